This is an optimization exercise on Yosys and OpenROAD, whose aim is small area, not a production implementation.
Where RTL was checked, it was by simulation tests only, not by an equivalence proof against the original.
The runs stand in the order in which they began. Some may have run side by side, so a run need not build on the results above it, and the first need not be the original design.
Not every run is shown, and edits may drop behaviour that the tests do not exercise.
Only the layout flow was run in runs 2 to 6, 15, 24 and 29; the RTL was not checked for function there.
The clock port is modelled as an ideal driver; clocking choices that lean on that would not hold on a real chip.
Power and IR drop assume default switching activity.

## design/flow/config.mk

```make
export PLATFORM = sky130hd
export DESIGN_NAME = relogio
export DESIGN_NICKNAME = relogio
export VERILOG_FILES = /design/flow/design.v
export SDC_FILE = /design/flow/constraint.sdc
export NUM_CORES = 4
export LEC_CHECK = 0
export CAP_MARGIN = 20
export CORE_MARGIN = 2
export CORE_UTILIZATION = 40
export SLEW_MARGIN = 20
```

## design/flow/run.sh

```bash
#!/bin/bash
# synth_recipe.tcl (not shown) runs the flow's synth.tcl, then flattens the netlist and writes it again
# the make line also repeats each setting of config.mk as NAME=value (left out here)
make -C /OpenROAD-flow-scripts/flow DESIGN_CONFIG=/design/flow/config.mk WORK_HOME=/design/flow/orfs CLKGATE_MAP_FILE= SYNTH_SCRIPT=/design/flow/synth_recipe.tcl finish
```

## design/flow/constraint.sdc

```tcl
create_clock -name core_clock -period 10.0 [get_ports {clock}]
set_input_delay 2.0000 -clock core_clock [delete_from_list [all_inputs] [get_ports {clock}]]
set_output_delay 2.0000 -clock core_clock [all_outputs]
set_load 0.01 [all_outputs]
```

## design/flow/design.v

```verilog
module edge_detector
#(parameter DEBOUNCE = 130)
(
  input clock, reset, din,
  output reg rising
);
  reg [16:0] contador;
  reg [1:0] EA;
  always @(posedge clock or posedge reset)
  begin
    if (reset == 1'b1) begin
	  EA <= 2'd0;
      rising <= 1'b0;
	  contador <= 17'd0;
    end
    else begin
      case (EA)
        2'd0 : begin
          if (din == 1'b1) begin
            contador <= 17'd0;
			EA <= 2'd1;
			rising <= 1'b1;
          end
        end
        2'd1 : begin
	      EA <= 2'd2;
	      rising <= 1'b0;
        end	
        default : begin
          if (din == 1'b0 && contador > DEBOUNCE) begin  
            EA <= 2'd0;
		  end
		  else begin
		    contador <= contador + 1;
          end
        end
      endcase
    end
  end
endmodule
module timer
  #(parameter HALF_MS_CONT = 5000)
(
  input [2:0] cont,
  input [6:0] min,
  input [6:0] sec,
  input [6:0] hora,
  input reset,
  input clock,
  output [7:0] an,   
  output [7:0] dec_cat,  
  output reg [6:0] hora_left, min_left, sec_left
);
    reg clk_1;
    reg [31:0] cont_50K;
    always @(posedge clock or posedge reset)
    begin
      if (reset == 1'b1) begin  
        clk_1   <= 1'b0;
        cont_50K <= 32'd0;  
      end
      else begin
        if (cont_50K == HALF_MS_CONT-1) begin
          clk_1  <= ~clk_1;  
          cont_50K <= 32'd0;  
       end
      else begin
        cont_50K <= cont_50K + 1'b1;  
      end
    end
end
wire tick_1 = (cont_50K == HALF_MS_CONT-1) && (clk_1 == 1'b0);
always @(posedge clock or posedge reset)
begin
  if(reset)begin
    hora_left <= 7'd0;
    min_left <= 7'd0;
    sec_left <= 7'd0;
  end
  else if (tick_1) begin
    if(cont != 2'd0)begin
      hora_left <= hora;
      min_left <= min;
      sec_left <= sec;
    end
    else begin
      if(hora_left == 7'd23 && min_left == 7'd59 && sec_left == 7'd59)
      begin
          hora_left <= 7'd0;
          min_left <= 7'd0;
          sec_left <= 7'd0;
      end
      else if (min_left == 7'd59 && sec_left == 7'd59)
      begin
          hora_left <= hora_left + 1'b1;
          min_left <= 7'd0;
          sec_left <= 7'd0;
      end
      else if (sec_left == 7'd59)
      begin
          min_left <= min_left + 1'b1;
          sec_left <= 7'd0;
      end
      else begin
          sec_left <= sec_left + 1'b1;
      end
    end
  end
end
endmodule                                                  
module dspl_drv_NexysA7 
#(parameter HALF_MS_COUNT = 5)
(
  input clock, reset,
  input [5:0] d1, d2, d3, d4, d5, d6, d7, d8,
  output reg [7:0] an, dec_cat
);
  reg ck_1KHz;
  reg [2:0] dig_selection;
  reg [4:0] selected_dig;
  reg [31:0] count_50K;
  always @(posedge clock or posedge reset)
  begin
    if (reset == 1'b1) begin
      ck_1KHz   <= 1'b0;
      count_50K <= 32'd0;
    end
    else begin
      if (count_50K == HALF_MS_COUNT-1) begin
        ck_1KHz   <= ~ck_1KHz;
        count_50K <= 32'd0;
      end
      else begin
        count_50K <= count_50K + 1;
      end
    end
  end
  wire tick_1KHz = (count_50K == HALF_MS_COUNT-1) && (ck_1KHz == 1'b0);
  always @(posedge clock or posedge reset)
  begin
    if (reset == 1'b1) begin
      dig_selection <= 3'd0;
      selected_dig  <= 5'd0;
      an            <= 8'b11111111;  
    end
    else if (tick_1KHz) begin
      if (dig_selection == 3'b111) begin
        dig_selection <= 3'd0;
      end
      else begin
        dig_selection <= dig_selection + 1;
      end
      case (dig_selection)
        3'd0 : begin
          selected_dig <= d1[4:0];
          an <= {7'b1111111, ~d1[5]};
        end
        3'd1 : begin
          selected_dig <= d2[4:0];
          an <= {6'b111111, ~d2[5], 1'b1};
        end
        3'd2 : begin
          selected_dig <= d3[4:0];
          an <= {5'b11111, ~d3[5], 2'b11};
        end
        3'd3 : begin
          selected_dig <= d4[4:0];
          an <= {4'b1111, ~d4[5], 3'b111};
        end
        3'd4 : begin
          selected_dig <= d5[4:0];
          an <= {3'b111, ~d5[5], 4'b1111};
        end
        3'd5 : begin
          selected_dig <= d6[4:0];
          an <= {2'b11, ~d6[5], 5'b11111};
        end
        3'd6 : begin
          selected_dig <= d7[4:0];
          an <= {1'b1, ~d7[5], 6'b111111};
        end
        default : begin
          selected_dig <= d8[4:0];
          an <= {~d8[5], 7'b1111111};
        end
      endcase
    end
  end
  always @*
  begin
    case (selected_dig[4:1])
      4'h0 : dec_cat[7:1] = 7'b0000001;
      4'h1 : dec_cat[7:1] = 7'b1001111;
      4'h2 : dec_cat[7:1] = 7'b0010010;
      4'h3 : dec_cat[7:1] = 7'b0000110;
      4'h4 : dec_cat[7:1] = 7'b1001100;
      4'h5 : dec_cat[7:1] = 7'b0100100;
      4'h6 : dec_cat[7:1] = 7'b0100000;
      4'h7 : dec_cat[7:1] = 7'b0001111;
      4'h8 : dec_cat[7:1] = 7'b0000000;
      4'h9 : dec_cat[7:1] = 7'b0000100;
      4'hA : dec_cat[7:1] = 7'b0001000;
      4'hB : dec_cat[7:1] = 7'b1100000;
      4'hC : dec_cat[7:1] = 7'b0110001;
      4'hD : dec_cat[7:1] = 7'b1000010;
      4'hE : dec_cat[7:1] = 7'b0110000;
      default : dec_cat[7:1] = 7'b0111000;
    endcase
    dec_cat[0] = ~selected_dig[0];
  end
endmodule
module relogio
#(parameter HALF_MS_COUNT = 5000)
(
        input clock,
        input reset,
        input soma,
        input subtracao,
        input cont,
        input start,
        output [7:0]an,
        output [7:0]dec_cat
    );
    reg [1:0]EA;  
    reg [2:0]cont_a;  
    reg [6:0] r_hora,r_min,r_sec;  
    wire soma_ed, subtracao_ed,cont_ed,luz_h,luz_m,luz_s;
    wire [7:0] an_s, dec_cat_timer;
    reg clock500ms;
    reg [31:0] count;
    wire [3:0] uni_hora, dez_hora, uni_min, dez_min, uni_seg, dez_seg;
    wire [6:0] hora, min, sec;
     always @(posedge clock or posedge reset)
  begin
    if (reset == 1'b1) 
    begin
      clock500ms <= 1'b0;
      count <= 32'd0;
    end
    else 
    begin
            if (count == (HALF_MS_COUNT/2)-1 || cont_ed == 1'b1) 
      begin
        clock500ms <= ~clock500ms;
        count <= 32'd0;
      end
      else 
      begin
        count <= count + 32'd1;
      end
    end
  end
    assign luz_h = (clock500ms == 1'b0 && EA == 2'd1) ? 1'b0 :
                    1'b1;
    assign luz_m = (clock500ms == 1'b0 && EA == 2'd2) ? 1'b0 :
                    1'b1;
    assign luz_s = (clock500ms == 1'b0 && EA == 2'd3) ? 1'b0 :
                    1'b1;
    timer timepp (.clock(clock), .reset(reset), .hora(r_hora), .min(r_min), .sec(r_sec), .an(an_s), .dec_cat(dec_cat_timer), .cont(cont_a), .hora_left(hora), .min_left(min), .sec_left(sec)); 
    edge_detector menosf (.clock(clock), .reset(reset), .din(subtracao), .rising(subtracao_ed));
    edge_detector maisf (.clock(clock), .reset(reset), .din(soma), .rising(soma_ed));
    edge_detector contf (.clock(clock), .reset(reset), .din(cont), .rising(cont_ed));
    always@(posedge reset or posedge clock)begin   
    if(reset == 1 )begin
        EA <= 2'd0;
    end 
    else begin
    case(EA)
      2'd0: 
        begin
          if(cont_a == 1)begin 
            EA <= 2'd1;
          end
        end
      2'd1: 
        begin
          if(cont_a == 2)begin 
            EA <= 2'd2; 
          end
        end
      2'd2: 
        begin
          if(cont_a == 3)begin 
            EA <= 2'd3; 
          end
        end
      2'd3:  
      begin
          if(cont_a == 4)begin 
            EA <= 2'd0;
          end 
       end
       default: begin
            EA <= 2'd0; 
       end 
    endcase
    end
    end
always @(posedge clock or posedge reset)
begin
    if(reset == 1'b1)
    begin
        r_hora <= 7'd0;
        r_min <= 7'd0;
        r_sec <= 7'd0;
    end
    else
    begin
         if(EA == 2'd0)
         begin
             r_hora <= hora;
             r_min <= min;
             r_sec <= sec;
         end
        else
        if(EA == 2'd1)
        begin
           if(soma_ed == 1'b1)
           begin
                if(r_hora < 7'd23)
                begin
                     r_hora <= r_hora + 7'd1;
                end
                else
                begin
                     r_hora <= 7'd23;
                end
              end
              else if(subtracao_ed == 1'b1)
              begin
                if(r_hora > 7'd0)
                begin
                     r_hora <= r_hora - 7'd1;
                end
                else
                begin
                     r_hora <= 7'd0;
                end
              end
        end
        else if(EA == 2'd2)
        begin
            if(soma_ed == 1'b1)
           begin
                if(r_min < 7'd59)
                begin
                     r_min <= r_min + 7'd1;
                end
                else
                begin
                     r_min <= 7'd59;
                end
              end
              else if(subtracao_ed == 1'b1)
              begin
                if(r_min > 7'd0)
                begin
                     r_min <= r_min - 7'd1;
                end
                else
                begin
                     r_min <= 7'd0;
                end
              end
        end
        else if(EA == 2'd3)
        begin
            if(soma_ed == 1'b1)
           begin
                if(r_sec < 7'd59)
                begin
                     r_sec <= r_sec + 7'd1;
                end
                else
                begin
                     r_sec <= 7'd59;
                end
              end
              else if(subtracao_ed == 1'b1)
              begin
                if(r_sec > 7'd0)
                begin
                     r_sec <= r_sec - 7'd1;
                end
                else
                begin
                     r_sec <= 7'd0;
                end
              end
        end
    end
end
always @(posedge clock or posedge reset)
begin
    if(reset == 1'b1)
    begin
        cont_a <= 3'd0;
    end
    else
    begin
        if(cont_ed == 1'b1)
        begin
            cont_a <= cont_a + 1;
    end
        if(EA == 2'd0 && cont_a == 3'd4)
        begin
            cont_a <= 3'd0;
        end
    end
end
assign dez_hora = (r_hora/10);
assign uni_hora = (r_hora%10);
assign uni_min = (r_min%10);
assign dez_min = (r_min/10);
assign uni_seg = (r_sec%10);
assign dez_seg = (r_sec/10);
dspl_drv_NexysA7 driver (.reset(reset), .clock(clock), .d1({luz_s,uni_seg[3:0],1'b0}), .d2({luz_s,dez_seg[3:0],1'b0}), .d3({luz_m,uni_min[3:0],1'b0}), .d4({luz_m,dez_min[3:0],1'b0}), .d5({luz_h,uni_hora[3:0],1'b0}), .d6({luz_h,dez_hora[3:0],1'b0}), .d8({1'b1,2'b0, EA[1:0],1'b0}), .d7(6'd0), .an(an), .dec_cat(dec_cat));
endmodule
```

==> results_dict.tcl, run 1 <==
set metrics [dict create \
    globalRouteTotalUtil_pct 16.9 \
    first_iter_violations 664 \
    seq_area_um2 5510 \
    hold_class "flip-flop to flip-flop" \
    seq_area_frac_synth_pct 42.4 \
    synthTopCellsByArea "dfrtp_1, xnor2_1, nor2_1" \
    synth_area_per_cell_um2 8.99 \
    clkPwrFrac_pct 28.6 \
    postLayoutSetupSlackWorst_ps 5450 \
    layout_common_cells "dfrtp_1, nor2_1, nand2_1, nand3_1, o21ai_0" \
    areaGrowthSynthToFinish_pct 11.2 \
    p_leak_nw 6.34 \
    fmax_mhz 220 \
    p_per_area_nw_per_um2 230 \
    nFillCells 3139 \
    relSlewSlack_pct 31.7 \
    overflow 0 \
    io_pins 22 \
    drc 0 \
    synth_adder_area_share_pct 4.14 \
    vias 10190 \
    vias_per_cell 5.38 \
    ys_ff_latch 220 \
    cp_max_fo 6 \
    drive_gt1_share_pct 6.88 \
    grt_pass1_wl_mm 48.7 \
    post_cts_resized 0 \
    critPathArrivalTime_ps 2550 \
    skew_ps 17.6 \
    rrSetupSlack_ps 5520 \
    grt_pass1_vias 9917 \
    rsz0062_at_grt "no" \
    post-place-ws_ps 5250 \
    antenna_found_initial 0 \
    finalPower_mw 3.32 \
    rows 66 \
    ctsRootBufferMaster "clkbuf_16" \
    multi_input_area_um2 7060 \
    yosys.area_share.simple_pct 23.5 \
    internal_power_mw 2.07 \
    ctsLongestPathBuffers 3 \
    portBuffers 18 \
    fin_crit_sh_pct 45.5 \
    fp.dieH_um 184 \
    synth_top_area_cell "dfrtp_1" \
    setup_viol_count_final 0 \
    hold_viol 0 \
    switching_share_pct 37.8 \
    synth_top_area_share_pct 41.0 \
    p_sw_mw 1.26 \
    synth_edf_count 0 \
    critical_path.startpoint_type "flip-flop" \
    synth_area_um2 13000 \
    synth_top_family_by_area "simple AND/OR/NAND/NOR gates" \
    report.final.slew_viol_count 0 \
    synth-main-ff-cell "dfrtp_1" \
    initial_core_util_pct 40.3 \
    synth.distinct_cells 78 \
    tns_ps 0 \
    endpoint_kind "output pin" \
    wl_per_cell_um 14.7 \
    yosys_warnings 4 \
    finalWirelength_mm 27.8 \
    ir_drop_mv 0.166 \
    place_congestion 0.831 \
    async_flop_share_pct 100 \
    tightest_slew_ps 1010 \
    coreArea_um2 32300 \
    synth_compound_gate_area_share_pct 12.8 \
    whs_ps 456 \
    clk_latency_ps 550 \
    cts_tree "yes" \
    antenna_cells 0 \
    hold_buffers 0 \
    final_cells 1895 \
    finalCriticalPeriod_ps 4550 \
    post-cts-setup-buffers 0 \
    syn-instance-count 1446 \
    status "complete, no violations" \
    grt_max_degree 95 \
    dp_cells 1848 \
    drv_cap 0 \
    critPathRequiredTime_ps 8000 \
    dieArea_um2 34000 \
    mostFrequentLayoutCell "dfrtp_1" \
    synth.area.mux_share_pct 3.56 \
    cts.sinks 220 \
    place_hpwl_mm 18.8 \
    pwr-share-seq_pct 36.3 \
    synthXorXnorAreaFrac_pct 9.97 \
    p_comb_share_pct 35.1 \
    clk_pin_slew_worst_paths_ps 60 \
    die_w_um 184 \
    fin_nets 1485 \
    ant_nets 0 \
    htreeDepth 1 \
    crit_type "flip-flop to output pin" \
    first_pass_iters 5 \
    numCtsBuffers 27 \
]
worst max-delay path, cell delays in order (launching register included):
cell and delay [ps]:
dfrtp_1 450, inv_1 150, ha_1 240, nor2b_1 80, or3b_2 450, o21ai_0 90, clkdlybuf4s50_1 560
Yosys cell counts, types with 6 or more instances:
library cell,n
nor3b_1,6
nor2b_1,18
mux2_2,10
nand3_1,90
inv_1,48
a22oi_1,8
a211oi_1,10
and3_1,44
and4_1,9
nor2_1,176
dfstp_2,7
ha_1,43
nor4_1,26
o21ai_1,13
or3_1,8
xor2_1,72
mux2i_1,30
and2_1,11
o211ai_1,8
nand2b_1,13
buf_2,12
a31oi_1,10
nand4_1,21
o21ai_0,87
o311ai_0,7
xnor2_1,76
or4_1,6
a21oi_1,62
clkbuf_1,46
nand2_1,110
o31ai_1,9
nor3_1,40
a21o_1,6
dfrtp_1,213
final cells by class:
| type | count | share of cell area (%) |
|---|---|---|
| multi-input combinational | 1110 | 48.8 |
| timing repair buffer | 27 | 1.85 |
| inverter | 50 | 1.35 |
| clock buffer | 39 | 5.47 |
| sequential | 220 | 38.1 |
| clock inverter | 7 | 0.562 |
| tap | 442 | 3.82 |
worst paths after layout:
path	start	to	cells past startpoint
max reg2reg	driver.dig_selection[2]$_DFFE_PP0P_	driver.selected_dig[2]$_DFFE_PP0P_	13
max in group asynchronous	reset	timepp.cont_50K[27]$_DFF_PP0_	3
min in group asynchronous	reset	count[7]$_DFF_PP0_	2
min	timepp.clk_1$_DFFE_PP0N_	timepp.clk_1$_DFFE_PP0N_	1
max	driver.selected_dig[2]$_DFFE_PP0P_	dec_cat[7]	6
min reg2reg	timepp.clk_1$_DFFE_PP0N_	timepp.clk_1$_DFFE_PP0N_	1
power groups by stage:
stage / logic [mW] / registers (mW) / clock network, mW
2_1_floorplan: 0.978 / 1.08 / 0
3_3_place_gp: 1.13 / 1.21 / 0
3_5_place_dp: 1.15 / 1.21 / 0
4_1_cts: 1.16 / 1.20 / 0.987
5_1_grt: 1.33 / 1.23 / 1.02
6_report: 1.17 / 1.21 / 0.951
logic make-up after synthesis:
| family | after synthesis |
|---|---|
| compound gates | 264 |
| other cells | 1 |
| fa+ha+maj | 43 |
| simple gates | 610 |
| buf+inv | 117 |
| xor+xnor | 148 |
| flops | 220 |
| mux | 43 |
stage by stage:
stage	instance area, µm²	utilization, %
global placement	13500	41.9
detailed placement	13500	41.9
finish	14500	44.8
global route	14500	44.8
floorplan	13000	-
CTS	14400	44.6
sequential cells by signal, summed over array words and instances, names as in the netlist, 2 cells and up:
signal                flops
r_hora                    7
contf.contador           17
driver.count_50K         32
maisf.contador           17
contf.EA                  2
timepp.min_left           7
EA                        2
maisf.EA                  2
r_sec                     7
r_min                     7
cont_a                    3
timepp.hora_left          7
menosf.EA                 2
menosf.contador          17
count                    32
driver.an                 7
driver.dig_selection      3
timepp.cont_50K          32
driver.selected_dig       4
timepp.sec_left           7
per-layer routing:
layer | track usage [%] | share of wire (%)
met1 | 23.9 | 49
met2 | 27.6 | 46
met3 | 2.07 | 3.1
met4 | 4.42 | 1.9
met5 | 0 | 0
==> run 2, diff against run 1 <==
==> design/flow/design.v (replaced) <==
module edge_detector
#(parameter DEBOUNCE = 130)
(
  input clock, reset, din,
  output reg rising
);
  reg        waiting;
  reg [16:0] contador;
  wire done = ~din & (contador > DEBOUNCE);
  always @(posedge clock or posedge reset)
  begin
    if (reset == 1'b1) begin
      rising  <= 1'b0;
      waiting <= 1'b0;
    end
    else begin
      rising  <= ~rising & ~waiting & din;
      waiting <= rising | (waiting & ~done);
    end
  end
  always @(posedge clock)
  begin
    if (rising)
      contador <= 17'd0;
    else
      contador <= contador + 17'd1;
  end
endmodule
module relogio
(
        input clock,
        input reset,
        input soma,
        input subtracao,
        input cont,
        input start,
        output [7:0] an,
        output [7:0] dec_cat
);
  wire soma_ed, subtracao_ed, cont_ed;
  edge_detector menosf (.clock(clock), .reset(reset), .din(subtracao), .rising(subtracao_ed));
  edge_detector maisf  (.clock(clock), .reset(reset), .din(soma),      .rising(soma_ed));
  edge_detector contf  (.clock(clock), .reset(reset), .din(cont),      .rising(cont_ed));
  reg [3:0] ph;
  reg [2:0] dig;
  reg [6:0] q;
  wire ph_end = ph[3] & ph[0];                     
  wire q_end  = &q[6:2];                           
  wire step   = ph_end;
  wire tick   = (ph == 4'd4) & (dig == 3'd4) & (q == 7'd62);
  always @(posedge clock or posedge reset)
  begin
    if (reset) begin
      ph  <= 4'd5;
      dig <= 3'd0;
      q   <= 7'd0;
    end
    else begin
      ph <= ph_end ? 4'd0 : ph + 4'd1;
      if (step) begin
        dig <= dig + 3'd1;
        if (dig == 3'd7)
          q <= q_end ? 7'd0 : q + 7'd1;
      end
    end
  end
  reg [1:0] EA;
  reg r1, ca;
  always @(posedge clock or posedge reset)
  begin
    if (reset) begin
      EA <= 2'd0;
      r1 <= 1'b0;
      ca <= 1'b0;
    end
    else begin
      r1 <= cont_ed;
      ca <= cont_ed | r1 | (EA != 2'd0);
      if (r1)
        EA <= EA + 2'd1;
    end
  end
  reg [11:0] bcnt;
  reg blink;
  wire bend = bcnt[11] & bcnt[8] & bcnt[7] & bcnt[6] & bcnt[1] & bcnt[0];  
  always @(posedge clock or posedge reset)
  begin
    if (reset) begin
      bcnt  <= 12'd0;
      blink <= 1'b0;
    end
    else if (bend | cont_ed) begin
      bcnt  <= 12'd0;
      blink <= ~blink;
    end
    else
      bcnt <= bcnt + 12'd1;
  end
  reg [1:0] ah1; reg [3:0] ah0;
  reg [2:0] am1; reg [3:0] am0;
  reg [2:0] as1; reg [3:0] as0;
  reg [1:0] bh1; reg [3:0] bh0;
  reg [2:0] bm1; reg [3:0] bm0;
  reg [2:0] bs1; reg [3:0] bs0;
  wire s0_9  = as0[3] & as0[0];
  wire s1_5  = as1[2] & as1[0];
  wire m0_9  = am0[3] & am0[0];
  wire m1_5  = am1[2] & am1[0];
  wire h_23  = ah1[1] & (ah0 == 4'd3);
  wire h0_9  = ah0[3] & ah0[0];
  wire s_59  = s1_5 & s0_9;
  wire m_59  = m1_5 & m0_9;
  wire [3:0] is0 = s0_9 ? 4'd0 : as0 + 4'd1;
  wire [2:0] is1 = s0_9 ? (s1_5 ? 3'd0 : as1 + 3'd1) : as1;
  wire [3:0] im0 = s_59 ? (m0_9 ? 4'd0 : am0 + 4'd1) : am0;
  wire [2:0] im1 = (s_59 & m0_9) ? (m1_5 ? 3'd0 : am1 + 3'd1) : am1;
  wire hinc = s_59 & m_59;
  wire [3:0] ih0 = hinc ? ((h0_9 | h_23) ? 4'd0 : ah0 + 4'd1) : ah0;
  wire [1:0] ih1 = hinc ? (h_23 ? 2'd0 : (h0_9 ? ah1 + 2'd1 : ah1)) : ah1;
  always @(posedge clock or posedge reset)
  begin
    if (reset) begin
      {bh1, bh0, bm1, bm0, bs1, bs0} <= 20'd0;
    end
    else if (tick) begin
      if (ca)
        {bh1, bh0, bm1, bm0, bs1, bs0} <= {ah1, ah0, am1, am0, as1, as0};
      else
        {bh1, bh0, bm1, bm0, bs1, bs0} <= {ih1, ih0, im1, im0, is1, is0};
    end
  end
  wire up = soma_ed;
  wire dn = subtracao_ed & ~soma_ed;
  reg [1:0] nh1; reg [3:0] nh0;
  reg [2:0] nm1; reg [3:0] nm0;
  reg [2:0] ns1; reg [3:0] ns0;
  always @*
  begin
    {nh1, nh0, nm1, nm0, ns1, ns0} = {ah1, ah0, am1, am0, as1, as0};
    case (EA)
      2'd1: begin
        if (up & ~h_23) begin
          nh0 = h0_9 ? 4'd0 : ah0 + 4'd1;
          nh1 = h0_9 ? ah1 + 2'd1 : ah1;
        end
        else if (dn & ((ah1 != 2'd0) | (ah0 != 4'd0))) begin
          nh0 = (ah0 == 4'd0) ? 4'd9 : ah0 - 4'd1;
          nh1 = (ah0 == 4'd0) ? ah1 - 2'd1 : ah1;
        end
      end
      2'd2: begin
        if (up & ~m_59) begin
          nm0 = m0_9 ? 4'd0 : am0 + 4'd1;
          nm1 = m0_9 ? am1 + 3'd1 : am1;
        end
        else if (dn & ((am1 != 3'd0) | (am0 != 4'd0))) begin
          nm0 = (am0 == 4'd0) ? 4'd9 : am0 - 4'd1;
          nm1 = (am0 == 4'd0) ? am1 - 3'd1 : am1;
        end
      end
      2'd3: begin
        if (up & ~s_59) begin
          ns0 = s0_9 ? 4'd0 : as0 + 4'd1;
          ns1 = s0_9 ? as1 + 3'd1 : as1;
        end
        else if (dn & ((as1 != 3'd0) | (as0 != 4'd0))) begin
          ns0 = (as0 == 4'd0) ? 4'd9 : as0 - 4'd1;
          ns1 = (as0 == 4'd0) ? as1 - 3'd1 : as1;
        end
      end
      default: begin
        {nh1, nh0, nm1, nm0, ns1, ns0} = {bh1, bh0, bm1, bm0, bs1, bs0};
      end
    endcase
  end
  always @(posedge clock)
  begin
    {ah1, ah0, am1, am0, as1, as0} <= {nh1, nh0, nm1, nm0, ns1, ns0};
  end
  reg [3:0] sel;
  reg lit;
  wire luz_h = blink | (EA != 2'd1);
  wire luz_m = blink | (EA != 2'd2);
  wire luz_s = blink | (EA != 2'd3);
  reg [3:0] dval;
  reg dlit;
  always @*
  begin
    case (dig)
      3'd0: begin dval = as0;          dlit = luz_s; end
      3'd1: begin dval = {1'b0, as1};  dlit = luz_s; end
      3'd2: begin dval = am0;          dlit = luz_m; end
      3'd3: begin dval = {1'b0, am1};  dlit = luz_m; end
      3'd4: begin dval = ah0;          dlit = luz_h; end
      3'd5: begin dval = {2'b0, ah1};  dlit = luz_h; end
      3'd6: begin dval = 4'd0;         dlit = 1'b0;  end
      default: begin dval = {2'b0, EA}; dlit = 1'b1; end
    endcase
  end
  always @(posedge clock or posedge reset)
  begin
    if (reset) begin
      sel <= 4'd0;
      lit <= 1'b0;
    end
    else if (step) begin
      sel <= dval;
      lit <= dlit;
    end
  end
  wire [2:0] shown = dig - 3'd1;
  genvar gi;
  generate
    for (gi = 0; gi < 8; gi = gi + 1) begin : g_an
      assign an[gi] = ~(lit & (shown == gi));
    end
  endgenerate
  wire d3 = sel[3], d2 = sel[2], d1 = sel[1], d0 = sel[0];
  wire [6:0] seg;
  assign seg[6] = ~(d3 | d1 | (d2 & d0) | (~d2 & ~d0));
  assign seg[5] = ~(~d2 | ~(d1 ^ d0));
  assign seg[4] = ~(d2 | ~d1 | d0);
  assign seg[3] = ~(d3 | (~d2 & ~d0) | (d1 & ~d0) | (~d2 & d1) | (d2 & ~d1 & d0));
  assign seg[2] = ~((~d2 & ~d0) | (d1 & ~d0));
  assign seg[1] = ~(d3 | (~d1 & ~d0) | (d2 & ~d1) | (d2 & ~d0));
  assign seg[0] = ~(d3 | (d1 & ~d2) | (d2 & ~d1) | (d1 & ~d0));
  assign dec_cat = {seg, 1'b1};
endmodule
==> run 2 against run 1 <==
Compared with the run above: clock-buffer cell count fell by 19; worst setup slack improved by 340 ps; die area fell by 42%; clock power fell by 28%; sequential share of layout area fell by 0.64 points; global-route usage fell by 0.81 points; utilization rose by 0.95 points; flip-flop and latch count fell by 87; register-to-register slack improved by 1600 ps; cell count fell by 44%; total power fell by 31%; sequential power fell by 24%; highest routed layer unchanged.
==> results_dict.tcl, run 2 <==
set metrics [dict create \
    status "complete, no violations" \
    finalWirelength_mm 15.2 \
    final_cells 1064 \
    endpoint_kind "output pin" \
    finalCriticalPeriod_ps 4210 \
    p_per_area_nw_per_um2 271 \
    grt_pass1_wl_mm 26.1 \
    critPathRequiredTime_ps 8000 \
    hold_viol 0 \
    grt_pass1_vias 5355 \
    clkPwrFrac_pct 29.9 \
    min_path_cells 1 \
    switching_share_pct 36.2 \
    io_pins 22 \
    ir_drop_mv 0.144 \
    portBuffers 19 \
    antenna_cells 0 \
    tns_ps 0 \
    synthTopCellsByArea "dfrtp_1, dfxtp_1, edfxtp_1" \
    vias_per_cell 5.35 \
    drive_gt1_share_pct 7.59 \
    seq_area_frac_synth_pct 42.4 \
    p_comb_share_pct 30.2 \
    finalPower_mw 2.30 \
    first_pass_iters 7 \
    worst_r2r_path_depth 6 \
    ctsLongestPathBuffers 2 \
    skew_ps 9.91 \
    clk_latency_ps 420 \
    hold_buffers 0 \
    report.final.slew_viol_count 0 \
    cts.sinks 133 \
    postLayoutSetupSlackWorst_ps 5790 \
    rr_startpoint "am0[0]$_DFFE_PP_" \
    fmax_mhz 237 \
    coreArea_um2 18500 \
    globalRouteTotalUtil_pct 16.1 \
    fp.dieH_um 141 \
    grt_max_degree 63 \
    first_iter_violations 327 \
    synth_top_area_share_pct 20.0 \
    place_hpwl_mm 10.1 \
    areaGrowthSynthToFinish_pct 13.1 \
    ys_ff_latch 133 \
    yosys_warnings 2 \
    ant_nets 0 \
    synth.top_cells.by_count "nor2_1, nand2_1, dfrtp_1" \
    post_cts_resized 0 \
    dp_cells 1032 \
    synth_edf_count 20 \
    critPathArrivalTime_ps 2210 \
    synth_area_um2 7490 \
    vias 5692 \
    place_congestion 0.791 \
    drc 0 \
    async_flop_share_pct 46.6 \
    post-cts-setup-buffers 0 \
    p_leak_nw 3.55 \
    synth-main-ff-cell "dfrtp_1" \
    relSlewSlack_pct 43.0 \
    initial_core_util_pct 40.4 \
    r2r-end "am1[0]$_DFFE_PP_" \
    rsz0062_at_grt "no" \
    ctsRootBufferMaster "clkbuf_16" \
    holdPathEnd "contf.rising$_DFF_PP0_" \
    nFillCells 1765 \
    cp_max_fo 7 \
    tightest_slew_ps 849 \
    mostFrequentLayoutCell "nor2_1" \
    internal_power_mw 1.46 \
    setup_viol_count_final 0 \
    critical_path.startpoint_type "flip-flop" \
    min_from "contf.waiting$_DFF_PP0_" \
    syn-instance-count 820 \
    dieArea_um2 19800 \
    antenna_found_initial 0 \
    cts_tree "yes" \
    synth_top_area_cell "dfrtp_1" \
    numCtsBuffers 17 \
    synth_area_per_cell_um2 9.13 \
    fin_crit_sh_pct 42.1 \
    yosysMostFrequentCell "nor2_1" \
    p_sw_uw 833 \
    drv_cap 0 \
    overflow 0 \
    post-place-ws_ps 6220 \
    synth.distinct_cells 73 \
    clk_pin_slew_worst_paths_ps 60 \
    die_w_um 141 \
    rows 50 \
    crit_type "flip-flop to output pin" \
    hold_class "flip-flop to flip-flop" \
    fin_nets 861 \
    layout_common_cells "nor2_1, nand2_1, dfrtp_1, dfxtp_1, o21ai_0" \
    pwr-share-seq_pct 39.9 \
    top_regs "contf.contador (17), maisf.contador (17), menosf.contador (17)" \
    htreeDepth 4 \
    rrSetupSlack_ps 7090 \
    wl_per_cell_um 14.3 \
]
-- run 2: critical path, cell delays in order, from the launching register on --
cell             delay, ps
dfrtp_1                460
inv_1                  120
ha_1                   230
xor2_1                 160
and2_1                 210
nand2_1                 70
clkdlybuf4s50_1        540
-- run 2: logic make-up (layout without fill, tap and decap cells) --
group,after synthesis,in the layout,share of synthesized area [%]
DFF,133,133,42.4
muxes,18,18,2.61
AOI/OAI and AO/OA,160,160,14.1
other,1,1,0.0501
xor gates and xnor gates,59,59,6.90
buffers and inverters,82,92,4.34
adders and majority gates,38,38,6.35
and+or+nand+nor,329,329,23.3
-- run 2: area by class of cell --
cell class / count / area, µm² / area share, %
clock buffers: 20 / 500 / 5.91
repair buffers: 22 / 213 / 2.51
well taps: 234 / 293 / 3.46
multi-input cells: 605 / 3990 / 47.1
clock inverters: 12 / 159 / 1.88
flip-flops and latches: 133 / 3180 / 37.5
inverters: 38 / 143 / 1.68
-- run 2: stage by stage --
stage               utilization, %  hold slack (ps)  cell area [µm²]
detailed placement            42.2              431             7810
global placement              42.2              424             7810
floorplan                        -              405             7490
finish                        45.8              438             8470
global route                  45.8              456             8470
CTS                           45.8              438             8470
-- run 2: power by group through the flow --
stage | logic [mW] | registers (mW) | clock network (mW)
floorplan | 0.613 | 0.799 | 0
global placement | 0.689 | 0.922 | 0
detailed placement | 0.698 | 0.927 | 0
CTS | 0.700 | 0.917 | 0.705
global route | 0.789 | 0.946 | 0.729
finish | 0.694 | 0.916 | 0.687
-- run 2: how the worst max path moves through the flow --
stage                             from                end  slack (ps)
global placement    dig[1]$_DFFE_PP0P_              an[7]        6260
finish              dig[1]$_DFFE_PP0P_              an[7]        5790
global route        dig[1]$_DFFE_PP0P_              an[0]        5650
detailed placement  dig[1]$_DFFE_PP0P_              an[7]        6220
floorplan                        reset  EA[0]$_DFFE_PP0P_        6460
CTS                 dig[1]$_DFFE_PP0P_              an[7]        5770
-- run 2: layer usage --
layer	part of all wire [%]	vias to the layer above	GRT usage, %
li1	-	2902	-
met1	50	2685	21.9
met2	45	87	24.9
met3	3.7	18	3.67
met4	1.2	0	6.68
met5	0	-	0
==> run 3, diff against run 2 <==
--- a/design/flow/config.mk
+++ b/design/flow/config.mk
@@ -7,5 +7,5 @@
 export LEC_CHECK = 0
 export CAP_MARGIN = 20
 export CORE_MARGIN = 2
-export CORE_UTILIZATION = 40
+export CORE_UTILIZATION = 70
 export SLEW_MARGIN = 20
==> run 3 against run 2 <==
Compared with the run above: maximum frequency is 3.7% lower; critical path depth stayed put; still clean on timing, DRC and antenna; hold slack better by 17 ps; utilization is 34 points higher; register-to-register slack better by 40 ps; total power is 3.5% lower; largest cell class unchanged; die area is 42% lower; synthesized cell count stayed put; global-route usage is 12 points higher; non-clock buffer count stayed put.
==> results_dict.tcl, run 3 <==
set metrics [dict create \
    status "complete, no violations" \
    met1_length_mm 6.80 \
    synth.top_cells.by_count "nor2_1, nand2_1, dfrtp_1" \
    crit_type "flip-flop to output pin" \
    post_cts_resized 0 \
    rows 37 \
    skew_ps 4.62 \
    topRoutingLayerUsed "met4" \
    grt_max_degree 63 \
    antenna_cells 0 \
    initial_core_util_pct 72.2 \
    clk_pin_slew_worst_paths_ps 60 \
    worst_path_max_delay_cell "clkdlybuf4s50_1" \
    relSlewSlack_pct 41.5 \
    vias 5987 \
    pwr-share-seq_pct 41.3 \
    cts_tree "yes" \
    hold_class "flip-flop to flip-flop" \
    synth_top_area_share_pct 20.0 \
    switching_share_pct 37.5 \
    tns_ps 0 \
    vias_per_cell 6.20 \
    fin_nets 861 \
    portBuffers 19 \
    path_cells "inv_1, ha_1, xnor2_1, and2_1, nand2_1, clkdlybuf4s50_1" \
    top_regs "contf.contador (17), maisf.contador (17), menosf.contador (17)" \
    hold_buffers 0 \
    ys_ff_latch 133 \
    ctsLongestPathBuffers 2 \
    first_pass_iters 6 \
    globalRouteTotalUtil_pct 28.4 \
    synth.distinct_cells 73 \
    internal_power_mw 1.38 \
    hold_viol 0 \
    wl_per_cell_um 16.0 \
    finalWirelength_mm 15.5 \
    min_from "menosf.waiting$_DFF_PP0_" \
    finalCoreUtilization_pct 79.6 \
    synth_edf_count 20 \
    placed_cell_area_um2 7690 \
    rsz0062_at_grt "no" \
    finalPower_mw 2.22 \
    endpoint_kind "output pin" \
    fmax_mhz 229 \
    p_sw_uw 831 \
    critical_path.startpoint_type "flip-flop" \
    drc 0 \
    async_flop_share_pct 46.6 \
    mostFrequentLayoutCell "nor2_1" \
    r2r-end "am1[1]$_DFFE_PP_" \
    yosysMostFrequentCell "nor2_1" \
    synth_area_um2 7490 \
    design_area_um2 8260 \
    die_w_um 107 \
    setup_viol_count_final 0 \
    p_leak_nw 3.51 \
    grt_pass1_vias 5726 \
    coreArea_um2 10400 \
    areaGrowthSynthToFinish_pct 10.2 \
    post-cts-setup-buffers 0 \
    synth_area_per_cell_um2 9.13 \
    critPathRequiredTime_ps 8000 \
    routed-wl-met2_mm 7.65 \
    syn-instance-count 820 \
    drive_gt1_share_pct 7.35 \
    io_pins 22 \
    place_congestion 0.910 \
    slowest_delay_ps 510 \
    critPathArrivalTime_ps 2370 \
    synthTopCellsByArea "dfrtp_1, dfxtp_1, edfxtp_1" \
    ir_drop_mv 0.179 \
    fin_crit_sh_pct 43.7 \
    finalCriticalPeriod_ps 4370 \
    cp_max_fo 7 \
    met3WireLength_um 776 \
    clkPwrFrac_pct 26.7 \
    holdPathEnd "menosf.rising$_DFF_PP0_" \
    p_per_area_nw_per_um2 268 \
    rrSetupSlack_ps 7130 \
    drv_cap 0 \
    clk_latency_ps 540 \
    ant_nets 0 \
    cts.sinks 133 \
    place_hpwl_mm 10.2 \
    yosys_warnings 2 \
    min_path_cells 1 \
    rr_startpoint "am0[0]$_DFFE_PP_" \
    synth-main-ff-cell "dfrtp_1" \
    htreeDepth 4 \
    tightest_slew_ps 871 \
    overflow 0 \
    synth_top_area_cell "dfrtp_1" \
    dieArea_um2 11500 \
    numCtsBuffers 17 \
    fp.dieH_um 107 \
    first_iter_violations 504 \
    crit_start "dig[1]$_DFFE_PP0P_" \
    grt_pass1_wl_mm 26.3 \
    layout_common_cells "nor2_1, nand2_1, dfrtp_1, dfxtp_1, o21ai_0" \
    ctsRootBufferMaster "clkbuf_8" \
    seq_area_frac_synth_pct 42.4 \
    antenna_found_initial 0 \
    worst_r2r_path_depth 6 \
    report.final.slew_viol_count 0 \
    p_comb_share_pct 32.0 \
]
run 3: cell count changes in the layout (fill, tap and decap cells not counted), sizes merged:
cell and change:
bufinv -2, clkbuf +2, clkinv +1, inv -1
run 3: power by group through the flow:
stage / sequential, mW / combinational [mW] / clock, mW
detailed placement: 0.920 / 0.701 / 0
CTS: 0.911 / 0.708 / 0.600
finish: 0.916 / 0.709 / 0.591
floorplan: 0.799 / 0.613 / 0
global route: 0.940 / 0.803 / 0.621
global placement: 0.908 / 0.669 / 0
run 3: cells by family (layout without fill, tap and decap cells):
logic type	count (synthesis)	in the layout	share of synthesized area (%)
muxes	18	18	2.61
AOI/OAI and AO/OA	160	160	14.1
adders and majority gates	38	38	6.35
and+or+nand+nor	329	329	23.3
DFF	133	133	42.4
other	1	1	0.0501
buffers and inverters	82	92	4.34
xor gates and xnor gates	59	59	6.90
run 3: worst max path at each step:
stage	to	slack, ps	cells past startpoint
after floorplan	EA[0]$_DFFE_PP0P_	6460	1
after global placement	an[7]	6290	6
after detailed placement	an[5]	6230	6
after CTS	an[3]	5610	6
after global routing	an[3]	5500	6
final	an[3]	5630	6
run 3: routing by layer:
layer	track usage, %	vias up
met3	6.66	24
met1	35.4	2896
met2	47.6	170
met4	11.4	0
li1	-	2897
met5	0	-
run 3: layout make-up:
type	instances	area [µm²]
Clock buffer	22	474
Clock inverter	10	92.6
Fill cell	706	2110
Inverter	38	143
Multi-Input combinational cell	605	3990
Sequential cell	133	3180
Tap cell	136	170
Timing Repair Buffer	22	213
run 3: per-stage QoR:
step                      worst slack (ps)  hold WS (ps)  cells
after floorplan                       6460           405    820
after global placement                6290           420    934
after detailed placement              6230           428    934
after CTS                             5610           455    966
after global routing                  5500           458    966
final                                 5630           455    966
run 3: worst max-delay path: cells and delay by family, from the launching register on:
kind	cells	cell delay, ps
XOR/XNOR	1	190
adder cells (fa/ha/maj)	1	230
buffers and inverters	2	620
AND/OR/NAND/NOR	2	330
flip-flops	1	460
==> run 4, diff against run 3 <==
--- a/design/flow/config.mk
+++ b/design/flow/config.mk
@@ -5,6 +5,7 @@
 export SDC_FILE = /design/flow/constraint.sdc
 export NUM_CORES = 4
 export LEC_CHECK = 0
+export ABC_AREA = 1
 export CAP_MARGIN = 20
 export CORE_MARGIN = 2
 export CORE_UTILIZATION = 70
==> run 4 against run 3 <==
Compared with the run above: maximum frequency shrank 1.7%; largest power group unchanged; worst setup slack worse by 74 ps; via count increased by 14%; critical endpoint is now an[6]; critical path type unchanged; global-route usage grew 2.0 points; die area rose by 3.6%; sequential power shrank 4.4%; cell count increased by 28%; register-to-register slack better by 730 ps; critical path depth is 1 higher; largest cell class unchanged; highest routed layer unchanged; hold slack got worse by 28 ps; combinational power increased by 3.0%.
==> results_dict.tcl, run 4 <==
set metrics [dict create \
    overflow 0 \
    p_leak_nw 4.05 \
    finalCriticalPeriod_ps 4440 \
    fmax_mhz 225 \
    seq_area_frac_synth_pct 40.9 \
    place_hpwl_mm 11.6 \
    p_per_area_nw_per_um2 260 \
    finalWirelength_mm 17.0 \
    grt_pass1_wl_mm 28.8 \
    report.final.slew_viol_count 0 \
    synth_top_area_cell "dfrtp_1" \
    post-cts-setup-buffers 0 \
    synth_area_um2 7770 \
    vias_per_cell 5.50 \
    grt_max_degree 63 \
    areaGrowthSynthToFinish_pct 10.8 \
    min_from "contf.waiting$_DFF_PP0_" \
    vias 6812 \
    place_congestion 0.913 \
    critPathRequiredTime_ps 8000 \
    holdPathEnd "contf.rising$_DFF_PP0_" \
    top_regs "contf.contador (17), maisf.contador (17), menosf.contador (17)" \
    endpoint_kind "output pin" \
    crit_top_cell "inv_1" \
    worst_r2r_path_depth 5 \
    fin_nets 1129 \
    synth.distinct_cells 45 \
    slowest_delay_ps 540 \
    mostFrequentLayoutCell "nand2_1" \
    htreeDepth 4 \
    worst_path_max_delay_cell "clkdlybuf4s50_1" \
    ant_nets 0 \
    synth_area_per_cell_um2 7.27 \
    hold_buffers 0 \
    ir_drop_mv 0.199 \
    ctsRootBufferMaster "clkbuf_8" \
    status "complete, no violations" \
    ys_ff_latch 133 \
    tightest_slew_ps 886 \
    r2r-end "am0[3]$_DFFE_PP_" \
    syn-instance-count 1069 \
    synth_edf_count 20 \
    synthTopCellsByArea "dfrtp_1, nand2_1, dfxtp_1" \
    wl_per_cell_um 13.8 \
    hold_viol 0 \
    drive_gt1_share_pct 7.65 \
    cts.sinks 133 \
    first_pass_iters 7 \
    numCtsBuffers 17 \
    clk_pin_slew_worst_paths_ps 60 \
    ctsLongestPathBuffers 2 \
    die_w_um 109 \
    antenna_cells 0 \
    tns_ps 0 \
    first_iter_violations 663 \
    portBuffers 19 \
    synth-main-ff-cell "dfrtp_1" \
    rrSetupSlack_ps 7860 \
    skew_ps 6.43 \
    fp.dieH_um 109 \
    post_cts_resized 0 \
    critPathArrivalTime_ps 2440 \
    io_pins 22 \
    cts_tree "yes" \
    final_cells 1238 \
    yosysMostFrequentCell "nand2_1" \
    rr_startpoint "maisf.rising$_DFF_PP0_" \
    antenna_found_initial 0 \
    async_flop_share_pct 46.6 \
    dieArea_um2 12000 \
    grt_pass1_vias 6476 \
    hold_class "flip-flop to flip-flop" \
    setup_viol_count_final 0 \
    yosys_warnings 2 \
    layout_common_cells "nand2_1, nor2_1, inv_1, nand3_1, dfrtp_1" \
    crit_type "flip-flop to output pin" \
    rsz0062_at_grt "no" \
    rows 38 \
    path_cells "inv_1, ha_1, or2_2, nand2_1, inv_1, nand3_1, clkdlybuf4s50_1" \
    initial_core_util_pct 71.7 \
    critical_path.startpoint_type "flip-flop" \
    clk_latency_ps 540 \
    whs_ps 427 \
    synth_top_area_share_pct 19.3 \
    globalRouteTotalUtil_pct 30.4 \
    cp_max_fo 5 \
    fin_crit_sh_pct 44.4 \
    dp_cells 1206 \
    synth.top_cells.by_count "nand2_1, nor2_1, inv_1" \
    relSlewSlack_pct 40.9 \
    drv_cap 0 \
    coreArea_um2 10800 \
    min_path_cells 1 \
    drc 0 \
]
run 4: layout make-up:
type / count / area, µm²
clock buffers: 18 / 418
clock inverters: 14 / 175
fillers: 808 / 2230
inverters: 139 / 524
multi-input cells: 774 / 3940
flip-flops and latches: 133 / 3180
well taps: 140 / 175
repair buffers: 20 / 198
run 4: cells by family after synthesis:
family / count (synthesis) / synth area share (%)
xor gates and xnor gates: 24 / 2.71
and+or+nand+nor: 578 / 32.3
DFF: 133 / 40.9
adders and majority gates: 38 / 6.12
other: 1 / 0.0483
AOI/OAI and AO/OA: 133 / 9.54
buffers and inverters: 162 / 8.36
run 4: worst max-delay path by stage:
stage                       startpoint                 to
finish              dig[1]$_DFFE_PP0P_              an[6]
floorplan                        reset  EA[0]$_DFFE_PP0P_
global route        dig[1]$_DFFE_PP0P_              an[6]
global placement    dig[1]$_DFFE_PP0P_              an[4]
detailed placement  dig[1]$_DFFE_PP0P_              an[6]
CTS                 dig[1]$_DFFE_PP0P_              an[6]
run 4: critical path, delay by kind of cell, from the launching register on:
family	cells	cell delay, ps
buf+inv	3	760
flops	1	410
fa+ha+maj	1	210
simple gates	3	520
run 4: routing by layer:
metal | GRT usage [%] | part of all wire (%)
met2 | 51.5 | 49
met3 | 5.45 | 4.7
met5 | 0 | 0
met1 | 38.2 | 44
met4 | 12.9 | 2.5
run 4: where the power goes:
group / switching (mW) / leakage, nW / internal (mW)
clock network: 0.249 / 0.286 / 0.384
logic: 0.452 / 2.34 / 0.278
registers: 0.176 / 1.42 / 0.700
run 4: through the flow:
stage	power [mW]	utilization, %	setup WS (ps)	area [µm²]
after floorplan	1.39	-	6460	7770
after global placement	1.56	73.9	6220	8020
after detailed placement	1.59	73.9	6150	8020
after CTS	2.23	79.4	5560	8610
after global routing	2.39	79.4	5390	8610
final	2.24	79.4	5560	8610
==> run 5, diff against run 4 <==
--- a/design/flow/config.mk
+++ b/design/flow/config.mk
@@ -5,8 +5,8 @@
 export SDC_FILE = /design/flow/constraint.sdc
 export NUM_CORES = 4
 export LEC_CHECK = 0
-export ABC_AREA = 1
 export CAP_MARGIN = 20
 export CORE_MARGIN = 2
 export CORE_UTILIZATION = 70
+export CTS_BUF_LIST = sky130_fd_sc_hd__clkbuf_4
 export SLEW_MARGIN = 20
==> run 5 against run 4 <==
Compared with the run above: utilization decreased by 2.6 points; worst setup slack improved by 100 ps; sequential power increased by 4.2%; synthesized cell count decreased by 23%; critical path type unchanged; clock skew increased by 8.8 ps; cell count decreased by 22%; routed wire length decreased by 12%; combinational power decreased by 3.0%; highest routed layer unchanged.
==> results_dict.tcl, run 5 <==
set metrics [dict create \
    critPathBufInv 2 \
    areaGrowthSynthToFinish_pct 6.31 \
    relSlewSlack_pct 41.5 \
    initial_core_util_pct 72.2 \
    endpoint_kind "output pin" \
    tns_ps 0 \
    vias_per_cell 6.21 \
    hold_class "flip-flop to flip-flop" \
    synth.top_cells.by_count "nor2_1, nand2_1, dfrtp_1" \
    tightest_slew_ps 872 \
    die_w_um 107 \
    hold_viol 0 \
    globalRouteTotalUtil_pct 27.4 \
    post-cts-setup-buffers 0 \
    synth.distinct_cells 73 \
    fp.dieH_um 107 \
    ant_nets 0 \
    clk_latency_ps 560 \
    hold_buffers 0 \
    synth_area_um2 7490 \
    skew_ps 15.2 \
    yosys_warnings 2 \
    numCtsBuffers 17 \
    cp_max_fo 7 \
    synthTopCellsByArea "dfrtp_1, dfxtp_1, edfxtp_1" \
    first_pass_iters 5 \
    place_hpwl_mm 10.2 \
    layout_common_cells "nor2_1, nand2_1, dfrtp_1, dfxtp_1, o21ai_0" \
    drive_gt1_share_pct 7.35 \
    place_congestion 0.910 \
    ctsLongestPathBuffers 2 \
    dieArea_um2 11500 \
    synth_edf_count 20 \
    setup_viol_count_final 0 \
    io_pins 22 \
    p_per_area_nw_per_um2 248 \
    vias 5998 \
    synth_top_area_cell "dfrtp_1" \
    antenna_cells 0 \
    fmax_mhz 230 \
    post_cts_resized 0 \
    report.final.slew_viol_count 0 \
    grt_max_degree 63 \
    fin_crit_sh_pct 43.4 \
    async_flop_share_pct 46.6 \
    ir_drop_mv 0.195 \
    synth-main-ff-cell "dfrtp_1" \
    synth_top_area_share_pct 20.0 \
    crit_type "flip-flop to output pin" \
    overflow 0 \
    synth_area_per_cell_um2 9.13 \
    portBuffers 19 \
    drv_cap 0 \
    first_iter_violations 517 \
    htreeDepth 4 \
    slowest_delay_ps 540 \
    critical_path.startpoint_type "flip-flop" \
    fin_nets 861 \
    grt_pass1_vias 5660 \
    drc 0 \
    status "complete, no violations" \
    mostFrequentLayoutCell "nor2_1" \
    worst_path_max_delay_cell "clkdlybuf4s50_1" \
    p_leak_nw 3.38 \
    yosysMostFrequentCell "nor2_1" \
    seq_area_um2 3180 \
    cts.sinks 133 \
    cts_tree "yes" \
    whs_ps 440 \
    rsz0062_at_grt "no" \
    critPathRequiredTime_ps 8000 \
    wl_per_cell_um 15.5 \
    clk_pin_slew_worst_paths_ps 110 \
    ys_ff_latch 133 \
    ctsRootBufferMaster "clkbuf_4" \
    critPathArrivalTime_ps 2340 \
    rows 37 \
    finalWirelength_mm 15.0 \
    top_regs "contf.contador (17), maisf.contador (17), menosf.contador (17)" \
    grt_pass1_wl_mm 25.4 \
    finalPower_mw 1.97 \
    critPathTopFamily "buffers and inverters" \
    antenna_found_initial 0 \
    seq_area_frac_synth_pct 42.4 \
    finalCoreUtilization_pct 76.8 \
    finalCriticalPeriod_ps 4340 \
    path_cells "inv_1, ha_1, xor2_1, and2_1, nand2_1, clkdlybuf4s50_1" \
    syn-instance-count 820 \
    multi_input_area_um2 3990 \
    nFillCells 769 \
    coreArea_um2 10400 \
]
## run 5: worst reg2reg max path, delay by kind of cell (launching register included)
family	cells	cell delay (ps)
simple gates	2	490
fa+ha+maj	1	280
buf+inv	1	140
flops	1	700
compound gates	2	1000
## run 5: logic make-up after synthesis
logic type                 share of synthesized area [%]
and+or+nand+nor                                     23.3
AOI/OAI and AO/OA                                   14.1
DFF                                                 42.4
buffers and inverters                               4.34
xor gates and xnor gates                            6.90
adders and majority gates                           6.35
muxes                                               2.61
other                                             0.0501
## run 5: layer usage
| metal | part of all wire, % | track usage [%] |
|---|---|---|
| met4 | 1.7 | 11.1 |
| met3 | 5.6 | 6.78 |
| met1 | 44 | 33.9 |
| met2 | 49 | 45.9 |
| met5 | 0 | 0 |
## run 5: final cells by class
cell class / count / area share, %
well taps: 136 / 2.14
multi-input cells: 605 / 50.1
repair buffers: 22 / 2.67
inverters: 38 / 1.79
clock buffers: 19 / 1.79
clock inverters: 13 / 1.63
flip-flops and latches: 133 / 39.9
## run 5: through the flow
stage	area [µm²]	setup WS, ps	std cells
finish	7960	5660	966
CTS	7960	5580	966
floorplan	7490	6460	820
global route	7960	5460	966
detailed placement	7690	6230	934
global placement	7690	6290	934
## run 5: path summary, 6_finish.rpt
path                                                from                       to  slack, ps  cells past startpoint
worst max-delay path                  dig[1]$_DFFE_PP0P_                    an[5]       5660                      6
worst min-delay path            menosf.waiting$_DFF_PP0_  menosf.rising$_DFF_PP0_        440                      1
worst max register to register          am0[0]$_DFFE_PP_         am1[1]$_DFFE_PP_       7110                      6
worst min register to register  menosf.waiting$_DFF_PP0_  menosf.rising$_DFF_PP0_        440                      1
max in group asynchronous                          reset       bh0[1]$_DFFE_PP0P_       7470                      3
min in group asynchronous                          reset  contf.waiting$_DFF_PP0_       1990                      3
## run 5: where the power goes
group	switching [mW]	leakage [nW]	internal (mW)	total, mW
clock network	0.199	0.157	0.153	0.353
registers	0.219	1.42	0.694	0.913
logic	0.379	1.80	0.329	0.708
total	0.797	3.38	1.18	1.97
==> run 6, diff against run 5 <==
--- a/design/flow/config.mk
+++ b/design/flow/config.mk
@@ -8,5 +8,5 @@
 export CAP_MARGIN = 20
 export CORE_MARGIN = 2
 export CORE_UTILIZATION = 70
-export CTS_BUF_LIST = sky130_fd_sc_hd__clkbuf_4
+export CTS_BUF_LIST = sky130_fd_sc_hd__clkbuf_8
 export SLEW_MARGIN = 20
==> run 6 against run 5 <==
Compared with the run above: non-clock buffer count unchanged; routed wire length up 1.2%; flip-flop and latch count unchanged; utilization up 1.1 points; final area up 1.5%; highest routed layer unchanged; largest cell class unchanged; clock power up 25%; largest power group unchanged; hold slack worse by 5.2 ps; first-iteration DRC count down 6.2%.
==> results_dict.tcl, run 6 <==
set metrics [dict create \
    status "complete, no violations" \
    syn-instance-count 820 \
    portBuffers 19 \
    mostFrequentLayoutCell "nor2_1" \
    synthTopCellsByArea "dfrtp_1, dfxtp_1, edfxtp_1" \
    post_cts_resized 0 \
    multi_input_area_um2 3990 \
    placed_cell_area_um2 7690 \
    seq_area_um2 3180 \
    rsz0062_at_grt "no" \
    areaGrowthSynthToFinish_pct 7.90 \
    synth.distinct_cells 73 \
    grt_max_degree 63 \
    top_regs "contf.contador (17), maisf.contador (17), menosf.contador (17)" \
    antenna_cells 0 \
    clkPwrFrac_pct 21.4 \
    p_comb_share_pct 34.4 \
    wl_per_cell_um 15.7 \
    crit_type "flip-flop to output pin" \
    drc 0 \
    overflow 0 \
    die_w_um 107 \
    place_hpwl_mm 10.2 \
    yosysMostFrequentCell "nor2_1" \
    coreArea_um2 10400 \
    fmax_mhz 236 \
    htreeDepth 4 \
    cp_max_fo 7 \
    layout_common_cells "nor2_1, nand2_1, dfrtp_1, dfxtp_1, o21ai_0" \
    tightest_slew_ps 860 \
    skew_ps 9.19 \
    synth-main-ff-cell "dfrtp_1" \
    place_congestion 0.910 \
    hold_class "flip-flop to flip-flop" \
    report.final.slew_viol_count 0 \
    ctsRootBufferMaster "clkbuf_8" \
    internal_power_mw 1.26 \
    synth_area_per_cell_um2 9.13 \
    drive_gt1_share_pct 7.35 \
    synth_top_area_cell "dfrtp_1" \
    hold_viol 0 \
    finalCriticalPeriod_ps 4240 \
    vias_per_cell 6.18 \
    endpoint_kind "output pin" \
    ir_drop_mv 0.189 \
    whs_ps 435 \
    antenna_found_initial 0 \
    clk_latency_ps 450 \
    first_iter_violations 485 \
    fin_crit_sh_pct 42.4 \
    p_sw_uw 809 \
    p_per_area_nw_per_um2 256 \
    critical_path.startpoint_type "flip-flop" \
    grt_pass1_vias 5653 \
    setup_viol_count_final 0 \
    ys_ff_latch 133 \
    clk_pin_slew_worst_paths_ps 70 \
    pwr-share-seq_pct 44.3 \
    async_flop_share_pct 46.6 \
    globalRouteTotalUtil_pct 27.5 \
    hold_buffers 0 \
    nFillCells 750 \
    post-cts-setup-buffers 0 \
    numCtsBuffers 17 \
    critPathArrivalTime_ps 2240 \
    fin_nets 861 \
    path_cells "inv_1, ha_1, xor2_1, and2_1, nand2_1, clkdlybuf4s50_1" \
    first_pass_iters 9 \
    initial_core_util_pct 72.2 \
    rows 37 \
    dieArea_um2 11500 \
    slowest_delay_ps 540 \
    synth_area_um2 7490 \
    tns_ps 0 \
    design_area_um2 8080 \
    io_pins 22 \
    ant_nets 0 \
    fp.dieH_um 107 \
    cts.sinks 133 \
    relSlewSlack_pct 42.3 \
    ctsLongestPathBuffers 2 \
    cts_tree "yes" \
    vias 5971 \
    critPathRequiredTime_ps 8000 \
    yosys_warnings 2 \
    drv_cap 0 \
    worst_path_max_delay_cell "clkdlybuf4s50_1" \
    synth_edf_count 20 \
    grt_pass1_wl_mm 25.6 \
    synth.top_cells.by_count "nor2_1, nand2_1, dfrtp_1" \
    synth_top_area_share_pct 20.0 \
    seq_area_frac_synth_pct 42.4 \
    switching_share_pct 39.1 \
    p_leak_nw 3.44 \
    finalWirelength_mm 15.2 \
]
run 6: cell count changes in the layout (fill, tap and decap cells not counted), sizes merged:
cell	delta
clkinv	-2
inv	+2
run 6: path summary, 6_finish.rpt:
| check | cells after the start | from | slack (ps) | to |
|---|---|---|---|---|
| max in group asynchronous | 3 | reset | 7350 | bm1[1]$_DFFE_PP0P_ |
| min in group asynchronous | 3 | reset | 2100 | contf.waiting$_DFF_PP0_ |
| worst min-delay path | 1 | contf.waiting$_DFF_PP0_ | 440 | contf.rising$_DFF_PP0_ |
| worst max-delay path | 6 | dig[1]$_DFFE_PP0P_ | 5760 | an[5] |
| worst min register to register | 1 | contf.waiting$_DFF_PP0_ | 440 | contf.rising$_DFF_PP0_ |
| worst max register to register | 6 | am0[0]$_DFFE_PP_ | 7130 | am1[1]$_DFFE_PP_ |
run 6: metrics by stage:
step | cells | total power [mW] | setup WS (ps) | utilization [%]
after floorplan | 820 | 1.41 | 6460 | -
after global placement | 934 | 1.58 | 6290 | 74.2
after detailed placement | 934 | 1.62 | 6230 | 74.2
after CTS | 966 | 2.07 | 5730 | 77.9
after global routing | 966 | 2.21 | 5610 | 77.9
final | 966 | 2.07 | 5760 | 77.9
run 6: layer usage:
metal	GRT usage (%)	part of all wire, %	vias to the layer above	wire [µm]
met5	0	0	-	0
met4	10.2	1.6	0	243
met3	6.90	4.6	25	697
met2	46.1	49	137	7420
met1	34.4	45	2910	6830
li1	-	-	2899	-
run 6: area by class of cell:
cell class | count | area share (%)
multi-input cells | 605 | 49.4
inverters | 38 | 1.76
clock inverters | 13 | 1.61
clock buffers | 19 | 3.24
repair buffers | 22 | 2.63
flip-flops and latches | 133 | 39.3
well taps | 136 | 2.11
run 6: power by group through the flow:
| stage | clock [mW] | sequential [mW] | combinational, mW |
|---|---|---|---|
| floorplan | 0 | 0.799 | 0.613 |
| global placement | 0 | 0.908 | 0.669 |
| detailed placement | 0 | 0.920 | 0.701 |
| CTS | 0.449 | 0.910 | 0.708 |
| global route | 0.470 | 0.939 | 0.804 |
| finish | 0.442 | 0.915 | 0.711 |
run 6: logic make-up after synthesis:
logic type / share of synthesized area, %
simple gates: 23.3
compound gates: 14.1
flops: 42.4
buf+inv: 4.34
xor+xnor: 6.90
fa+ha+maj: 6.35
mux: 2.61
other cells: 0.0501
run 6: worst max-delay path: cells and delay by family (launching register included):
family	cells	cell delay [ps]
and+or+nand+nor	2	290
buffers and inverters	2	660
DFF	1	470
adders and majority gates	1	230
xor gates and xnor gates	1	160
==> run 7, diff against run 6 <==
--- a/design/flow/design.v
+++ b/design/flow/design.v
@@ -96,87 +96,51 @@
     else
       bcnt <= bcnt + 12'd1;
   end
-  reg [1:0] ah1; reg [3:0] ah0;
-  reg [2:0] am1; reg [3:0] am0;
-  reg [2:0] as1; reg [3:0] as0;
-  reg [1:0] bh1; reg [3:0] bh0;
-  reg [2:0] bm1; reg [3:0] bm0;
-  reg [2:0] bs1; reg [3:0] bs0;
-  wire s0_9  = as0[3] & as0[0];
-  wire s1_5  = as1[2] & as1[0];
-  wire m0_9  = am0[3] & am0[0];
-  wire m1_5  = am1[2] & am1[0];
-  wire h_23  = ah1[1] & (ah0 == 4'd3);
-  wire h0_9  = ah0[3] & ah0[0];
-  wire s_59  = s1_5 & s0_9;
-  wire m_59  = m1_5 & m0_9;
-  wire [3:0] is0 = s0_9 ? 4'd0 : as0 + 4'd1;
-  wire [2:0] is1 = s0_9 ? (s1_5 ? 3'd0 : as1 + 3'd1) : as1;
-  wire [3:0] im0 = s_59 ? (m0_9 ? 4'd0 : am0 + 4'd1) : am0;
-  wire [2:0] im1 = (s_59 & m0_9) ? (m1_5 ? 3'd0 : am1 + 3'd1) : am1;
-  wire hinc = s_59 & m_59;
-  wire [3:0] ih0 = hinc ? ((h0_9 | h_23) ? 4'd0 : ah0 + 4'd1) : ah0;
-  wire [1:0] ih1 = hinc ? (h_23 ? 2'd0 : (h0_9 ? ah1 + 2'd1 : ah1)) : ah1;
+  reg [4:0] ah, bh;
+  reg [5:0] am, as, bm, bs;
+  wire s_59 = (as == 6'd59);
+  wire m_59 = (am == 6'd59);
+  wire h_23 = (ah == 5'd23);
+  wire sel_h = (EA == 2'd1) | ((EA == 2'd0) & s_59 & m_59);
+  wire sel_m = (EA == 2'd2) | ((EA == 2'd0) & s_59 & ~m_59);
+  wire [5:0] f = sel_h ? {1'b0, ah} : sel_m ? am : as;
+  wire f_max = sel_h ? h_23 : sel_m ? m_59 : s_59;
+  wire [5:0] f_inc = f + 6'd1;
+  wire [5:0] f_dec = f - 6'd1;
+  wire [5:0] is = sel_h | sel_m ? 6'd0 : f_inc;
+  wire [5:0] im = sel_h ? 6'd0 : sel_m ? f_inc : am;
+  wire [4:0] ih = sel_h ? (h_23 ? 5'd0 : f_inc[4:0]) : ah;
   always @(posedge clock or posedge reset)
   begin
     if (reset) begin
-      {bh1, bh0, bm1, bm0, bs1, bs0} <= 20'd0;
+      {bh, bm, bs} <= 17'd0;
     end
     else if (tick) begin
       if (ca)
-        {bh1, bh0, bm1, bm0, bs1, bs0} <= {ah1, ah0, am1, am0, as1, as0};
+        {bh, bm, bs} <= {ah, am, as};
       else
-        {bh1, bh0, bm1, bm0, bs1, bs0} <= {ih1, ih0, im1, im0, is1, is0};
+        {bh, bm, bs} <= {ih, im, is};
     end
   end
   wire up = soma_ed;
   wire dn = subtracao_ed & ~soma_ed;
-  reg [1:0] nh1; reg [3:0] nh0;
-  reg [2:0] nm1; reg [3:0] nm0;
-  reg [2:0] ns1; reg [3:0] ns0;
+  wire [5:0] fn = (up & ~f_max) ? f_inc : (dn & (f != 6'd0)) ? f_dec : f;
+  wire [4:0] nh = (EA == 2'd0) ? bh : (EA == 2'd1) ? fn[4:0] : ah;
+  wire [5:0] nm = (EA == 2'd0) ? bm : (EA == 2'd2) ? fn : am;
+  wire [5:0] ns = (EA == 2'd0) ? bs : (EA == 2'd3) ? fn : as;
+  always @(posedge clock)
+    {ah, am, as} <= {nh, nm, ns};
+  reg [5:0] fsel;
   always @*
-  begin
-    {nh1, nh0, nm1, nm0, ns1, ns0} = {ah1, ah0, am1, am0, as1, as0};
-    case (EA)
-      2'd1: begin
-        if (up & ~h_23) begin
-          nh0 = h0_9 ? 4'd0 : ah0 + 4'd1;
-          nh1 = h0_9 ? ah1 + 2'd1 : ah1;
-        end
-        else if (dn & ((ah1 != 2'd0) | (ah0 != 4'd0))) begin
-          nh0 = (ah0 == 4'd0) ? 4'd9 : ah0 - 4'd1;
-          nh1 = (ah0 == 4'd0) ? ah1 - 2'd1 : ah1;
-        end
-      end
-      2'd2: begin
-        if (up & ~m_59) begin
-          nm0 = m0_9 ? 4'd0 : am0 + 4'd1;
-          nm1 = m0_9 ? am1 + 3'd1 : am1;
-        end
-        else if (dn & ((am1 != 3'd0) | (am0 != 4'd0))) begin
-          nm0 = (am0 == 4'd0) ? 4'd9 : am0 - 4'd1;
-          nm1 = (am0 == 4'd0) ? am1 - 3'd1 : am1;
-        end
-      end
-      2'd3: begin
-        if (up & ~s_59) begin
-          ns0 = s0_9 ? 4'd0 : as0 + 4'd1;
-          ns1 = s0_9 ? as1 + 3'd1 : as1;
-        end
-        else if (dn & ((as1 != 3'd0) | (as0 != 4'd0))) begin
-          ns0 = (as0 == 4'd0) ? 4'd9 : as0 - 4'd1;
-          ns1 = (as0 == 4'd0) ? as1 - 3'd1 : as1;
-        end
-      end
-      default: begin
-        {nh1, nh0, nm1, nm0, ns1, ns0} = {bh1, bh0, bm1, bm0, bs1, bs0};
-      end
+    case (dig[2:1])
+      2'd0: fsel = as;
+      2'd1: fsel = am;
+      default: fsel = {1'b0, ah};
     endcase
-  end
-  always @(posedge clock)
-  begin
-    {ah1, ah0, am1, am0, as1, as0} <= {nh1, nh0, nm1, nm0, ns1, ns0};
-  end
+  wire [2:0] ftens = (fsel >= 6'd50) ? 3'd5 : (fsel >= 6'd40) ? 3'd4 : (fsel >= 6'd30) ? 3'd3 :
+                     (fsel >= 6'd20) ? 3'd2 : (fsel >= 6'd10) ? 3'd1 : 3'd0;
+  wire [5:0] funits6 = fsel - ftens * 4'd10;
+  wire [3:0] funits = funits6[3:0];
   reg [3:0] sel;
   reg lit;
   wire luz_h = blink | (EA != 2'd1);
@@ -187,14 +151,17 @@
   always @*
   begin
     case (dig)
-      3'd0: begin dval = as0;          dlit = luz_s; end
-      3'd1: begin dval = {1'b0, as1};  dlit = luz_s; end
-      3'd2: begin dval = am0;          dlit = luz_m; end
-      3'd3: begin dval = {1'b0, am1};  dlit = luz_m; end
-      3'd4: begin dval = ah0;          dlit = luz_h; end
-      3'd5: begin dval = {2'b0, ah1};  dlit = luz_h; end
-      3'd6: begin dval = 4'd0;         dlit = 1'b0;  end
-      default: begin dval = {2'b0, EA}; dlit = 1'b1; end
+      3'd0, 3'd2, 3'd4: dval = funits;
+      3'd1, 3'd3, 3'd5: dval = {1'b0, ftens};
+      3'd6: dval = 4'd0;
+      default: dval = {2'b0, EA};
+    endcase
+    case (dig)
+      3'd0, 3'd1: dlit = luz_s;
+      3'd2, 3'd3: dlit = luz_m;
+      3'd4, 3'd5: dlit = luz_h;
+      3'd6: dlit = 1'b0;
+      default: dlit = 1'b1;
     endcase
   end
   always @(posedge clock or posedge reset)
==> run 7 against run 6 <==
Compared with the run above: still clean; hold slack worse by 3.0 ps; final area shrank 5.5%; register-to-register slack worse by 1300 ps; largest power group is now combinational cells; highest routed layer unchanged.
==> results_dict.tcl, run 7 <==
set metrics [dict create \
    status "complete, no violations" \
    first_pass_iters 7 \
    synth_area_per_cell_um2 9.14 \
    p_per_area_nw_per_um2 288 \
    overflow 0 \
    tns_ps 0 \
    rows 36 \
    synth.distinct_cells 71 \
    p_leak_nw 3.28 \
    numCtsBuffers 17 \
    tightest_slew_ps 1080 \
    globalRouteTotalUtil_pct 27.8 \
    rsz0062_at_grt "no" \
    coreArea_um2 9730 \
    portBuffers 19 \
    async_flop_share_pct 46.5 \
    setup_viol_count_final 0 \
    critPathTopFamily "buffers and inverters" \
    htreeDepth 4 \
    antenna_cells 0 \
    synth_top_area_share_pct 20.4 \
    drv_cap 0 \
    vias 5692 \
    post-cts-setup-buffers 0 \
    critPathRequiredTime_ps 8000 \
    cp_max_fo 12 \
    fin_crit_sh_pct 45.4 \
    fp.dieH_um 104 \
    skew_ps 15.7 \
    clk_pin_slew_worst_paths_ps 70 \
    path_cells "inv_1, ha_1, xnor2_1, nand3_1, clkdlybuf4s50_1" \
    critPathBufInv 2 \
    hold_viol 0 \
    drive_gt1_share_pct 5.96 \
    finalCriticalPeriod_ps 4540 \
    ir_drop_mv 0.167 \
    clk_latency_ps 450 \
    grt_pass1_vias 5309 \
    yosys_warnings 2 \
    synth_area_um2 7000 \
    antenna_found_initial 0 \
    first_iter_violations 366 \
    synth_top_area_cell "dfrtp_1" \
    place_congestion 0.936 \
    critical_path.startpoint_type "flip-flop" \
    synth.top_cells.by_count "nor2_1, dfrtp_1, nand2_1" \
    cts_tree "yes" \
    dp_cells 889 \
    initial_core_util_pct 72.0 \
    post_cts_resized 0 \
    synth-main-ff-cell "dfrtp_1" \
    drc 0 \
    final_cells 921 \
    ys_ff_latch 127 \
    io_pins 22 \
    place_hpwl_mm 10.1 \
    critPathArrivalTime_ps 2540 \
    seq_area_frac_synth_pct 43.0 \
    wl_per_cell_um 16.1 \
    hold_class "flip-flop to flip-flop" \
    die_w_um 104 \
    grt_max_degree 60 \
    yosysMostFrequentCell "nor2_1" \
    slowest_delay_ps 680 \
    worst_path_max_delay_cell "dfrtp_1" \
    grt_pass1_wl_mm 24.5 \
    placed_cell_area_um2 7250 \
    ctsLongestPathBuffers 2 \
    synth_edf_count 17 \
    areaGrowthSynthToFinish_pct 9.06 \
    mostFrequentLayoutCell "nor2_1" \
    report.final.slew_viol_count 0 \
    synthTopCellsByArea "dfrtp_1, dfxtp_1, edfxtp_1" \
    cts.sinks 127 \
    hold_buffers 0 \
    relSlewSlack_pct 27.6 \
    design_area_um2 7640 \
    nFillCells 663 \
    fmax_mhz 220 \
    crit_type "flip-flop to output pin" \
    syn-instance-count 766 \
    dieArea_um2 10800 \
    finalWirelength_mm 14.8 \
    layout_common_cells "nor2_1, dfrtp_1, nand2_1, dfxtp_1, xor2_1" \
    vias_per_cell 6.18 \
    fin_nets 812 \
    endpoint_kind "output pin" \
    ant_nets 0 \
    ctsRootBufferMaster "clkbuf_8" \
    top_regs "contf.contador (17), maisf.contador (17), menosf.contador (17)" \
]
[run 7: layout make-up]
class                   instances  area, µm²  share of cell area [%]
clock buffers                  20        275                    3.60
clock inverters                12        106                    1.39
inverters                      34        128                    1.67
multi-input cells             573       3740                    48.9
flip-flops and latches        127       3010                    39.4
well taps                     133        166                    2.18
repair buffers                 22        213                    2.79
[run 7: cells by family after synthesis]
group	count (synthesis)	synth area share, %
buf+inv	66	3.72
xor+xnor	67	8.38
simple gates	317	22.6
compound gates	141	14.2
other cells	1	0.0536
fa+ha+maj	31	5.65
mux	16	2.43
flops	127	43.0
[run 7: worst paths after layout]
kind                       depth (start not counted)                        to                    start  slack (ps)
max in group asynchronous                          3         bs[3]$_DFFE_PP0P_                    reset        7430
min                                                1    contf.rising$_DFF_PP0_  contf.waiting$_DFF_PP0_         430
max                                                5                     an[3]       dig[1]$_DFFE_PP0P_        5460
max reg2reg                                       14           am[1]$_DFFE_PP_        EA[0]$_DFFE_PP0P_        5810
min in group asynchronous                          3  menosf.waiting$_DFF_PP0_                    reset        2080
min reg2reg                                        1    contf.rising$_DFF_PP0_  contf.waiting$_DFF_PP0_         430
[run 7: per-layer routing]
metal	up-vias	wire length [µm]	part of all wire [%]	GRT usage, %
li1	2735	-	-	-
met5	-	0	0	0
met4	0	476	3.2	13.2
met2	164	7070	48	45.1
met1	2750	6430	43	36.4
met3	43	811	5.5	4.95
[run 7: per-stage QoR]
| stage | total power, mW | util, % | setup WS (ps) | hold slack, ps |
|---|---|---|---|---|
| floorplan | 1.50 | - | 6530 | 408 |
| global placement | 1.70 | 74.6 | 6040 | 415 |
| detailed placement | 1.75 | 74.6 | 5930 | 423 |
| CTS | 2.19 | 78.5 | 5460 | 433 |
| global route | 2.33 | 78.5 | 5320 | 453 |
| finish | 2.20 | 78.5 | 5460 | 432 |
[run 7: where the power goes]
part	total (mW)	internal, mW	leakage, nW	switching (mW)
Combinational	0.926	0.377	1.70	0.550
Sequential	0.842	0.675	1.35	0.167
Clock	0.428	0.235	0.220	0.193
Total	2.20	1.29	3.28	0.910
==> run 8, diff against run 7 <==
==> design/flow/flow/run.sh (new file) <==
#!/bin/bash
# Own layout flow: the standard flow (standard.sh) with
#  - the standard synthesis script plus an area-oriented ABC script and
#    no full/half-adder extraction (flow/abc_proc.tcl, flow/area.abc);
#  - ports buffered with the smallest buffer.
# Each tool's full output stays in orfs/logs/ (one log per step); make's own
# output goes to flow_make.log.
set -euo pipefail
W=$(pwd)
export OWN_ABC_SCRIPT=$W/flow/area.abc
{ head -n 1 "$W/synth_recipe.tcl"; cat "$W/flow/abc_proc.tcl"; tail -n +2 "$W/synth_recipe.tcl"; } > "$W/own_synth.tcl"
bash "$W/standard.sh" SYNTH_SCRIPT="$W/own_synth.tcl" ADDER_MAP_FILE= \
  BUFFER_PORTS_ARGS="-buffer_cell sky130_fd_sc_hd__buf_1" finish > "$W/flow_make.log" 2>&1
==> design/flow/flow/abc_proc.tcl (new file) <==
# Map the logic for area: run ABC with flow/area.abc in place of the
# script the standard synthesis passes (registers are mapped before ABC
# runs, so they stay as the standard synthesis makes them).
proc abc {args} {
  set i [lsearch $args -script]
  if {$i >= 0} { lset args [expr {$i + 1}] $::env(OWN_ABC_SCRIPT) }
  yosys abc {*}$args
}
==> design/flow/flow/area.abc (new file) <==
strash
ifraig
dc2
strash
dch -f
amap
==> design/flow/standard.sh (new file) <==
#!/bin/bash
# synth_recipe.tcl (not shown) runs the flow's synth.tcl, then flattens the netlist and writes it again
# the make line also repeats each setting of config.mk as NAME=value (left out here)
make -C /OpenROAD-flow-scripts/flow DESIGN_CONFIG=/design/flow/config.mk WORK_HOME=/design/flow/orfs CLKGATE_MAP_FILE= SYNTH_SCRIPT=/design/flow/synth_recipe.tcl "${@:-finish}"
removed: design/flow/run.sh
==> run 8 against run 7 <==
Compared with the run above: sequential share of layout area grew 8.1 points; maximum frequency shrank 8.8%; clock-buffer cell count shrank 2; critical path depth grew 10; cell count shrank 9.9%; register-to-register slack lost 780 ps; global-route usage grew 3.0 points; utilization grew 2.6 points; hold slack lost 8.1 ps; critical path type is now flip-flop to flip-flop; largest cell class is now sequential cells; highest routed layer unchanged.
==> results_dict.tcl, run 8 <==
set metrics [dict create \
    status "complete, no violations" \
    grt_max_degree 60 \
    antenna_found_initial 0 \
    cts_tree "yes" \
    synth.top_cells.by_count "nor2_1, clkinv_1, o21ai_0" \
    first_pass_iters 5 \
    ys_ff_latch 127 \
    whs_ps 424 \
    finalWirelength_mm 12.6 \
    place_hpwl_mm 8.53 \
    crit_start "EA[0]$_DFFE_PP0P_" \
    grt_pass1_wl_mm 21.4 \
    antenna_cells 0 \
    numCtsBuffers 17 \
    async_flop_share_pct 46.5 \
    synth_area_per_cell_um2 8.46 \
    io_pins 22 \
    ir_drop_mv 0.230 \
    fp.dieH_um 94.2 \
    hold_buffers 0 \
    mostFrequentLayoutCell "nor2_1" \
    dieArea_um2 8880 \
    setup_viol_count_final 0 \
    tightest_slew_ps 1030 \
    vias_per_cell 6.15 \
    synth_top_area_share_pct 25.0 \
    synth.distinct_cells 38 \
    cts.sinks 127 \
    finalCriticalPeriod_ps 4970 \
    critPathBufInv 3 \
    wl_per_cell_um 15.2 \
    critical_path.startpoint_type "flip-flop" \
    rows 32 \
    rr_startpoint "EA[0]$_DFFE_PP0P_" \
    synth-main-ff-cell "dfrtp_1" \
    drive_gt1_share_pct 5.49 \
    path_cells "clkinv_1, a31oi_1, clkinv_1, or2_0, a32oi_1, nor2b_1, nand4_1, o211ai_1, clkinv_1, nand2_1, o31ai_1, o21ai_0, a21oi_1, o21ai_0, o21ai_0" \
    ctsRootBufferMaster "clkbuf_8" \
    coreArea_um2 7810 \
    top_regs "contf.contador (17), maisf.contador (17), menosf.contador (17)" \
    endpoint_kind "flip-flop" \
    vias 5107 \
    post-cts-setup-buffers 0 \
    hold_class "flip-flop to flip-flop" \
    first_iter_violations 571 \
    synth_top_area_cell "dfrtp_1" \
    initial_core_util_pct 73.0 \
    layout_common_cells "nor2_1, clkinv_1, o21ai_0, dfrtp_1, dfxtp_1" \
    p_leak_nw 2.46 \
    seq_area_frac_synth_pct 52.8 \
    drc 0 \
    relSlewSlack_pct 30.7 \
    min_from "menosf.contador[0]$_SDFF_PP0_" \
    p_per_area_nw_per_um2 288 \
    yosysMostFrequentCell "nor2_1" \
    post_cts_resized 0 \
    htreeDepth 4 \
    critPathTopFamily "compound AO/OA/AOI/OAI gates" \
    syn-instance-count 673 \
    skew_ps 12.1 \
    areaGrowthSynthToFinish_pct 11.2 \
    tns_ps 0 \
    drv_cap 0 \
    portBuffers 19 \
    die_w_um 94.2 \
    report.final.slew_viol_count 0 \
    place_congestion 0.913 \
    ctsLongestPathBuffers 2 \
    critPathArrivalTime_ps 5130 \
    globalRouteTotalUtil_pct 30.9 \
    overflow 0 \
    slowest_delay_ps 630 \
    synth_edf_count 17 \
    fmax_mhz 201 \
    critPathRequiredTime_ps 10160 \
    clk_latency_ps 430 \
    synthTopCellsByArea "dfrtp_1, dfxtp_1, edfxtp_1" \
    synth_area_um2 5700 \
    yosys_warnings 2 \
    clk_pin_slew_worst_paths_ps 80 \
    worst_path_max_delay_cell "a31oi_1" \
    rsz0062_at_grt "no" \
    cp_max_fo 12 \
    hold_viol 0 \
    fin_crit_sh_pct 49.7 \
    fin_nets 721 \
    crit_type "flip-flop to flip-flop" \
    ant_nets 0 \
    grt_pass1_vias 4775 \
]
==> run 8: changes by cell type in the layout (fill, tap and decap cells not counted), moves of 28 or more <==
cell      change
xor2_1       -47
clkinv_1     +72
ha_1         -30
inv_1        -37
o21ai_0      +37
nor3_1       +28
==> run 8: stage by stage <==
stage          cells  area [µm²]  total power [mW]  setup WS [ps]  util, %
6_report         830        6330              1.83           5030     81.1
5_1_grt          830        6330              1.94           4730     81.1
4_1_cts          830        6330              1.81           5250     81.1
3_5_place_dp     798        5930              1.36           5270     76.0
3_3_place_gp     798        5930              1.32           5380     76.0
2_1_floorplan    673        5700              1.18           5950        -
==> run 8: cells by family (layout without fill, tap and decap cells) <==
logic type	count (synthesis)	after routing	share of synthesized area, %
other	1	1	0.0658
AO/OA/AOI/OAI	166	166	17.7
buffers and inverters	75	130	5.01
flip-flops	127	127	52.8
AND/OR/NAND/NOR	304	304	24.3
==> run 8: worst paths after layout <==
| path | endpoint | slack [ps] | depth (start not counted) |
|---|---|---|---|
| max | ah[4]$_DFFE_PP_ | 5030 | 15 |
| min | menosf.contador[0]$_SDFF_PP0_ | 420 | 1 |
| max reg2reg | ah[4]$_DFFE_PP_ | 5030 | 15 |
| min reg2reg | menosf.contador[0]$_SDFF_PP0_ | 420 | 1 |
| max in group asynchronous | EA[1]$_DFFE_PP0P_ | 7770 | 3 |
| min in group asynchronous | bcnt[9]$_DFF_PP0_ | 1760 | 3 |
==> run 8: routing by layer <==
layer | GRT usage, % | wire length (µm) | vias up | part of all wire, %
met5 | 0 | 0 | - | 0
met4 | 14.3 | 324 | 0 | 2.6
met3 | 6.90 | 895 | 42 | 7.1
met2 | 49.4 | 6060 | 217 | 48
met1 | 40.1 | 5350 | 2375 | 42
li1 | - | - | 2473 | -
==> run 8: worst reg2reg max path, stage by stage (launching register included) <==
cell,delay (ps)
dfrtp_1,470
clkinv_1,400
a31oi_1,630
clkinv_1,500
or2_0,330
a32oi_1,450
nor2b_1,350
nand4_1,170
o211ai_1,370
clkinv_1,150
nand2_1,130
o31ai_1,110
o21ai_0,210
a21oi_1,130
o21ai_0,160
o21ai_0,150
==> run 8: report_power, final <==
| group | internal, mW | leakage (nW) | total, mW | switching [mW] |
|---|---|---|---|---|
| registers | 0.669 | 1.35 | 0.784 | 0.115 |
| logic | 0.199 | 0.910 | 0.596 | 0.397 |
| clock network | 0.233 | 0.203 | 0.448 | 0.215 |
| total | 1.10 | 2.46 | 1.83 | 0.727 |
==> run 8: area by class of cell <==
cell class / count / area (µm²)
flip-flops and latches: 127 / 3010
multi-input cells: 471 / 2410
well taps: 102 / 128
clock buffers: 18 / 248
clock inverters: 14 / 155
fillers: 507 / 1470
repair buffers: 24 / 109
inverters: 74 / 278
==> run 9, diff against run 8 <==
--- a/design/flow/flow/run.sh
+++ b/design/flow/flow/run.sh
@@ -10,4 +10,5 @@
 export OWN_ABC_SCRIPT=$W/flow/area.abc
 { head -n 1 "$W/synth_recipe.tcl"; cat "$W/flow/abc_proc.tcl"; tail -n +2 "$W/synth_recipe.tcl"; } > "$W/own_synth.tcl"
 bash "$W/standard.sh" SYNTH_SCRIPT="$W/own_synth.tcl" ADDER_MAP_FILE= \
-  BUFFER_PORTS_ARGS="-buffer_cell sky130_fd_sc_hd__buf_1" finish > "$W/flow_make.log" 2>&1
+  BUFFER_PORTS_ARGS="-buffer_cell sky130_fd_sc_hd__buf_1" \
+  CTS_ARGS="-sink_clustering_enable -repair_clock_nets -dont_use_dummy_load -buf_list sky130_fd_sc_hd__clkbuf_4" finish > "$W/flow_make.log" 2>&1
==> run 9 against run 8 <==
Compared with the run above: hold slack improved by 6.6 ps; non-clock buffer count stayed put; total power fell by 12%; sequential power about the same; largest cell class unchanged; largest power group unchanged; highest routed layer unchanged.
==> results_dict.tcl, run 9 <==
set metrics [dict create \
    seq_area_frac_synth_pct 52.8 \
    ant_nets 0 \
    layout_common_cells "nor2_1, clkinv_1, o21ai_0, dfrtp_1, dfxtp_1" \
    yosysMostFrequentCell "nor2_1" \
    io_pins 22 \
    fp.dieH_um 94.2 \
    post-cts-setup-buffers 0 \
    async_flop_share_pct 46.5 \
    tns_ps 0 \
    synth.top_cells.by_count "nor2_1, clkinv_1, o21ai_0" \
    ctsRootBufferMaster "clkbuf_4" \
    synth.distinct_cells 38 \
    report.final.slew_viol_count 0 \
    ir_drop_mv 0.199 \
    fmax_mhz 201 \
    synth-main-ff-cell "dfrtp_1" \
    coreArea_um2 7810 \
    mostFrequentLayoutCell "nor2_1" \
    synthXorXnorAreaFrac_pct 0 \
    grt_max_degree 60 \
    hold_class "flip-flop to flip-flop" \
    clk_pin_slew_worst_paths_ps 100 \
    ctsLongestPathBuffers 2 \
    endpoint_kind "flip-flop" \
    grt_pass1_wl_mm 21.1 \
    yosys_warnings 2 \
    whs_ps 431 \
    rows 32 \
    skew_ps 53.7 \
    cts_tree "yes" \
    hold_buffers 0 \
    dieArea_um2 8880 \
    hold_viol 0 \
    critPathRequiredTime_ps 10230 \
    cts.sinks 127 \
    status "complete, no violations" \
    htreeDepth 4 \
    overflow 0 \
    drv_cap 0 \
    die_w_um 94.2 \
    synth_top_area_cell "dfrtp_1" \
    critPathArrivalTime_ps 5200 \
    synth_area_um2 5700 \
    setup_viol_count_final 0 \
    p_leak_nw 2.33 \
    clk_latency_ps 540 \
    synth_adder_area_share_pct 0 \
    ys_ff_latch 127 \
    vias_per_cell 6.18 \
    drive_gt1_share_pct 3.65 \
    drc 0 \
    antenna_found_initial 0 \
    grt_pass1_vias 4649 \
    finalCriticalPeriod_ps 4970 \
    critical_path.startpoint_type "flip-flop" \
    syn-instance-count 673 \
    globalRouteTotalUtil_pct 30.4 \
    numCtsBuffers 17 \
    place_congestion 0.913 \
    synth_top_family_by_area "simple AND/OR/NAND/NOR gates" \
    first_iter_violations 483 \
    synth_top_area_share_pct 25.0 \
    first_pass_iters 6 \
    rsz0062_at_grt "no" \
    synth_edf_count 17 \
    top_regs "contf.contador (17), maisf.contador (17), menosf.contador (17)" \
    yosys.area_share.simple_pct 24.3 \
    synth_area_per_cell_um2 8.46 \
    crit_type "flip-flop to flip-flop" \
    fin_crit_sh_pct 49.7 \
    post_cts_resized 0 \
    wl_per_cell_um 15.1 \
    place_hpwl_mm 8.53 \
    synthTopCellsByArea "dfrtp_1, dfxtp_1, edfxtp_1" \
    finalCoreUtilization_pct 77.6 \
    synth_compound_gate_area_share_pct 17.7 \
    vias 5034 \
    fin_nets 721 \
    p_per_area_nw_per_um2 265 \
    synth.area.mux_share_pct 0 \
    finalWirelength_mm 12.3 \
    portBuffers 19 \
    nFillCells 575 \
    relSlewSlack_pct 30.8 \
    initial_core_util_pct 73.0 \
    antenna_cells 0 \
    areaGrowthSynthToFinish_pct 6.35 \
    cp_max_fo 12 \
    tightest_slew_ps 1030 \
]
==> run 9: cell types whose count changed in the layout (fill, tap and decap cells not counted) <==
cell / change
inv_6: -6
inv_1: -1
clkinvlp_4: -2
clkbuf_4: +17
clkbuf_8: -18
clkinv_4: -2
bufinv_16: -2
inv_4: -1
==> run 9: final timing paths <==
path	from	to	slack [ps]	depth (start not counted)
setup reg to reg	EA[0]$_DFFE_PP0P_	ah[4]$_DFFE_PP_	5030	15
max in group asynchronous	reset	ca$_DFF_PP0_	7820	3
hold reg to reg	menosf.contador[0]$_SDFF_PP0_	menosf.contador[0]$_SDFF_PP0_	430	1
setup / recovery	EA[0]$_DFFE_PP0P_	ah[4]$_DFFE_PP_	5030	15
min in group asynchronous	reset	bcnt[2]$_DFF_PP0_	1640	3
hold / removal	menosf.contador[0]$_SDFF_PP0_	menosf.contador[0]$_SDFF_PP0_	430	1
==> run 9: per-layer routing <==
metal  GRT usage [%]  wire length [µm]
met1            40.7              5410
met2            47.9              5760
met3            6.90               861
met4            12.9               295
met5               0                 0
==> run 9: area by class of cell <==
cell class,count,area (µm²),area share (%)
clock buffer,17,128,2.11
inverter,74,278,4.58
multi-input combinational,471,2410,39.7
sequential,127,3010,49.7
tap,102,128,2.11
timing repair buffer,24,109,1.80
==> run 9: stage by stage <==
| stage | instance area, µm² | total power, mW | cells | worst slack, ps |
|---|---|---|---|---|
| after CTS | 6060 | 1.59 | 815 | 5250 |
| after floorplan | 5700 | 1.18 | 673 | 5950 |
| after detailed placement | 5930 | 1.36 | 798 | 5270 |
| after global placement | 5930 | 1.32 | 798 | 5380 |
| after global routing | 6060 | 1.72 | 815 | 4740 |
| final | 6060 | 1.60 | 815 | 5030 |
==> run 9: cells by family (layout without fill, tap and decap cells) <==
logic type      Yosys count  in the layout
flops                   127            127
simple gates            304            304
compound gates          166            166
buf+inv                  75            115
other cells               1              1
==> run 9: power breakdown <==
part / internal (mW) / switching [mW]
Clock: 0.0775 / 0.150
Combinational: 0.199 / 0.395
Sequential: 0.668 / 0.114
Total: 0.945 / 0.660
==> run 9: worst max-delay path, stage by stage (launching register included) <==
cell	delay, ps
dfrtp_1	470
clkinv_1	400
a31oi_1	630
clkinv_1	480
or2_0	320
a32oi_1	460
nor2b_1	350
nand4_1	180
o211ai_1	370
clkinv_1	150
nand2_1	130
o31ai_1	100
o21ai_0	200
a21oi_1	120
o21ai_0	170
o21ai_0	160
==> run 10, diff against run 9 <==
--- a/design/flow/flow/run.sh
+++ b/design/flow/flow/run.sh
@@ -11,4 +11,4 @@
 { head -n 1 "$W/synth_recipe.tcl"; cat "$W/flow/abc_proc.tcl"; tail -n +2 "$W/synth_recipe.tcl"; } > "$W/own_synth.tcl"
 bash "$W/standard.sh" SYNTH_SCRIPT="$W/own_synth.tcl" ADDER_MAP_FILE= \
   BUFFER_PORTS_ARGS="-buffer_cell sky130_fd_sc_hd__buf_1" \
-  CTS_ARGS="-sink_clustering_enable -repair_clock_nets -dont_use_dummy_load -buf_list sky130_fd_sc_hd__clkbuf_4" finish > "$W/flow_make.log" 2>&1
+  CTS_ARGS="-sink_clustering_enable -repair_clock_nets -dont_use_dummy_load -buf_list sky130_fd_sc_hd__clkbuf_8" finish > "$W/flow_make.log" 2>&1
==> run 10 against run 9 <==
Compared with the run above: final area is 1.8% higher; flip-flop and latch count unchanged; global-route usage up 0.081 points; utilization grew 1.4 points; first-iteration DRC count increased by 17%; total power increased by 5.3%; synthesized cell count did not move; critical path type unchanged; largest cell class unchanged; largest power group unchanged.
==> results_dict.tcl, run 10 <==
set metrics [dict create \
    status "complete, no violations" \
    coreArea_um2 7810 \
    routed-wl-met2_mm 6.01 \
    hold_buffers 0 \
    critical_path.startpoint_type "flip-flop" \
    top_regs "contf.contador (17), maisf.contador (17), menosf.contador (17)" \
    ant_nets 0 \
    ir_drop_mv 0.208 \
    report.final.slew_viol_count 0 \
    globalRouteTotalUtil_pct 30.5 \
    async_flop_share_pct 46.5 \
    synth_adder_area_share_pct 0 \
    dieArea_um2 8880 \
    clk_pin_slew_worst_paths_ps 70 \
    drive_gt1_share_pct 3.65 \
    initial_core_util_pct 73.0 \
    topRoutingLayerUsed "met4" \
    hold_viol 0 \
    synth_top_area_share_pct 25.0 \
    seq_area_frac_synth_pct 52.8 \
    first_pass_iters 8 \
    grt_pass1_wl_mm 21.2 \
    clkPwrFrac_pct 18.4 \
    numCtsBuffers 17 \
    finalCriticalPeriod_ps 5000 \
    yosysMostFrequentCell "nor2_1" \
    cp_max_fo 12 \
    p_comb_share_pct 35.2 \
    syn-instance-count 673 \
    wl_per_cell_um 15.4 \
    p_per_area_nw_per_um2 274 \
    fin_nets 721 \
    grt_pass1_vias 4710 \
    synth_area_um2 5700 \
    yosys_warnings 2 \
    first_iter_violations 563 \
    synth.area.mux_share_pct 0 \
    switching_share_pct 39.8 \
    io_pins 22 \
    portBuffers 19 \
    layout_common_cells "nor2_1, clkinv_1, o21ai_0, dfrtp_1, dfxtp_1" \
    fin_crit_sh_pct 50.0 \
    met1_length_mm 5.37 \
    rsz0062_at_grt "no" \
    fp.dieH_um 94.2 \
    place_hpwl_mm 8.53 \
    synth_compound_gate_area_share_pct 17.7 \
    p_leak_nw 2.38 \
    synth.distinct_cells 38 \
    endpoint_kind "flip-flop" \
    internal_power_mw 1.02 \
    antenna_found_initial 0 \
    grt_max_degree 60 \
    htreeDepth 4 \
    clk_latency_ps 440 \
    drv_cap 0 \
    ctsRootBufferMaster "clkbuf_8" \
    post_cts_resized 0 \
    ctsLongestPathBuffers 2 \
    overflow 0 \
    crit_type "flip-flop to flip-flop" \
    met3WireLength_um 888 \
    critPathArrivalTime_ps 5130 \
    areaGrowthSynthToFinish_pct 8.21 \
    cts_tree "yes" \
    synth.top_cells.by_count "nor2_1, clkinv_1, o21ai_0" \
    ys_ff_latch 127 \
    drc 0 \
    yosys.area_share.simple_pct 24.3 \
    tns_ps 0 \
    finalWirelength_mm 12.6 \
    post-cts-setup-buffers 0 \
    skew_ps 34.5 \
    synth_area_per_cell_um2 8.46 \
    vias 5073 \
    die_w_um 94.2 \
    hold_class "flip-flop to flip-flop" \
    rows 32 \
    setup_viol_count_final 0 \
    synthTopCellsByArea "dfrtp_1, dfxtp_1, edfxtp_1" \
    critPathRequiredTime_ps 10130 \
    tightest_slew_ps 1040 \
    place_congestion 0.913 \
    synth-main-ff-cell "dfrtp_1" \
    antenna_cells 0 \
    synth_edf_count 17 \
    synthXorXnorAreaFrac_pct 0 \
    synth_top_area_cell "dfrtp_1" \
    pwr-share-seq_pct 46.4 \
    mostFrequentLayoutCell "nor2_1" \
    p_sw_uw 672 \
    fmax_mhz 200 \
    cts.sinks 127 \
    relSlewSlack_pct 29.6 \
    vias_per_cell 6.22 \
    synth_top_family_by_area "simple AND/OR/NAND/NOR gates" \
    finalCoreUtilization_pct 79.0 \
]
## run 10: cell types whose count changed in the layout (fill, tap and decap cells not counted)
cell      previous run  this run
clkbuf_4            17         0
clkbuf_8             0        17
## run 10: logic make-up after synthesis
family,Yosys count
flip-flops,127
other,1
buffers and inverters,75
AO/OA/AOI/OAI,166
AND/OR/NAND/NOR,304
## run 10: final timing paths
path                                                    start                       endpoint  slack, ps  depth (start not counted)
worst max register to register              EA[0]$_DFFE_PP0P_                ah[4]$_DFFE_PP_       5000                         15
worst min register to register  menosf.contador[0]$_SDFF_PP0_  menosf.contador[0]$_SDFF_PP0_        430                          1
worst max-delay path                        EA[0]$_DFFE_PP0P_                ah[4]$_DFFE_PP_       5000                         15
min in group asynchronous                               reset              bcnt[2]$_DFF_PP0_       1750                          3
worst min-delay path            menosf.contador[0]$_SDFF_PP0_  menosf.contador[0]$_SDFF_PP0_        430                          1
max in group asynchronous                               reset              bh[0]$_DFFE_PP0P_       7740                          3
## run 10: through the flow
step | cells | setup slack (ps) | hold WS (ps) | cell area, µm² | total power [mW]
after floorplan | 673 | 5950 | 394 | 5700 | 1.18
after global placement | 798 | 5380 | 405 | 5930 | 1.32
after detailed placement | 798 | 5270 | 412 | 5930 | 1.36
after CTS | 815 | 5220 | 428 | 6160 | 1.67
after global routing | 815 | 4710 | 446 | 6160 | 1.80
final | 815 | 5000 | 426 | 6160 | 1.69
## run 10: metal layers
metal  global-route usage, %  vias to the layer above
met3                    6.34                       39
met5                       0                        -
met2                    48.6                      237
li1                        -                     2454
met4                    13.3                        0
met1                    40.5                     2343
## run 10: final cells by class
type / count / area (µm²)
Clock buffer: 17 / 234
Inverter: 74 / 278
Sequential cell: 127 / 3010
Timing Repair Buffer: 24 / 109
Multi-Input combinational cell: 471 / 2410
Tap cell: 102 / 128
Fill cell: 546 / 1640
## run 10: critical path: stages, from the launching register on
cell      delay [ps]
dfrtp_1          460
clkinv_1         420
a31oi_1          620
clkinv_1         480
or2_0            320
a32oi_1          460
nor2b_1          360
nand4_1          180
o211ai_1         370
clkinv_1         140
nand2_1          130
o31ai_1          100
o21ai_0          210
a21oi_1          120
o21ai_0          170
o21ai_0          160
## run 10: power by group through the flow
stage	Sequential, mW	Combinational, mW	Clock (mW)
after detailed placement	0.788	0.571	0
after floorplan	0.750	0.432	0
after CTS	0.780	0.580	0.313
after global routing	0.797	0.668	0.337
final	0.785	0.594	0.311
after global placement	0.782	0.542	0
==> run 11, diff against run 10 <==
--- a/design/flow/flow/run.sh
+++ b/design/flow/flow/run.sh
@@ -11,4 +11,4 @@
 { head -n 1 "$W/synth_recipe.tcl"; cat "$W/flow/abc_proc.tcl"; tail -n +2 "$W/synth_recipe.tcl"; } > "$W/own_synth.tcl"
 bash "$W/standard.sh" SYNTH_SCRIPT="$W/own_synth.tcl" ADDER_MAP_FILE= \
   BUFFER_PORTS_ARGS="-buffer_cell sky130_fd_sc_hd__buf_1" \
-  CTS_ARGS="-sink_clustering_enable -repair_clock_nets -dont_use_dummy_load -buf_list sky130_fd_sc_hd__clkbuf_8" finish > "$W/flow_make.log" 2>&1
+  CTS_ARGS="-sink_clustering_enable -repair_clock_nets -dont_use_dummy_load -buf_list sky130_fd_sc_hd__clkbuf_8 -sink_clustering_size 30 -sink_clustering_max_diameter 200" finish > "$W/flow_make.log" 2>&1
==> run 11 against run 10 <==
Compared with the run above: still clean; routed wire length unchanged; via count unchanged; total power unchanged; sequential share of layout area unchanged; global-route usage unchanged; maximum frequency unchanged; critical path type unchanged; largest cell class unchanged; highest routed layer unchanged.
==> results_dict.tcl, run 11 <==
set metrics [dict create \
    status "complete, no violations" \
    critPathArrivalTime_ps 5130 \
    setup_viol_count_final 0 \
    ys_ff_latch 127 \
    p_leak_nw 2.38 \
    synth_top_area_cell "dfrtp_1" \
    mostFrequentLayoutCell "nor2_1" \
    critical_path.startpoint_type "flip-flop" \
    drv_cap 0 \
    htreeDepth 4 \
    critPathTopFamily "compound AO/OA/AOI/OAI gates" \
    fin_nets 721 \
    drive_gt1_share_pct 3.65 \
    areaGrowthSynthToFinish_pct 8.21 \
    endpoint_kind "flip-flop" \
    antenna_found_initial 0 \
    first_pass_iters 8 \
    finalWirelength_mm 12.6 \
    dp_cells 798 \
    synthTopCellsByArea "dfrtp_1, dfxtp_1, edfxtp_1" \
    syn-instance-count 673 \
    synth.top_cells.by_count "nor2_1, clkinv_1, o21ai_0" \
    cts_tree "yes" \
    grt_pass1_vias 4710 \
    synth-main-ff-cell "dfrtp_1" \
    relSlewSlack_pct 29.6 \
    hold_viol 0 \
    vias 5073 \
    ir_drop_mv 0.208 \
    p_per_area_nw_per_um2 274 \
    clk_latency_ps 440 \
    cts.sinks 127 \
    overflow 0 \
    fp.dieH_um 94.2 \
    synth_area_per_cell_um2 8.46 \
    place_hpwl_mm 8.53 \
    seq_area_frac_synth_pct 52.8 \
    ant_nets 0 \
    vias_per_cell 6.22 \
    finalCriticalPeriod_ps 5000 \
    coreArea_um2 7810 \
    synth_edf_count 17 \
    die_w_um 94.2 \
    initial_core_util_pct 73.0 \
    ctsRootBufferMaster "clkbuf_8" \
    dieArea_um2 8880 \
    yosys_warnings 2 \
    tightest_slew_ps 1040 \
    post_cts_resized 0 \
    finalCoreUtilization_pct 79.0 \
    slowest_delay_ps 620 \
    crit_type "flip-flop to flip-flop" \
    first_iter_violations 563 \
    synth_top_area_share_pct 25.0 \
    path_cells "clkinv_1, a31oi_1, clkinv_1, or2_0, a32oi_1, nor2b_1, nand4_1, o211ai_1, clkinv_1, nand2_1, o31ai_1, o21ai_0, a21oi_1, o21ai_0, o21ai_0" \
    drc 0 \
    fmax_mhz 200 \
    rsz0062_at_grt "no" \
    skew_ps 34.5 \
    clk_pin_slew_worst_paths_ps 70 \
    portBuffers 19 \
    wl_per_cell_um 15.4 \
    tns_ps 0 \
    report.final.slew_viol_count 0 \
    grt_max_degree 60 \
    antenna_cells 0 \
    globalRouteTotalUtil_pct 30.5 \
    place_congestion 0.913 \
    async_flop_share_pct 46.5 \
    layout_common_cells "nor2_1, clkinv_1, o21ai_0, dfrtp_1, dfxtp_1" \
    rows 32 \
    critPathBufInv 3 \
    synth.distinct_cells 38 \
    yosysMostFrequentCell "nor2_1" \
    critPathRequiredTime_ps 10130 \
    grt_pass1_wl_mm 21.2 \
    numCtsBuffers 17 \
    final_cells 815 \
    top_regs "contf.contador (17), maisf.contador (17), menosf.contador (17)" \
    cp_max_fo 12 \
    nFillCells 546 \
    io_pins 22 \
    hold_buffers 0 \
    hold_class "flip-flop to flip-flop" \
    fin_crit_sh_pct 50.0 \
    synth_area_um2 5700 \
    ctsLongestPathBuffers 2 \
    post-cts-setup-buffers 0 \
    worst_path_max_delay_cell "a31oi_1" \
]
==> run 11: cell counts in the layout (fill, tap and decap cells not counted) <==
No cell type changed its count.
==> run 11: area by class of cell <==
| cell class | instances | area [µm²] | area share, % |
|---|---|---|---|
| Clock buffer | 17 | 234 | 3.80 |
| Inverter | 74 | 278 | 4.51 |
| Multi-Input combinational cell | 471 | 2410 | 39.0 |
| Sequential cell | 127 | 3010 | 48.8 |
| Tap cell | 102 | 128 | 2.07 |
| Timing Repair Buffer | 24 | 109 | 1.77 |
==> run 11: final timing paths <==
path                                                from                            end  slack (ps)  cells after the start
max in group asynchronous                          reset              bh[0]$_DFFE_PP0P_        7740                      3
setup / recovery                       EA[0]$_DFFE_PP0P_                ah[4]$_DFFE_PP_        5000                     15
min in group asynchronous                          reset              bcnt[2]$_DFF_PP0_        1750                      3
hold / removal             menosf.contador[0]$_SDFF_PP0_  menosf.contador[0]$_SDFF_PP0_         430                      1
setup reg to reg                       EA[0]$_DFFE_PP0P_                ah[4]$_DFFE_PP_        5000                     15
hold reg to reg            menosf.contador[0]$_SDFF_PP0_  menosf.contador[0]$_SDFF_PP0_         430                      1
==> run 11: power breakdown <==
group / total [mW] / internal, mW / switching, mW / leakage, nW
sequential: 0.785 / 0.670 / 0.115 / 1.35
combinational: 0.594 / 0.199 / 0.395 / 0.910
clock: 0.311 / 0.149 / 0.162 / 0.122
==> run 11: layer usage <==
metal | global-route usage, % | vias up | share of wire (%)
li1 | - | 2454 | -
met1 | 40.5 | 2343 | 43
met2 | 48.6 | 237 | 48
met3 | 6.34 | 39 | 7.1
met4 | 13.3 | 0 | 2.4
met5 | 0 | - | 0
==> run 11: stage by stage <==
stage / instance area, µm² / hold WS [ps] / worst slack [ps] / total power [mW]
floorplan: 5700 / 394 / 5950 / 1.18
global placement: 5930 / 405 / 5380 / 1.32
detailed placement: 5930 / 412 / 5270 / 1.36
CTS: 6160 / 428 / 5220 / 1.67
global route: 6160 / 446 / 4710 / 1.80
finish: 6160 / 426 / 5000 / 1.69
==> run 11: logic make-up (layout without fill, tap and decap cells) <==
group                  Yosys count  after routing  share of synthesized area (%)
AOI/OAI and AO/OA              166            166                           17.7
buffers and inverters           75            115                           5.01
and+or+nand+nor                304            304                           24.3
DFF                            127            127                           52.8
other                            1              1                         0.0658
==> run 12, diff against run 11 <==
--- a/design/flow/flow/run.sh
+++ b/design/flow/flow/run.sh
@@ -11,4 +11,4 @@
 { head -n 1 "$W/synth_recipe.tcl"; cat "$W/flow/abc_proc.tcl"; tail -n +2 "$W/synth_recipe.tcl"; } > "$W/own_synth.tcl"
 bash "$W/standard.sh" SYNTH_SCRIPT="$W/own_synth.tcl" ADDER_MAP_FILE= \
   BUFFER_PORTS_ARGS="-buffer_cell sky130_fd_sc_hd__buf_1" \
-  CTS_ARGS="-sink_clustering_enable -repair_clock_nets -dont_use_dummy_load -buf_list sky130_fd_sc_hd__clkbuf_8 -sink_clustering_size 30 -sink_clustering_max_diameter 200" finish > "$W/flow_make.log" 2>&1
+  CTS_ARGS="-sink_clustering_enable -repair_clock_nets -dont_use_dummy_load -buf_list sky130_fd_sc_hd__clkbuf_16 -sink_clustering_size 40 -sink_clustering_max_diameter 200" finish > "$W/flow_make.log" 2>&1
==> run 12 against run 11 <==
Compared with the run above: final area grew 3.1%; area after synthesis stayed put; sequential power up 0.5%; clock skew fell by 14 ps; critical path type unchanged; largest cell class unchanged; largest power group unchanged.
==> results_dict.tcl, run 12 <==
set metrics [dict create \
    numCtsBuffers 17 \
    die_w_um 94.2 \
    wl_per_cell_um 16.0 \
    synth_top_area_share_pct 25.0 \
    synth.top_cells.by_count "nor2_1, clkinv_1, o21ai_0" \
    place_congestion 0.913 \
    synthTopCellsByArea "dfrtp_1, dfxtp_1, edfxtp_1" \
    synth.distinct_cells 38 \
    worst_path_max_delay_cell "a31oi_1" \
    hold_viol 0 \
    finalWirelength_mm 13.0 \
    seq_area_um2 3010 \
    p_leak_nw 2.46 \
    tightest_slew_ps 1070 \
    htreeDepth 4 \
    path_cells "clkinv_1, a31oi_1, clkinv_1, or2_0, a32oi_1, nor2b_1, nand4_1, o211ai_1, clkinv_1, nand2_1, o31ai_1, o21ai_0, a21oi_1, o21ai_0, o21ai_0" \
    grt.busiest_layer "met2" \
    p_per_area_nw_per_um2 294 \
    io_pins 22 \
    nFillCells 521 \
    hold_class "flip-flop to flip-flop" \
    top_regs "contf.contador (17), maisf.contador (17), menosf.contador (17)" \
    cts.sinks 127 \
    critPathRequiredTime_ps 10130 \
    ctsRootBufferMaster "clkbuf_16" \
    endpoint_kind "flip-flop" \
    drive_gt1_share_pct 3.65 \
    clk_pin_slew_worst_paths_ps 50 \
    tns_ps 0 \
    syn-instance-count 673 \
    vias_per_cell 6.26 \
    critical_path.startpoint_type "flip-flop" \
    overflow 0 \
    seq_area_frac_synth_pct 52.8 \
    grtUsageMet1_pct 40.9 \
    ir_drop_mv 0.236 \
    grt_use_met3_pct 8.03 \
    ctsLongestPathBuffers 2 \
    antenna_cells 0 \
    post-cts-setup-buffers 0 \
    initial_core_util_pct 73.0 \
    drc 0 \
    rows 32 \
    fp.dieH_um 94.2 \
    rsz0062_at_grt "no" \
    ant_nets 0 \
    crit_type "flip-flop to flip-flop" \
    setup_viol_count_final 0 \
    report.final.slew_viol_count 0 \
    drv_cap 0 \
    mostFrequentLayoutCell "nor2_1" \
    cp_max_fo 12 \
    grt_pass1_wl_mm 22.1 \
    yosys_warnings 2 \
    place_hpwl_mm 8.53 \
    synth-main-ff-cell "dfrtp_1" \
    coreArea_um2 7810 \
    async_flop_share_pct 46.5 \
    relSlewSlack_pct 28.0 \
    synth_edf_count 17 \
    layout_common_cells "nor2_1, clkinv_1, o21ai_0, dfrtp_1, dfxtp_1" \
    fin_crit_sh_pct 50.9 \
    slowest_delay_ps 650 \
    portBuffers 19 \
    finalPower_mw 1.87 \
    post_cts_resized 0 \
    grt_pass1_vias 4813 \
    vias 5104 \
    finalCriticalPeriod_ps 5090 \
    skew_ps 20.4 \
    areaGrowthSynthToFinish_pct 11.6 \
    multi_input_area_um2 2410 \
    status "complete, no violations" \
    synth_top_area_cell "dfrtp_1" \
    clk_latency_ps 410 \
    met2_usage_pct 52.3 \
    hold_buffers 0 \
    critPathArrivalTime_ps 5220 \
    yosysMostFrequentCell "nor2_1" \
    fin_nets 721 \
    first_iter_violations 509 \
    synth_area_um2 5700 \
    cts_tree "yes" \
    grt_max_degree 60 \
    ys_ff_latch 127 \
    first_pass_iters 6 \
    antenna_found_initial 0 \
    globalRouteTotalUtil_pct 32.0 \
    synth_area_per_cell_um2 8.46 \
    fmax_mhz 197 \
    dieArea_um2 8880 \
]
-- run 12: cell counts after synthesis --
No cell type changed its count.
-- run 12: logic make-up (layout without fill, tap and decap cells) --
| kind of cell | count (synthesis) | in the layout | synth area share [%] |
|---|---|---|---|
| compound gates | 166 | 166 | 17.7 |
| buf+inv | 75 | 115 | 5.01 |
| flops | 127 | 127 | 52.8 |
| other cells | 1 | 1 | 0.0658 |
| simple gates | 304 | 304 | 24.3 |
-- run 12: cell type report --
type | count | share of cell area, %
clock buffer | 17 | 6.69
inverter | 74 | 4.37
multi-input combinational | 471 | 37.9
sequential | 127 | 47.4
tap | 102 | 2.01
timing repair buffer | 24 | 1.71
-- run 12: metrics by stage --
step	setup slack (ps)	util (%)	instance area, µm²	cells	hold WS [ps]
after floorplan	5950	-	5700	673	394
after global placement	5380	76.0	5930	798	405
after detailed placement	5270	76.0	5930	798	412
after CTS	5190	81.4	6360	815	427
after global routing	4680	81.4	6360	815	440
final	4910	81.4	6360	815	422
-- run 12: final timing paths --
path,startpoint,end,slack [ps],depth (start not counted)
max in group asynchronous,reset,maisf.rising$_DFF_PP0_,7720,3
max reg2reg,EA[0]$_DFFE_PP0P_,as[4]$_DFFE_PP_,4910,15
min reg2reg,menosf.contador[0]$_SDFF_PP0_,menosf.contador[0]$_SDFF_PP0_,420,1
max,EA[0]$_DFFE_PP0P_,as[4]$_DFFE_PP_,4910,15
min in group asynchronous,reset,bcnt[2]$_DFF_PP0_,1780,3
min,menosf.contador[0]$_SDFF_PP0_,menosf.contador[0]$_SDFF_PP0_,420,1
-- run 12: power by group --
group	leakage, nW	switching, mW	total, mW	internal (mW)
Clock	0.209	0.184	0.477	0.292
Sequential	1.35	0.118	0.789	0.671
Combinational	0.910	0.402	0.601	0.199
-- run 12: critical path: cells and delay by family, from the launching register on --
family / cells / cell delay [ps]
buffers and inverters: 3 / 1070
flip-flops: 1 / 470
AND/OR/NAND/NOR: 4 / 1010
AO/OA/AOI/OAI: 8 / 2250
-- run 12: metal layers --
metal | up-vias | wire (µm)
li1 | 2454 | -
met1 | 2395 | 5560
met2 | 220 | 6380
met3 | 35 | 845
met4 | 0 | 265
met5 | - | 0
==> run 13, diff against run 12 <==
--- a/design/flow/flow/run.sh
+++ b/design/flow/flow/run.sh
@@ -11,4 +11,4 @@
 { head -n 1 "$W/synth_recipe.tcl"; cat "$W/flow/abc_proc.tcl"; tail -n +2 "$W/synth_recipe.tcl"; } > "$W/own_synth.tcl"
 bash "$W/standard.sh" SYNTH_SCRIPT="$W/own_synth.tcl" ADDER_MAP_FILE= \
   BUFFER_PORTS_ARGS="-buffer_cell sky130_fd_sc_hd__buf_1" \
-  CTS_ARGS="-sink_clustering_enable -repair_clock_nets -dont_use_dummy_load -buf_list sky130_fd_sc_hd__clkbuf_16 -sink_clustering_size 40 -sink_clustering_max_diameter 200" finish > "$W/flow_make.log" 2>&1
+  CTS_ARGS="-sink_clustering_enable -repair_clock_nets -dont_use_dummy_load -buf_list {sky130_fd_sc_hd__clkbuf_4 sky130_fd_sc_hd__clkbuf_8}" finish > "$W/flow_make.log" 2>&1
==> run 13 against run 12 <==
Compared with the run above: still clean; flip-flop and latch count is the same; critical path depth is the same; synthesized cell count is the same; largest power group unchanged; highest routed layer unchanged.
==> results_dict.tcl, run 13 <==
set metrics [dict create \
    p_leak_nw 2.38 \
    ant_nets 0 \
    holdPathEnd "menosf.contador[0]$_SDFF_PP0_" \
    layout_common_cells "nor2_1, clkinv_1, o21ai_0, dfrtp_1, dfxtp_1" \
    place_congestion 0.913 \
    finalCriticalPeriod_ps 5000 \
    ctsRootBufferMaster "clkbuf_8" \
    antenna_cells 0 \
    ctsLongestPathBuffers 2 \
    ys_ff_latch 127 \
    fin_crit_sh_pct 50.0 \
    finalPower_mw 1.69 \
    io_pins 22 \
    async_flop_share_pct 46.5 \
    min_from "menosf.contador[0]$_SDFF_PP0_" \
    clk_pin_slew_worst_paths_ps 70 \
    place_hpwl_mm 8.53 \
    rrSetupSlack_ps 5000 \
    synth_edf_count 17 \
    vias 5073 \
    top_regs "contf.contador (17), maisf.contador (17), menosf.contador (17)" \
    worst_path_max_delay_cell "a31oi_1" \
    synth.top_cells.by_count "nor2_1, clkinv_1, o21ai_0" \
    fp.dieH_um 94.2 \
    critical_path.startpoint_type "flip-flop" \
    worst_r2r_path_depth 15 \
    slowest_delay_ps 620 \
    tightest_slew_ps 1040 \
    relSlewSlack_pct 29.6 \
    areaGrowthSynthToFinish_pct 8.21 \
    critPathTopFamily "compound AO/OA/AOI/OAI gates" \
    finalCoreUtilization_pct 79.0 \
    synth_top_area_share_pct 25.0 \
    seq_area_frac_synth_pct 52.8 \
    r2r-end "ah[4]$_DFFE_PP_" \
    synth_area_um2 5700 \
    coreArea_um2 7810 \
    dp_cells 798 \
    cp_max_fo 12 \
    synthTopCellsByArea "dfrtp_1, dfxtp_1, edfxtp_1" \
    critPathArrivalTime_ps 5130 \
    first_iter_violations 563 \
    initial_core_util_pct 73.0 \
    rows 32 \
    path_cells "clkinv_1, a31oi_1, clkinv_1, or2_0, a32oi_1, nor2b_1, nand4_1, o211ai_1, clkinv_1, nand2_1, o31ai_1, o21ai_0, a21oi_1, o21ai_0, o21ai_0" \
    globalRouteTotalUtil_pct 30.5 \
    wl_per_cell_um 15.4 \
    rsz0062_at_grt "no" \
    cts_tree "yes" \
    critPathBufInv 3 \
    design_area_um2 6160 \
    mostFrequentLayoutCell "nor2_1" \
    grt_pass1_vias 4710 \
    yosys_warnings 2 \
    overflow 0 \
    report.final.slew_viol_count 0 \
    finalWirelength_mm 12.6 \
    vias_per_cell 6.22 \
    numCtsBuffers 17 \
    hold_viol 0 \
    die_w_um 94.2 \
    post-cts-setup-buffers 0 \
    fmax_mhz 200 \
    yosysMostFrequentCell "nor2_1" \
    synth.distinct_cells 38 \
    clk_latency_ps 440 \
    cts.sinks 127 \
    synth_area_per_cell_um2 8.46 \
    setup_viol_count_final 0 \
    hold_class "flip-flop to flip-flop" \
    skew_ps 34.5 \
    status "complete, no violations" \
    nFillCells 546 \
    placed_cell_area_um2 5930 \
    crit_type "flip-flop to flip-flop" \
    critPathRequiredTime_ps 10130 \
    endpoint_kind "flip-flop" \
    ir_drop_mv 0.208 \
    rr_startpoint "EA[0]$_DFFE_PP0P_" \
    grt_pass1_wl_mm 21.2 \
    synth-main-ff-cell "dfrtp_1" \
    drc 0 \
    drv_cap 0 \
    htreeDepth 4 \
    min_path_cells 1 \
    drive_gt1_share_pct 3.65 \
    hold_buffers 0 \
    dieArea_um2 8880 \
    portBuffers 19 \
    fin_nets 721 \
    tns_ps 0 \
    antenna_found_initial 0 \
    final_cells 815 \
    post_cts_resized 0 \
    grt_max_degree 60 \
    first_pass_iters 8 \
    synth_top_area_cell "dfrtp_1" \
    p_per_area_nw_per_um2 274 \
    syn-instance-count 673 \
]
## run 13: worst max path at each step
| stage | start | endpoint | slack, ps | cells after the start |
|---|---|---|---|---|
| floorplan | as[3]$_DFFE_PP_ | ah[4]$_DFFE_PP_ | 5950 | 16 |
| global placement | EA[0]$_DFFE_PP0P_ | ah[4]$_DFFE_PP_ | 5380 | 15 |
| CTS | EA[0]$_DFFE_PP0P_ | ah[4]$_DFFE_PP_ | 5220 | 15 |
| finish | EA[0]$_DFFE_PP0P_ | ah[4]$_DFFE_PP_ | 5000 | 15 |
| detailed placement | EA[0]$_DFFE_PP0P_ | ah[4]$_DFFE_PP_ | 5270 | 15 |
| global route | EA[0]$_DFFE_PP0P_ | ah[4]$_DFFE_PP_ | 4710 | 15 |
## run 13: worst reg2reg max path: cells and delay by family, from the launching register on
kind | cells | cell delay (ps)
AND/OR/NAND/NOR | 4 | 1000
buffers and inverters | 3 | 1040
AO/OA/AOI/OAI | 8 | 2210
flip-flops | 1 | 460
## run 13: logic make-up (layout without fill, tap and decap cells)
family	count (synthesis)	after routing	share of synthesized area, %
flops	127	127	52.8
simple gates	304	304	24.3
compound gates	166	166	17.7
other cells	1	1	0.0658
buf+inv	75	115	5.01
## run 13: area by class of cell
class	instances	area, µm²	area share, %
timing repair buffer	24	109	1.77
tap	102	128	2.07
clock buffer	17	234	3.80
inverter	74	278	4.51
multi-input combinational	471	2410	39.0
sequential	127	3010	48.8
## run 13: report_power, final
part | internal (mW) | switching (mW)
registers | 0.670 | 0.115
clock network | 0.149 | 0.162
logic | 0.199 | 0.395
total | 1.02 | 0.672
## run 13: per-stage QoR
stage	hold slack, ps	setup WS (ps)
2_1_floorplan	394	5950
3_3_place_gp	405	5380
3_5_place_dp	412	5270
4_1_cts	428	5220
5_1_grt	446	4710
6_report	426	5000
## run 13: routing by layer
metal	GRT usage (%)	share of wire [%]	vias up
met5	0	0	-
met4	13.3	2.4	0
met3	6.34	7.1	39
li1	-	-	2454
met2	48.6	48	237
met1	40.5	43	2343
==> run 14, diff against run 13 <==
--- a/design/flow/flow/run.sh
+++ b/design/flow/flow/run.sh
@@ -11,4 +11,4 @@
 { head -n 1 "$W/synth_recipe.tcl"; cat "$W/flow/abc_proc.tcl"; tail -n +2 "$W/synth_recipe.tcl"; } > "$W/own_synth.tcl"
 bash "$W/standard.sh" SYNTH_SCRIPT="$W/own_synth.tcl" ADDER_MAP_FILE= \
   BUFFER_PORTS_ARGS="-buffer_cell sky130_fd_sc_hd__buf_1" \
-  CTS_ARGS="-sink_clustering_enable -repair_clock_nets -dont_use_dummy_load -buf_list {sky130_fd_sc_hd__clkbuf_4 sky130_fd_sc_hd__clkbuf_8}" finish > "$W/flow_make.log" 2>&1
+  CTS_ARGS="-sink_clustering_enable -repair_clock_nets -dont_use_dummy_load -buf_list sky130_fd_sc_hd__clkbuf_4" finish > "$W/flow_make.log" 2>&1
--- a/design/flow/config.mk
+++ b/design/flow/config.mk
@@ -7,6 +7,6 @@
 export LEC_CHECK = 0
 export CAP_MARGIN = 20
 export CORE_MARGIN = 2
-export CORE_UTILIZATION = 70
+export CORE_UTILIZATION = 85
 export CTS_BUF_LIST = sky130_fd_sc_hd__clkbuf_8
 export SLEW_MARGIN = 20
==> run 14 against run 13 <==
Compared with the run above: area after synthesis unchanged; synthesized cell count unchanged; the flow now stops in global placement without I/O (3_1_place_gp_skip_io).
==> results_dict.tcl, run 14 <==
set metrics [dict create \
    status "aborted with a tool error" \
    lastStage "global placement without I/O (3_1_place_gp_skip_io)" \
    first-error "[ERROR GPL-0301] Utilization 101.117 % exceeds 100%." \
    synthTopCellsByArea "dfrtp_1, dfxtp_1, edfxtp_1" \
    synth_area_per_cell_um2 8.46 \
    synth_area_um2 5700 \
    rows 29 \
    synth.distinct_cells 38 \
    yosys_warnings 2 \
    yosysMostFrequentCell "nor2_1" \
    synth.top_cells.by_count "nor2_1, clkinv_1, o21ai_0" \
    synth_edf_count 17 \
    syn-instance-count 673 \
    async_flop_share_pct 46.5 \
    die_w_um 85.9 \
    synth-main-ff-cell "dfrtp_1" \
    synth_top_area_cell "dfrtp_1" \
    initial_core_util_pct 88.7 \
    ys_ff_latch 127 \
    fp.dieH_um 85.9 \
    synth_top_area_share_pct 25.0 \
    seq_area_frac_synth_pct 52.8 \
]
## run 14: cell counts after synthesis
Identical to the previous run, type by type.
## run 14: kinds of logic after synthesis
group / count (synthesis) / synth area share, %
buffers and inverters: 75 / 5.01
other: 1 / 0.0658
DFF: 127 / 52.8
and+or+nand+nor: 304 / 24.3
AOI/OAI and AO/OA: 166 / 17.7
==> run 15, diff against run 14 <==
--- a/design/flow/design.v
+++ b/design/flow/design.v
@@ -7,7 +7,7 @@
   reg        waiting;
   reg [16:0] contador;
   wire done = ~din & (contador > DEBOUNCE);
-  always @(posedge clock or posedge reset)
+  always @(posedge clock)
   begin
     if (reset == 1'b1) begin
       rising  <= 1'b0;
@@ -48,7 +48,7 @@
   wire q_end  = &q[6:2];                           
   wire step   = ph_end;
   wire tick   = (ph == 4'd4) & (dig == 3'd4) & (q == 7'd62);
-  always @(posedge clock or posedge reset)
+  always @(posedge clock)
   begin
     if (reset) begin
       ph  <= 4'd5;
@@ -66,7 +66,7 @@
   end
   reg [1:0] EA;
   reg r1, ca;
-  always @(posedge clock or posedge reset)
+  always @(posedge clock)
   begin
     if (reset) begin
       EA <= 2'd0;
@@ -82,19 +82,21 @@
   end
   reg [11:0] bcnt;
   reg blink;
-  wire bend = bcnt[11] & bcnt[8] & bcnt[7] & bcnt[6] & bcnt[1] & bcnt[0];  
-  always @(posedge clock or posedge reset)
+  wire bend = (bcnt == 12'd518);
+  wire bfb  = ~(bcnt[11] ^ bcnt[5] ^ bcnt[3] ^ bcnt[0]);
+  always @(posedge clock)
   begin
-    if (reset) begin
-      bcnt  <= 12'd0;
+    if (reset | bend | cont_ed)
+      bcnt <= 12'd0;
+    else
+      bcnt <= {bcnt[10:0], bfb};
+  end
+  always @(posedge clock)
+  begin
+    if (reset)
       blink <= 1'b0;
-    end
-    else if (bend | cont_ed) begin
-      bcnt  <= 12'd0;
+    else if (bend | cont_ed)
       blink <= ~blink;
-    end
-    else
-      bcnt <= bcnt + 12'd1;
   end
   reg [4:0] ah, bh;
   reg [5:0] am, as, bm, bs;
@@ -110,7 +112,7 @@
   wire [5:0] is = sel_h | sel_m ? 6'd0 : f_inc;
   wire [5:0] im = sel_h ? 6'd0 : sel_m ? f_inc : am;
   wire [4:0] ih = sel_h ? (h_23 ? 5'd0 : f_inc[4:0]) : ah;
-  always @(posedge clock or posedge reset)
+  always @(posedge clock)
   begin
     if (reset) begin
       {bh, bm, bs} <= 17'd0;
--- a/design/flow/flow/run.sh
+++ b/design/flow/flow/run.sh
@@ -11,4 +11,4 @@
 { head -n 1 "$W/synth_recipe.tcl"; cat "$W/flow/abc_proc.tcl"; tail -n +2 "$W/synth_recipe.tcl"; } > "$W/own_synth.tcl"
 bash "$W/standard.sh" SYNTH_SCRIPT="$W/own_synth.tcl" ADDER_MAP_FILE= \
   BUFFER_PORTS_ARGS="-buffer_cell sky130_fd_sc_hd__buf_1" \
-  CTS_ARGS="-sink_clustering_enable -repair_clock_nets -dont_use_dummy_load -buf_list sky130_fd_sc_hd__clkbuf_4" finish > "$W/flow_make.log" 2>&1
+  CTS_ARGS="-sink_clustering_enable -repair_clock_nets -dont_use_dummy_load -root_buf sky130_fd_sc_hd__clkbuf_16 -buf_list sky130_fd_sc_hd__clkbuf_4" finish > "$W/flow_make.log" 2>&1
--- a/design/flow/config.mk
+++ b/design/flow/config.mk
@@ -7,6 +7,6 @@
 export LEC_CHECK = 0
 export CAP_MARGIN = 20
 export CORE_MARGIN = 2
-export CORE_UTILIZATION = 85
+export CORE_UTILIZATION = 70
 export CTS_BUF_LIST = sky130_fd_sc_hd__clkbuf_8
 export SLEW_MARGIN = 20
==> run 15 against run 14 <==
Compared with the run above: the run now finishes clean; synthesized cell count grew 0.45%; area after synthesis shrank 3.5%.
==> results_dict.tcl, run 15 <==
set metrics [dict create \
    critical_path.startpoint_type "flip-flop" \
    hold_class "flip-flop to flip-flop" \
    globalRouteTotalUtil_pct 29.6 \
    drive_gt1_share_pct 3.21 \
    crit_type "flip-flop to flip-flop" \
    seq_area_frac_synth_pct 49.8 \
    synth.top_cells.by_count "nor2_1, dfxtp_1, clkinv_1" \
    clk_latency_ps 360 \
    htreeDepth 4 \
    tightest_slew_ps 1030 \
    p_per_area_nw_per_um2 181 \
    portBuffers 19 \
    critPathArrivalTime_ps 4540 \
    post_cts_resized 0 \
    synth_top_area_share_pct 38.2 \
    synthTopCellsByArea "dfxtp_1, edfxtp_1, nor2_1" \
    fin_nets 724 \
    relSlewSlack_pct 31.0 \
    die_w_um 92.6 \
    yosysMostFrequentCell "nor2_1" \
    cts_tree "yes" \
    synth_area_um2 5500 \
    tns_ps 0 \
    fmax_mhz 222 \
    post-cts-setup-buffers 0 \
    first_iter_violations 398 \
    mostFrequentLayoutCell "nor2_1" \
    skew_ps 49.8 \
    final_cells 818 \
    endpoint_kind "flip-flop" \
    clk_pin_slew_worst_paths_ps 80 \
    ir_drop_mv 0.133 \
    numCtsBuffers 17 \
    coreArea_um2 7650 \
    initial_core_util_pct 71.9 \
    nFillCells 586 \
    fin_crit_sh_pct 45.1 \
    top_regs "contf.contador (17), maisf.contador (17), menosf.contador (17)" \
    hold_viol 0 \
    vias_per_cell 6.16 \
    io_pins 22 \
    dp_cells 801 \
    areaGrowthSynthToFinish_pct 6.90 \
    antenna_found_initial 0 \
    vias 5037 \
    cts.sinks 127 \
    synth-main-ff-cell "dfxtp_1" \
    grt_pass1_vias 4572 \
    finalWirelength_mm 11.9 \
    antenna_cells 0 \
    synth_top_area_cell "dfxtp_1" \
    fp.dieH_um 92.6 \
    synth.distinct_cells 45 \
    report.final.slew_viol_count 0 \
    ctsRootBufferMaster "clkbuf_16" \
    async_flop_share_pct 3.94 \
    place_congestion 0.949 \
    grt_max_degree 33 \
    status "complete, no violations" \
    drc 0 \
    yosys_warnings 2 \
    overflow 0 \
    finalCriticalPeriod_ps 4510 \
    layout_common_cells "nor2_1, dfxtp_1, clkinv_1, o21ai_0, nand2_1" \
    place_hpwl_mm 8.32 \
    ant_nets 0 \
    cp_max_fo 13 \
    setup_viol_count_final 0 \
    p_leak_nw 2.05 \
    syn-instance-count 676 \
    synth_edf_count 17 \
    ctsLongestPathBuffers 2 \
    rsz0062_at_grt "no" \
    rows 32 \
    first_pass_iters 8 \
    critPathRequiredTime_ps 10040 \
    grt_pass1_wl_mm 20.3 \
    hold_buffers 0 \
    dieArea_um2 8580 \
    ys_ff_latch 127 \
    drv_cap 0 \
    wl_per_cell_um 14.5 \
    synth_area_per_cell_um2 8.13 \
]
## run 15: changes by cell type after synthesis, moves of 5 or more
cell      previous run  this run
a21oi_1             28        18
and2_0              18        10
clkinv_1            74        80
dfrtp_1             57         5
dfxtp_1             51       105
nand2_1             49        54
nor2_1             126       115
nor3b_1              0         8
## run 15: report_power, final
part           switching, mW  internal, mW
Sequential            0.0523         0.568
Clock                  0.149        0.0927
Combinational          0.127        0.0769
## run 15: cell type report
cell class | instances | area [µm²] | area share (%)
Sequential cell | 127 | 2740 | 46.6
Multi-Input combinational cell | 468 | 2460 | 41.8
Inverter | 80 | 300 | 5.11
Clock buffer | 17 | 145 | 2.47
Tap cell | 102 | 128 | 2.17
Timing Repair Buffer | 24 | 109 | 1.85
## run 15: per-layer routing
layer	track usage, %	vias up	routed length [µm]
met1	37.4	2299	5180
li1	-	2492	-
met2	48.2	210	5510
met4	13.2	0	298
met3	7.16	36	865
met5	0	-	0
## run 15: cell families (layout without fill, tap and decap cells)
| family | count (synthesis) | after routing | synth area share, % |
|---|---|---|---|
| AND/OR/NAND/NOR | 302 | 302 | 25.7 |
| AO/OA/AOI/OAI | 165 | 165 | 18.8 |
| flip-flops | 127 | 127 | 49.8 |
| buffers and inverters | 81 | 121 | 5.60 |
| other | 1 | 1 | 0.0682 |
## run 15: critical path: stages, from the launching register on
cell	delay, ps
edfxtp_1	460
nand4_1	130
nor3b_1	270
clkinv_1	130
o22ai_1	810
clkinv_1	450
a22oi_1	280
nor2_1	60
a21oi_1	200
clkinv_1	140
nor2_1	140
nand3_1	110
clkinv_1	60
a21oi_1	100
nand2_1	120
nor2_1	60
nand2_1	130
o21ai_0	90
o221ai_1	280
o21ai_0	160
## run 15: path summary, 6_finish.rpt
path	from	slack (ps)	cells past startpoint	endpoint
min in group asynchronous	reset	1960	3	sel[0]$_DFFE_PP0P_
hold / removal	ph[0]$_SDFF_PP1_	410	1	ph[0]$_SDFF_PP1_
setup / recovery	as[1]$_DFFE_PP_	5490	19	as[3]$_DFFE_PP_
setup reg to reg	as[1]$_DFFE_PP_	5490	19	as[3]$_DFFE_PP_
max in group asynchronous	reset	7800	3	sel[2]$_DFFE_PP0P_
hold reg to reg	ph[0]$_SDFF_PP1_	410	1	ph[0]$_SDFF_PP1_
## run 15: stage by stage
step,hold WS [ps],util [%],setup slack [ps],instance area [µm²],total power [mW]
floorplan,380,-,6510,5500,0.767
global placement,388,74.9,5760,5730,0.819
detailed placement,390,74.9,5690,5730,0.831
CTS,406,76.8,5630,5880,1.07
global route,417,76.8,5080,5880,1.12
finish,407,76.8,5490,5880,1.07
==> run 16, diff against run 15 <==
--- a/design/flow/design.v
+++ b/design/flow/design.v
@@ -41,26 +41,25 @@
   edge_detector menosf (.clock(clock), .reset(reset), .din(subtracao), .rising(subtracao_ed));
   edge_detector maisf  (.clock(clock), .reset(reset), .din(soma),      .rising(soma_ed));
   edge_detector contf  (.clock(clock), .reset(reset), .din(cont),      .rising(cont_ed));
-  reg [3:0] ph;
+  reg [4:0] ph;      
   reg [2:0] dig;
-  reg [6:0] q;
-  wire ph_end = ph[3] & ph[0];                     
-  wire q_end  = &q[6:2];                           
-  wire step   = ph_end;
-  wire tick   = (ph == 4'd4) & (dig == 3'd4) & (q == 7'd62);
+  reg [6:0] q;       
+  wire step   = ~ph[4] & ph[3];                    
+  wire q_end  = (q == 7'd80);                      
+  wire tick   = ph[4] & ~ph[3] & (dig == 3'd4) & (q == 7'd60);   
   always @(posedge clock)
   begin
     if (reset) begin
-      ph  <= 4'd5;
+      ph  <= 5'd0;
       dig <= 3'd0;
       q   <= 7'd0;
     end
     else begin
-      ph <= ph_end ? 4'd0 : ph + 4'd1;
+      ph <= {ph[3:0], ~ph[4]};
       if (step) begin
         dig <= dig + 3'd1;
         if (dig == 3'd7)
-          q <= q_end ? 7'd0 : q + 7'd1;
+          q <= q_end ? 7'd0 : {q[5:0], ~(q[6] ^ q[5])};
       end
     end
   end
--- a/design/flow/flow/run.sh
+++ b/design/flow/flow/run.sh
@@ -11,4 +11,4 @@
 { head -n 1 "$W/synth_recipe.tcl"; cat "$W/flow/abc_proc.tcl"; tail -n +2 "$W/synth_recipe.tcl"; } > "$W/own_synth.tcl"
 bash "$W/standard.sh" SYNTH_SCRIPT="$W/own_synth.tcl" ADDER_MAP_FILE= \
   BUFFER_PORTS_ARGS="-buffer_cell sky130_fd_sc_hd__buf_1" \
-  CTS_ARGS="-sink_clustering_enable -repair_clock_nets -dont_use_dummy_load -root_buf sky130_fd_sc_hd__clkbuf_16 -buf_list sky130_fd_sc_hd__clkbuf_4" finish > "$W/flow_make.log" 2>&1
+  CTS_ARGS="-sink_clustering_enable -repair_clock_nets -dont_use_dummy_load -buf_list sky130_fd_sc_hd__clkbuf_4" finish > "$W/flow_make.log" 2>&1
--- a/design/flow/config.mk
+++ b/design/flow/config.mk
@@ -7,6 +7,6 @@
 export LEC_CHECK = 0
 export CAP_MARGIN = 20
 export CORE_MARGIN = 2
-export CORE_UTILIZATION = 70
+export CORE_UTILIZATION = 78
 export CTS_BUF_LIST = sky130_fd_sc_hd__clkbuf_8
 export SLEW_MARGIN = 20
==> run 16 against run 15 <==
Compared with the run above: still clean; first-iteration DRC count up 14%; via count up 0.26%; sequential share of layout area up 0.91 points; total power down 6.4%; sequential power down 2%; combinational power down about 20%; clock power down 6%; non-clock buffer count unchanged; maximum frequency down 1.9%; clock skew up 2.3 ps; routed wire length up 5.5%; flip-flop and latch count up 1; critical endpoint is now am[4]$_DFFE_PP_.
==> results_dict.tcl, run 16 <==
set metrics [dict create \
    status "complete, no violations" \
    internal_power_uw 704 \
    fp.dieH_um 87.6 \
    synth_area_um2 5450 \
    synthTopCellsByArea "dfxtp_1, edfxtp_1, nor2_1" \
    synth-main-ff-cell "dfxtp_1" \
    report.final.slew_viol_count 0 \
    finalCriticalPeriod_ps 4590 \
    slowest_delay_ps 990 \
    vias 5050 \
    drive_gt1_share_pct 3.34 \
    min_from "bcnt[10]$_SDFF_PP0_" \
    synth.distinct_cells 48 \
    seq_area_um2 2760 \
    grt_pass1_wl_mm 20.7 \
    ir_drop_mv 0.138 \
    hold_buffers 0 \
    synth_compound_gate_area_share_pct 19.3 \
    yosysMostFrequentCell "dfxtp_1" \
    critPathTopFamily "compound AO/OA/AOI/OAI gates" \
    min_path_cells 2 \
    skew_ps 52.2 \
    yosys.area_share.simple_pct 24.2 \
    die_w_um 87.6 \
    setup_viol_count_final 0 \
    path_cells "clkinv_1, o22ai_1, clkinv_1, a22oi_1, o22ai_1, nor2_1, nand3_1, o211ai_1, nor2_1, nand2_1, nor2_1, nand2_1, nor2_1, a21oi_1, a221o_1, o21ai_0" \
    syn-instance-count 648 \
    synth_area_per_cell_um2 8.41 \
    critPathRequiredTime_ps 10220 \
    crit_top_cell "nor2_1" \
    met3WireLength_um 971 \
    synth_edf_count 17 \
    rows 30 \
    switching_share_pct 29.5 \
    holdPathEnd "bcnt[11]$_SDFF_PP0_" \
    endpoint_kind "flip-flop" \
    p_leak_nw 2.13 \
    fmax_mhz 218 \
    critPathArrivalTime_ps 4810 \
    synth_adder_area_share_pct 0 \
    first_iter_violations 453 \
    hold_class "flip-flop to flip-flop" \
    areaGrowthSynthToFinish_pct 6.50 \
    overflow 0 \
    first_pass_iters 10 \
    rrSetupSlack_ps 5410 \
    postLayoutSetupSlackWorst_ps 5410 \
    worst_r2r_path_depth 16 \
    yosys_warnings 2 \
    fin_nets 696 \
    p_comb_share_pct 16.3 \
    top_regs "contf.contador (17), maisf.contador (17), menosf.contador (17)" \
    cts_tree "yes" \
    routed-wl-met2_mm 6.13 \
    io_pins 22 \
    dieArea_um2 7670 \
    post-cts-setup-buffers 0 \
    wl_per_cell_um 16.0 \
    antenna_found_initial 0 \
    numCtsBuffers 17 \
    grt_max_degree 35 \
    globalRouteTotalUtil_pct 34.5 \
    r2r-end "am[4]$_DFFE_PP_" \
    rsz0062_at_grt "no" \
    ctsLongestPathBuffers 2 \
    synthXorXnorAreaFrac_pct 0.161 \
    met1_length_mm 5.06 \
    critical_path.startpoint_type "flip-flop" \
    ctsRootBufferMaster "clkbuf_4" \
    place_congestion 0.991 \
    grt_pass1_vias 4781 \
    design_area_um2 5810 \
    placed_cell_area_um2 5680 \
    mostFrequentLayoutCell "dfxtp_1" \
    drc 0 \
    htreeDepth 4 \
    vias_per_cell 6.44 \
    seq_area_frac_synth_pct 50.6 \
    synth.top_cells.by_count "dfxtp_1, nor2_1, clkinv_1" \
    clk_latency_ps 520 \
    tightest_slew_ps 1150 \
    multi_input_area_um2 2390 \
    place_hpwl_mm 8.71 \
    tns_ps 0 \
    worst_path_max_delay_cell "o22ai_1" \
    coreArea_um2 6790 \
    synth.area.mux_share_pct 0 \
    clk_pin_slew_worst_paths_ps 110 \
    initial_core_util_pct 80.2 \
    clkPwrFrac_pct 22.7 \
    post-place-ws_ps 5770 \
    post_cts_resized 0 \
    async_flop_share_pct 3.91 \
    nFillCells 425 \
    synth_top_area_cell "dfxtp_1" \
    antenna_cells 0 \
    topRoutingLayerUsed "met4" \
    rr_startpoint "EA[1]$_SDFFE_PP0P_" \
    p_sw_uw 294 \
    pwr-share-seq_pct 61.0 \
    layout_common_cells "dfxtp_1, nor2_1, clkinv_1, o21ai_0, nor3_1" \
    ys_ff_latch 128 \
    finalWirelength_mm 12.5 \
    cts.sinks 128 \
    crit_type "flip-flop to flip-flop" \
    worst-path-stages 16 \
    drv_cap 0 \
    p_per_area_nw_per_um2 172 \
    synth_top_area_share_pct 38.9 \
    relSlewSlack_pct 23.6 \
    ant_nets 0 \
    hold_viol 0 \
    portBuffers 19 \
    fin_crit_sh_pct 45.9 \
    cp_max_fo 13 \
    critPathBufInv 2 \
    synth_top_family_by_area "simple AND/OR/NAND/NOR gates" \
]
==> run 16: layout make-up <==
type / count / area share, %
Inverter: 80 / 5.17
Sequential cell: 128 / 47.5
Tap cell: 96 / 2.07
Multi-Input combinational cell: 439 / 41.2
Timing Repair Buffer: 24 / 1.87
Clock buffer: 17 / 2.20
==> run 16: power groups by stage <==
stage / Combinational (mW) / Sequential [mW] / Clock [mW]
2_1_floorplan: 0.122 / 0.604 / 0
3_3_place_gp: 0.152 / 0.614 / 0
3_5_place_dp: 0.159 / 0.618 / 0
4_1_cts: 0.160 / 0.607 / 0.229
5_1_grt: 0.185 / 0.614 / 0.250
6_report: 0.163 / 0.609 / 0.227
==> run 16: worst register-to-register path, delay by kind of cell (launching register included) <==
kind                   cells  cell delay, ps
AND/OR/NAND/NOR            7             720
AO/OA/AOI/OAI              7            2280
flip-flops                 1             480
buffers and inverters      2             840
==> run 16: kinds of logic after synthesis <==
group	count (synthesis)
XOR/XNOR	1
flip-flops	128
AND/OR/NAND/NOR	276
buffers and inverters	81
other	1
AO/OA/AOI/OAI	161
==> run 16: through the flow <==
stage	std cells	hold WS, ps	utilization [%]	power, mW
3_5_place_dp	767	427	83.6	0.777
6_report	784	415	85.5	0.998
2_1_floorplan	648	398	-	0.726
3_3_place_gp	767	404	83.6	0.766
4_1_cts	784	419	85.5	0.995
5_1_grt	784	444	85.5	1.05
==> run 16: routing by layer <==
layer	track usage (%)	vias to the layer above
met5	0	-
met3	10.3	43
met2	60.0	257
met4	14.7	0
met1	39.7	2326
li1	-	2424
==> run 16: worst max-delay path by stage <==
stage                            start              end  slack (ps)
floorplan              as[2]$_DFFE_PP_  ah[4]$_DFFE_PP_        6550
global placement    EA[1]$_SDFFE_PP0P_  am[3]$_DFFE_PP_        5800
detailed placement  EA[1]$_SDFFE_PP0P_  as[3]$_DFFE_PP_        5770
CTS                 EA[1]$_SDFFE_PP0P_  am[4]$_DFFE_PP_        5700
global route        EA[1]$_SDFFE_PP0P_  am[3]$_DFFE_PP_        5110
finish              EA[1]$_SDFFE_PP0P_  am[4]$_DFFE_PP_        5410
==> run 17, diff against run 16 <==
--- a/design/flow/flow/run.sh
+++ b/design/flow/flow/run.sh
@@ -11,4 +11,4 @@
 { head -n 1 "$W/synth_recipe.tcl"; cat "$W/flow/abc_proc.tcl"; tail -n +2 "$W/synth_recipe.tcl"; } > "$W/own_synth.tcl"
 bash "$W/standard.sh" SYNTH_SCRIPT="$W/own_synth.tcl" ADDER_MAP_FILE= \
   BUFFER_PORTS_ARGS="-buffer_cell sky130_fd_sc_hd__buf_1" \
-  CTS_ARGS="-sink_clustering_enable -repair_clock_nets -dont_use_dummy_load -buf_list sky130_fd_sc_hd__clkbuf_4" finish > "$W/flow_make.log" 2>&1
+  CTS_ARGS="-sink_clustering_enable -repair_clock_nets -dont_use_dummy_load -buf_list sky130_fd_sc_hd__clkbuf_4 -sink_clustering_size 6 -sink_clustering_max_diameter 40" finish > "$W/flow_make.log" 2>&1
--- a/design/flow/config.mk
+++ b/design/flow/config.mk
@@ -7,6 +7,6 @@
 export LEC_CHECK = 0
 export CAP_MARGIN = 20
 export CORE_MARGIN = 2
-export CORE_UTILIZATION = 78
+export CORE_UTILIZATION = 70
 export CTS_BUF_LIST = sky130_fd_sc_hd__clkbuf_8
 export SLEW_MARGIN = 20
==> run 17 against run 16 <==
Compared with the run above: still clean; register-to-register slack gained 580 ps; first-iteration DRC count rose by 17%; die area is 11% higher; clock skew shrank 15 ps; cell count increased by 0.64%; global-route usage decreased by 4.1 points; area after synthesis did not move.
==> results_dict.tcl, run 17 <==
set metrics [dict create \
    worst_path_max_delay_cell "dfxtp_1" \
    die_w_um 92.3 \
    synth.top_cells.by_count "dfxtp_1, nor2_1, clkinv_1" \
    slowest_delay_ps 590 \
    coreArea_um2 7650 \
    vias_per_cell 6.18 \
    dieArea_um2 8510 \
    grt.busiest_layer "met2" \
    wl_per_cell_um 15.4 \
    critPathTopFamily "flip-flops" \
    grt_pass1_wl_mm 20.7 \
    hold_buffers 0 \
    finalCriticalPeriod_ps 4200 \
    synth_adder_area_share_pct 0 \
    critPathBufInv 3 \
    design_area_um2 5810 \
    cts.sinks 128 \
    syn-instance-count 648 \
    path_cells "clkinv_1, nor2_1, clkinv_1, nor2_1, nand2_1, buf_1" \
    placed_cell_area_um2 5680 \
    layout_common_cells "dfxtp_1, nor2_1, clkinv_1, o21ai_0, nor3_1" \
    clk_pin_slew_worst_paths_ps 110 \
    nFillCells 590 \
    fin_nets 695 \
    p_per_area_nw_per_um2 172 \
    rrSetupSlack_ps 5990 \
    endpoint_kind "output pin" \
    critPathArrivalTime_ps 2200 \
    fmax_mhz 238 \
    first_pass_iters 7 \
    skew_ps 37.5 \
    fp.dieH_um 92.3 \
    grtUsageMet1_pct 39.1 \
    seq_area_frac_synth_pct 50.6 \
    dp_cells 772 \
    synth_edf_count 17 \
    antenna_found_initial 0 \
    drv_cap 0 \
    first_iter_violations 528 \
    place_hpwl_mm 8.45 \
    areaGrowthSynthToFinish_pct 6.50 \
    grt_max_degree 35 \
    status "complete, no violations" \
    finalWirelength_mm 12.2 \
    worst_r2r_path_depth 18 \
    r2r-end "as[4]$_DFFE_PP_" \
    grt_pass1_vias 4606 \
    hold_viol 0 \
    multi_input_area_um2 2390 \
    synth.area.mux_share_pct 0 \
    ir_drop_mv 0.142 \
    rsz0062_at_grt "no" \
    fin_crit_sh_pct 42.0 \
    clk_latency_ps 490 \
    p_leak_nw 2.12 \
    critical_path.startpoint_type "flip-flop" \
    tns_ps 0 \
    met2_usage_pct 51.5 \
    synth_top_family_by_area "simple AND/OR/NAND/NOR gates" \
    drc 0 \
    critPathRequiredTime_ps 8000 \
    yosysMostFrequentCell "dfxtp_1" \
    min_from "bcnt[8]$_SDFF_PP0_" \
    globalRouteTotalUtil_pct 30.5 \
    synthXorXnorAreaFrac_pct 0.161 \
    overflow 0 \
    cts_tree "yes" \
    cp_max_fo 12 \
    synth_area_per_cell_um2 8.41 \
    post-cts-setup-buffers 0 \
    ctsLongestPathBuffers 2 \
    hold_class "flip-flop to flip-flop" \
    initial_core_util_pct 71.3 \
    min_path_cells 2 \
    async_flop_share_pct 3.91 \
    holdPathEnd "bcnt[9]$_SDFF_PP0_" \
    antenna_cells 0 \
    rr_startpoint "EA[0]$_SDFFE_PP0P_" \
    vias 4876 \
    synth_top_area_cell "dfxtp_1" \
    yosys_warnings 2 \
    top_regs "contf.contador (17), maisf.contador (17), menosf.contador (17)" \
    final_cells 789 \
    yosys.area_share.simple_pct 24.2 \
    portBuffers 19 \
    relSlewSlack_pct 28.3 \
    io_pins 22 \
    synth.distinct_cells 48 \
    ant_nets 0 \
    setup_viol_count_final 0 \
    report.final.slew_viol_count 0 \
    synth-main-ff-cell "dfxtp_1" \
    crit_type "flip-flop to output pin" \
    ctsRootBufferMaster "clkbuf_4" \
    finalCoreUtilization_pct 75.9 \
    place_congestion 0.986 \
    rows 32 \
    grt_use_met3_pct 5.59 \
    synth_compound_gate_area_share_pct 19.3 \
    seq_area_um2 2760 \
    drive_gt1_share_pct 3.20 \
    synth_area_um2 5450 \
    tightest_slew_ps 1070 \
    mostFrequentLayoutCell "dfxtp_1" \
    htreeDepth 4 \
    synthTopCellsByArea "dfxtp_1, edfxtp_1, nor2_1" \
    crit_start "dig[2]$_SDFFE_PP0P_" \
    numCtsBuffers 17 \
    synth_top_area_share_pct 38.9 \
    post_cts_resized 0 \
    ys_ff_latch 128 \
]
run 17: cell counts after synthesis:
No cell type changed its count.
run 17: worst min-delay path, delay by kind of cell (launching register included):
family,cells,cell delay (ps)
buffers and inverters,1,50
flip-flops,1,300
AND/OR/NAND/NOR,1,40
run 17: per-layer routing:
layer	wire, µm	vias up	share of wire, %
met1	5350	2251	44
met4	204	0	1.7
met2	5800	190	48
met3	798	22	6.6
li1	-	2413	-
met5	0	-	0
run 17: final cells by class:
type / count / share of cell area [%]
flip-flops and latches: 128 / 47.5
inverters: 80 / 5.17
well taps: 102 / 2.20
clock buffers: 17 / 2.20
repair buffers: 23 / 1.75
multi-input cells: 439 / 41.2
run 17: power breakdown:
group	total, mW	switching [mW]	internal [mW]
Clock	0.228	0.150	0.0779
Sequential	0.607	0.0421	0.565
Combinational	0.163	0.102	0.0611
Total	0.998	0.294	0.704
run 17: per-stage QoR:
stage | hold WS (ps) | setup slack [ps] | power [mW]
2_1_floorplan | 398 | 6550 | 0.726
3_3_place_gp | 405 | 5570 | 0.768
3_5_place_dp | 418 | 5490 | 0.777
4_1_cts | 409 | 5800 | 1.00
5_1_grt | 433 | 5590 | 1.05
6_report | 409 | 5800 | 0.998
run 17: logic make-up after synthesis:
group,after synthesis
and+or+nand+nor,276
xor gates and xnor gates,1
DFF,128
AOI/OAI and AO/OA,161
other,1
buffers and inverters,81
run 17: worst max path at each step:
stage | cells past startpoint | endpoint
2_1_floorplan | 16 | ah[4]$_DFFE_PP_
4_1_cts | 6 | an[6]
5_1_grt | 6 | an[6]
3_3_place_gp | 4 | q[0]$_SDFFE_PP0P_
6_report | 6 | an[6]
3_5_place_dp | 4 | q[5]$_SDFFE_PP0P_
==> run 18, diff against run 17 <==
==> design/flow/flow/area.abc (replaced) <==
strash
ifraig
dc2
&get -n
&deepsyn -T 60
&put
strash
&get -n
&dch -f
&nf -R 1000 -p
&put
==> run 18 against run 17 <==
Compared with the run above: combinational power fell by 18%; sequential share of layout area is 1.7 points higher; via count decreased by 7.2%; die area fell by 3.0%; clock-buffer cell count unchanged; flip-flop and latch count stayed put; cell count is 9.4% lower; total power shrank 3.5%; global-route usage down 0.59 points; clock skew up 14 ps; still clean on timing, DRC and antenna; non-clock buffer count decreased by 3; register-to-register slack worse by 550 ps.
==> results_dict.tcl, run 18 <==
set metrics [dict create \
    numCtsBuffers 17 \
    setup_viol_count_final 0 \
    hold_viol 0 \
    tns_ps 0 \
    pwr-share-seq_pct 62.4 \
    slowest_delay_ps 480 \
    ant_nets 0 \
    synth_area_um2 5280 \
    internal_power_uw 692 \
    skew_ps 51.1 \
    place_congestion 0.962 \
    synth.distinct_cells 45 \
    synth.top_cells.by_count "dfxtp_1, nand2_1, nor2_1" \
    rsz0062_at_grt "no" \
    ctsLongestPathBuffers 2 \
    yosysMostFrequentCell "dfxtp_1" \
    p_per_area_nw_per_um2 172 \
    fp.dieH_um 90.9 \
    post_cts_resized 0 \
    drc 0 \
    globalRouteTotalUtil_pct 29.9 \
    synth_top_area_share_pct 40.2 \
    overflow 0 \
    whs_ps 422 \
    rows 31 \
    post-place-ws_ps 5450 \
    coreArea_um2 7290 \
    ctsRootBufferMaster "clkbuf_4" \
    p_leak_nw 2.21 \
    cts.sinks 128 \
    fmax_mhz 219 \
    status "complete, no violations" \
    report.final.slew_viol_count 0 \
    clkPwrFrac_pct 23.7 \
    layout_common_cells "dfxtp_1, nand2_1, nor2_1, a21oi_1, nor3_1" \
    top_regs "contf.contador (17), maisf.contador (17), menosf.contador (17)" \
    hold_buffers 0 \
    portBuffers 19 \
    ys_ff_latch 128 \
    path_cells "clkinv_1, nand2_1, nand2_1, o21ai_0, and3_1, nor2_1, a21oi_1, nor2_1, and2_0, nand2_1, and3_1, nand2_1, o31ai_1, a21oi_1, o21ai_0, o21a_1" \
    synth_top_area_cell "dfxtp_1" \
    io_pins 22 \
    synth_edf_count 17 \
    first_pass_iters 5 \
    synth-main-ff-cell "dfxtp_1" \
    synth_area_per_cell_um2 9.12 \
    critPathArrivalTime_ps 4910 \
    dieArea_um2 8250 \
    htreeDepth 4 \
    place_hpwl_mm 8.25 \
    endpoint_kind "flip-flop" \
    areaGrowthSynthToFinish_pct 6.16 \
    drv_cap 0 \
    crit_top_cell "nand2_1" \
    vias_per_cell 6.33 \
    relSlewSlack_pct 30.8 \
    mostFrequentLayoutCell "dfxtp_1" \
    die_w_um 90.9 \
    critical_path.startpoint_type "flip-flop" \
    cp_max_fo 10 \
    grt_pass1_vias 4251 \
    antenna_found_initial 1 \
    hold_class "flip-flop to flip-flop" \
    fin_nets 623 \
    worst_path_max_delay_cell "dfxtp_1" \
    clk_pin_slew_worst_paths_ps 80 \
    critPathBufInv 1 \
    grt_pass1_wl_mm 19.7 \
    cts_tree "yes" \
    synthTopCellsByArea "dfxtp_1, edfxtp_1, a21oi_1" \
    vias 4527 \
    clk_latency_ps 500 \
    initial_core_util_pct 72.4 \
    p_comb_share_pct 13.9 \
    finalWirelength_mm 11.7 \
    fin_crit_sh_pct 45.6 \
    yosys_warnings 2 \
    yosys.area_share.simple_pct 24.2 \
    synth.area.mux_share_pct 0.403 \
    critPathTopFamily "simple AND/OR/NAND/NOR gates" \
    finalCriticalPeriod_ps 4560 \
    crit_type "flip-flop to flip-flop" \
    p_sw_uw 271 \
    tightest_slew_ps 1030 \
    seq_area_frac_synth_pct 52.2 \
    postLayoutSetupSlackWorst_ps 5440 \
    critPathRequiredTime_ps 10350 \
    first_iter_violations 489 \
    grt_max_degree 21 \
    synth_top_family_by_area "simple AND/OR/NAND/NOR gates" \
    async_flop_share_pct 3.91 \
    synthXorXnorAreaFrac_pct 1.82 \
    syn-instance-count 579 \
    drive_gt1_share_pct 2.93 \
    ir_drop_mv 0.106 \
    post-cts-setup-buffers 0 \
    synth_adder_area_share_pct 0 \
    wl_per_cell_um 16.4 \
    nFillCells 558 \
    switching_share_pct 28.1 \
    synth_compound_gate_area_share_pct 20.2 \
]
==> run 18: cell types whose count changed after synthesis, sizes merged, moves of 11 or more <==
cell	before	now
o21ai	58	41
nand4	15	3
o21a	2	18
and3	34	23
nand2	28	55
o22ai	14	2
a22oi	6	19
nor2	104	53
nor3	55	44
clkinv	80	13
and2	11	31
a21oi	18	46
==> run 18: cells by family (layout without fill, tap and decap cells) <==
kind of cell | Yosys count | after routing
compound gates | 167 | 167
xor+xnor | 11 | 11
buf+inv | 14 | 50
flops | 128 | 128
mux | 2 | 2
other cells | 1 | 2
simple gates | 256 | 256
==> run 18: metrics by stage <==
stage	instances	area [µm²]	power, mW	utilization [%]
2_1_floorplan	579	5280	0.700	-
3_3_place_gp	697	5480	0.734	75.1
3_5_place_dp	697	5480	0.743	75.1
4_1_cts	714	5600	0.964	76.8
5_1_grt	715	5610	1.01	76.9
6_report	715	5610	0.962	76.9
==> run 18: final cells by class <==
type / instances / area, µm² / area share [%]
sequential: 128 / 2760 / 49.2
multi-input combinational: 437 / 2470 / 44.0
clock buffer: 17 / 128 / 2.28
tap: 99 / 124 / 2.21
timing repair buffer: 20 / 78.8 / 1.41
inverter: 13 / 48.8 / 0.871
antenna: 1 / 2.50 / 0.0446
==> run 18: path summary, 6_finish.rpt <==
check / startpoint / slack [ps] / cells after the start / end
worst min register to register: contf.waiting$_SDFF_PP0_ / 420 / 1 / contf.rising$_SDFF_PP0_
min in group asynchronous: reset / 1670 / 3 / lit$_DFFE_PP0P_
worst min-delay path: contf.waiting$_SDFF_PP0_ / 420 / 1 / contf.rising$_SDFF_PP0_
worst max register to register: EA[1]$_SDFFE_PP0P_ / 5440 / 16 / am[4]$_DFFE_PP_
worst max-delay path: EA[1]$_SDFFE_PP0P_ / 5440 / 16 / am[4]$_DFFE_PP_
max in group asynchronous: reset / 8070 / 3 / sel[1]$_DFFE_PP0P_
==> run 18: worst register-to-register path, cell delays in order, from the launching register on <==
cell and delay [ps]:
dfxtp_1 480, clkinv_1 390, nand2_1 470, nand2_1 350, o21ai_0 250, and3_1 380
nor2_1 180, a21oi_1 380, nor2_1 110, and2_0 190, nand2_1 70, and3_1 230
nand2_1 110, o31ai_1 390, a21oi_1 80, o21ai_0 180, o21a_1 200
==> run 18: power groups by stage <==
stage | logic, mW | clock network [mW] | registers, mW
after floorplan | 0.100 | 0 | 0.600
after global placement | 0.125 | 0 | 0.609
after detailed placement | 0.131 | 0 | 0.612
after CTS | 0.132 | 0.232 | 0.600
after global routing | 0.150 | 0.252 | 0.607
final | 0.134 | 0.228 | 0.601
==> run 18: layer usage <==
| layer | track usage, % | share of wire, % | wire length [µm] | up-vias |
|---|---|---|---|---|
| li1 | - | - | - | 2187 |
| met2 | 50.1 | 48 | 5660 | 202 |
| met4 | 9.22 | 1.7 | 203 | 0 |
| met1 | 38.5 | 44 | 5110 | 2118 |
| met3 | 7.01 | 6.4 | 746 | 20 |
| met5 | 0 | 0 | 0 | - |
==> run 19, diff against run 18 <==
--- a/design/flow/design.v
+++ b/design/flow/design.v
@@ -1,12 +1,16 @@
 module edge_detector
-#(parameter DEBOUNCE = 130)
 (
   input clock, reset, din,
   output reg rising
 );
   reg        waiting;
-  reg [16:0] contador;
-  wire done = ~din & (contador > DEBOUNCE);
+  reg [16:0] lfsr;
+  reg        above;
+  wire zero_low = (lfsr[15:0] == 16'd0);
+  wire last     = lfsr[16] & zero_low;                   
+  wire at_130   = lfsr[16] & lfsr[13] & lfsr[3];         
+  wire feedback = lfsr[16] ^ lfsr[13] ^ zero_low;
+  wire done = ~din & above;
   always @(posedge clock)
   begin
     if (reset == 1'b1) begin
@@ -20,10 +24,14 @@
   end
   always @(posedge clock)
   begin
-    if (rising)
-      contador <= 17'd0;
-    else
-      contador <= contador + 17'd1;
+    if (rising) begin
+      lfsr  <= 17'd0;
+      above <= 1'b0;
+    end
+    else begin
+      lfsr  <= {lfsr[15:0], feedback};
+      above <= ~last & (above | at_130);
+    end
   end
 endmodule
 module relogio
==> run 19 against run 18 <==
Compared with the run above: still clean; hold slack better by 5.4 ps; maximum frequency up 3.7%; total power grew 2.5%; register-to-register slack improved by 160 ps; worst setup slack better by 160 ps; final area shrank 2.9%; clock-buffer cell count stayed put; sequential power increased by 2%; critical path type unchanged; critical endpoint is now as[5]$_DFFE_PP_.
==> results_dict.tcl, run 19 <==
set metrics [dict create \
    hold_buffers 0 \
    wl_per_cell_um 16.0 \
    io_pins 22 \
    rsz0062_at_grt "no" \
    finalCriticalPeriod_ps 4400 \
    seq_area_um2 2820 \
    initial_core_util_pct 71.3 \
    first_pass_iters 7 \
    ctsRootBufferMaster "clkbuf_4" \
    met2_usage_pct 42.8 \
    ctsLongestPathBuffers 2 \
    synthTopCellsByArea "dfxtp_1, edfxtp_1, nor2b_1" \
    layout_common_cells "dfxtp_1, nor2b_1, nand2_1, nor2_1, o21ai_0" \
    areaGrowthSynthToFinish_pct 6.46 \
    critPathRequiredTime_ps 10360 \
    place_congestion 0.916 \
    tns_ps 0 \
    grt_pass1_wl_mm 16.9 \
    mostFrequentLayoutCell "dfxtp_1" \
    critical_path.startpoint_type "flip-flop" \
    yosys_warnings 2 \
    post-cts-setup-buffers 0 \
    async_flop_share_pct 3.82 \
    hold_class "flip-flop to flip-flop" \
    synth_top_area_cell "dfxtp_1" \
    clk_latency_ps 520 \
    final_cells 656 \
    finalWirelength_mm 10.5 \
    synth-main-ff-cell "dfxtp_1" \
    report.final.slew_viol_count 0 \
    portBuffers 19 \
    rows 31 \
    postLayoutSetupSlackWorst_ps 5600 \
    grtUsageMet1_pct 36.7 \
    synth_top_area_share_pct 42.7 \
    die_w_um 89.5 \
    skew_ps 50.7 \
    drc 0 \
    overflow 0 \
    coreArea_um2 7180 \
    endpoint_kind "flip-flop" \
    cp_max_fo 17 \
    vias_per_cell 6.12 \
    htreeDepth 4 \
    ant_nets 0 \
    status "complete, no violations" \
    setup_viol_count_final 0 \
    hold_viol 0 \
    globalRouteTotalUtil_pct 27.9 \
    clk_pin_slew_worst_paths_ps 100 \
    dieArea_um2 8010 \
    grt_max_degree 24 \
    synth.distinct_cells 45 \
    cts_tree "yes" \
    whs_ps 427 \
    numCtsBuffers 17 \
    p_leak_nw 2.15 \
    synth_area_um2 5110 \
    vias 4017 \
    drive_gt1_share_pct 3.41 \
    ys_ff_latch 131 \
    ir_drop_mv 0.162 \
    fp.dieH_um 89.5 \
    yosysMostFrequentCell "dfxtp_1" \
    antenna_cells 0 \
    relSlewSlack_pct 31.1 \
    synth.top_cells.by_count "dfxtp_1, nor2b_1, nand2_1" \
    nFillCells 536 \
    crit_type "flip-flop to flip-flop" \
    seq_area_frac_synth_pct 55.1 \
    post_cts_resized 0 \
    fmax_mhz 227 \
    grt_use_met3_pct 8.96 \
    syn-instance-count 520 \
    first_iter_violations 343 \
    post-place-ws_ps 5780 \
    drv_cap 0 \
    antenna_found_initial 0 \
    synth_edf_count 17 \
    synth_area_per_cell_um2 9.84 \
    p_per_area_nw_per_um2 181 \
    place_hpwl_mm 7.25 \
    grt.busiest_layer "met2" \
    fin_crit_sh_pct 44.0 \
    tightest_slew_ps 1030 \
    fin_nets 565 \
    critPathArrivalTime_ps 4750 \
    dp_cells 639 \
    top_regs "contf.lfsr (17), maisf.lfsr (17), menosf.lfsr (17)" \
    multi_input_area_um2 2250 \
    grt_pass1_vias 3614 \
    cts.sinks 131 \
]
[run 19: path summary, 6_finish.rpt]
check | startpoint | depth (start not counted) | slack (ps) | to
worst min-delay path | menosf.waiting$_SDFF_PP0_ | 1 | 430 | menosf.rising$_SDFF_PP0_
min in group asynchronous | reset | 3 | 1720 | sel[3]$_DFFE_PP0P_
worst min register to register | menosf.waiting$_SDFF_PP0_ | 1 | 430 | menosf.rising$_SDFF_PP0_
worst max-delay path | EA[0]$_SDFFE_PP0P_ | 16 | 5600 | as[5]$_DFFE_PP_
max in group asynchronous | reset | 3 | 7940 | sel[0]$_DFFE_PP0P_
worst max register to register | EA[0]$_SDFFE_PP0P_ | 16 | 5600 | as[5]$_DFFE_PP_
[run 19: cells by family after synthesis]
| family | synth area share [%] |
|---|---|
| mux | 0.391 |
| simple gates | 25.4 |
| buf+inv | 0.881 |
| flops | 55.1 |
| other cells | 0.0733 |
| compound gates | 15.8 |
| xor+xnor | 2.40 |
[run 19: area by class of cell]
cell class	instances	area share, %
inverter	10	0.689
clock buffer	17	2.34
timing repair buffer	21	1.59
sequential	131	51.7
multi-input combinational	378	41.4
tap	99	2.27
[run 19: stage by stage]
step	total power [mW]	util, %	area [µm²]
finish	0.987	75.9	5450
global route	1.04	75.9	5450
CTS	0.993	75.9	5450
detailed placement	0.767	74.1	5320
global placement	0.761	74.1	5320
floorplan	0.724	-	5110
[run 19: power by group]
group          leakage (nW)  internal (mW)  switching (mW)
logic                 0.920         0.0643          0.0769
registers              1.15          0.579          0.0370
clock network        0.0782         0.0777           0.152
total                  2.15          0.721           0.266
[run 19: worst max-delay path, stage by stage, from the launching register on]
cell      delay (ps)
dfxtp_1          540
nor2_1            90
buf_4            210
nor2b_1          230
o22ai_1          170
nor2_1           570
nor2_1           200
a22oi_1          230
nand2_1          140
o41ai_1          500
nand3b_1         160
o21ai_0          160
and3_1           220
and2_0           180
and3_1           170
nor3_1           340
a21o_1           130
[run 19: layer usage]
metal / vias up / part of all wire, %
li1: 1965 / -
met1: 1853 / 45
met2: 169 / 45
met3: 30 / 7.5
met4: 0 / 2.3
met5: - / 0
==> run 20, diff against run 19 <==
--- a/design/flow/config.mk
+++ b/design/flow/config.mk
@@ -8,5 +8,4 @@
 export CAP_MARGIN = 20
 export CORE_MARGIN = 2
 export CORE_UTILIZATION = 70
-export CTS_BUF_LIST = sky130_fd_sc_hd__clkbuf_8
 export SLEW_MARGIN = 20
==> run 20 against run 19 <==
Compared with the run above: still clean on timing, DRC and antenna; routed wire length stayed put; critical path depth stayed put; sequential power hardly changed; first-iteration DRC count stayed put; highest routed layer unchanged.
==> results_dict.tcl, run 20 <==
set metrics [dict create \
    coreArea_um2 7180 \
    drive_gt1_share_pct 3.41 \
    antenna_found_initial 0 \
    relSlewSlack_pct 31.1 \
    layout_common_cells "dfxtp_1, nor2b_1, nand2_1, nor2_1, o21ai_0" \
    ctsRootBufferMaster "clkbuf_4" \
    wl_per_cell_um 16.0 \
    fp.dieH_um 89.5 \
    finalCriticalPeriod_ps 4400 \
    synth_top_area_cell "dfxtp_1" \
    ir_drop_mv 0.162 \
    first_iter_violations 343 \
    hold_buffers 0 \
    post-cts-setup-buffers 0 \
    yosysMostFrequentCell "dfxtp_1" \
    cts_tree "yes" \
    nFillCells 536 \
    dieArea_um2 8010 \
    synth_edf_count 17 \
    synth_area_um2 5110 \
    cp_max_fo 17 \
    overflow 0 \
    tns_ps 0 \
    critPathArrivalTime_ps 4750 \
    rsz0062_at_grt "no" \
    top_regs "contf.lfsr (17), maisf.lfsr (17), menosf.lfsr (17)" \
    hold_class "flip-flop to flip-flop" \
    postLayoutSetupSlackWorst_ps 5600 \
    numCtsBuffers 17 \
    ctsLongestPathBuffers 2 \
    drc 0 \
    post-place-ws_ps 5780 \
    report.final.slew_viol_count 0 \
    finalPower_uw 987 \
    portBuffers 19 \
    critical_path.startpoint_type "flip-flop" \
    initial_core_util_pct 71.3 \
    synth.distinct_cells 45 \
    endpoint_kind "flip-flop" \
    vias_per_cell 6.12 \
    fin_crit_sh_pct 44.0 \
    finalWirelength_mm 10.5 \
    setup_viol_count_final 0 \
    tightest_slew_ps 1030 \
    fmax_mhz 227 \
    synth-main-ff-cell "dfxtp_1" \
    grt_pass1_vias 3614 \
    drv_cap 0 \
    antenna_cells 0 \
    areaGrowthSynthToFinish_pct 6.46 \
    async_flop_share_pct 3.82 \
    syn-instance-count 520 \
    globalRouteTotalUtil_pct 27.9 \
    crit_type "flip-flop to flip-flop" \
    place_hpwl_mm 7.25 \
    first_pass_iters 7 \
    ant_nets 0 \
    ys_ff_latch 131 \
    die_w_um 89.5 \
    fin_nets 565 \
    skew_ps 50.7 \
    mostFrequentLayoutCell "dfxtp_1" \
    seq_area_frac_synth_pct 55.1 \
    synth_top_area_share_pct 42.7 \
    synthTopCellsByArea "dfxtp_1, edfxtp_1, nor2b_1" \
    p_leak_nw 2.15 \
    post_cts_resized 0 \
    clk_latency_ps 520 \
    place_congestion 0.916 \
    io_pins 22 \
    yosys_warnings 2 \
    rows 31 \
    cts.sinks 131 \
    vias 4017 \
    synth.top_cells.by_count "dfxtp_1, nor2b_1, nand2_1" \
    clk_pin_slew_worst_paths_ps 100 \
    htreeDepth 4 \
    p_per_area_nw_per_um2 181 \
    synth_area_per_cell_um2 9.84 \
    grt_pass1_wl_mm 16.9 \
    critPathRequiredTime_ps 10360 \
    status "complete, no violations" \
    hold_viol 0 \
    grt_max_degree 24 \
]
## run 20: cell counts after synthesis
No cell type changed its count.
## run 20: final timing paths
check | cells after the start | from | slack, ps | endpoint
worst max-delay path | 16 | EA[0]$_SDFFE_PP0P_ | 5600 | as[5]$_DFFE_PP_
worst min-delay path | 1 | menosf.waiting$_SDFF_PP0_ | 430 | menosf.rising$_SDFF_PP0_
worst max register to register | 16 | EA[0]$_SDFFE_PP0P_ | 5600 | as[5]$_DFFE_PP_
worst min register to register | 1 | menosf.waiting$_SDFF_PP0_ | 430 | menosf.rising$_SDFF_PP0_
max in group asynchronous | 3 | reset | 7940 | sel[0]$_DFFE_PP0P_
min in group asynchronous | 3 | reset | 1720 | sel[3]$_DFFE_PP0P_
## run 20: final cells by class
type / count / area, µm² / area share (%)
Clock buffer: 17 / 128 / 2.34
Tap cell: 99 / 124 / 2.27
Sequential cell: 131 / 2820 / 51.7
Inverter: 10 / 37.5 / 0.689
Timing Repair Buffer: 21 / 86.3 / 1.59
Multi-Input combinational cell: 378 / 2250 / 41.4
## run 20: metal layers
metal  vias to the layer above  track usage, %  share of wire (%)
li1                       1965               -                  -
met2                       169            42.8                 45
met4                         0            11.1                2.3
met5                         -               0                  0
met1                      1853            36.7                 45
met3                        30            8.96                7.5
## run 20: critical path, cell delays in order (launching register included)
cell and delay (ps):
dfxtp_1 540, nor2_1 90, buf_4 210, nor2b_1 230
o22ai_1 170, nor2_1 570, nor2_1 200, a22oi_1 230
nand2_1 140, o41ai_1 500, nand3b_1 160, o21ai_0 160
and3_1 220, and2_0 180, and3_1 170, nor3_1 340
a21o_1 130
## run 20: logic make-up after synthesis
logic type / count (synthesis) / synth area share (%)
compound gates: 117 / 15.8
xor+xnor: 14 / 2.40
buf+inv: 11 / 0.881
flops: 131 / 55.1
mux: 2 / 0.391
other cells: 1 / 0.0733
simple gates: 244 / 25.4
## run 20: report_power, final
group,internal [mW],switching [mW]
Combinational,0.0643,0.0769
Sequential,0.579,0.0370
Clock,0.0777,0.152
Total,0.721,0.266
## run 20: stage by stage
stage	utilization (%)	cells	hold slack [ps]	area [µm²]
4_1_cts	75.9	656	427	5450
3_5_place_dp	74.1	639	420	5320
6_report	75.9	656	427	5450
3_3_place_gp	74.1	639	413	5320
2_1_floorplan	-	520	400	5110
5_1_grt	75.9	656	444	5450
==> run 21, diff against run 20 <==
--- a/design/flow/design.v
+++ b/design/flow/design.v
@@ -4,8 +4,10 @@
   output reg rising
 );
   reg        waiting;
-  reg [16:0] lfsr;
+  localparam [16:0] ODD = 17'h0AAAA;
+  reg [16:0] st;
   reg        above;
+  wire [16:0] lfsr = st ^ ODD;
   wire zero_low = (lfsr[15:0] == 16'd0);
   wire last     = lfsr[16] & zero_low;                   
   wire at_130   = lfsr[16] & lfsr[13] & lfsr[3];         
@@ -25,11 +27,11 @@
   always @(posedge clock)
   begin
     if (rising) begin
-      lfsr  <= 17'd0;
+      st    <= ODD;
       above <= 1'b0;
     end
     else begin
-      lfsr  <= {lfsr[15:0], feedback};
+      st    <= {lfsr[15:0], feedback} ^ ODD;
       above <= ~last & (above | at_130);
     end
   end
@@ -49,7 +51,9 @@
   edge_detector menosf (.clock(clock), .reset(reset), .din(subtracao), .rising(subtracao_ed));
   edge_detector maisf  (.clock(clock), .reset(reset), .din(soma),      .rising(soma_ed));
   edge_detector contf  (.clock(clock), .reset(reset), .din(cont),      .rising(cont_ed));
-  reg [4:0] ph;      
+  localparam [4:0] PODD = 5'b01010;
+  reg [4:0] pst;
+  wire [4:0] ph = pst ^ PODD;
   reg [2:0] dig;
   reg [6:0] q;       
   wire step   = ~ph[4] & ph[3];                    
@@ -58,12 +62,12 @@
   always @(posedge clock)
   begin
     if (reset) begin
-      ph  <= 5'd0;
+      pst <= PODD;
       dig <= 3'd0;
       q   <= 7'd0;
     end
     else begin
-      ph <= {ph[3:0], ~ph[4]};
+      pst <= {ph[3:0], ~ph[4]} ^ PODD;
       if (step) begin
         dig <= dig + 3'd1;
         if (dig == 3'd7)
@@ -87,16 +91,18 @@
         EA <= EA + 2'd1;
     end
   end
-  reg [11:0] bcnt;
+  localparam [11:0] BODD = 12'hAAA;
+  reg [11:0] bst;
   reg blink;
+  wire [11:0] bcnt = bst ^ BODD;
   wire bend = (bcnt == 12'd518);
   wire bfb  = ~(bcnt[11] ^ bcnt[5] ^ bcnt[3] ^ bcnt[0]);
   always @(posedge clock)
   begin
     if (reset | bend | cont_ed)
-      bcnt <= 12'd0;
+      bst <= BODD;
     else
-      bcnt <= {bcnt[10:0], bfb};
+      bst <= {bcnt[10:0], bfb} ^ BODD;
   end
   always @(posedge clock)
   begin
@@ -110,15 +116,18 @@
   wire s_59 = (as == 6'd59);
   wire m_59 = (am == 6'd59);
   wire h_23 = (ah == 5'd23);
-  wire sel_h = (EA == 2'd1) | ((EA == 2'd0) & s_59 & m_59);
-  wire sel_m = (EA == 2'd2) | ((EA == 2'd0) & s_59 & ~m_59);
+  wire up = soma_ed;
+  wire dn = subtracao_ed & ~soma_ed;
+  wire run = (EA == 2'd0);
+  wire sel_h = (EA == 2'd1) | (run & s_59 & m_59);
+  wire sel_m = (EA == 2'd2) | (run & s_59 & ~m_59);
   wire [5:0] f = sel_h ? {1'b0, ah} : sel_m ? am : as;
   wire f_max = sel_h ? h_23 : sel_m ? m_59 : s_59;
-  wire [5:0] f_inc = f + 6'd1;
-  wire [5:0] f_dec = f - 6'd1;
-  wire [5:0] is = sel_h | sel_m ? 6'd0 : f_inc;
-  wire [5:0] im = sel_h ? 6'd0 : sel_m ? f_inc : am;
-  wire [4:0] ih = sel_h ? (h_23 ? 5'd0 : f_inc[4:0]) : ah;
+  wire count_up = run | up;
+  wire [5:0] f_ud = count_up ? f + 6'd1 : f - 6'd1;
+  wire [5:0] is = sel_h | sel_m ? 6'd0 : f_ud;
+  wire [5:0] im = sel_h ? 6'd0 : sel_m ? f_ud : am;
+  wire [4:0] ih = sel_h ? (h_23 ? 5'd0 : f_ud[4:0]) : ah;
   always @(posedge clock)
   begin
     if (reset) begin
@@ -131,14 +140,13 @@
         {bh, bm, bs} <= {ih, im, is};
     end
   end
-  wire up = soma_ed;
-  wire dn = subtracao_ed & ~soma_ed;
-  wire [5:0] fn = (up & ~f_max) ? f_inc : (dn & (f != 6'd0)) ? f_dec : f;
-  wire [4:0] nh = (EA == 2'd0) ? bh : (EA == 2'd1) ? fn[4:0] : ah;
-  wire [5:0] nm = (EA == 2'd0) ? bm : (EA == 2'd2) ? fn : am;
-  wire [5:0] ns = (EA == 2'd0) ? bs : (EA == 2'd3) ? fn : as;
-  always @(posedge clock)
-    {ah, am, as} <= {nh, nm, ns};
+  wire chg = up ? ~f_max : (dn & (f != 6'd0));
+  always @(posedge clock)
+  begin
+    if (run | (chg & (EA == 2'd1))) ah <= run ? bh : f_ud[4:0];
+    if (run | (chg & (EA == 2'd2))) am <= run ? bm : f_ud;
+    if (run | (chg & (EA == 2'd3))) as <= run ? bs : f_ud;
+  end
   reg [5:0] fsel;
   always @*
     case (dig[2:1])
==> run 21 against run 20 <==
Compared with the run above: still clean; cell count shrank 1.1%; worst setup slack got worse by 260 ps; routed wire length shrank 1.5%; largest power group unchanged.
==> results_dict.tcl, run 21 <==
set metrics [dict create \
    status "complete, no violations" \
    initial_core_util_pct 72.5 \
    vias 3916 \
    vias_per_cell 6.03 \
    cp_max_fo 16 \
    io_pins 22 \
    first_iter_violations 333 \
    synth_area_per_cell_um2 9.53 \
    skew_ps 34.7 \
    top_regs "contf.st (17), maisf.st (17), menosf.st (17)" \
    post_cts_resized 0 \
    crit_type "primary input to flip-flop" \
    fin_crit_sh_pct 46.6 \
    antenna_found_initial 0 \
    yosys_warnings 2 \
    antenna_cells 0 \
    tns_ps 0 \
    drive_gt1_share_pct 3.25 \
    critPathArrivalTime_ps 5090 \
    ys_ff_latch 131 \
    synth-main-ff-cell "dfxtp_1" \
    portBuffers 19 \
    mostFrequentLayoutCell "dfxtp_1" \
    synth.distinct_cells 46 \
    die_w_um 87.9 \
    setup_viol_count_final 0 \
    critical_path.startpoint_type "primary input" \
    hold_class "flip-flop to flip-flop" \
    cts_tree "yes" \
    numCtsBuffers 17 \
    dieArea_um2 7730 \
    async_flop_share_pct 3.82 \
    drc 0 \
    overflow 0 \
    wl_per_cell_um 15.9 \
    fmax_mhz 215 \
    clk_latency_ps 500 \
    slowest_delay_ps 650 \
    clk_pin_slew_worst_paths_ps 80 \
    critPathBufInv 2 \
    hold_viol 0 \
    fp.dieH_um 87.9 \
    ir_drop_mv 0.142 \
    grt_pass1_wl_mm 16.9 \
    post-cts-setup-buffers 0 \
    grt_max_degree 21 \
    path_cells "buf_1, clkinv_1, nand4_1, or4b_1, nor2_1, nand2_1, o21ai_0, or3_1, nor2b_1, a221o_1" \
    globalRouteTotalUtil_pct 28.8 \
    htreeDepth 4 \
    p_leak_nw 2.02 \
    seq_area_frac_synth_pct 57.2 \
    whs_ps 368 \
    ant_nets 0 \
    final_cells 649 \
    synth_top_area_cell "dfxtp_1" \
    nFillCells 472 \
    dp_cells 632 \
    areaGrowthSynthToFinish_pct 6.47 \
    tightest_slew_ps 911 \
    rsz0062_at_grt "no" \
    p_per_area_nw_per_um2 193 \
    synthTopCellsByArea "dfxtp_1, edfxtp_1, nor2_1" \
    grt_pass1_vias 3610 \
    worst_path_max_delay_cell "clkinv_1" \
    drv_cap 0 \
    first_pass_iters 6 \
    synth_edf_count 17 \
    layout_common_cells "dfxtp_1, nor2_1, nand2_1, o21ai_0, buf_1" \
    coreArea_um2 6790 \
    ctsRootBufferMaster "clkbuf_4" \
    finalCriticalPeriod_ps 4660 \
    report.final.slew_viol_count 0 \
    place_congestion 1.03 \
    fin_nets 561 \
    place_hpwl_mm 7.20 \
    syn-instance-count 517 \
    endpoint_kind "flip-flop" \
    synth_top_area_share_pct 44.3 \
    finalWirelength_mm 10.3 \
    critPathTopFamily "simple AND/OR/NAND/NOR gates" \
    ctsLongestPathBuffers 2 \
    cts.sinks 131 \
    yosysMostFrequentCell "dfxtp_1" \
    rows 30 \
    critPathRequiredTime_ps 10420 \
    synth.top_cells.by_count "dfxtp_1, nor2_1, nand2_1" \
    synth_area_um2 4930 \
    relSlewSlack_pct 39.2 \
    hold_buffers 0 \
]
-- run 21: layout make-up --
cell class	instances	area [µm²]	area share [%]
clock buffers	17	128	2.43
multi-input cells	373	2060	39.2
flip-flops and latches	131	2820	53.7
inverters	12	45.0	0.858
well taps	96	120	2.29
repair buffers	20	78.8	1.50
-- run 21: worst register-to-register path: stages (launching register included) --
cell,delay (ps)
edfxtp_1,470
and4b_1,280
a31oi_1,100
a21oi_1,400
clkinv_1,200
a21oi_1,180
o21ai_0,140
and2_0,180
nor2b_1,140
mux2_1,390
and3_1,200
o32ai_1,320
a21boi_1,700
-- run 21: power breakdown --
part	total [mW]	switching [mW]	internal, mW	leakage [nW]
sequential	0.627	0.0435	0.583	1.14
combinational	0.159	0.0962	0.0625	0.803
clock	0.228	0.150	0.0778	0.0782
total	1.01	0.290	0.724	2.02
-- run 21: path summary, 6_finish.rpt --
kind | from | endpoint | depth (start not counted) | slack, ps
min reg2reg | pst[2]$_SDFF_PP0_ | pst[3]$_SDFF_PP1_ | 1 | 370
max in group asynchronous | reset | sel[2]$_DFFE_PP0P_ | 2 | 7920
min in group asynchronous | reset | lit$_DFFE_PP0P_ | 2 | 1810
max | reset | bh[3]$_SDFFE_PP0P_ | 10 | 5340
max reg2reg | am[2]$_DFFE_PP_ | as[3]$_DFFE_PP_ | 12 | 5910
min | pst[2]$_SDFF_PP0_ | pst[3]$_SDFF_PP1_ | 1 | 370
-- run 21: cells by family after synthesis --
group,synth area share [%]
muxes,0.228
DFF,57.2
and+or+nand+nor,24.1
AOI/OAI and AO/OA,15.1
other,0.0761
buffers and inverters,1.07
xor gates and xnor gates,2.31
-- run 21: routing by layer --
layer  wire (µm)  vias up  part of all wire, %  GRT usage (%)
li1            -     1913                    -              -
met1        4620     1832                   45           39.0
met2        4690      149                   45           43.1
met3         791       22                  7.7           9.05
met4         216        0                  2.1           12.2
met5           0        -                    0              0
-- run 21: through the flow --
| step | setup slack (ps) | power (mW) | util, % | instance area (µm²) |
|---|---|---|---|---|
| finish | 5340 | 1.01 | 77.2 | 5250 |
| global route | 5020 | 1.06 | 77.2 | 5250 |
| CTS | 5380 | 1.02 | 77.2 | 5250 |
| detailed placement | 4870 | 0.793 | 75.4 | 5120 |
| global placement | 4930 | 0.785 | 75.4 | 5120 |
| floorplan | 6010 | 0.740 | - | 4930 |
==> run 22, diff against run 21 <==
--- a/design/flow/flow/run.sh
+++ b/design/flow/flow/run.sh
@@ -11,4 +11,4 @@
 { head -n 1 "$W/synth_recipe.tcl"; cat "$W/flow/abc_proc.tcl"; tail -n +2 "$W/synth_recipe.tcl"; } > "$W/own_synth.tcl"
 bash "$W/standard.sh" SYNTH_SCRIPT="$W/own_synth.tcl" ADDER_MAP_FILE= \
   BUFFER_PORTS_ARGS="-buffer_cell sky130_fd_sc_hd__buf_1" \
-  CTS_ARGS="-sink_clustering_enable -repair_clock_nets -dont_use_dummy_load -buf_list sky130_fd_sc_hd__clkbuf_4 -sink_clustering_size 6 -sink_clustering_max_diameter 40" finish > "$W/flow_make.log" 2>&1
+  CTS_ARGS="-sink_clustering_enable -repair_clock_nets -dont_use_dummy_load -buf_list sky130_fd_sc_hd__clkbuf_8 -sink_clustering_size 40 -sink_clustering_max_diameter 300 -sink_clustering_levels 1" finish > "$W/flow_make.log" 2>&1
==> run 22 against run 21 <==
Compared with the run above: global-route usage is 0.35 points higher; still clean on timing, DRC and antenna; combinational power about the same; clock skew shrank 11 ps; largest cell class unchanged.
==> results_dict.tcl, run 22 <==
set metrics [dict create \
    status "complete, no violations" \
    report.final.slew_viol_count 0 \
    place_congestion 1.03 \
    hold_buffers 0 \
    synthXorXnorAreaFrac_pct 2.31 \
    synth_area_per_cell_um2 9.53 \
    globalRouteTotalUtil_pct 29.2 \
    synth.distinct_cells 46 \
    synth_top_area_cell "dfxtp_1" \
    critical_path.startpoint_type "primary input" \
    ir_drop_mv 0.156 \
    post-cts-setup-buffers 0 \
    antenna_cells 0 \
    p_per_area_nw_per_um2 205 \
    cts.sinks 131 \
    fin_crit_sh_pct 48.0 \
    synth_adder_area_share_pct 0 \
    areaGrowthSynthToFinish_pct 8.63 \
    synth_top_area_share_pct 44.3 \
    skew_ps 23.7 \
    initial_core_util_pct 72.5 \
    synthTopCellsByArea "dfxtp_1, edfxtp_1, nor2_1" \
    tightest_slew_ps 1170 \
    coreArea_um2 6790 \
    post_cts_resized 0 \
    r2r-end "as[3]$_DFFE_PP_" \
    worst_r2r_path_depth 12 \
    finalCoreUtilization_pct 78.8 \
    portBuffers 19 \
    synth.area.mux_share_pct 0.228 \
    place_hpwl_mm 7.20 \
    crit_type "primary input to flip-flop" \
    drv_cap 0 \
    die_w_um 87.9 \
    grt_pass1_vias 3636 \
    critPathArrivalTime_ps 5160 \
    top_regs "contf.st (17), maisf.st (17), menosf.st (17)" \
    synth_area_um2 4930 \
    cts_tree "yes" \
    finalPower_mw 1.10 \
    clk_latency_ps 430 \
    synth_compound_gate_area_share_pct 15.1 \
    fmax_mhz 208 \
    rsz0062_at_grt "no" \
    tns_ps 0 \
    cp_max_fo 16 \
    layout_common_cells "dfxtp_1, nor2_1, nand2_1, o21ai_0, buf_1" \
    ctsLongestPathBuffers 2 \
    syn-instance-count 517 \
    postLayoutSetupSlackWorst_ps 5200 \
    rr_startpoint "am[2]$_DFFE_PP_" \
    async_flop_share_pct 3.82 \
    setup_viol_count_final 0 \
    yosysMostFrequentCell "dfxtp_1" \
    wl_per_cell_um 16.1 \
    synth.top_cells.by_count "dfxtp_1, nor2_1, nand2_1" \
    fin_nets 561 \
    mostFrequentLayoutCell "dfxtp_1" \
    hold_class "flip-flop to flip-flop" \
    yosys.area_share.simple_pct 24.1 \
    relSlewSlack_pct 21.1 \
    overflow 0 \
    htreeDepth 4 \
    endpoint "bh[3]$_SDFFE_PP0P_" \
    rrSetupSlack_ps 5640 \
    antenna_found_initial 0 \
    synth_top_family_by_area "simple AND/OR/NAND/NOR gates" \
    ctsRootBufferMaster "clkbuf_8" \
    post-place-ws_ps 4870 \
    crit_start "reset" \
    finalWirelength_mm 10.4 \
    numCtsBuffers 17 \
    hold_viol 0 \
    endpoint_kind "flip-flop" \
    first_iter_violations 387 \
    yosys_warnings 2 \
    drive_gt1_share_pct 3.25 \
    ant_nets 0 \
    vias 3963 \
    clk_pin_slew_worst_paths_ps 60 \
    drc 0 \
    fp.dieH_um 87.9 \
    first_pass_iters 5 \
    io_pins 22 \
    grt_max_degree 21 \
    seq_area_frac_synth_pct 57.2 \
    critPathRequiredTime_ps 10360 \
    dieArea_um2 7730 \
    synth_edf_count 17 \
    grt_pass1_wl_mm 17.1 \
    vias_per_cell 6.11 \
    finalCriticalPeriod_ps 4800 \
    rows 30 \
    ys_ff_latch 131 \
    synth-main-ff-cell "dfxtp_1" \
    p_leak_nw 2.07 \
]
-- run 22: power breakdown --
part | switching (mW) | internal [mW] | leakage (nW)
clock | 0.162 | 0.149 | 0.122
sequential | 0.0443 | 0.585 | 1.14
combinational | 0.0957 | 0.0625 | 0.803
-- run 22: critical path, stage by stage --
cell and delay [ps]:
buf_1 500, clkinv_1 650, nand4_1 250, or4b_1 270, nor2_1 110, nand2_1 220
o21ai_0 400, or3_1 500, nor2b_1 130, a221o_1 110
-- run 22: worst min-delay path by stage --
stage,start,endpoint,slack [ps],depth (start not counted)
floorplan,pst[0]$_SDFF_PP0_,pst[1]$_SDFF_PP1_,340,1
global placement,pst[2]$_SDFF_PP0_,pst[3]$_SDFF_PP1_,350,1
detailed placement,pst[2]$_SDFF_PP0_,pst[3]$_SDFF_PP1_,360,1
CTS,pst[2]$_SDFF_PP0_,pst[3]$_SDFF_PP1_,370,1
finish,pst[2]$_SDFF_PP0_,pst[3]$_SDFF_PP1_,360,1
global route,pst[0]$_SDFF_PP0_,pst[1]$_SDFF_PP1_,390,1
-- run 22: kinds of logic (layout without fill, tap and decap cells) --
kind of cell,count (synthesis),after routing
XOR/XNOR,13,13
buffers and inverters,13,49
AO/OA/AOI/OAI,108,108
AND/OR/NAND/NOR,250,250
flip-flops,131,131
other,1,1
multiplexers,1,1
-- run 22: layout make-up --
| cell class | count | area [µm²] |
|---|---|---|
| clock buffers | 17 | 234 |
| repair buffers | 20 | 78.8 |
| well taps | 96 | 120 |
| fillers | 462 | 1440 |
| multi-input cells | 373 | 2060 |
| flip-flops and latches | 131 | 2820 |
| inverters | 12 | 45.0 |
-- run 22: per-stage QoR --
stage               cells  hold WS [ps]  cell area [µm²]
floorplan             517           343             4930
global placement      632           353             5120
detailed placement    632           356             5120
global route          649           392             5350
CTS                   649           367             5350
finish                649           363             5350
-- run 22: routing by layer --
metal	up-vias	part of all wire (%)	GRT usage, %
met5	-	0	0
met4	0	2.6	14.1
met3	30	7.2	7.35
met2	163	46	43.7
met1	1858	44	39.8
li1	1912	-	-
==> run 23, diff against run 22 <==
--- a/design/flow/flow/run.sh
+++ b/design/flow/flow/run.sh
@@ -11,4 +11,4 @@
 { head -n 1 "$W/synth_recipe.tcl"; cat "$W/flow/abc_proc.tcl"; tail -n +2 "$W/synth_recipe.tcl"; } > "$W/own_synth.tcl"
 bash "$W/standard.sh" SYNTH_SCRIPT="$W/own_synth.tcl" ADDER_MAP_FILE= \
   BUFFER_PORTS_ARGS="-buffer_cell sky130_fd_sc_hd__buf_1" \
-  CTS_ARGS="-sink_clustering_enable -repair_clock_nets -dont_use_dummy_load -buf_list sky130_fd_sc_hd__clkbuf_8 -sink_clustering_size 40 -sink_clustering_max_diameter 300 -sink_clustering_levels 1" finish > "$W/flow_make.log" 2>&1
+  CTS_ARGS="-repair_clock_nets -dont_use_dummy_load -buf_list sky130_fd_sc_hd__clkbuf_8" finish > "$W/flow_make.log" 2>&1
==> run 23 against run 22 <==
Compared with the run above: utilization is the same; largest cell class unchanged; total power did not move; sequential power about the same; still clean; worst setup slack did not move; hold slack is the same; sequential share of layout area unchanged; final area unchanged; global-route usage stayed put.
==> results_dict.tcl, run 23 <==
set metrics [dict create \
    rsz0062_at_grt "no" \
    ys_ff_latch 131 \
    numCtsBuffers 17 \
    portBuffers 19 \
    yosys.area_share.simple_pct 24.1 \
    hold_class "flip-flop to flip-flop" \
    synth_area_um2 4930 \
    synth_top_area_cell "dfxtp_1" \
    drc 0 \
    synthXorXnorAreaFrac_pct 2.31 \
    htreeDepth 4 \
    critPathArrivalTime_ps 5160 \
    finalWirelength_mm 10.4 \
    globalRouteTotalUtil_pct 29.2 \
    first_pass_iters 5 \
    drive_gt1_share_pct 3.25 \
    fin_nets 561 \
    mostFrequentLayoutCell "dfxtp_1" \
    synth_top_family_by_area "simple AND/OR/NAND/NOR gates" \
    tns_ps 0 \
    coreArea_um2 6790 \
    critPathTopFamily "simple AND/OR/NAND/NOR gates" \
    grt_max_degree 21 \
    skew_ps 23.7 \
    worst_r2r_path_depth 12 \
    place_hpwl_mm 7.20 \
    syn-instance-count 517 \
    p_leak_nw 2.07 \
    worst_path_max_delay_cell "clkinv_1" \
    hold_buffers 0 \
    synth_area_per_cell_um2 9.53 \
    die_w_um 87.9 \
    ir_drop_mv 0.156 \
    p_per_area_nw_per_um2 205 \
    setup_viol_count_final 0 \
    critPathRequiredTime_ps 10360 \
    yosysMostFrequentCell "dfxtp_1" \
    fp.dieH_um 87.9 \
    wl_per_cell_um 16.1 \
    post-cts-setup-buffers 0 \
    overflow 0 \
    synth.top_cells.by_count "dfxtp_1, nor2_1, nand2_1" \
    synth-main-ff-cell "dfxtp_1" \
    path_cells "buf_1, clkinv_1, nand4_1, or4b_1, nor2_1, nand2_1, o21ai_0, or3_1, nor2b_1, a221o_1" \
    critical_path.startpoint_type "primary input" \
    cts.sinks 131 \
    areaGrowthSynthToFinish_pct 8.63 \
    slowest_delay_ps 650 \
    worst-path-stages 10 \
    place_congestion 1.03 \
    endpoint_kind "flip-flop" \
    post_cts_resized 0 \
    synthTopCellsByArea "dfxtp_1, edfxtp_1, nor2_1" \
    clk_latency_ps 430 \
    grt_pass1_vias 3636 \
    hold_viol 0 \
    synth.distinct_cells 46 \
    rows 30 \
    top_regs "contf.st (17), maisf.st (17), menosf.st (17)" \
    ctsRootBufferMaster "clkbuf_8" \
    initial_core_util_pct 72.5 \
    min_path_cells 1 \
    synth_compound_gate_area_share_pct 15.1 \
    antenna_found_initial 0 \
    crit_type "primary input to flip-flop" \
    first_iter_violations 387 \
    synth_top_area_share_pct 44.3 \
    finalPower_mw 1.10 \
    critPathBufInv 2 \
    grt_pass1_wl_mm 17.1 \
    yosys_warnings 2 \
    synth_adder_area_share_pct 0 \
    drv_cap 0 \
    finalCriticalPeriod_ps 4800 \
    fmax_mhz 208 \
    fin_crit_sh_pct 48.0 \
    status "complete, no violations" \
    cts_tree "yes" \
    report.final.slew_viol_count 0 \
    vias_per_cell 6.11 \
    tightest_slew_ps 1170 \
    cp_max_fo 16 \
    dieArea_um2 7730 \
    ant_nets 0 \
    vias 3963 \
    seq_area_um2 2820 \
    clk_pin_slew_worst_paths_ps 60 \
    async_flop_share_pct 3.82 \
    layout_common_cells "dfxtp_1, nor2_1, nand2_1, o21ai_0, buf_1" \
    synth.area.mux_share_pct 0.228 \
    nFillCells 462 \
    io_pins 22 \
    relSlewSlack_pct 21.1 \
    multi_input_area_um2 2060 \
    seq_area_frac_synth_pct 57.2 \
    antenna_cells 0 \
    synth_edf_count 17 \
    ctsLongestPathBuffers 2 \
]
-- run 23: cell counts after synthesis --
Identical to the previous run, type by type.
-- run 23: worst paths after layout --
path | start | endpoint | slack, ps
max reg2reg | am[2]$_DFFE_PP_ | as[3]$_DFFE_PP_ | 5640
max in group asynchronous | reset | sel[2]$_DFFE_PP0P_ | 7850
min | pst[2]$_SDFF_PP0_ | pst[3]$_SDFF_PP1_ | 360
min in group asynchronous | reset | lit$_DFFE_PP0P_ | 1880
min reg2reg | pst[2]$_SDFF_PP0_ | pst[3]$_SDFF_PP1_ | 360
max | reset | bh[3]$_SDFFE_PP0P_ | 5200
-- run 23: stage by stage --
| stage | instance area [µm²] | setup slack, ps | instances | utilization (%) | hold slack, ps |
|---|---|---|---|---|---|
| after floorplan | 4930 | 6010 | 517 | - | 343 |
| after global placement | 5120 | 4930 | 632 | 75.4 | 353 |
| after detailed placement | 5120 | 4870 | 632 | 75.4 | 356 |
| after CTS | 5350 | 5250 | 649 | 78.8 | 367 |
| after global routing | 5350 | 4870 | 649 | 78.8 | 392 |
| final | 5350 | 5200 | 649 | 78.8 | 363 |
-- run 23: worst register-to-register path: cells and delay by family, from the launching register on --
| kind | cells | cell delay [ps] |
|---|---|---|
| AOI/OAI and AO/OA | 6 | 2110 |
| and+or+nand+nor | 4 | 800 |
| DFF | 1 | 470 |
| muxes | 1 | 380 |
| buffers and inverters | 1 | 210 |
-- run 23: metal layers --
metal	global-route usage, %	vias to the layer above	share of wire, %
li1	-	1912	-
met1	39.8	1858	44
met2	43.7	163	46
met3	7.35	30	7.2
met4	14.1	0	2.6
met5	0	-	0
-- run 23: layout make-up --
| class | instances | share of cell area [%] |
|---|---|---|
| repair buffers | 20 | 1.47 |
| inverters | 12 | 0.841 |
| flip-flops and latches | 131 | 52.6 |
| clock buffers | 17 | 4.37 |
| multi-input cells | 373 | 38.4 |
| well taps | 96 | 2.24 |
-- run 23: logic make-up (layout without fill, tap and decap cells) --
kind of cell	count (synthesis)	after routing
compound gates	108	108
xor+xnor	13	13
buf+inv	13	49
flops	131	131
mux	1	1
other cells	1	1
simple gates	250	250
-- run 23: power breakdown --
group / internal, mW / switching, mW
Combinational: 0.0625 / 0.0957
Clock: 0.149 / 0.162
Sequential: 0.585 / 0.0443
Total: 0.796 / 0.302
==> run 24, diff against run 23 <==
--- a/design/flow/design.v
+++ b/design/flow/design.v
@@ -57,7 +57,7 @@
   reg [2:0] dig;
   reg [6:0] q;       
   wire step   = ~ph[4] & ph[3];                    
-  wire q_end  = (q == 7'd80);                      
+  wire q_end  = q[6] & ~q[5] & ~q[3] & ~q[2] & ~q[1] & ~q[0];
   wire tick   = ph[4] & ~ph[3] & (dig == 3'd4) & (q == 7'd60);   
   always @(posedge clock)
   begin
@@ -95,7 +95,8 @@
   reg [11:0] bst;
   reg blink;
   wire [11:0] bcnt = bst ^ BODD;
-  wire bend = (bcnt == 12'd518);
+  wire bend = ~bcnt[10] & bcnt[9] & ~bcnt[7] & ~bcnt[6] & ~bcnt[5] & ~bcnt[4] &
+              ~bcnt[3] & bcnt[2] & bcnt[1] & ~bcnt[0];
   wire bfb  = ~(bcnt[11] ^ bcnt[5] ^ bcnt[3] ^ bcnt[0]);
   always @(posedge clock)
   begin
@@ -113,9 +114,9 @@
   end
   reg [4:0] ah, bh;
   reg [5:0] am, as, bm, bs;
-  wire s_59 = (as == 6'd59);
-  wire m_59 = (am == 6'd59);
-  wire h_23 = (ah == 5'd23);
+  wire s_59 = as[5] & as[4] & as[3] & as[1] & as[0];
+  wire m_59 = am[5] & am[4] & am[3] & am[1] & am[0];
+  wire h_23 = ah[4] & ah[2] & ah[1] & ah[0];
   wire up = soma_ed;
   wire dn = subtracao_ed & ~soma_ed;
   wire run = (EA == 2'd0);
--- a/design/flow/flow/run.sh
+++ b/design/flow/flow/run.sh
@@ -11,4 +11,4 @@
 { head -n 1 "$W/synth_recipe.tcl"; cat "$W/flow/abc_proc.tcl"; tail -n +2 "$W/synth_recipe.tcl"; } > "$W/own_synth.tcl"
 bash "$W/standard.sh" SYNTH_SCRIPT="$W/own_synth.tcl" ADDER_MAP_FILE= \
   BUFFER_PORTS_ARGS="-buffer_cell sky130_fd_sc_hd__buf_1" \
-  CTS_ARGS="-repair_clock_nets -dont_use_dummy_load -buf_list sky130_fd_sc_hd__clkbuf_8" finish > "$W/flow_make.log" 2>&1
+  CTS_ARGS="-sink_clustering_enable -repair_clock_nets -dont_use_dummy_load -buf_list sky130_fd_sc_hd__clkbuf_4 -sink_clustering_size 6 -sink_clustering_max_diameter 40" finish > "$W/flow_make.log" 2>&1
==> run 24 against run 23 <==
Compared with the run above: routed wire length decreased by 3.3%; flip-flop and latch count unchanged; utilization decreased by 1.3 points; maximum frequency decreased by 8.0%; die area hardly changed; largest cell class unchanged; final area down 1.6%; clock-buffer cell count unchanged; global-route usage is 1.6 points lower.
==> results_dict.tcl, run 24 <==
set metrics [dict create \
    ctsLongestPathBuffers 2 \
    ctsRootBufferMaster "clkbuf_4" \
    numCtsBuffers 17 \
    p_comb_share_pct 15.5 \
    post_cts_resized 0 \
    critPathRequiredTime_ps 10110 \
    grt_max_degree 24 \
    seq_area_frac_synth_pct 57.1 \
    clkPwrFrac_pct 22.5 \
    globalRouteTotalUtil_pct 27.6 \
    fp.dieH_um 88.0 \
    relSlewSlack_pct 20.4 \
    endpoint_kind "flip-flop" \
    fin_nets 554 \
    setup_viol_count_final 0 \
    clk_pin_slew_worst_paths_ps 80 \
    ir_drop_mv 0.130 \
    tns_ps 0 \
    multi_input_area_um2 2090 \
    dp_cells 625 \
    skew_ps 28.7 \
    htreeDepth 4 \
    report.final.slew_viol_count 0 \
    cp_max_fo 22 \
    place_congestion 0.912 \
    synth_area_per_cell_um2 9.69 \
    grt_pass1_wl_mm 16.2 \
    ant_nets 0 \
    synthTopCellsByArea "dfxtp_1, edfxtp_1, nand2_1" \
    switching_share_pct 28.6 \
    die_w_um 88.0 \
    vias 3903 \
    p_leak_nw 1.99 \
    fin_crit_sh_pct 52.2 \
    synth_edf_count 17 \
    status "complete, no violations" \
    pwr-share-seq_pct 61.9 \
    hold_class "flip-flop to flip-flop" \
    hold_viol 0 \
    async_flop_share_pct 3.82 \
    rows 30 \
    yosysMostFrequentCell "dfxtp_1" \
    synth_top_area_cell "dfxtp_1" \
    wl_per_cell_um 15.7 \
    drive_gt1_share_pct 3.85 \
    first_iter_violations 293 \
    synth.distinct_cells 43 \
    layout_common_cells "dfxtp_1, nand2_1, nor2_1, nand2b_1, o21ai_0" \
    nFillCells 502 \
    crit_type "flip-flop to flip-flop" \
    post-cts-setup-buffers 0 \
    mostFrequentLayoutCell "dfxtp_1" \
    drc 0 \
    top_regs "contf.st (17), maisf.st (17), menosf.st (17)" \
    p_sw_uw 292 \
    synth-main-ff-cell "dfxtp_1" \
    rsz0062_at_grt "no" \
    internal_power_uw 730 \
    yosys_warnings 2 \
    ys_ff_latch 131 \
    antenna_cells 0 \
    synth.top_cells.by_count "dfxtp_1, nand2_1, nor2_1" \
    finalWirelength_mm 10.1 \
    vias_per_cell 6.08 \
    synth_area_um2 4930 \
    dieArea_um2 7740 \
    coreArea_um2 6790 \
    clk_latency_ps 530 \
    overflow 0 \
    portBuffers 19 \
    syn-instance-count 509 \
    initial_core_util_pct 72.6 \
    critPathArrivalTime_ps 5330 \
    hold_buffers 0 \
    finalCriticalPeriod_ps 5220 \
    areaGrowthSynthToFinish_pct 6.80 \
    place_hpwl_mm 6.91 \
    final_cells 642 \
    io_pins 22 \
    synth_top_area_share_pct 44.2 \
    tightest_slew_ps 1180 \
    cts.sinks 131 \
    p_per_area_nw_per_um2 194 \
    antenna_found_initial 0 \
    grt_pass1_vias 3539 \
    critical_path.startpoint_type "flip-flop" \
    drv_cap 0 \
    fmax_mhz 192 \
    seq_area_um2 2820 \
    first_pass_iters 6 \
    cts_tree "yes" \
]
==> run 24: cell types whose count changed after synthesis, moves of 7 or more <==
cell,delta
nor2_1,-17
nand2b_1,+26
nor2b_1,-7
nand2_1,-15
a22oi_1,+11
==> run 24: kinds of logic (layout without fill, tap and decap cells) <==
logic type / Yosys count / in the layout / synth area share (%)
other: 1 / 1 / 0.0760
AOI/OAI and AO/OA: 124 / 124 / 16.6
xor gates and xnor gates: 15 / 15 / 2.66
and+or+nand+nor: 231 / 231 / 22.9
DFF: 131 / 131 / 57.1
buffers and inverters: 7 / 44 / 0.609
==> run 24: stage by stage <==
step	instance area [µm²]	util (%)	power, mW	setup slack [ps]	hold slack [ps]
3_5_place_dp	5130	75.5	0.799	4750	358
5_1_grt	5270	77.6	1.07	4510	385
3_3_place_gp	5130	75.5	0.791	4980	346
6_report	5270	77.6	1.02	4780	363
4_1_cts	5260	77.4	1.02	4650	364
2_1_floorplan	4930	-	0.749	5490	343
==> run 24: path summary, 6_finish.rpt <==
| kind | startpoint | endpoint | slack [ps] | cells after the start |
|---|---|---|---|---|
| hold / removal | bst[8]$_SDFF_PP0_ | bst[9]$_SDFF_PP1_ | 360 | 1 |
| min in group asynchronous | reset | lit$_DFFE_PP0P_ | 1620 | 3 |
| setup / recovery | EA[0]$_SDFFE_PP0P_ | as[0]$_DFFE_PP_ | 4780 | 14 |
| setup reg to reg | EA[0]$_SDFFE_PP0P_ | as[0]$_DFFE_PP_ | 4780 | 14 |
| max in group asynchronous | reset | sel[2]$_DFFE_PP0P_ | 8160 | 3 |
| hold reg to reg | bst[8]$_SDFF_PP0_ | bst[9]$_SDFF_PP1_ | 360 | 1 |
==> run 24: power groups by stage <==
stage	Sequential, mW	Combinational (mW)	Clock [mW]
final	0.633	0.159	0.230
after global routing	0.639	0.178	0.256
after CTS	0.631	0.158	0.235
after detailed placement	0.643	0.157	0
after global placement	0.641	0.150	0
after floorplan	0.627	0.122	0
==> run 24: worst max-delay path, stage by stage, from the launching register on <==
cell	delay, ps
dfxtp_1	580
or2_0	160
buf_4	260
o21ai_1	330
nor3_1	760
nor2_1	270
a21oi_1	460
or3_1	200
nor2_1	40
a31oi_1	300
a211oi_1	170
nand2_1	110
nand3b_1	90
o21ai_0	150
a21boi_0	960
==> run 24: final cells by class <==
class	instances	share of cell area [%]
Sequential cell	131	53.5
Multi-Input combinational cell	371	39.8
Clock buffer	17	2.42
Tap cell	96	2.28
Timing Repair Buffer	21	1.64
Inverter	6	0.427
==> run 24: layer usage <==
metal  part of all wire, %  track usage, %
met1                    45            36.6
met2                    45            41.9
met3                   8.0            9.14
met4                   2.1            11.2
met5                     0               0
==> run 25, diff against run 24 <==
--- a/design/flow/design.v
+++ b/design/flow/design.v
@@ -57,7 +57,7 @@
   reg [2:0] dig;
   reg [6:0] q;       
   wire step   = ~ph[4] & ph[3];                    
-  wire q_end  = q[6] & ~q[5] & ~q[3] & ~q[2] & ~q[1] & ~q[0];
+  wire q_end  = (q == 7'd80);                      
   wire tick   = ph[4] & ~ph[3] & (dig == 3'd4) & (q == 7'd60);   
   always @(posedge clock)
   begin
@@ -95,8 +95,7 @@
   reg [11:0] bst;
   reg blink;
   wire [11:0] bcnt = bst ^ BODD;
-  wire bend = ~bcnt[10] & bcnt[9] & ~bcnt[7] & ~bcnt[6] & ~bcnt[5] & ~bcnt[4] &
-              ~bcnt[3] & bcnt[2] & bcnt[1] & ~bcnt[0];
+  wire bend = (bcnt == 12'd518);
   wire bfb  = ~(bcnt[11] ^ bcnt[5] ^ bcnt[3] ^ bcnt[0]);
   always @(posedge clock)
   begin
@@ -114,9 +113,9 @@
   end
   reg [4:0] ah, bh;
   reg [5:0] am, as, bm, bs;
-  wire s_59 = as[5] & as[4] & as[3] & as[1] & as[0];
-  wire m_59 = am[5] & am[4] & am[3] & am[1] & am[0];
-  wire h_23 = ah[4] & ah[2] & ah[1] & ah[0];
+  wire s_59 = (as == 6'd59);
+  wire m_59 = (am == 6'd59);
+  wire h_23 = (ah == 5'd23);
   wire up = soma_ed;
   wire dn = subtracao_ed & ~soma_ed;
   wire run = (EA == 2'd0);
@@ -142,11 +141,17 @@
     end
   end
   wire chg = up ? ~f_max : (dn & (f != 6'd0));
-  always @(posedge clock)
-  begin
-    if (run | (chg & (EA == 2'd1))) ah <= run ? bh : f_ud[4:0];
-    if (run | (chg & (EA == 2'd2))) am <= run ? bm : f_ud;
-    if (run | (chg & (EA == 2'd3))) as <= run ? bs : f_ud;
+  wire ld_h = ~run & chg & (EA == 2'd1);
+  wire ld_m = ~run & chg & (EA == 2'd2);
+  wire ld_s = ~run & chg & (EA == 2'd3);
+  wire kp_h = ~run & ~ld_h;
+  wire kp_m = ~run & ~ld_m;
+  wire kp_s = ~run & ~ld_s;
+  always @(posedge clock)
+  begin
+    ah <= ({5{run}} & bh) | ({5{ld_h}} & f_ud[4:0]) | ({5{kp_h}} & ah);
+    am <= ({6{run}} & bm) | ({6{ld_m}} & f_ud)      | ({6{kp_m}} & am);
+    as <= ({6{run}} & bs) | ({6{ld_s}} & f_ud)      | ({6{kp_s}} & as);
   end
   reg [5:0] fsel;
   always @*
==> design/flow/flow/area.abc (replaced) <==
strash
ifraig
dc2
&get -n
&deepsyn -T 60 -S 7
&put
strash
dch -f
amap
==> run 25 against run 24 <==
Compared with the run above: first-iteration DRC count is 76% higher; sequential power is 7.9% lower; critical endpoint is now bm[4]$_SDFFE_PP0P_; area after synthesis is 2.0% lower; critical path type is now primary input to flip-flop; via count is 7.3% higher; clock power is 2% lower; combinational power is about 50% lower; clock-buffer cell count stayed put; die area is 1.9% lower; clock skew is 19 ps higher; critical path depth is 4 lower.
==> results_dict.tcl, run 25 <==
set metrics [dict create \
    synth_top_family_by_area "simple AND/OR/NAND/NOR gates" \
    synthTopCellsByArea "dfxtp_1, a222oi_1, nor2_1" \
    drive_gt1_share_pct 3.08 \
    yosysMostFrequentCell "dfxtp_1" \
    final_cells 664 \
    ys_ff_latch 131 \
    die_w_um 87.1 \
    ir_drop_mv 0.166 \
    synthXorXnorAreaFrac_pct 0 \
    tns_ps 0 \
    ctsRootBufferMaster "clkbuf_4" \
    first_iter_violations 516 \
    place_congestion 0.947 \
    clk_latency_ps 510 \
    critPathArrivalTime_ps 5120 \
    initial_core_util_pct 71.6 \
    fin_nets 592 \
    hold_viol 0 \
    async_flop_share_pct 3.82 \
    skew_ps 47.8 \
    synth.top_cells.by_count "dfxtp_1, nor2_1, clkinv_1" \
    synth.distinct_cells 43 \
    rsz0062_at_grt "no" \
    report.final.slew_viol_count 0 \
    wl_per_cell_um 15.6 \
    rows 30 \
    critPathRequiredTime_ps 10360 \
    finalCriticalPeriod_ps 4760 \
    grt_pass1_vias 3829 \
    hold_buffers 0 \
    place_hpwl_mm 7.40 \
    post-cts-setup-buffers 0 \
    dp_cells 647 \
    path_cells "buf_1, clkinv_1, o21ai_0, o22ai_1, nand4b_1, or2_0, nor2_1, or2_0, a222oi_1, clkinv_1" \
    io_pins 22 \
    p_comb_share_pct 8.9 \
    syn-instance-count 548 \
    slowest_delay_ps 540 \
    overflow 0 \
    fin_crit_sh_pct 47.6 \
    htreeDepth 4 \
    fmax_mhz 210 \
    synth_area_per_cell_um2 8.82 \
    min_path_cells 1 \
    status "complete, no violations" \
    critPathBufInv 3 \
    synth_adder_area_share_pct 0 \
    seq_area_frac_synth_pct 54.8 \
    relSlewSlack_pct 39.7 \
    pwr-share-seq_pct 65.6 \
    worst-path-stages 10 \
    vias 4188 \
    synth_compound_gate_area_share_pct 18.7 \
    clkPwrFrac_pct 25.4 \
    internal_power_uw 670 \
    worst_r2r_path_depth 14 \
    crit_type "primary input to flip-flop" \
    grt_pass1_wl_mm 17.1 \
    antenna_found_initial 0 \
    numCtsBuffers 17 \
    portBuffers 19 \
    endpoint_kind "flip-flop" \
    synth_top_area_share_pct 52.2 \
    hold_class "flip-flop to flip-flop" \
    p_per_area_nw_per_um2 173 \
    antenna_cells 0 \
    mostFrequentLayoutCell "dfxtp_1" \
    areaGrowthSynthToFinish_pct 6.19 \
    fp.dieH_um 87.1 \
    top_regs "contf.st (17), maisf.st (17), menosf.st (17)" \
    p_sw_uw 219 \
    setup_viol_count_final 0 \
    drc 0 \
    globalRouteTotalUtil_pct 28.6 \
    worst_path_max_delay_cell "clkinv_1" \
    dieArea_um2 7590 \
    first_pass_iters 6 \
    yosys.area_share.simple_pct 19.5 \
    critical_path.startpoint_type "primary input" \
    synth_area_um2 4830 \
    post_cts_resized 0 \
    synth.area.mux_share_pct 0 \
    ctsLongestPathBuffers 2 \
    clk_pin_slew_worst_paths_ps 100 \
    tightest_slew_ps 895 \
    p_leak_nw 1.92 \
    layout_common_cells "dfxtp_1, nor2_1, clkinv_1, nand2_1, a222oi_1" \
    ant_nets 0 \
    synth_top_area_cell "dfxtp_1" \
    cp_max_fo 14 \
    vias_per_cell 6.31 \
    drv_cap 0 \
    grt_max_degree 23 \
    cts_tree "yes" \
    yosys_warnings 2 \
    finalWirelength_mm 10.4 \
    critPathTopFamily "buffers and inverters" \
    synth_edf_count 0 \
    cts.sinks 131 \
    coreArea_um2 6760 \
    synth-main-ff-cell "dfxtp_1" \
    switching_share_pct 24.6 \
]
[run 25: cell types whose count changed in the layout (fill, tap and decap cells not counted), sizes merged, moves of 10 or more]
cell / delta
o22ai: +13
o21a: -16
a22oi: -24
dfxtp: +17
nand2b: -28
a21oi: -11
clkinv: +81
a222oi: +37
nor2: +32
edfxtp: -17
a22o: -10
[run 25: cell families (layout without fill, tap and decap cells)]
family                 count (synthesis)  in the layout
AND/OR/NAND/NOR                      210            210
flip-flops                           131            131
AO/OA/AOI/OAI                        118            118
buffers and inverters                 88            124
other                                  1              1
[run 25: through the flow]
step | cell area, µm² | hold slack [ps] | setup slack [ps] | util (%) | total power, mW
final | 5130 | 357 | 5240 | 76.0 | 0.889
after global routing | 5130 | 369 | 4850 | 76.0 | 0.930
after CTS | 5130 | 361 | 5260 | 76.0 | 0.893
after detailed placement | 5010 | 362 | 4760 | 74.1 | 0.673
after global placement | 5010 | 348 | 4780 | 74.1 | 0.667
after floorplan | 4830 | 343 | 6030 | - | 0.647
[run 25: layout make-up]
| cell class | count | area (µm²) |
|---|---|---|
| multi-input cells | 329 | 1850 |
| clock buffers | 17 | 128 |
| fillers | 492 | 1620 |
| flip-flops and latches | 131 | 2650 |
| well taps | 80 | 100 |
| repair buffers | 20 | 78.8 |
| inverters | 87 | 327 |
[run 25: worst paths after layout]
path,slack [ps],start,endpoint
worst max-delay path,5240,reset,bm[4]$_SDFFE_PP0P_
worst min-delay path,360,maisf.st[0]$_SDFF_PP0_,maisf.st[1]$_SDFF_PP1_
worst max register to register,5760,as[0]$_DFF_P_,as[5]$_DFF_P_
worst min register to register,360,maisf.st[0]$_SDFF_PP0_,maisf.st[1]$_SDFF_PP1_
max in group asynchronous,8030,reset,sel[0]$_DFFE_PP0P_
min in group asynchronous,1740,reset,lit$_DFFE_PP0P_
[run 25: per-layer routing]
layer	global-route usage [%]	wire length [µm]
met5	0	0
met4	12.2	244
met3	8.06	743
met2	46.1	4910
met1	36.2	4450
[run 25: power groups by stage]
stage,clock [mW],sequential [mW],combinational (mW)
final,0.226,0.583,0.0794
after global routing,0.253,0.587,0.0901
after CTS,0.231,0.583,0.0792
after detailed placement,0,0.595,0.0785
after global placement,0,0.593,0.0740
after floorplan,0,0.587,0.0605
==> run 26, diff against run 25 <==
--- a/design/flow/design.v
+++ b/design/flow/design.v
@@ -141,17 +141,11 @@
     end
   end
   wire chg = up ? ~f_max : (dn & (f != 6'd0));
-  wire ld_h = ~run & chg & (EA == 2'd1);
-  wire ld_m = ~run & chg & (EA == 2'd2);
-  wire ld_s = ~run & chg & (EA == 2'd3);
-  wire kp_h = ~run & ~ld_h;
-  wire kp_m = ~run & ~ld_m;
-  wire kp_s = ~run & ~ld_s;
-  always @(posedge clock)
-  begin
-    ah <= ({5{run}} & bh) | ({5{ld_h}} & f_ud[4:0]) | ({5{kp_h}} & ah);
-    am <= ({6{run}} & bm) | ({6{ld_m}} & f_ud)      | ({6{kp_m}} & am);
-    as <= ({6{run}} & bs) | ({6{ld_s}} & f_ud)      | ({6{kp_s}} & as);
+  always @(posedge clock)
+  begin
+    if (run | (chg & (EA == 2'd1))) ah <= run ? bh : f_ud[4:0];
+    if (run | (chg & (EA == 2'd2))) am <= run ? bm : f_ud;
+    if (run | (chg & (EA == 2'd3))) as <= run ? bs : f_ud;
   end
   reg [5:0] fsel;
   always @*
==> design/flow/flow/run.sh (replaced) <==
#!/bin/bash
# Own layout flow: the standard flow (standard.sh) with
#  - the standard synthesis script plus an area-oriented ABC script and
#    no full/half-adder extraction (flow/abc_proc.tcl, flow/area.abc);
#  - ports buffered with the smallest buffer;
#  - CTS with clkbuf_4 and no dummy loads, then clock buffers whose
#    flip-flop clock pins see a slew above 100 ps upsized (flow/post_cts.tcl).
# Each tool's full output stays in orfs/logs/ (one log per step); make's own
# output goes to flow_make.log.
set -euo pipefail
W=$(pwd)
export OWN_ABC_SCRIPT=$W/flow/area.abc
{ head -n 1 "$W/synth_recipe.tcl"; cat "$W/flow/abc_proc.tcl"; tail -n +2 "$W/synth_recipe.tcl"; } > "$W/own_synth.tcl"
bash "$W/standard.sh" SYNTH_SCRIPT="$W/own_synth.tcl" ADDER_MAP_FILE= \
  BUFFER_PORTS_ARGS="-buffer_cell sky130_fd_sc_hd__buf_1" \
  POST_CTS_TCL="$W/flow/post_cts.tcl" \
  CTS_ARGS="-sink_clustering_enable -repair_clock_nets -dont_use_dummy_load -buf_list sky130_fd_sc_hd__clkbuf_4 -sink_clustering_size 6 -sink_clustering_max_diameter 40" finish > "$W/flow_make.log" 2>&1
==> design/flow/flow/area.abc (replaced) <==
strash
ifraig
dc2
&get -n
&deepsyn -T 60
&put
strash
&get -n
&dch -f
&nf -R 1000 -p
&put
==> design/flow/flow/post_cts.tcl (new file) <==
proc own_clk_pin_slew {inst} {
  set out [get_pins -of_objects $inst -filter "direction == output"]
  set net [get_nets -of_objects $out]
  set worst 0
  foreach p [get_pins -of_objects $net -filter "direction == input"] {
    if {[get_property $p name] == "CLK"} {
      set s [get_property $p slew_max]
      if {$s > $worst} { set worst $s }
    }
  }
  return $worst
}
set own_next [dict create sky130_fd_sc_hd__clkbuf_4 sky130_fd_sc_hd__clkbuf_8 \
                          sky130_fd_sc_hd__clkbuf_8 sky130_fd_sc_hd__clkbuf_16]
set own_db [ord::get_db]
set own_block [ord::get_db_block]
for {set own_pass 0} {$own_pass < 3} {incr own_pass} {
  estimate_parasitics -placement
  set own_swap {}
  foreach inst [get_cells -filter "ref_name =~ sky130_fd_sc_hd__clkbuf_*"] {
    set ref [get_property $inst ref_name]
    if {[dict exists $own_next $ref] && [own_clk_pin_slew $inst] > 0.100} {
      lappend own_swap [list [get_full_name $inst] $ref]
    }
  }
  if {[llength $own_swap] == 0} { break }
  foreach s $own_swap {
    lassign $s name ref
    set odb_inst [$own_block findInst $name]
    $odb_inst swapMaster [$own_db findMaster [dict get $own_next $ref]]
    puts "own post-CTS: $name $ref -> [dict get $own_next $ref]"
  }
}
detailed_placement
check_placement -verbose
estimate_parasitics -placement
==> run 26 against run 25 <==
Compared with the run above: still clean on timing, DRC and antenna; first-iteration DRC count is 37% lower; worst setup slack better by 820 ps; largest power group unchanged; die area grew 2.4%; synthesized cell count decreased by 5.5%; flip-flop and latch count unchanged.
==> results_dict.tcl, run 26 <==
set metrics [dict create \
    status "complete, no violations" \
    areaGrowthSynthToFinish_pct 7.02 \
    holdPathEnd "pst[1]$_SDFF_PP1_" \
    relSlewSlack_pct 45.1 \
    antenna_found_initial 0 \
    finalWirelength_mm 9.93 \
    cts_tree "yes" \
    coreArea_um2 6830 \
    vias_per_cell 6.09 \
    place_congestion 0.911 \
    grt_max_degree 26 \
    grt_pass1_wl_mm 16.6 \
    placed_cell_area_um2 5160 \
    first_iter_violations 325 \
    path_cells "o21ai_0, a21oi_1, nor4b_1, nor2b_1, buf_1" \
    critical_path.startpoint_type "flip-flop" \
    yosysMostFrequentCell "dfxtp_1" \
    setup_viol_count_final 0 \
    drc 0 \
    hold_viol 0 \
    synth.top_cells.by_count "dfxtp_1, nor2_1, nand2_1" \
    yosys_warnings 2 \
    synth-main-ff-cell "dfxtp_1" \
    ir_drop_mv 0.123 \
    dieArea_um2 7770 \
    antenna_cells 0 \
    synth_top_area_share_pct 44.0 \
    ys_ff_latch 131 \
    synthTopCellsByArea "dfxtp_1, edfxtp_1, nor2_1" \
    dp_cells 634 \
    synth.distinct_cells 45 \
    p_leak_nw 2.10 \
    whs_ps 361 \
    cts.sinks 131 \
    final_cells 651 \
    skew_ps 35.0 \
    rrSetupSlack_ps 6350 \
    io_pins 22 \
    critPathArrivalTime_ps 1940 \
    synth_area_per_cell_um2 9.57 \
    top_regs "contf.st (17), maisf.st (17), menosf.st (17)" \
    die_w_um 88.1 \
    place_hpwl_mm 7.04 \
    min_path_cells 1 \
    globalRouteTotalUtil_pct 27.7 \
    syn-instance-count 518 \
    async_flop_share_pct 3.82 \
    grt_pass1_vias 3613 \
    drive_gt1_share_pct 3.60 \
    tns_ps 0 \
    seq_area_frac_synth_pct 56.9 \
    portBuffers 19 \
    layout_common_cells "dfxtp_1, nor2_1, nand2_1, a21oi_1, o21ai_0" \
    endpoint_kind "output pin" \
    worst_r2r_path_depth 14 \
    crit_type "flip-flop to output pin" \
    vias 3967 \
    report.final.slew_viol_count 0 \
    finalPower_mw 1.03 \
    rows 30 \
    synth_edf_count 17 \
    first_pass_iters 5 \
    critPathRequiredTime_ps 8000 \
    fp.dieH_um 88.1 \
    synth_top_area_cell "dfxtp_1" \
    p_per_area_nw_per_um2 194 \
    rsz0062_at_grt "no" \
    overflow 0 \
    slowest_delay_ps 450 \
    fmax_mhz 254 \
    clk_latency_ps 520 \
    clk_pin_slew_worst_paths_ps 90 \
    fin_nets 563 \
    cp_max_fo 7 \
    worst_path_max_delay_cell "dfrtp_1" \
    initial_core_util_pct 72.5 \
    rr_startpoint "as[2]$_DFFE_PP_" \
    hold_class "flip-flop to flip-flop" \
    wl_per_cell_um 15.3 \
    design_area_um2 5300 \
    r2r-end "as[5]$_DFFE_PP_" \
    fin_crit_sh_pct 39.4 \
    min_from "pst[0]$_SDFF_PP0_" \
    synth_area_um2 4950 \
    tightest_slew_ps 823 \
    ant_nets 0 \
    finalCriticalPeriod_ps 3940 \
    mostFrequentLayoutCell "dfxtp_1" \
    drv_cap 0 \
]
run 26: cell type report:
type,count,area (µm²)
flip-flops and latches,131,2820
multi-input cells,370,2070
fillers,501,1530
clock buffers,17,146
well taps,96,120
repair buffers,21,86.3
inverters,16,60.1
run 26: per-layer routing:
metal | vias to the layer above | wire length [µm] | global-route usage [%]
li1 | 1916 | - | -
met1 | 1858 | 4490 | 36.4
met2 | 161 | 4510 | 43.3
met3 | 32 | 668 | 7.35
met4 | 0 | 271 | 12.5
met5 | - | 0 | 0
run 26: worst max path at each step:
stage / slack (ps) / cells after the start / start / endpoint
global route: 5860 / 9 / reset / bh[4]$_SDFFE_PP0P_
global placement: 5550 / 8 / reset / bm[1]$_SDFFE_PP0P_
finish: 6060 / 5 / sel[1]$_DFFE_PP0P_ / dec_cat[7]
detailed placement: 5670 / 9 / reset / bh[4]$_SDFFE_PP0P_
floorplan: 6460 / 4 / sel[1]$_DFFE_PP0P_ / dec_cat[7]
run 26: worst max-delay path: cells and delay by family (launching register included):
kind,cells,cell delay [ps]
AND/OR/NAND/NOR,2,560
AO/OA/AOI/OAI,2,260
flip-flops,1,450
buffers and inverters,1,150
run 26: power breakdown:
| group | internal (mW) | leakage, nW | switching [mW] | total, mW |
|---|---|---|---|---|
| Sequential | 0.583 | 1.15 | 0.0422 | 0.625 |
| Combinational | 0.0676 | 0.862 | 0.0945 | 0.162 |
| Clock | 0.0901 | 0.0860 | 0.153 | 0.243 |
run 26: through the flow:
stage,worst slack [ps],util (%)
2_1_floorplan,6460,-
3_3_place_gp,5550,75.4
3_5_place_dp,5670,75.5
5_1_grt,5860,77.6
6_report,6060,77.6
run 26: logic make-up after synthesis:
| group | Yosys count | synth area share [%] |
|---|---|---|
| AO/OA/AOI/OAI | 120 | 16.2 |
| XOR/XNOR | 15 | 2.65 |
| buffers and inverters | 17 | 1.36 |
| flip-flops | 131 | 56.9 |
| other | 1 | 0.0757 |
| AND/OR/NAND/NOR | 234 | 22.9 |
==> run 27, diff against run 26 <==
==> design/flow/flow/area.abc (replaced) <==
strash
ifraig
dc2
&get -n
&deepsyn -T 60 -S 7
&put
strash
dch -f
amap
==> run 27 against run 26 <==
Compared with the run above: cell count increased by 6.9%; clock power increased by 2%; area after synthesis decreased by 0.66%; clock skew decreased by 8.8 ps; global-route usage increased by 1.6 points; maximum frequency decreased by 9.8%; final area decreased by 0.54%; combinational power about the same; flip-flop and latch count unchanged; critical path type is now flip-flop to flip-flop; critical endpoint is now as[1]$_DFFE_PP_.
==> results_dict.tcl, run 27 <==
set metrics [dict create \
    status "complete, no violations" \
    clk_latency_ps 510 \
    tns_ps 0 \
    p_per_area_nw_per_um2 197 \
    rr_startpoint "EA[1]$_SDFFE_PP0P_" \
    initial_core_util_pct 72.4 \
    fin_crit_sh_pct 43.7 \
    areaGrowthSynthToFinish_pct 7.14 \
    dieArea_um2 7720 \
    first_iter_violations 579 \
    synthTopCellsByArea "dfxtp_1, edfxtp_1, nor2_1" \
    yosysMostFrequentCell "dfxtp_1" \
    grt_max_degree 28 \
    grt_pass1_wl_mm 17.3 \
    endpoint "as[1]$_DFFE_PP_" \
    drive_gt1_share_pct 3.17 \
    hold_viol 0 \
    antenna_cells 0 \
    cp_max_fo 8 \
    endpoint_kind "flip-flop" \
    coreArea_um2 6790 \
    finalPower_mw 1.04 \
    crit_type "flip-flop to flip-flop" \
    vias 4168 \
    portBuffers 19 \
    fin_nets 608 \
    synth_area_um2 4920 \
    ant_nets 0 \
    rsz0062_at_grt "no" \
    place_hpwl_mm 7.59 \
    die_w_um 87.9 \
    top_regs "contf.st (17), maisf.st (17), menosf.st (17)" \
    grt_pass1_vias 3791 \
    syn-instance-count 563 \
    globalRouteTotalUtil_pct 29.4 \
    finalCoreUtilization_pct 77.6 \
    ir_drop_mv 0.158 \
    mostFrequentLayoutCell "dfxtp_1" \
    whs_ps 355 \
    synth_top_area_cell "dfxtp_1" \
    fp.dieH_um 87.9 \
    clk_pin_slew_worst_paths_ps 90 \
    synth_area_per_cell_um2 8.74 \
    io_pins 22 \
    overflow 0 \
    first_pass_iters 7 \
    seq_area_frac_synth_pct 57.2 \
    report.final.slew_viol_count 0 \
    rows 30 \
    r2r-end "as[1]$_DFFE_PP_" \
    design_area_um2 5270 \
    critPathRequiredTime_ps 10120 \
    cts.sinks 131 \
    fmax_mhz 229 \
    worst_r2r_path_depth 15 \
    place_congestion 0.964 \
    synth_top_area_share_pct 44.3 \
    critPathArrivalTime_ps 4490 \
    synth.distinct_cells 38 \
    hold_class "flip-flop to flip-flop" \
    nFillCells 477 \
    cts_tree "yes" \
    wl_per_cell_um 15.3 \
    synth_edf_count 17 \
    drc 0 \
    finalWirelength_mm 10.7 \
    placed_cell_area_um2 5120 \
    critical_path.startpoint_type "flip-flop" \
    async_flop_share_pct 3.82 \
    layout_common_cells "dfxtp_1, nor2_1, clkinv_1, nand2_1, o21ai_0" \
    tightest_slew_ps 882 \
    p_leak_nw 2.02 \
    relSlewSlack_pct 41.0 \
    synth-main-ff-cell "dfxtp_1" \
    vias_per_cell 5.99 \
    skew_ps 26.2 \
    antenna_found_initial 0 \
    setup_viol_count_final 0 \
    drv_cap 0 \
    ys_ff_latch 131 \
    finalCriticalPeriod_ps 4370 \
    synth.top_cells.by_count "dfxtp_1, nor2_1, clkinv_1" \
    crit_start "EA[1]$_SDFFE_PP0P_" \
    rrSetupSlack_ps 5630 \
    yosys_warnings 2 \
]
-- run 27: cell types whose count changed after synthesis, sizes merged, moves of 6 or more --
| cell | change |
|---|---|
| a21o | -9 |
| a22o | -12 |
| clkinv | +56 |
| nand2b | -11 |
| nor2 | +34 |
| nor2b | -15 |
| nor3 | +9 |
| o21ai | +6 |
| o22ai | +12 |
| xnor2 | -12 |
-- run 27: logic make-up after synthesis --
family	share of synthesized area, %
other	0.0762
flip-flops	57.2
AO/OA/AOI/OAI	16.0
AND/OR/NAND/NOR	21.1
buffers and inverters	5.64
-- run 27: worst min-delay path by stage --
stage	from	end	cells past startpoint
after floorplan	pst[0]$_SDFF_PP0_	pst[1]$_SDFF_PP1_	1
after global placement	pst[2]$_SDFF_PP0_	pst[3]$_SDFF_PP1_	1
after detailed placement	pst[2]$_SDFF_PP0_	pst[3]$_SDFF_PP1_	1
after global routing	menosf.st[8]$_SDFF_PP0_	menosf.st[9]$_SDFF_PP1_	1
final	pst[2]$_SDFF_PP0_	pst[3]$_SDFF_PP1_	1
-- run 27: per-layer routing --
metal / wire, µm / global-route usage (%) / up-vias / part of all wire (%)
met5: 0 / 0 / - / 0
met2: 4940 / 46.3 / 178 / 46
met1: 4620 / 39.4 / 1940 / 43
li1: - / - / 2030 / -
met3: 925 / 8.11 / 20 / 8.7
met4: 194 / 9.93 / 0 / 1.8
-- run 27: final cells by class --
| cell class | count | area (µm²) | area share (%) |
|---|---|---|---|
| Sequential cell | 131 | 2820 | 53.4 |
| Clock buffer | 17 | 153 | 2.89 |
| Multi-Input combinational cell | 359 | 1830 | 34.6 |
| Inverter | 72 | 270 | 5.12 |
| Tap cell | 96 | 120 | 2.28 |
| Timing Repair Buffer | 21 | 86.3 | 1.64 |
-- run 27: metrics by stage --
stage                     setup WS (ps)  std cells
after detailed placement           5740        679
final                              5630        696
after floorplan                    6570        563
after global routing               5270        696
after global placement             5860        679
-- run 27: critical path: stages, from the launching register on --
cell and delay [ps]:
dfxtp_1 400, nor2_1 440, nor2_1 120, a41oi_1 240, a21oi_1 90, nand2_1 110, clkinv_1 160, a222oi_1 740
nor3_1 170, o22ai_1 240, clkinv_1 140, o221ai_1 160, nor2_1 110, o32ai_1 310, nor2_1 100, nor2_1 450
-- run 27: where the power goes --
part	total, mW	internal [mW]	switching, mW
clock network	0.248	0.0943	0.154
registers	0.624	0.583	0.0407
logic	0.164	0.0611	0.103
==> run 28, diff against run 27 <==
--- a/design/flow/design.v
+++ b/design/flow/design.v
@@ -141,11 +141,17 @@
     end
   end
   wire chg = up ? ~f_max : (dn & (f != 6'd0));
-  always @(posedge clock)
-  begin
-    if (run | (chg & (EA == 2'd1))) ah <= run ? bh : f_ud[4:0];
-    if (run | (chg & (EA == 2'd2))) am <= run ? bm : f_ud;
-    if (run | (chg & (EA == 2'd3))) as <= run ? bs : f_ud;
+  wire ld_h = ~run & chg & (EA == 2'd1);
+  wire ld_m = ~run & chg & (EA == 2'd2);
+  wire ld_s = ~run & chg & (EA == 2'd3);
+  wire kp_h = ~run & ~ld_h;
+  wire kp_m = ~run & ~ld_m;
+  wire kp_s = ~run & ~ld_s;
+  always @(posedge clock)
+  begin
+    ah <= ({5{run}} & bh) | ({5{ld_h}} & f_ud[4:0]) | ({5{kp_h}} & ah);
+    am <= ({6{run}} & bm) | ({6{ld_m}} & f_ud)      | ({6{kp_m}} & am);
+    as <= ({6{run}} & bs) | ({6{ld_s}} & f_ud)      | ({6{kp_s}} & as);
   end
   reg [5:0] fsel;
   always @*
==> run 28 against run 27 <==
Compared with the run above: still clean on timing, DRC and antenna; clock skew grew 8.7 ps; non-clock buffer count shrank 1; total power decreased by 12%; register-to-register slack improved by 120 ps; flip-flop and latch count is the same; hold slack gained 7.7 ps; synthesized cell count fell by 2.7%; utilization decreased by 1.2 points; worst setup slack got worse by 380 ps; largest cell class unchanged; largest power group unchanged.
==> results_dict.tcl, run 28 <==
set metrics [dict create \
    rows 30 \
    globalRouteTotalUtil_pct 28.7 \
    relSlewSlack_pct 35.7 \
    fmax_mhz 210 \
    place_hpwl_mm 7.40 \
    grt_max_degree 23 \
    portBuffers 19 \
    critPathRequiredTime_ps 10390 \
    cts_tree "yes" \
    status "complete, no violations" \
    hold_viol 0 \
    tightest_slew_ps 954 \
    top_regs "contf.st (17), maisf.st (17), menosf.st (17)" \
    place_congestion 0.947 \
    dieArea_um2 7590 \
    synth.top_cells.by_count "dfxtp_1, nor2_1, clkinv_1" \
    cts.sinks 131 \
    whs_ps 363 \
    clkPwrFrac_pct 27.4 \
    finalPower_uw 913 \
    p_leak_nw 1.93 \
    synth.distinct_cells 43 \
    ys_ff_latch 131 \
    synth_area_um2 4830 \
    rsz0062_at_grt "no" \
    ant_nets 0 \
    drc 0 \
    finalCriticalPeriod_ps 4750 \
    synth-main-ff-cell "dfxtp_1" \
    ir_drop_mv 0.157 \
    fin_crit_sh_pct 47.5 \
    first_pass_iters 7 \
    tns_ps 0 \
    syn-instance-count 548 \
    mostFrequentLayoutCell "dfxtp_1" \
    switching_share_pct 24.4 \
    report.final.slew_viol_count 0 \
    endpoint_kind "flip-flop" \
    skew_ps 34.9 \
    cp_max_fo 14 \
    grt_pass1_wl_mm 17.1 \
    p_sw_uw 223 \
    seq_area_frac_synth_pct 54.8 \
    synth_area_per_cell_um2 8.82 \
    synth_top_area_share_pct 52.2 \
    io_pins 22 \
    antenna_found_initial 0 \
    fp.dieH_um 87.1 \
    grt_pass1_vias 3830 \
    vias_per_cell 6.37 \
    clk_latency_ps 530 \
    coreArea_um2 6760 \
    async_flop_share_pct 3.82 \
    p_per_area_nw_per_um2 177 \
    synth_edf_count 0 \
    drive_gt1_share_pct 3.08 \
    overflow 0 \
    drv_cap 0 \
    first_iter_violations 509 \
    antenna_cells 0 \
    p_comb_share_pct 8.7 \
    synth_top_area_cell "dfxtp_1" \
    finalWirelength_mm 10.4 \
    layout_common_cells "dfxtp_1, nor2_1, clkinv_1, nand2_1, a222oi_1" \
    crit_type "primary input to flip-flop" \
    hold_class "flip-flop to flip-flop" \
    areaGrowthSynthToFinish_pct 6.83 \
    synthTopCellsByArea "dfxtp_1, a222oi_1, nor2_1" \
    initial_core_util_pct 71.6 \
    critPathArrivalTime_ps 5140 \
    critical_path.startpoint_type "primary input" \
    internal_power_uw 690 \
    pwr-share-seq_pct 63.9 \
    wl_per_cell_um 15.6 \
    setup_viol_count_final 0 \
    die_w_um 87.1 \
    fin_nets 592 \
    yosys_warnings 2 \
    vias 4227 \
    clk_pin_slew_worst_paths_ps 80 \
    yosysMostFrequentCell "dfxtp_1" \
]
## run 28: cell count changes in the layout (fill, tap and decap cells not counted), sizes merged, moves of 10 or more
cell,change
a222oi,+28
dfxtp,+17
edfxtp,-17
clkinv,+15
a21oi,-14
nor2,-12
a22oi,-10
## run 28: through the flow
stage               area, µm²  std cells  worst slack [ps]  utilization, %
floorplan                4830        548              6030               -
global placement         5010        647              4780            74.1
detailed placement       5010        647              4760            74.1
global route             5160        664              4880            76.4
finish                   5160        664              5250            76.4
## run 28: routing by layer
layer  global-route usage (%)  wire length (µm)
met1                     36.2              4420
met2                     46.2              4930
met3                     8.91               762
met4                     11.3               266
met5                        0                 0
## run 28: path summary, 6_finish.rpt
check                                       start            endpoint  slack, ps  cells after the start
max in group asynchronous                   reset  sel[3]$_DFFE_PP0P_       8050                      2
worst max register to register      as[0]$_DFF_P_       as[4]$_DFF_P_       5750                     14
worst min-delay path            pst[0]$_SDFF_PP0_   pst[1]$_SDFF_PP1_        360                      1
worst max-delay path                        reset  bm[4]$_SDFFE_PP0P_       5250                     10
min in group asynchronous                   reset     lit$_DFFE_PP0P_       1720                      2
worst min register to register  pst[0]$_SDFF_PP0_   pst[1]$_SDFF_PP1_        360                      1
## run 28: logic make-up after synthesis
kind of cell	count (synthesis)	synth area share [%]
buffers and inverters	88	6.91
other	1	0.0776
flip-flops	131	54.8
AND/OR/NAND/NOR	210	19.5
AO/OA/AOI/OAI	118	18.7
## run 28: final cells by class
type | instances | area (µm²)
Tap cell | 80 | 100
Inverter | 87 | 327
Sequential cell | 131 | 2650
Timing Repair Buffer | 20 | 78.8
Multi-Input combinational cell | 329 | 1850
Clock buffer | 17 | 159
Fill cell | 485 | 1590
## run 28: worst max-delay path, stage by stage
cell      delay, ps
buf_1           480
clkinv_1        550
o21ai_0         480
o22ai_1         160
nand4b_1        280
or2_0           190
nor2_1          140
or2_0           340
a222oi_1        390
clkinv_1        120
## run 28: power by group through the flow
| stage | clock network [mW] | logic, mW | registers, mW |
|---|---|---|---|
| global route | 0.277 | 0.0901 | 0.587 |
| floorplan | 0 | 0.0605 | 0.587 |
| finish | 0.251 | 0.0790 | 0.583 |
| detailed placement | 0 | 0.0785 | 0.595 |
| global placement | 0 | 0.0740 | 0.593 |
==> run 29, diff against run 28 <==
--- a/design/flow/design.v
+++ b/design/flow/design.v
@@ -54,8 +54,10 @@
   localparam [4:0] PODD = 5'b01010;
   reg [4:0] pst;
   wire [4:0] ph = pst ^ PODD;
-  reg [2:0] dig;
-  reg [6:0] q;       
+  reg [2:0] dign;
+  reg [6:0] qn;      
+  wire [2:0] dig = ~dign;
+  wire [6:0] q = ~qn;
   wire step   = ~ph[4] & ph[3];                    
   wire q_end  = (q == 7'd80);                      
   wire tick   = ph[4] & ~ph[3] & (dig == 3'd4) & (q == 7'd60);   
@@ -63,15 +65,15 @@
   begin
     if (reset) begin
       pst <= PODD;
-      dig <= 3'd0;
-      q   <= 7'd0;
+      dign <= 3'b111;
+      qn   <= 7'b1111111;
     end
     else begin
       pst <= {ph[3:0], ~ph[4]} ^ PODD;
       if (step) begin
-        dig <= dig + 3'd1;
+        dign <= ~(dig + 3'd1);
         if (dig == 3'd7)
-          q <= q_end ? 7'd0 : {q[5:0], ~(q[6] ^ q[5])};
+          qn <= q_end ? 7'b1111111 : ~{q[5:0], ~(q[6] ^ q[5])};
       end
     end
   end
==> run 29 against run 28 <==
Compared with the run above: clock power fell by 3%; combinational power rose by 8.5%; hold slack improved by 0.86 ps; synthesized cell count increased by 2.7%; sequential power barely moved; still clean on timing, DRC and antenna.
==> results_dict.tcl, run 29 <==
set metrics [dict create \
    status "complete, no violations" \
    report.final.slew_viol_count 0 \
    drc 0 \
    seq_area_frac_synth_pct 54.3 \
    first_pass_iters 7 \
    first_iter_violations 417 \
    endpoint_kind "flip-flop" \
    rsz0062_at_grt "no" \
    vias_per_cell 6.14 \
    critical_path.startpoint_type "flip-flop" \
    hold_viol 0 \
    grt_max_degree 24 \
    place_congestion 0.939 \
    seq_area_um2 2650 \
    critPathRequiredTime_ps 10380 \
    dieArea_um2 7650 \
    coreArea_um2 6760 \
    initial_core_util_pct 72.2 \
    ant_nets 0 \
    cts.sinks 131 \
    synth_top_area_cell "dfxtp_1" \
    drv_cap 0 \
    mostFrequentLayoutCell "dfxtp_1" \
    multi_input_area_um2 1900 \
    finalWirelength_mm 10.5 \
    whs_ps 364 \
    synth_area_per_cell_um2 8.67 \
    synth-main-ff-cell "dfxtp_1" \
    critPathArrivalTime_ps 5910 \
    vias 4175 \
    synth_area_um2 4880 \
    areaGrowthSynthToFinish_pct 6.72 \
    die_w_um 87.5 \
    synth.distinct_cells 40 \
    nFillCells 488 \
    async_flop_share_pct 3.82 \
    ys_ff_latch 131 \
    yosysMostFrequentCell "dfxtp_1" \
    p_per_area_nw_per_um2 175 \
    crit_type "flip-flop to flip-flop" \
    layout_common_cells "dfxtp_1, nor2_1, clkinv_1, nand2_1, a222oi_1" \
    synthTopCellsByArea "dfxtp_1, a222oi_1, nor2_1" \
    finalCriticalPeriod_ps 5520 \
    cts_tree "yes" \
    skew_ps 27.2 \
    syn-instance-count 563 \
    wl_per_cell_um 15.5 \
    ir_drop_mv 0.139 \
    finalCoreUtilization_pct 77.1 \
    finalPower_uw 912 \
    antenna_found_initial 0 \
    antenna_cells 0 \
    synth_top_area_share_pct 51.7 \
    relSlewSlack_pct 35.0 \
    tightest_slew_ps 967 \
    top_regs "contf.st (17), maisf.st (17), menosf.st (17)" \
    io_pins 22 \
    cp_max_fo 7 \
    portBuffers 19 \
    postLayoutSetupSlackWorst_ps 4480 \
    grt_pass1_vias 3934 \
    grt_pass1_wl_mm 17.5 \
    overflow 0 \
    drive_gt1_share_pct 3.33 \
    globalRouteTotalUtil_pct 29.5 \
    fmax_mhz 181 \
    yosys_warnings 2 \
    post-place-ws_ps 4700 \
    clk_latency_ps 520 \
    clk_pin_slew_worst_paths_ps 100 \
    tns_ps 0 \
    place_hpwl_mm 7.66 \
    fin_crit_sh_pct 55.2 \
    synth.top_cells.by_count "dfxtp_1, nor2_1, clkinv_1" \
    setup_viol_count_final 0 \
    rows 30 \
    fp.dieH_um 87.5 \
    synth_edf_count 0 \
    fin_nets 608 \
    p_leak_nw 1.98 \
    hold_class "flip-flop to flip-flop" \
]
[run 29: changes by cell type after synthesis, moves of 3 or more]
cell	change
o22ai_1	-5
or2_0	+9
nor2_1	+3
nand2b_1	+3
nand3_1	+3
a21oi_1	+9
[run 29: per-layer routing]
metal,vias up,part of all wire [%],GRT usage [%]
met2,157,47,48.3
met4,0,1.3,10.9
met3,17,7.1,7.68
met1,1956,44,37.6
met5,-,0,0
li1,2045,-,-
[run 29: logic make-up (layout without fill, tap and decap cells)]
kind of cell / after synthesis / in the layout / share of synthesized area, %
and+or+nand+nor: 224 / 224 / 20.7
DFF: 131 / 131 / 54.3
AOI/OAI and AO/OA: 118 / 118 / 18.1
buffers and inverters: 89 / 126 / 6.92
other: 1 / 1 / 0.0768
[run 29: power by group]
group          switching [mW]  internal [mW]  total (mW)  leakage, nW
logic                  0.0515         0.0342      0.0857        0.798
registers              0.0237          0.558       0.582         1.09
clock network           0.154         0.0901       0.244       0.0860
total                   0.229          0.682       0.912         1.98
[run 29: cell type report]
cell class              instances  area share, %
clock buffers                  17           2.81
well taps                      80           1.92
flip-flops and latches        131           50.8
inverters                      88           6.34
multi-input cells             343           36.4
repair buffers                 21           1.66
[run 29: metrics by stage]
step	cells	cell area, µm²
after floorplan	563	4880
after global placement	663	5060
after detailed placement	663	5060
after global routing	680	5210
final	680	5210
[run 29: path summary, 6_finish.rpt]
| kind | slack (ps) | depth (start not counted) | from | end |
|---|---|---|---|---|
| worst max-delay path | 4480 | 19 | as[0]$_DFF_P_ | as[1]$_DFF_P_ |
| worst min-delay path | 360 | 1 | pst[2]$_SDFF_PP0_ | pst[3]$_SDFF_PP1_ |
| worst max register to register | 4480 | 19 | as[0]$_DFF_P_ | as[1]$_DFF_P_ |
| worst min register to register | 360 | 1 | pst[2]$_SDFF_PP0_ | pst[3]$_SDFF_PP1_ |
| max in group asynchronous | 8130 | 3 | reset | sel[2]$_DFFE_PP0P_ |
| min in group asynchronous | 1610 | 3 | reset | sel[3]$_DFFE_PP0P_ |
[run 29: critical path, cell delays in order (launching register included)]
cell      delay, ps
dfxtp_1         400
clkinv_1        150
or3_1           420
o21ai_0         540
nor2_1          180
a222oi_1        500
nand2_1         180
nor3_1          270
o22ai_1         130
a21oi_1         280
a21oi_1          80
a21oi_1         180
nor2_1           60
a21oi_1         210
a21oi_1         100
o21a_1          200
nor3_1          720
nor2_1          290
a222oi_1        360
clkinv_1        110

[what the ideal ports hide]
In the flow no input, the clock included, has a driving cell. The finished layouts below were timed again as built, in two steps. Step 1: set_driving_cell puts a clkbuf_16 on clock and a buf_2 on each other input, an assumption about the parent block. Step 2, shift: input delay + t, output delay - t, t = (earliest + latest rising clock arrival at the registers) / 2. This alone moves slack from input paths to output paths. Slacks: ideal ports / drivers / drivers and shift; pairs: ideal ports / drivers.
run	t (ns)	slack for setup (ns)	latest minus earliest clock arrival (ns)	worst register clock-pin slew, ns
run 1	0.591	5.449 / 5.401 / 5.517	0.020 / 0.019	0.06 / 0.06
run 2	0.462	5.789 / 5.746 / 6.208	0.010 / 0.010	0.06 / 0.06
run 3	0.577	5.630 / 5.593 / 6.169	0.005 / 0.005	0.06 / 0.06
run 4	0.569	5.556 / 5.521 / 6.090	0.006 / 0.007	0.06 / 0.06
run 5	0.587	5.656 / 5.621 / 6.209	0.015 / 0.015	0.12 / 0.12
run 6	0.476	5.758 / 5.723 / 6.199	0.010 / 0.010	0.08 / 0.08
run 7	0.469	5.463 / 5.432 / 5.813	0.019 / 0.019	0.08 / 0.08
run 8	0.462	5.027 / 5.027 / 5.027	0.012 / 0.012	0.08 / 0.08
run 9	0.544	5.026 / 5.026 / 5.026	0.055 / 0.054	0.12 / 0.12
run 10	0.453	5.001 / 5.001 / 5.001	0.035 / 0.036	0.08 / 0.08
run 11	0.453	5.001 / 5.001 / 5.001	0.035 / 0.036	0.08 / 0.08
run 12	0.441	4.912 / 4.912 / 4.912	0.022 / 0.021	0.06 / 0.06
run 13	0.453	5.001 / 5.001 / 5.001	0.035 / 0.036	0.08 / 0.08
run 15	0.375	5.495 / 5.495 / 5.495	0.058 / 0.058	0.12 / 0.12
run 16	0.526	5.407 / 5.407 / 5.407	0.053 / 0.053	0.12 / 0.12
run 17	0.502	5.802 / 5.768 / 5.519	0.038 / 0.037	0.11 / 0.11
run 18	0.510	5.438 / 5.438 / 5.394	0.052 / 0.052	0.12 / 0.12
run 19	0.522	5.602 / 5.602 / 5.602	0.052 / 0.052	0.12 / 0.12
run 20	0.522	5.602 / 5.602 / 5.602	0.052 / 0.052	0.12 / 0.12
run 21	0.517	5.338 / 5.339 / 4.822	0.037 / 0.038	0.11 / 0.11
run 22	0.446	5.196 / 5.198 / 4.752	0.028 / 0.028	0.08 / 0.08
run 23	0.446	5.196 / 5.198 / 4.752	0.028 / 0.028	0.08 / 0.08
run 24	0.535	4.780 / 4.780 / 4.780	0.042 / 0.042	0.12 / 0.12
run 25	0.514	5.236 / 5.238 / 4.724	0.050 / 0.050	0.12 / 0.12
run 26	0.536	6.057 / 6.026 / 5.630	0.036 / 0.035	0.10 / 0.10
run 27	0.524	5.628 / 5.628 / 5.628	0.027 / 0.026	0.09 / 0.09
run 28	0.540	5.249 / 5.251 / 4.711	0.035 / 0.035	0.10 / 0.10
run 29	0.538	4.476 / 4.476 / 4.476	0.032 / 0.032	0.10 / 0.10
After both steps every run listed still meets setup and hold. The setup slack of run 28, which loses most, moves by +0.002 ns with the drivers and by -0.538 ns with both steps.
